From an optimization exercise on the open Yosys and OpenROAD flow, aimed at small area; shortcuts taken in it are not production practice.
Only simulation tests tie the RTL to the original design; equivalence was not proved.
Order is by start time. A run may have started before the one above it ended, and the first run may already hold edits.
Not every run is shown, and edits may drop behaviour that the tests do not exercise.
No activity file was given, so power comes from the tool's default toggle rates.

==> design/flow/design.v <==
module pipeline #(
  parameter LENGTH = 1,
  parameter WIDTH = 1
)(
  input clk,
  input rst,
  input enable,
  input [WIDTH-1:0] in,
  output [WIDTH-1:0] out
);
reg [WIDTH-1:0] pipe_d [LENGTH-1:0];
reg [WIDTH-1:0] pipe_q [LENGTH-1:0];
integer i;
assign out = pipe_q[LENGTH-1];
always @(*) begin
  if (enable)
    pipe_d[0] = in;
  else 
    pipe_d[0] = pipe_q[0];
  for (i = 1; i < LENGTH; i = i + 1) begin
    if (enable)
      pipe_d[i] = pipe_q[i-1];
    else
      pipe_d[i] = pipe_q[i];
  end
end
always @(posedge clk) begin
  for (i = 0; i < LENGTH; i = i + 1) begin
    if (rst) 
      pipe_q[i] <= 1'd0;
    else
      pipe_q[i] <= pipe_d[i];
  end
end
endmodule
module hsv_div (
  output rfd,
  input clk,
  input [13:0] dividend,
  input [8:0] divisor,
  output [13:0] quotient,
  output [1:0] fractional
);
  localparam STEPS = 16;
  assign rfd = 1'b1;
  reg [15:0] num_q [0:STEPS];   
  reg [8:0]  rem_q [0:STEPS];
  reg [8:0]  den_q [0:STEPS];
  reg [15:0] out_q;
  reg [9:0] trial;
  reg [9:0] diff;
  integer i;
  always @(posedge clk) begin
    num_q[0] <= {dividend, 2'b00};
    rem_q[0] <= 9'd0;
    den_q[0] <= divisor;
    for (i = 0; i < STEPS; i = i + 1) begin
      trial = {rem_q[i], num_q[i][15]};
      diff = trial - {1'b0, den_q[i]};
      if (trial >= {1'b0, den_q[i]}) begin
        rem_q[i+1] <= diff[8:0];
        num_q[i+1] <= {num_q[i][14:0], 1'b1};
      end else begin
        rem_q[i+1] <= trial[8:0];
        num_q[i+1] <= {num_q[i][14:0], 1'b0};
      end
      den_q[i+1] <= den_q[i];
    end
    out_q <= num_q[STEPS];
  end
  assign quotient = out_q[15:2];
  assign fractional = out_q[1:0];
endmodule
module rgb_to_hsv(
    input clk,
    input rst,
    input [4:0] r,
    input [5:0] g,
    input [4:0] b,
    output reg [7:0] h,
    output reg [7:0] s,
    output [5:0] v,
    input in_valid,
    output out_valid
  );
  reg [5:0] r1,g1,b1;
  reg [5:0] max, min;
  reg [5:0] delta;
  reg [13:0] h_tmp;
  reg [13:0] h_top_d, h_top_q, s_top_d, s_top_q;
  reg [8:0] s_bottom_d, s_bottom_q, h_bottom_d, h_bottom_q;
  wire [15:0] h_div, s_div;
  reg [1:0] h_add;
  wire [1:0] h_add_delay;
  reg [7:0] h_add_tmp;
  reg h_neg;
  wire h_neg_delay;
  hsv_div h_divider (
      .clk(clk),  
      .rfd(),  
      .dividend(h_top_q),  
      .divisor(h_bottom_q),  
      .quotient(h_div),  
      .fractional()  
    );
  hsv_div s_divider (
      .clk(clk),  
      .rfd(),  
      .dividend(s_top_q),  
      .divisor(s_bottom_q),  
      .quotient(s_div),  
      .fractional()  
    );
  pipeline #(.LENGTH(19), .WIDTH(6+2+1+1)) v_pipe (
    .clk(clk),
    .rst(rst),
    .enable(1'b1),
    .in({max,h_add,h_neg,in_valid}),
    .out({v,h_add_delay,h_neg_delay,out_valid})
  );
  always @* begin
    max = 6'd0;
    h_add = 2'd0;
    h_top_d = h_top_q;
    h_bottom_d = h_bottom_q;
    s_top_d = s_top_q;
    s_bottom_d = s_bottom_q;
    h = 8'bx;
    s = 6'bx;
    h_neg = 1'bx;
    r1 = 6'd0;
    g1 = 6'd0;
    b1 = 6'd0;
    min = 6'd0;
    delta = 6'd0;
    h_tmp = 14'd0;
    h_add_tmp = 8'd0;
    if (in_valid) begin
      r1 = {r,r[4]};
      g1 = g;
      b1 = {b,b[4]};
      max = r1 > g1 ? (b1 > r1 ? b1 : r1) : (b1 > g1 ? b1 : g1);
      min = r1 < g1 ? (b1 < r1 ? b1 : r1) : (b1 < g1 ? b1 : g1);
      delta = max - min;
      s_top_d = {delta, 8'b0} - delta;  
      s_bottom_d = max > 0 ? max : 9'd1; 
      h_bottom_d = delta > 6'd0 ? delta * 6'd6 : 9'd6;
      if (r1 == max) begin
        h_tmp = (g1 >= b1 ? (g1 - b1) : (b1 - g1));
        h_neg = g1 >= b1 ? 1'b0 : 1'b1;
        h_add = 2'd0;
      end else if (g1 == max) begin
        h_tmp = (b1 >= r1 ? (b1 - r1) : (r1 - b1));
        h_neg = b1 >= r1 ? 1'b0 : 1'b1;
        h_add = 2'd1;
      end else begin
        h_tmp = (r1 >= g1 ? (r1 - g1) : (g1 - r1));
        h_neg = r1 >= g1 ? 1'b0 : 1'b1;
        h_add = 2'd2;
      end
      h_top_d = {h_tmp, 8'b0} - h_tmp;  
    end
    if (out_valid) begin
      h_add_tmp = {h_add_delay, 6'b0} + h_add_delay;  
      if (h_neg_delay && h_div > h_add_tmp) begin
        h = 8'd255 - h_div + h_add_tmp;
      end else if (h_neg_delay) begin
        h = h_add_tmp - h_div;
      end else begin
        h = h_div + h_add_tmp;
      end
      s = s_div[7:0];
    end
  end
  always @(posedge clk) begin
    h_top_q <= h_top_d;
    h_bottom_q <= h_bottom_d;
    s_top_q <= s_top_d;
    s_bottom_q <= s_bottom_d;
  end
endmodule
module color_threshold (
    input clk,
    input rst,
    input end_frame_in,
    input end_line_in,
    input new_pixel_in,
    input [15:0] pixel_in,
    output end_frame_out,
    output end_line_out,
    output new_pixel_out,
    output pixel_out
  );
  wire end_frame, end_line, new_pixel, pixel;
  pipeline #(.LENGTH(19), .WIDTH(2)) pixel_pipe (
    .clk(clk),
    .rst(rst),
    .enable(1'b1),
    .in({end_frame_in, end_line_in}),
    .out({end_frame, end_line})
  );
  pipeline #(.LENGTH(1), .WIDTH(4)) out_pipe (
    .clk(clk),
    .rst(rst),
    .enable(1'b1),
    .in({end_frame, end_line, new_pixel, pixel}),
    .out({end_frame_out, end_line_out, new_pixel_out, pixel_out})
  );
  wire [7:0] h,s;
  wire [5:0] v;
  rgb_to_hsv color_converter (
      .clk(clk),
      .rst(rst),
      .r(pixel_in[15:11]),
      .g(pixel_in[10:5]),
      .b(pixel_in[4:0]),
      .h(h),
      .s(s),
      .v(v),
      .in_valid(new_pixel_in),
      .out_valid(new_pixel)
    );
  assign pixel = (h < 5 || h > 245) && s > 115 && s < 210 && v > 30;
endmodule
module run_finder (
    input clk,
    input rst,
    input end_frame_in,
    input end_line_in,
    input new_pixel,
    input pixel,
    output reg [10:0] run_start,
    output reg [10:0] run_end,
    output reg new_run,
    output reg end_line_out,
    output reg end_frame_out
  );
  reg [10:0] row_d, row_q, col_d, col_q;
  reg [10:0] start_d, start_q;
  reg found_start_d, found_start_q;
  always @* begin
    row_d = row_q;
    col_d = col_q;
    found_start_d = found_start_q;
    start_d = start_q;
    run_start = 10'bx;
    run_end = 10'bx;
    new_run = 1'b0;
    end_line_out = 1'b0;
    end_frame_out = 1'b0;
    if (new_pixel) begin
      col_d = col_q + 1'b1;
      if (found_start_q) begin
        if (!pixel) begin
          run_start = start_q;
          run_end = col_q;
          new_run = 1'b1;
          found_start_d = 1'b0;
        end
      end else begin
        if (pixel) begin
          found_start_d = 1'b1;
          start_d = col_q;
        end
      end
    end
    if (end_line_in) begin
      col_d = 10'd0;
      row_d = row_q + 1'b1;
      found_start_d = 1'b0;
      if (found_start_q) begin
        run_start = start_q;
        run_end = col_q;
        new_run = 1'b1;
      end
      end_line_out = 1'b1;
    end
    if (end_frame_in) begin
      col_d = 10'd0;
      row_d = 10'd0;
      end_frame_out = 1'b1;
      found_start_d = 1'b0;
    end
  end
  always @(posedge clk) begin
    if (rst) begin
      row_q <= 10'd0;
      col_q <= 10'd0;
      found_start_q <= 1'b0;
    end else begin
      row_q <= row_d;
      col_q <= col_d;
      found_start_q <= found_start_d;
    end
    start_q <= start_d;
  end
endmodule
module color_run_finder (
    input clk,
    input rst,
    input end_frame_in,
    input end_line_in,
    input new_pixel_in,
    input [15:0] pixel_in,
    output [10:0] run_start,
    output [10:0] run_end,
    output new_run,
    output end_line_out,
    output end_frame_out
  );
  wire color_end_frame, color_end_line, color_new_pixel, color_pixel;
  color_threshold color_threshold (
      .clk(clk),
      .rst(rst),
      .end_frame_in(end_frame_in),
      .end_line_in(end_line_in),
      .new_pixel_in(new_pixel_in),
      .pixel_in(pixel_in),
      .end_frame_out(color_end_frame),
      .end_line_out(color_end_line),
      .new_pixel_out(color_new_pixel),
      .pixel_out(color_pixel)
    );
  run_finder run_finder (
      .clk(clk),
      .rst(rst),
      .end_frame_in(color_end_frame),
      .end_line_in(color_end_line),
      .new_pixel(color_new_pixel),
      .pixel(color_pixel),
      .run_start(run_start),
      .run_end(run_end),
      .new_run(new_run),
      .end_line_out(end_line_out),
      .end_frame_out(end_frame_out)
    );
endmodule
==> design/flow/run.sh <==
#!/bin/bash
# synth_recipe.tcl (not shown) runs the flow's synth.tcl, then flattens the netlist and writes it again
# the make line also repeats each setting of config.mk as NAME=value (left out here)
make -C /OpenROAD-flow-scripts/flow DESIGN_CONFIG=/design/flow/config.mk WORK_HOME=/design/flow/orfs CLKGATE_MAP_FILE= SYNTH_SCRIPT=/design/flow/synth_recipe.tcl finish
==> design/flow/config.mk <==
export PLATFORM = sky130hd
export DESIGN_NAME = color_run_finder
export DESIGN_NICKNAME = color_run_finder
export VERILOG_FILES = /design/flow/design.v
export SDC_FILE = /design/flow/constraint.sdc
export NUM_CORES = 4
export LEC_CHECK = 0
export CAP_MARGIN = 20
export CORE_MARGIN = 2
export CORE_UTILIZATION = 45
export PLACE_DENSITY = 0.6
export SLEW_MARGIN = 20
==> design/flow/constraint.sdc <==
create_clock -name core_clock -period 6.0 [get_ports {clk}]
set_input_delay 1.2000 -clock core_clock [delete_from_list [all_inputs] [get_ports {clk}]]
set_output_delay 1.2000 -clock core_clock [all_outputs]
set_load 0.01 [all_outputs]
==> results.sh, run 1 <==
export IMPL_outcome="timing/DRC/antenna clean"
export IMPL_cts_made_buffers=107
export IMPL_timing_final_setup_violations=0
export IMPL_reg2reg_setup_slack_ns=2.53
export IMPL_vias_per_cell=4.58
export IMPL_route_detailed_drc=0
export IMPL_synth_edf_count=52
export IMPL_hold_violations=0
export IMPL_power_ir_vdd_worst_mv=0.284
export IMPL_synth_async_reset_ratio=0
export IMPL_post_synth_top_area_cell="sky130_fd_sc_hd__dfxtp_1"
export IMPL_initial_utilization=0.454
export IMPL_fin_crit_ns=5.33
export IMPL_powerDensity_nw_per_um2=584
export IMPL_syn2layout_area_growth_pct=15.2
export IMPL_syn_area_um2=38600
export IMPL_grt_overflow=0
export IMPL_min_delay_path_depth=0
export IMPL_hold_bufs_at_cts=0
export IMPL_routed_length_on_met3_mm=1.99
export IMPL_timing_final_max_slew_violations=0
export IMPL_clk_pin_slew_worst_paths_ns=0.06
export IMPL_finalCritPeriodShare=0.888
export IMPL_global_route_wire_length_before_repair_mm=106
export IMPL_wl_per_cell_um=12.9
export IMPL_post_cts_repair_setup_buffers=0
export IMPL_worst_r2r_startpoint="color_threshold.color_converter.h_divider.out_q[2]"
export IMPL_drc_marker_count_from_the_first_detailed_route_iteration=923
export IMPL_fin_worst_skew_ns=0.0311
export IMPL_htree_levels=3
export IMPL_grt_max_degree=92
export IMPL_synth_sequential_area_ratio=0.589
export IMPL_ff_to_ff_end="color_threshold.out_pipe.pipe_q[0][0]"
export IMPL_die_width_um=297
export IMPL_worst_endpoint_arrival_ns=5.78
export IMPL_ctsRootBufferMaster="sky130_fd_sc_hd__clkbuf_16"
export IMPL_final_area_um2=44500
export IMPL_drtAntennaViolNets=0
export IMPL_yosysUniqueCellTypes=86
export IMPL_synthCells=3428
export IMPL_tritoncts_num_sinks=1110
export IMPL_min_delay_path_class="reg2reg"
export IMPL_pin_count=46
export IMPL_layout_nets=3887
export IMPL_critPathCaptureType="flop"
export IMPL_antenna_cell_count=0
export IMPL_slew_headroom=0.286
export IMPL_gp_congestion=0.889
export IMPL_max_clock_path_buffers=3
export IMPL_syn_mean_instance_area_um2=11.3
export IMPL_yosys_top_cells_area="sky130_fd_sc_hd__dfxtp_1 55%, sky130_fd_sc_hd__ha_1 8.2%, sky130_fd_sc_hd__nor2b_1 4.7%, sky130_fd_sc_hd__edfxtp_1 4.0%, sky130_fd_sc_hd__xnor2_1 3.0%"
export IMPL_dp_hpwl_mm=45.1
export IMPL_synth_seq_cells=1110
export IMPL_fp_row_count=107
export IMPL_grt_use_total=0.143
export IMPL_startpoint_to_endpoint_class_of_the_critical_path="in2reg"
export IMPL_transition_time_at_the_pin_with_the_least_slew_margin_ns=1.07
export IMPL_regArea_um2=22700
export IMPL_routed_top_layer="met4"
export IMPL_ys_warnings_count=17
export IMPL_routed_wl_mm=62.1
export IMPL_post_cts_resized_instances=0
export IMPL_finalPower_mw=26.0
export IMPL_multi_input_comb_area_um2=14500
export IMPL_filler_cell_count=7609
export IMPL_firstDrtPassIters=4
export IMPL_dr_total_vias=22078
export IMPL_chipHeight_um=297
export IMPL_met1_length_mm=28.0
export IMPL_unrepaired_setup_endpoints_after_global_routing="false"
export IMPL_core_area_um2=85100
export IMPL_fp_dieArea_um2=88200
export IMPL_p_leak_nw=19.7
export IMPL_number_of_antenna_violations_at_the_first_check_in_global_routing=0
export IMPL_cts_tree="built"
export IMPL_postSynthNetCount=3735
export IMPL_final_hold_worst_slack_ns=0.310
export IMPL_worstRegToRegCells=14
export IMPL_met2_length_mm=30.3
export IMPL_synth_top_area_share=0.549
export IMPL_drv_max_cap_violation_count=0
export IMPL_port_buffers=45
export IMPL_tns_ns=0
export IMPL_cp_max_fo=18
export IMPL_place_area_um2=40700
export IMPL_core_util_final=0.523
export IMPL_first_global_vias=22312
export IMPL_postSynth_topFlopCell="sky130_fd_sc_hd__dfxtp_1"
export IMPL_setup_worst_path_start_class="primary input"
export IMPL_insertion_delay_ns=0.66
export IMPL_crit_required_ns=6.45
export IMPL_achievable_freq_ghz=0.188
export IMPL_layout_cells_sized_above_1=0.0877
## where the power goes
part / total, mW / switching (mW) / internal (mW)
Clock: 6.86 / 2.75 / 4.11
Sequential: 10.8 / 0.953 / 9.87
Combinational: 8.32 / 4.32 / 4.00
Total: 26.0 / 8.02 / 18.0
## flip-flops by register name (all words and copies together) (netlist names), 8 cells and up
register and flops:
color_threshold.color_converter.h_bottom_q 8, color_threshold.color_converter.s_divider.den_q 78, run_finder.col_q 11, color_threshold.color_converter.h_divider.den_q 112, color_threshold.color_converter.s_divider.num_q 140, color_threshold.pixel_pipe.pipe_q 38, color_threshold.color_converter.h_divider.out_q 14, color_threshold.color_converter.h_divider.num_q 238
run_finder.start_q 11, color_threshold.color_converter.s_divider.rem_q 108, color_threshold.color_converter.s_top_q 13, color_threshold.color_converter.v_pipe.pipe_q 190, color_threshold.color_converter.h_divider.rem_q 117, color_threshold.color_converter.h_top_q 14
## cells in the final DEF (no fill, tap or decap), types with 68 or more instances in the layout
master                      instances
sky130_fd_sc_hd__dfxtp_1         1058
sky130_fd_sc_hd__inv_1            291
sky130_fd_sc_hd__nor2b_1          289
sky130_fd_sc_hd__ha_1             252
sky130_fd_sc_hd__a21oi_1          209
sky130_fd_sc_hd__nor2_1           199
sky130_fd_sc_hd__xnor2_1          132
sky130_fd_sc_hd__clkbuf_16        110
sky130_fd_sc_hd__a21o_1            94
sky130_fd_sc_hd__o21ai_0           91
sky130_fd_sc_hd__nand2b_1          84
sky130_fd_sc_hd__xor2_1            74
sky130_fd_sc_hd__buf_4             69
sky130_fd_sc_hd__nand2_1           68
## kinds of logic (layout without fill, tap and decap cells)
family                   Yosys count  count (layout)  synth area share
XOR/XNOR                         206             206            0.0467
AO/OA/AOI/OAI                    553             553            0.0929
adder cells (fa/ha/maj)          286             286            0.0993
buffers and inverters            363             608            0.0359
AND/OR/NAND/NOR                  861             861             0.122
flip-flops                      1110            1110             0.589
multiplexers                      49              49            0.0138
## how the worst max path moves through the flow
stage / start / end / slack (ns)
finish: pixel_in[2] / color_threshold.color_converter.h_top_q[13] / 0.67
detailed placement: pixel_in[2] / color_threshold.color_converter.s_top_q[10] / 0.04
global route: pixel_in[2] / color_threshold.color_converter.s_top_q[10] / 0.32
CTS: pixel_in[2] / color_threshold.color_converter.h_top_q[13] / 0.71
floorplan: pixel_in[10] / color_threshold.color_converter.s_top_q[10] / 0.44
global placement: pixel_in[3] / color_threshold.color_converter.s_top_q[10] / 0.10
## critical path, cell delays in order
cell	delay, ns
sky130_fd_sc_hd__clkdlybuf4s50_1	0.55
sky130_fd_sc_hd__inv_1	0.09
sky130_fd_sc_hd__ha_1	0.36
sky130_fd_sc_hd__and3_4	0.19
sky130_fd_sc_hd__a21boi_4	0.15
sky130_fd_sc_hd__o21ai_2	0.35
sky130_fd_sc_hd__mux2i_1	0.25
sky130_fd_sc_hd__o31a_1	0.39
sky130_fd_sc_hd__buf_4	0.32
sky130_fd_sc_hd__o31ai_1	0.11
sky130_fd_sc_hd__o22ai_1	0.42
sky130_fd_sc_hd__ha_1	0.34
sky130_fd_sc_hd__nand2_1	0.09
sky130_fd_sc_hd__nand2_1	0.05
sky130_fd_sc_hd__a21oi_1	0.17
sky130_fd_sc_hd__nor2b_1	0.06
sky130_fd_sc_hd__nor2_1	0.20
sky130_fd_sc_hd__o311ai_0	0.15
sky130_fd_sc_hd__a311oi_1	0.31
## per-stage QoR
step                      worst slack (ns)  std cells
after floorplan                      0.441       3428
after global placement               0.100       4615
after detailed placement            0.0399       4615
after CTS                            0.707       4817
after global routing                 0.323       4817
final                                0.674       4817
## synth_stat cells (all sizes together) (15+ instances only)
cell type  instances
nor2             200
nor2b            289
nor3              24
xnor2            132
nand3             27
mux2              29
fa                34
xor2              74
dfxtp           1058
edfxtp            52
a21o              94
o21bai            15
a21oi            212
nand4             42
inv              292
o21ai             97
ha               252
mux2i             20
and2              52
o31ai             21
clkbuf            62
nand2b            84
nand2             69
a211oi            17
## layer usage
metal  track usage  vias up
met5             0        -
li1              -    11689
met2         0.255      226
met4        0.0570        0
met1         0.172    10040
met3        0.0232      123
## cell type report
class | count | share of cell area
clock buffer | 153 | 0.0707
sequential | 1110 | 0.511
timing repair buffer | 114 | 0.0217
clock inverter | 49 | 0.0139
tap | 1144 | 0.0322
multi-input combinational | 1955 | 0.326
inverter | 292 | 0.0246
==> inputs of run 2 (changes only) <==
==> design/flow/design.v (replaced) <==
module color_match(input [15:0] p, output m);
  wire [4:0] r5 = p[15:11]; wire [5:0] G = p[10:5]; wire [5:0] R = {r5, r5[4]}; wire [5:0] B = {p[4:0], p[4]};
  wire [6:0] D = {1'b0,G} - {1'b0,B}; wire gb = ~D[6];
  wire [5:0] t = gb ? D[5:0] : (~D[5:0] + 6'd1);
  wire [5:0] mn = gb ? B : G;
  wire [6:0] d7 = {1'b0,R} - {1'b0,mn}; wire [5:0] d = d7[5:0];
  reg [5:0] LO, HI; reg [3:0] TG, TB;
  always @* begin case (r5[3:0])
    4'd0: begin LO = 6'd16; HI = 6'd27; end
    4'd1: begin LO = 6'd16; HI = 6'd28; end
    4'd2: begin LO = 6'd17; HI = 6'd30; end
    4'd3: begin LO = 6'd18; HI = 6'd32; end
    4'd4: begin LO = 6'd19; HI = 6'd33; end
    4'd5: begin LO = 6'd20; HI = 6'd35; end
    4'd6: begin LO = 6'd21; HI = 6'd37; end
    4'd7: begin LO = 6'd22; HI = 6'd38; end
    4'd8: begin LO = 6'd23; HI = 6'd40; end
    4'd9: begin LO = 6'd24; HI = 6'd41; end
    4'd10: begin LO = 6'd25; HI = 6'd43; end
    4'd11: begin LO = 6'd26; HI = 6'd45; end
    4'd12: begin LO = 6'd26; HI = 6'd46; end
    4'd13: begin LO = 6'd27; HI = 6'd48; end
    4'd14: begin LO = 6'd28; HI = 6'd50; end
    4'd15: begin LO = 6'd29; HI = 6'd51; end
  endcase end
  always @* begin case (d)
    6'd1: begin TG = 4'd0; TB = 4'd0; end
    6'd2: begin TG = 4'd0; TB = 4'd0; end
    6'd3: begin TG = 4'd0; TB = 4'd0; end
    6'd4: begin TG = 4'd0; TB = 4'd0; end
    6'd5: begin TG = 4'd0; TB = 4'd1; end
    6'd6: begin TG = 4'd0; TB = 4'd1; end
    6'd7: begin TG = 4'd0; TB = 4'd1; end
    6'd8: begin TG = 4'd0; TB = 4'd1; end
    6'd9: begin TG = 4'd1; TB = 4'd2; end
    6'd10: begin TG = 4'd1; TB = 4'd2; end
    6'd11: begin TG = 4'd1; TB = 4'd2; end
    6'd12: begin TG = 4'd1; TB = 4'd2; end
    6'd13: begin TG = 4'd1; TB = 4'd3; end
    6'd14: begin TG = 4'd1; TB = 4'd3; end
    6'd15: begin TG = 4'd1; TB = 4'd3; end
    6'd16: begin TG = 4'd1; TB = 4'd3; end
    6'd17: begin TG = 4'd1; TB = 4'd3; end
    6'd18: begin TG = 4'd2; TB = 4'd4; end
    6'd19: begin TG = 4'd2; TB = 4'd4; end
    6'd20: begin TG = 4'd2; TB = 4'd4; end
    6'd21: begin TG = 4'd2; TB = 4'd4; end
    6'd22: begin TG = 4'd2; TB = 4'd5; end
    6'd23: begin TG = 4'd2; TB = 4'd5; end
    6'd24: begin TG = 4'd2; TB = 4'd5; end
    6'd25: begin TG = 4'd2; TB = 4'd5; end
    6'd26: begin TG = 4'd3; TB = 4'd6; end
    6'd27: begin TG = 4'd3; TB = 4'd6; end
    6'd28: begin TG = 4'd3; TB = 4'd6; end
    6'd29: begin TG = 4'd3; TB = 4'd6; end
    6'd30: begin TG = 4'd3; TB = 4'd7; end
    6'd31: begin TG = 4'd3; TB = 4'd7; end
    6'd32: begin TG = 4'd3; TB = 4'd7; end
    6'd33: begin TG = 4'd3; TB = 4'd7; end
    6'd34: begin TG = 4'd3; TB = 4'd7; end
    6'd35: begin TG = 4'd4; TB = 4'd8; end
    6'd36: begin TG = 4'd4; TB = 4'd8; end
    6'd37: begin TG = 4'd4; TB = 4'd8; end
    6'd38: begin TG = 4'd4; TB = 4'd8; end
    6'd39: begin TG = 4'd4; TB = 4'd9; end
    6'd40: begin TG = 4'd4; TB = 4'd9; end
    6'd41: begin TG = 4'd4; TB = 4'd9; end
    6'd42: begin TG = 4'd4; TB = 4'd9; end
    6'd43: begin TG = 4'd5; TB = 4'd10; end
    6'd44: begin TG = 4'd5; TB = 4'd10; end
    6'd45: begin TG = 4'd5; TB = 4'd10; end
    6'd46: begin TG = 4'd5; TB = 4'd10; end
    6'd47: begin TG = 4'd5; TB = 4'd11; end
    6'd48: begin TG = 4'd5; TB = 4'd11; end
    6'd49: begin TG = 4'd5; TB = 4'd11; end
    6'd50: begin TG = 4'd5; TB = 4'd11; end
    6'd51: begin TG = 4'd5; TB = 4'd11; end
    6'd52: begin TG = 4'd6; TB = 4'd12; end
    6'd53: begin TG = 4'd6; TB = 4'd12; end
    6'd54: begin TG = 4'd6; TB = 4'd12; end
    6'd55: begin TG = 4'd6; TB = 4'd12; end
    6'd56: begin TG = 4'd6; TB = 4'd13; end
    6'd57: begin TG = 4'd6; TB = 4'd13; end
    6'd58: begin TG = 4'd6; TB = 4'd13; end
    6'd59: begin TG = 4'd6; TB = 4'd13; end
    6'd60: begin TG = 4'd7; TB = 4'd14; end
    6'd61: begin TG = 4'd7; TB = 4'd14; end
    6'd62: begin TG = 4'd7; TB = 4'd14; end
    6'd63: begin TG = 4'd7; TB = 4'd14; end
    default: begin TG = 4'd0; TB = 4'd0; end
  endcase end
  wire s_ok = ~d7[6] && d >= LO && d <= HI;
  wire h_ok = t[5:4]==2'b00 && (gb ? t[3:0] <= TG : t[3:0] <= TB);
  assign m = r5[4] && (R >= G) && (R >= B) && s_ok && h_ok;
endmodule
module run_finder (
    input clk,
    input rst,
    input end_frame_in,
    input end_line_in,
    input new_pixel,
    input pixel,
    output [10:0] run_start,
    output [10:0] run_end,
    output new_run,
    output end_line_out,
    output end_frame_out
  );
  reg [10:0] col_q, start_q;
  reg found_q;
  assign run_start = start_q;
  assign run_end = col_q;
  assign new_run = found_q & (end_line_in | (new_pixel & ~pixel));
  assign end_line_out = end_line_in;
  assign end_frame_out = end_frame_in;
  always @(posedge clk) begin
    if (rst || end_line_in || end_frame_in) begin
      col_q <= 11'd0;
      found_q <= 1'b0;
    end else if (new_pixel) begin
      col_q <= col_q + 1'b1;
      found_q <= pixel;
    end
    if (new_pixel && pixel && !found_q)
      start_q <= col_q;
  end
endmodule
module color_run_finder (
    input clk,
    input rst,
    input end_frame_in,
    input end_line_in,
    input new_pixel_in,
    input [15:0] pixel_in,
    output [10:0] run_start,
    output [10:0] run_end,
    output new_run,
    output end_line_out,
    output end_frame_out
  );
  wire match;
  color_match color_match (
      .p(pixel_in),
      .m(match)
    );
  run_finder run_finder (
      .clk(clk),
      .rst(rst),
      .end_frame_in(end_frame_in),
      .end_line_in(end_line_in),
      .new_pixel(new_pixel_in),
      .pixel(match),
      .run_start(run_start),
      .run_end(run_end),
      .new_run(new_run),
      .end_line_out(end_line_out),
      .end_frame_out(end_frame_out)
    );
endmodule
==> results.sh, run 2 <==
export IMPL_outcome="failed layout checks"
export IMPL_check_failures="negative setup slack"
export IMPL_crit_required_ns=4.80
export IMPL_port_buffers=45
export IMPL_drc_marker_count_from_the_first_detailed_route_iteration=88
export IMPL_insertion_delay_ns=0.26
export IMPL_postSynthNetCount=372
export IMPL_tritoncts_num_sinks=23
export IMPL_dr_total_vias=2566
export IMPL_dp_hpwl_mm=5.32
export IMPL_achievable_freq_ghz=0.138
export IMPL_route_detailed_drc=0
export IMPL_synth_edf_count=11
export IMPL_startpoint_to_endpoint_class_of_the_critical_path="in2out"
export IMPL_core_util_final=0.716
export IMPL_crit_buf_inv=3
export IMPL_synth_adder_area_share=0.253
export IMPL_complex_gate_fraction_of_the_synthesized_area=0.193
export IMPL_cell_at_the_slowest_stage_of_the_critical_path="sky130_fd_sc_hd__clkdlybuf4s50_1"
export IMPL_cts_made_buffers=3
export IMPL_worstRegToRegCells=5
export IMPL_transition_time_at_the_pin_with_the_least_slew_margin_ns=0.479
export IMPL_powerDensity_nw_per_um2=203
export IMPL_wl_per_cell_um=12.9
export IMPL_power_ir_vdd_worst_mv=0.108
export IMPL_mux_contribution_to_synthesized_area=0.0287
export IMPL_synthCells=301
export IMPL_chipHeight_um=79.6
export IMPL_vias_per_cell=5.17
export IMPL_ctsRootBufferMaster="sky130_fd_sc_hd__clkbuf_8"
export IMPL_drv_max_cap_violation_count=0
export IMPL_clk_pin_slew_worst_paths_ns=0.07
export IMPL_yosys_area_share_xor_xnor=0.0749
export IMPL_worst_endpoint_arrival_ns=6.05
export IMPL_number_of_antenna_violations_at_the_first_check_in_global_routing=0
export IMPL_worstPathCellList="clkdlybuf4s50_1 -> ha_4 -> a21oi_2 -> o21a_4 -> buf_6 -> nor2_4 -> a21o_1 -> ha_2 -> fa_2 -> nand2b_4 -> a21oi_4 -> xnor2_4 -> or4_4 -> nand2_2 -> a22oi_2 -> ha_1 -> nor2b_1 -> o21ai_1 -> a32oi_1 -> nor4_1 -> a31oi_1 -> or4_4 -> a22o_1 -> buf_2"
export IMPL_drtAntennaViolNets=0
export IMPL_global_route_wire_length_before_repair_mm=11.0
export IMPL_layout_cells_sized_above_1=0.297
export IMPL_first_global_vias=2489
export IMPL_firstDrtPassIters=4
export IMPL_synth_sequential_area_ratio=0.222
export IMPL_critPathCaptureType="primary output"
export IMPL_pre_cts_slack_ns=-2.33
export IMPL_antenna_cell_count=0
export IMPL_layout_nets=496
export IMPL_highest_count_cells_in_the_layout_ignoring_fill_and_taps="76 x sky130_fd_sc_hd__buf_4, 42 x sky130_fd_sc_hd__ha_1, 38 x sky130_fd_sc_hd__clkdlybuf4s50_1, 25 x sky130_fd_sc_hd__nor2_1, 25 x sky130_fd_sc_hd__a21oi_1"
export IMPL_fp_dieArea_um2=6340
export IMPL_timing_final_setup_violations=12
export IMPL_pin_count=46
export IMPL_grt_use_total=0.214
export IMPL_fin_crit_ns=7.25
export IMPL_fin_worst_skew_ns=0.00303
export IMPL_post_synth_top_area_cell="sky130_fd_sc_hd__ha_1"
export IMPL_synth_cells_most_frequent="48 x sky130_fd_sc_hd__ha_1, 27 x sky130_fd_sc_hd__nor2_1, 26 x sky130_fd_sc_hd__a21oi_1, 25 x sky130_fd_sc_hd__inv_1, 22 x sky130_fd_sc_hd__nand2_1"
export IMPL_yosysMostFrequentCell="sky130_fd_sc_hd__ha_1"
export IMPL_slew_headroom=0.678
export IMPL_unrepaired_setup_endpoints_after_global_routing="true"
export IMPL_critPathMaxStageDelay_ns=0.54
export IMPL_timing_final_max_slew_violations=0
export IMPL_htree_levels=1
export IMPL_setup_worst_path_start_class="primary input"
export IMPL_initial_utilization=0.467
export IMPL_gp_congestion=0.877
export IMPL_synth_top_area_share=0.233
export IMPL_cts_tree="built"
export IMPL_cp_max_fo=4
export IMPL_synth_async_reset_ratio=0
export IMPL_p_leak_nw=1.76
export IMPL_postSynth_topFlopCell="sky130_fd_sc_hd__dfxtp_1"
export IMPL_grt_max_degree=17
export IMPL_layout_commonest_cell="sky130_fd_sc_hd__buf_4"
export IMPL_hold_violations=0
export IMPL_ys_warnings_count=2
export IMPL_syn_mean_instance_area_um2=8.55
export IMPL_grt_overflow=0
export IMPL_critPathTopFamily="simple AND/OR/NAND/NOR gates"
export IMPL_synth_top_family_by_area="adder cells"
export IMPL_fp_row_count=27
export IMPL_hold_bufs_at_cts=0
export IMPL_yosys_top_cells_area="sky130_fd_sc_hd__ha_1 23%, sky130_fd_sc_hd__edfxtp_1 13%, sky130_fd_sc_hd__dfxtp_1 9.3%, sky130_fd_sc_hd__a21oi_1 5.1%, sky130_fd_sc_hd__xnor2_1 4.1%"
export IMPL_regArea_um2=571
export IMPL_multi_input_comb_area_um2=2030
export IMPL_min_delay_path_class="reg2reg"
export IMPL_largest_registers="run_finder.col_q: 11 flops, run_finder.start_q: 11 flops, run_finder.found_q: 1 flops"
export IMPL_yosysUniqueCellTypes=56
export IMPL_max_clock_path_buffers=2
export IMPL_finalCritPeriodShare=1.21
export IMPL_syn2layout_area_growth_pct=53.4
export IMPL_syn_area_um2=2570
export IMPL_core_area_um2=5510
export IMPL_synth_simple_gate_area_frac=0.175
export IMPL_filler_cell_count=449
export IMPL_number_of_logic_stages_on_the_critical_path_including_buffering=24
export IMPL_timing_critical_path_mode_cell="sky130_fd_sc_hd__or4_4"
export IMPL_synth_seq_cells=23
export IMPL_die_width_um=79.6
export IMPL_routed_wl_mm=6.42
export IMPL_min_delay_path_depth=0
export IMPL_layout_setup_ws_ns=-1.25
[run 2: cell count changes after synthesis, moves of 172 or more]
cell,change
sky130_fd_sc_hd__inv_1,-266
sky130_fd_sc_hd__ha_1,-204
sky130_fd_sc_hd__nor2b_1,-284
sky130_fd_sc_hd__dfxtp_1,-1046
sky130_fd_sc_hd__a21oi_1,-183
sky130_fd_sc_hd__nor2_1,-172
[run 2: worst register-to-register path, cell delays in order (launching register included)]
cell	delay [ns]
sky130_fd_sc_hd__dfxtp_1	0.41
sky130_fd_sc_hd__ha_1	0.20
sky130_fd_sc_hd__and3_1	0.28
sky130_fd_sc_hd__nand4_1	0.14
sky130_fd_sc_hd__xor2_1	0.15
sky130_fd_sc_hd__nor2_1	0.06
[run 2: cell families after synthesis]
kind of cell | after synthesis
mux | 6
xor+xnor | 22
flops | 23
buf+inv | 35
simple gates | 90
compound gates | 74
fa+ha+maj | 51
[run 2: per-layer routing]
metal | global-route usage | part of all wire | routed length, um
met5 | 0 | 0 | 0
met4 | 0.0638 | 0.016 | 102
met3 | 0.0124 | 0.028 | 177
met2 | 0.395 | 0.51 | 3310
met1 | 0.265 | 0.44 | 2830
[run 2: what timing repair did]
item                       in CTS  in global routing
setup buffers                   6                  5
resized for setup              32                 11
gates cloned                    2                  0
pin swaps                      18                 19
setup endpoints to repair      13                 13
[run 2: worst paths after layout]
kind                              from                     end  slack (ns)
hold reg to reg   run_finder.col_q[10]  run_finder.start_q[10]        0.49
setup / recovery          pixel_in[10]                 new_run       -1.25
setup reg to reg   run_finder.col_q[0]    run_finder.col_q[10]        4.64
hold / removal    run_finder.col_q[10]  run_finder.start_q[10]        0.49
[run 2: final cells by class]
cell class                      count  area share
Multi-Input combinational cell    244       0.513
Timing Repair Buffer              126       0.279
Sequential cell                    23       0.145
Inverter                           27      0.0289
Tap cell                           72      0.0228
Clock buffer                        4      0.0114
[run 2: stage by stage]
step	hold slack (ns)	TNS, ns	cell area [um2]	cells	total power [mW]
after floorplan	0.519	-4.98	2680	301	0.492
after global placement	0.458	-14.22	3700	479	0.664
after detailed placement	0.477	-15.74	3700	479	0.676
after CTS	0.496	-7.17	3860	491	0.790
after global routing	0.516	-7.16	3950	496	0.874
final	0.494	-4.88	3950	496	0.800
[run 2: power by group]
| group | switching (mW) | internal, mW |
|---|---|---|
| registers | 0.000359 | 0.163 |
| logic | 0.259 | 0.286 |
| clock network | 0.0440 | 0.0473 |
==> inputs of run 3 (changes only) <==
==> design/flow/design.v (replaced) <==
module color_match(p, m);
  input [15:0] p;
  wire [15:0] p;
  output m;
  wire m;
  wire [5:0] B;
  wire [5:0] DM;
  wire [5:0] G;
  wire [5:0] MLO;
  wire [5:0] R;
  wire _0_;
  wire _100_;
  wire _101_;
  wire _102_;
  wire _103_;
  wire _104_;
  wire _105_;
  wire _106_;
  wire _107_;
  wire _108_;
  wire _109_;
  wire _10_;
  wire _110_;
  wire _111_;
  wire _112_;
  wire _113_;
  wire _114_;
  wire _115_;
  wire _116_;
  wire _117_;
  wire _118_;
  wire _119_;
  wire _11_;
  wire _120_;
  wire _121_;
  wire _122_;
  wire _123_;
  wire _124_;
  wire _125_;
  wire _126_;
  wire _127_;
  wire _128_;
  wire _129_;
  wire _12_;
  wire _130_;
  wire _131_;
  wire _132_;
  wire _133_;
  wire _134_;
  wire _135_;
  wire _136_;
  wire _137_;
  wire _138_;
  wire _139_;
  wire _13_;
  wire _140_;
  wire _141_;
  wire _142_;
  wire _143_;
  wire _144_;
  wire _145_;
  wire _146_;
  wire _147_;
  wire _148_;
  wire _149_;
  wire _14_;
  wire _150_;
  wire _151_;
  wire _152_;
  wire _153_;
  wire _154_;
  wire _155_;
  wire _156_;
  wire _157_;
  wire _158_;
  wire _159_;
  wire _15_;
  wire _160_;
  wire _161_;
  wire _162_;
  wire _163_;
  wire _164_;
  wire _165_;
  wire _166_;
  wire _167_;
  wire _168_;
  wire _169_;
  wire _16_;
  wire _170_;
  wire _171_;
  wire _172_;
  wire _173_;
  wire _174_;
  wire _175_;
  wire _176_;
  wire _177_;
  wire _178_;
  wire _179_;
  wire _17_;
  wire _180_;
  wire _181_;
  wire _182_;
  wire _183_;
  wire _184_;
  wire _185_;
  wire _186_;
  wire _187_;
  wire _188_;
  wire _189_;
  wire _18_;
  wire _190_;
  wire _191_;
  wire _192_;
  wire _193_;
  wire _194_;
  wire _195_;
  wire _196_;
  wire _197_;
  wire _198_;
  wire _199_;
  wire _19_;
  wire _1_;
  wire _200_;
  wire _201_;
  wire _202_;
  wire _203_;
  wire _204_;
  wire _205_;
  wire _206_;
  wire _207_;
  wire _208_;
  wire _209_;
  wire _20_;
  wire _210_;
  wire _211_;
  wire _212_;
  wire _213_;
  wire _214_;
  wire _215_;
  wire _216_;
  wire _217_;
  wire _218_;
  wire _219_;
  wire _21_;
  wire _220_;
  wire _221_;
  wire _222_;
  wire _223_;
  wire _224_;
  wire _225_;
  wire _226_;
  wire _227_;
  wire _228_;
  wire _229_;
  wire _22_;
  wire _230_;
  wire _231_;
  wire _232_;
  wire _233_;
  wire _234_;
  wire _235_;
  wire _236_;
  wire _237_;
  wire _238_;
  wire _239_;
  wire _23_;
  wire _240_;
  wire _241_;
  wire _242_;
  wire _243_;
  wire _244_;
  wire _245_;
  wire _246_;
  wire _247_;
  wire _248_;
  wire _249_;
  wire _24_;
  wire _250_;
  wire _251_;
  wire _252_;
  wire _253_;
  wire _254_;
  wire _255_;
  wire _256_;
  wire _257_;
  wire _258_;
  wire _259_;
  wire _25_;
  wire _260_;
  wire _261_;
  wire _262_;
  wire _263_;
  wire _264_;
  wire _265_;
  wire _266_;
  wire _267_;
  wire _268_;
  wire _269_;
  wire _26_;
  wire _270_;
  wire _271_;
  wire _272_;
  wire _273_;
  wire _274_;
  wire _275_;
  wire _276_;
  wire _277_;
  wire _278_;
  wire _279_;
  wire _27_;
  wire _280_;
  wire _281_;
  wire _282_;
  wire _283_;
  wire _284_;
  wire _285_;
  wire _286_;
  wire _287_;
  wire _288_;
  wire _289_;
  wire _28_;
  wire _290_;
  wire _291_;
  wire _292_;
  wire _293_;
  wire _294_;
  wire _295_;
  wire _296_;
  wire _297_;
  wire _298_;
  wire _299_;
  wire _29_;
  wire _2_;
  wire _300_;
  wire _301_;
  wire _302_;
  wire _303_;
  wire _304_;
  wire _305_;
  wire _306_;
  wire _307_;
  wire _308_;
  wire _309_;
  wire _30_;
  wire _310_;
  wire _311_;
  wire _312_;
  wire _313_;
  wire _314_;
  wire _315_;
  wire _316_;
  wire _317_;
  wire _318_;
  wire _319_;
  wire _31_;
  wire _320_;
  wire _321_;
  wire _322_;
  wire _323_;
  wire _324_;
  wire _325_;
  wire _326_;
  wire _327_;
  wire _328_;
  wire _329_;
  wire _32_;
  wire _330_;
  wire _331_;
  wire _332_;
  wire _333_;
  wire _334_;
  wire _335_;
  wire _336_;
  wire _337_;
  wire _338_;
  wire _339_;
  wire _33_;
  wire _340_;
  wire _341_;
  wire _342_;
  wire _343_;
  wire _344_;
  wire _345_;
  wire _346_;
  wire _347_;
  wire _348_;
  wire _349_;
  wire _34_;
  wire _350_;
  wire _351_;
  wire _352_;
  wire _353_;
  wire _354_;
  wire _355_;
  wire _356_;
  wire _357_;
  wire _358_;
  wire _359_;
  wire _35_;
  wire _360_;
  wire _361_;
  wire _362_;
  wire _363_;
  wire _364_;
  wire _365_;
  wire _366_;
  wire _367_;
  wire _368_;
  wire _369_;
  wire _36_;
  wire _370_;
  wire _371_;
  wire _372_;
  wire _373_;
  wire _374_;
  wire _375_;
  wire _376_;
  wire _377_;
  wire _378_;
  wire _379_;
  wire _37_;
  wire _380_;
  wire _381_;
  wire _382_;
  wire _383_;
  wire _384_;
  wire _385_;
  wire _386_;
  wire _387_;
  wire _388_;
  wire _389_;
  wire _38_;
  wire _390_;
  wire _391_;
  wire _392_;
  wire _393_;
  wire _394_;
  wire _395_;
  wire _396_;
  wire _397_;
  wire _398_;
  wire _399_;
  wire _39_;
  wire _3_;
  wire _400_;
  wire _401_;
  wire _402_;
  wire _403_;
  wire _404_;
  wire _405_;
  wire _406_;
  wire _407_;
  wire _408_;
  wire _409_;
  wire _40_;
  wire _410_;
  wire _411_;
  wire _412_;
  wire _413_;
  wire _41_;
  wire _42_;
  wire _43_;
  wire _44_;
  wire _45_;
  wire _46_;
  wire _47_;
  wire _48_;
  wire _49_;
  wire _4_;
  wire _50_;
  wire _51_;
  wire _52_;
  wire _53_;
  wire _54_;
  wire _55_;
  wire _56_;
  wire _57_;
  wire _58_;
  wire _59_;
  wire _5_;
  wire _60_;
  wire _61_;
  wire _62_;
  wire _63_;
  wire _64_;
  wire _65_;
  wire _66_;
  wire _67_;
  wire _68_;
  wire _69_;
  wire _6_;
  wire _70_;
  wire _71_;
  wire _72_;
  wire _73_;
  wire _74_;
  wire _75_;
  wire _76_;
  wire _77_;
  wire _78_;
  wire _79_;
  wire _7_;
  wire _80_;
  wire _81_;
  wire _82_;
  wire _83_;
  wire _84_;
  wire _85_;
  wire _86_;
  wire _87_;
  wire _88_;
  wire _89_;
  wire _8_;
  wire _90_;
  wire _91_;
  wire _92_;
  wire _93_;
  wire _94_;
  wire _95_;
  wire _96_;
  wire _97_;
  wire _98_;
  wire _99_;
  wire _9_;
  wire [4:0] r5;
  assign _406_ = _410_ & p[13];
  assign _394_ = _413_ | _406_;
  assign _387_ = ~_394_;
  assign _386_ = _388_ & _387_;
  assign _142_ = ~p[14];
  assign _383_ = ~_401_;
  assign _381_ = _142_ & _383_;
  assign _230_ = _386_ | _381_;
  assign _340_ = _343_ & _342_;
  assign _231_ = _383_ | _142_;
  assign _2_ = _160_ | _157_;
  assign _314_ = _36_ & _2_;
  assign _309_ = ~_314_;
  assign _308_ = _407_ & _309_;
  assign _158_ = p[6] & _215_;
  assign _168_ = ~_158_;
  assign _303_ = _35_ & _309_;
  assign _300_ = _308_ | _303_;
  assign _172_ = _351_ & _168_;
  assign _330_ = _334_ & _340_;
  assign _295_ = _7_ & _309_;
  assign _204_ = _300_ | _295_;
  assign _409_ = ~p[10];
  assign _272_ = _360_ | _409_;
  assign _157_ = ~_163_;
  assign _245_ = _352_ & _272_;
  assign _348_ = _44_ & _70_;
  assign _163_ = _202_ | _275_;
  assign _229_ = _344_ & _272_;
  assign _199_ = _245_ | _229_;
  assign _179_ = _215_ & _168_;
  assign _198_ = _263_ & _320_;
  assign _191_ = ~_198_;
  assign _189_ = _192_ & _191_;
  assign _184_ = ~_199_;
  assign _212_ = _172_ | _179_;
  assign _180_ = _184_ & _191_;
  assign _232_ = _189_ | _180_;
  assign _149_ = ~p[13];
  assign _96_ = _142_ & _149_;
  assign _261_ = _360_ & p[10];
  assign _121_ = p[14] & p[13];
  assign _202_ = ~_215_;
  assign _108_ = _114_ | _323_;
  assign _53_ = ~_108_;
  assign _95_ = p[12] & _53_;
  assign _89_ = ~_95_;
  assign _297_ = _91_ & _89_;
  assign _290_ = p[4] & _202_;
  assign _73_ = _323_ & _110_;
  assign _390_ = _393_ | _392_;
  assign _41_ = _67_ | p[13];
  assign _312_ = ~_290_;
  assign _48_ = _149_ | _323_;
  assign _315_ = _111_ & _312_;
  assign _37_ = _48_ | _110_;
  assign _91_ = ~_96_;
  assign _19_ = _25_ & _91_;
  assign _265_ = ~_348_;
  assign _183_ = _202_ | _265_;
  assign _11_ = _142_ & _91_;
  assign _10_ = _19_ | _11_;
  assign _9_ = ~_37_;
  assign _328_ = _202_ & _312_;
  assign _5_ = _9_ & _91_;
  assign _0_ = _10_ | _5_;
  assign _403_ = _337_ & _336_;
  assign _23_ = _355_ & _212_;
  assign _67_ = ~_73_;
  assign _221_ = _149_ & _67_;
  assign _335_ = _315_ | _328_;
  assign _171_ = _221_ | _9_;
  assign _127_ = _142_ & _133_;
  assign _311_ = _302_ | _24_;
  assign _104_ = p[14] & _171_;
  assign _6_ = _127_ | _104_;
  assign _337_ = p[4] & _111_;
  assign _112_ = _212_ & _335_;
  assign _169_ = ~_6_;
  assign _222_ = _112_ & _169_;
  assign _355_ = ~_0_;
  assign _111_ = ~p[5];
  assign _209_ = _355_ & _335_;
  assign _215_ = _258_ & _249_;
  assign _247_ = _209_ & _169_;
  assign _29_ = _222_ | _247_;
  assign _12_ = ~_297_;
  assign _47_ = _167_ | _12_;
  assign _56_ = ~_29_;
  assign _63_ = _55_ & _56_;
  assign _66_ = ~_47_;
  assign _99_ = _63_ | _66_;
  assign _367_ = _54_ & _311_;
  assign _113_ = _167_ & _12_;
  assign _156_ = ~_367_;
  assign _370_ = _215_ | _156_;
  assign _137_ = _148_ & _91_;
  assign _141_ = _113_ | _137_;
  assign _151_ = ~_99_;
  assign _210_ = _141_ | _151_;
  assign _277_ = ~_79_;
  assign _239_ = _148_ | _91_;
  assign _24_ = ~_33_;
  assign _264_ = _246_ | _2_;
  assign _263_ = ~_272_;
  assign _267_ = _264_ | _263_;
  assign _271_ = ~_239_;
  assign _217_ = _267_ | _271_;
  assign _307_ = _313_ | _310_;
  assign _305_ = p[13] & p[12];
  assign _384_ = _202_ | _277_;
  assign _329_ = _305_ | _53_;
  assign _349_ = ~_329_;
  assign _354_ = p[13] & _349_;
  assign _302_ = _390_ & _304_;
  assign _260_ = _409_ & p[4];
  assign _358_ = p[12] & _349_;
  assign _26_ = _354_ | _358_;
  assign _281_ = _285_ | _284_;
  assign _368_ = _384_ | _311_;
  assign _344_ = ~_368_;
  assign _16_ = _121_ & _67_;
  assign _332_ = _352_ | _344_;
  assign _249_ = _252_ | _251_;
  assign _320_ = ~_332_;
  assign _273_ = _51_ & _320_;
  assign _14_ = _110_ & _142_;
  assign _17_ = _96_ | _14_;
  assign _21_ = ~_17_;
  assign _22_ = _20_ & _21_;
  assign _274_ = _279_ | _278_;
  assign _27_ = _22_ | _148_;
  assign _30_ = ~_26_;
  assign _31_ = _374_ & _30_;
  assign _32_ = ~_27_;
  assign _134_ = _31_ | _32_;
  assign _25_ = ~_41_;
  assign _45_ = _142_ & _25_;
  assign _114_ = ~_121_;
  assign _49_ = _323_ & _114_;
  assign _50_ = ~_45_;
  assign _71_ = _49_ & _50_;
  assign _324_ = _343_ & _327_;
  assign _61_ = _110_ & _108_;
  assign _64_ = ~_61_;
  assign _65_ = _89_ & _64_;
  assign _296_ = ~_207_;
  assign _268_ = _411_ | _296_;
  assign _405_ = _400_ & p[13];
  assign _72_ = _65_ | _45_;
  assign _256_ = ~_273_;
  assign _78_ = _76_ & _212_;
  assign _393_ = _395_ & _298_;
  assign _80_ = ~_71_;
  assign _81_ = _108_ & _80_;
  assign _82_ = _78_ | _81_;
  assign _131_ = ~_317_;
  assign _93_ = _82_ | _335_;
  assign _76_ = ~_72_;
  assign _94_ = _212_ | _76_;
  assign _97_ = ~_93_;
  assign _98_ = _374_ & _97_;
  assign _310_ = _380_ & _131_;
  assign _100_ = ~_94_;
  assign _101_ = _374_ & _100_;
  assign _102_ = _98_ | _101_;
  assign _253_ = _262_ | _256_;
  assign _234_ = ~_268_;
  assign _105_ = _30_ & _97_;
  assign _106_ = _102_ | _105_;
  assign _203_ = _253_ | _234_;
  assign _262_ = ~_276_;
  assign _109_ = _30_ & _100_;
  assign _135_ = _106_ | _109_;
  assign _275_ = ~p[9];
  assign _124_ = _21_ & _148_;
  assign _20_ = ~_16_;
  assign _125_ = _2_ | _20_;
  assign _128_ = ~_124_;
  assign _129_ = _20_ & _128_;
  assign _130_ = ~_125_;
  assign _136_ = _129_ | _130_;
  assign _139_ = ~_135_;
  assign _140_ = _138_ & _139_;
  assign _338_ = ~_2_;
  assign _270_ = _287_ & p[9];
  assign _143_ = _338_ & _272_;
  assign _144_ = _140_ | _143_;
  assign _145_ = ~_136_;
  assign _218_ = _144_ | _145_;
  assign _279_ = ~_282_;
  assign _152_ = _278_ & _279_;
  assign _153_ = _281_ & _282_;
  assign _170_ = _152_ | _153_;
  assign _252_ = ~_255_;
  assign _161_ = _251_ & _252_;
  assign _269_ = ~_274_;
  assign _188_ = _164_ & _249_;
  assign _8_ = _186_ | _262_;
  assign _174_ = _258_ & _202_;
  assign _258_ = ~_261_;
  assign _176_ = ~_170_;
  assign _177_ = _258_ & _176_;
  assign _178_ = _174_ | _177_;
  assign _380_ = ~p[7];
  assign _69_ = _202_ | _380_;
  assign _181_ = _252_ & _202_;
  assign _182_ = _178_ | _181_;
  assign _280_ = ~_311_;
  assign _43_ = p[1] & _202_;
  assign _185_ = _252_ & _176_;
  assign _190_ = _182_ | _185_;
  assign _193_ = ~_188_;
  assign _194_ = _176_ & _193_;
  assign _42_ = ~_69_;
  assign _196_ = _194_ | _283_;
  assign _197_ = ~_190_;
  assign _201_ = _196_ | _197_;
  assign _205_ = ~_201_;
  assign _206_ = _130_ & _205_;
  assign _374_ = _43_ | _42_;
  assign _208_ = _206_ & _191_;
  assign _294_ = _277_ & _280_;
  assign _77_ = _74_ & _165_;
  assign _211_ = _272_ & _205_;
  assign _54_ = _317_ | _119_;
  assign _213_ = _211_ & _191_;
  assign _219_ = _208_ | _213_;
  assign _192_ = ~_204_;
  assign _223_ = _184_ & _192_;
  assign _224_ = ~_217_;
  assign _225_ = _223_ | _224_;
  assign _226_ = ~_218_;
  assign _227_ = _225_ | _226_;
  assign _228_ = ~_219_;
  assign _233_ = _227_ | _228_;
  assign _236_ = ~_233_;
  assign _237_ = _235_ & _236_;
  assign _238_ = ~_231_;
  assign _299_ = _294_ & _215_;
  assign _240_ = _238_ & _236_;
  assign _241_ = _237_ | _240_;
  assign _242_ = ~_232_;
  assign _68_ = _70_ & _280_;
  assign _244_ = _242_ & _236_;
  assign m = _241_ | _244_;
  assign _220_ = _77_ | _68_;
  assign _360_ = ~p[4];
  assign _52_ = _340_ & _74_;
  assign _298_ = ~p[8];
  assign _395_ = ~p[2];
  assign _286_ = _331_ & _327_;
  assign _319_ = ~p[1];
  assign _292_ = _202_ | _367_;
  assign _207_ = _88_ | _107_;
  assign _369_ = ~p[6];
  assign _351_ = ~p[0];
  assign _333_ = ~_220_;
  assign _404_ = _292_ | _333_;
  assign _352_ = ~_370_;
  assign _316_ = _306_ | _352_;
  assign _343_ = ~_346_;
  assign _336_ = ~_340_;
  assign _334_ = ~_337_;
  assign _167_ = ~_374_;
  assign _379_ = _319_ & _380_;
  assign _346_ = _351_ & p[6];
  assign _376_ = _379_ | _378_;
  assign _413_ = _408_ | _412_;
  assign _214_ = _316_ | _167_;
  assign _287_ = ~p[3];
  assign _200_ = ~_404_;
  assign _118_ = _214_ | _200_;
  assign _306_ = ~_175_;
  assign _408_ = _402_ | _405_;
  assign _325_ = _299_ | _306_;
  assign _412_ = _410_ & _162_;
  assign _115_ = _316_ | _200_;
  assign _79_ = _70_ | _44_;
  assign _285_ = _287_ & _275_;
  assign _155_ = _339_ | _374_;
  assign _160_ = ~_166_;
  assign _373_ = ~_118_;
  assign _321_ = ~_324_;
  assign _342_ = ~_345_;
  assign _366_ = _187_ | _373_;
  assign _363_ = ~_155_;
  assign _289_ = _366_ | _363_;
  assign _62_ = ~_74_;
  assign _251_ = ~_254_;
  assign _293_ = _395_ & p[8];
  assign _304_ = ~_307_;
  assign _392_ = p[2] & p[8];
  assign _126_ = _321_ | _376_;
  assign _389_ = p[8] & _215_;
  assign _39_ = ~_389_;
  assign _243_ = ~_286_;
  assign _119_ = ~_126_;
  assign _60_ = _395_ & _39_;
  assign _282_ = _293_ | _302_;
  assign _357_ = ~_183_;
  assign _90_ = _215_ & _39_;
  assign _148_ = _60_ | _90_;
  assign _255_ = _270_ | _269_;
  assign _378_ = p[1] & p[7];
  assign _331_ = ~_403_;
  assign _276_ = _207_ | _212_;
  assign _317_ = _376_ & _321_;
  assign _301_ = _62_ & _331_;
  assign _327_ = ~_330_;
  assign _166_ = _215_ | _287_;
  assign _341_ = _301_ & _327_;
  assign _397_ = ~_341_;
  assign _398_ = _265_ & _397_;
  assign _411_ = ~_212_;
  assign _74_ = _334_ & _84_;
  assign _83_ = _398_ & _311_;
  assign _3_ = _325_ | _357_;
  assign _195_ = _367_ | _397_;
  assign _44_ = ~_52_;
  assign _254_ = _258_ & _257_;
  assign _248_ = _54_ & _44_;
  assign _257_ = ~_260_;
  assign _159_ = _248_ | _311_;
  assign _150_ = ~_195_;
  assign _339_ = ~_115_;
  assign _187_ = ~_8_;
  assign _410_ = ~_396_;
  assign _122_ = _202_ | _150_;
  assign _4_ = ~_148_;
  assign _120_ = ~_159_;
  assign _75_ = _122_ | _120_;
  assign _84_ = ~_87_;
  assign _87_ = _360_ & p[5];
  assign _59_ = ~_83_;
  assign _58_ = _202_ & _59_;
  assign _57_ = ~_75_;
  assign _86_ = ~_289_;
  assign _385_ = _1_ | _4_;
  assign _407_ = ~_322_;
  assign _28_ = ~_18_;
  assign _1_ = _58_ | _57_;
  assign _85_ = ~_1_;
  assign _13_ = _148_ | _85_;
  assign _123_ = ~_116_;
  assign _173_ = _243_ & _311_;
  assign _92_ = ~_13_;
  assign _103_ = _86_ | _92_;
  assign _36_ = ~_3_;
  assign _322_ = _103_ | _373_;
  assign _7_ = ~_385_;
  assign _18_ = _407_ | _7_;
  assign _34_ = _15_ & _28_;
  assign _35_ = ~_15_;
  assign _38_ = _35_ & _18_;
  assign _401_ = _34_ | _38_;
  assign _40_ = _338_ & _36_;
  assign _388_ = ~_399_;
  assign _116_ = _7_ | _92_;
  assign _46_ = _2_ & _3_;
  assign _117_ = _86_ | _373_;
  assign _132_ = ~_117_;
  assign _146_ = _123_ & _132_;
  assign _147_ = _116_ & _117_;
  assign _154_ = _146_ | _147_;
  assign _162_ = ~_154_;
  assign _399_ = p[13] & _162_;
  assign _15_ = _40_ | _46_;
  assign _216_ = _363_ | _373_;
  assign _165_ = ~_173_;
  assign _107_ = _280_ & _357_;
  assign _250_ = ~_216_;
  assign _259_ = _8_ | _250_;
  assign _266_ = ~_259_;
  assign _371_ = _86_ | _266_;
  assign _283_ = ~p[15];
  assign _288_ = _320_ & _283_;
  assign _51_ = ~_335_;
  assign _88_ = _54_ & _306_;
  assign _291_ = _51_ & _283_;
  assign _347_ = _288_ | _291_;
  assign _175_ = _215_ | _165_;
  assign _133_ = ~_171_;
  assign _318_ = _262_ | _234_;
  assign _326_ = ~_318_;
  assign _55_ = ~_23_;
  assign _350_ = _323_ & _326_;
  assign _33_ = _304_ | _390_;
  assign _246_ = ~_210_;
  assign _323_ = ~p[11];
  assign _353_ = _326_ | _323_;
  assign _278_ = ~_281_;
  assign _356_ = ~_347_;
  assign _359_ = _256_ & _356_;
  assign _345_ = _369_ & p[0];
  assign _361_ = ~_350_;
  assign _362_ = _359_ & _361_;
  assign _186_ = ~_203_;
  assign _364_ = _362_ | _186_;
  assign _365_ = ~_353_;
  assign _372_ = _364_ | _365_;
  assign _313_ = p[1] & _131_;
  assign _375_ = ~_371_;
  assign _377_ = _110_ & _375_;
  assign _284_ = p[3] & p[9];
  assign _382_ = ~_372_;
  assign _138_ = ~_134_;
  assign _391_ = _377_ | _382_;
  assign _110_ = ~p[12];
  assign _164_ = ~_161_;
  assign _396_ = _375_ | _110_;
  assign _70_ = ~_54_;
  assign _402_ = _400_ & _162_;
  assign _400_ = ~_391_;
  assign _235_ = ~_230_;
  assign DM = 6'hxx;
  assign MLO = 6'h0x;
  assign B = { p[4:0], p[4] };
  assign R = { p[15:11], p[15] };
  assign G = p[10:5];
  assign r5 = p[15:11];
endmodule
module run_finder (
    input clk,
    input rst,
    input end_frame_in,
    input end_line_in,
    input new_pixel,
    input pixel,
    output [10:0] run_start,
    output [10:0] run_end,
    output new_run,
    output end_line_out,
    output end_frame_out
  );
  reg np_q, x_q, ef_q;
  reg [10:0] col_q, start_q;
  reg found_q;
  always @(posedge clk) begin
    np_q <= ~rst & new_pixel;
    x_q <= ~rst & ((new_pixel & pixel) | end_line_in);
    ef_q <= ~rst & end_frame_in;
  end
  wire pm = np_q & x_q;
  wire pn = np_q & ~x_q;
  wire el = ~np_q & x_q;
  assign run_start = start_q;
  assign run_end = col_q;
  assign new_run = found_q & (pn | el);
  assign end_line_out = el;
  assign end_frame_out = ef_q;
  always @(posedge clk) begin
    if (rst || el || ef_q) begin
      col_q <= 11'd0;
      found_q <= 1'b0;
    end else if (np_q) begin
      col_q <= col_q + 1'b1;
      found_q <= x_q;
    end
    if (pm && !found_q)
      start_q <= col_q;
  end
endmodule
module color_run_finder (
    input clk,
    input rst,
    input end_frame_in,
    input end_line_in,
    input new_pixel_in,
    input [15:0] pixel_in,
    output [10:0] run_start,
    output [10:0] run_end,
    output new_run,
    output end_line_out,
    output end_frame_out
  );
  wire match;
  color_match color_match (
      .p(pixel_in),
      .m(match)
    );
  run_finder run_finder (
      .clk(clk),
      .rst(rst),
      .end_frame_in(end_frame_in),
      .end_line_in(end_line_in),
      .new_pixel(new_pixel_in),
      .pixel(match),
      .run_start(run_start),
      .run_end(run_end),
      .new_run(new_run),
      .end_line_out(end_line_out),
      .end_frame_out(end_frame_out)
    );
endmodule
==> results.sh, run 3 <==
export IMPL_chipHeight_um=72.8
export IMPL_p_leak_nw=1.10
export IMPL_crit_buf_inv=5
export IMPL_filler_cell_count=431
export IMPL_htree_levels=1
export IMPL_insertion_delay_ns=0.27
export IMPL_post_synth_top_area_cell="sky130_fd_sc_hd__edfxtp_1"
export IMPL_worstPathCellList="clkdlybuf4s50_1 -> inv_1 -> ha_1 -> inv_1 -> fa_1 -> fa_1 -> inv_1 -> fa_1 -> fa_1 -> fa_1 -> or3b_4 -> nor2_1 -> a21oi_1 -> ha_1 -> inv_1 -> a21oi_1 -> a2bb2oi_1 -> a2bb2oi_1 -> a21o_1 -> maj3_2 -> a211oi_2"
export IMPL_outcome="timing/DRC/antenna clean"
export IMPL_fp_row_count=25
export IMPL_synth_sequential_area_ratio=0.296
export IMPL_die_width_um=72.8
export IMPL_hold_bufs_at_cts=0
export IMPL_min_delay_path_class="reg2reg"
export IMPL_synth_async_reset_ratio=0
export IMPL_timing_critical_path_mode_cell="sky130_fd_sc_hd__fa_1"
export IMPL_number_of_antenna_violations_at_the_first_check_in_global_routing=0
export IMPL_cts_made_buffers=3
export IMPL_syn_area_um2=2130
export IMPL_port_buffers=45
export IMPL_grt_busiest_layer="met2"
export IMPL_largest_registers="run_finder.col_q: 11 flops, run_finder.start_q: 11 flops"
export IMPL_setup_worst_path_start_class="primary input"
export IMPL_synth_top_area_share=0.155
export IMPL_grt_use_total=0.176
export IMPL_vias_per_cell=5.36
export IMPL_syn_mean_instance_area_um2=9.14
export IMPL_post_cts_repair_setup_buffers=0
export IMPL_drc_marker_count_from_the_first_detailed_route_iteration=53
export IMPL_hold_violations=0
export IMPL_firstDrtPassIters=4
export IMPL_tns_ns=0
export IMPL_yosys_top_cells_area="sky130_fd_sc_hd__edfxtp_1 16%, sky130_fd_sc_hd__dfxtp_1 14%, sky130_fd_sc_hd__ha_1 10%, sky130_fd_sc_hd__fa_1 4.7%, sky130_fd_sc_hd__a21oi_1 4.0%"
export IMPL_multi_input_comb_area_um2=1350
export IMPL_cp_max_fo=7
export IMPL_use_met1=0.211
export IMPL_synth_edf_count=11
export IMPL_slew_headroom=0.370
export IMPL_tritoncts_num_sinks=26
export IMPL_layout_cells_non_filler=333
export IMPL_finalCritPeriodShare=0.925
export IMPL_wl_per_cell_um=13.2
export IMPL_core_area_um2=4630
export IMPL_routed_wl_mm=4.40
export IMPL_first_global_vias=1615
export IMPL_regArea_um2=631
export IMPL_dp_cells=329
export IMPL_syn2layout_area_growth_pct=26.6
export IMPL_pin_count=46
export IMPL_power_ir_vdd_worst_mv=0.109
export IMPL_min_delay_path_depth=0
export IMPL_critPathTopFamily="adder cells"
export IMPL_max_clock_path_buffers=2
export IMPL_ys_warnings_count=1
export IMPL_globalRouteMet3Util=0.0180
export IMPL_yosysUniqueCellTypes=60
export IMPL_highest_count_cells_in_the_layout_ignoring_fill_and_taps="45 x sky130_fd_sc_hd__clkdlybuf4s50_1, 21 x sky130_fd_sc_hd__inv_1, 21 x sky130_fd_sc_hd__nor2_1"
export IMPL_startpoint_to_endpoint_class_of_the_critical_path="in2reg"
export IMPL_global_route_wire_length_before_repair_mm=7.29
export IMPL_grt_overflow=0
export IMPL_timing_final_max_slew_violations=0
export IMPL_grt_max_degree=19
export IMPL_critPathMaxStageDelay_ns=0.51
export IMPL_layout_nets=323
export IMPL_fin_crit_ns=5.55
export IMPL_fp_dieArea_um2=5300
export IMPL_gp_congestion=0.780
export IMPL_cts_tree="built"
export IMPL_globalRouteMet2Util=0.319
export IMPL_ctsRootBufferMaster="sky130_fd_sc_hd__clkbuf_8"
export IMPL_drv_max_cap_violation_count=0
export IMPL_number_of_logic_stages_on_the_critical_path_including_buffering=21
export IMPL_postSynthNetCount=276
export IMPL_synthCells=233
export IMPL_drtAntennaViolNets=0
export IMPL_postSynth_topFlopCell="sky130_fd_sc_hd__dfxtp_1"
export IMPL_crit_required_ns=6.20
export IMPL_worstRegToRegCells=2
export IMPL_initial_utilization=0.460
export IMPL_transition_time_at_the_pin_with_the_least_slew_margin_ns=0.942
export IMPL_synth_seq_cells=26
export IMPL_post_cts_resized_instances=0
export IMPL_clk_pin_slew_worst_paths_ns=0.09
export IMPL_dr_total_vias=1785
export IMPL_layout_cells_sized_above_1=0.100
export IMPL_worst_endpoint_arrival_ns=5.75
export IMPL_unrepaired_setup_endpoints_after_global_routing="false"
export IMPL_achievable_freq_ghz=0.180
export IMPL_powerDensity_nw_per_um2=204
export IMPL_synth_cells_most_frequent="21 x sky130_fd_sc_hd__inv_1, 21 x sky130_fd_sc_hd__nor2_1, 17 x sky130_fd_sc_hd__a21oi_1, 17 x sky130_fd_sc_hd__ha_1, 17 x sky130_fd_sc_hd__nand2_1"
export IMPL_dp_hpwl_mm=3.61
export IMPL_route_detailed_drc=0
export IMPL_layout_commonest_cell="sky130_fd_sc_hd__clkdlybuf4s50_1"
export IMPL_fin_worst_skew_ns=0.00798
export IMPL_antenna_cell_count=0
export IMPL_timing_final_setup_violations=0
export IMPL_critPathCaptureType="flop"
export IMPL_cell_at_the_slowest_stage_of_the_critical_path="sky130_fd_sc_hd__fa_1"
run 3: changes by cell type after synthesis, moves of 5 or more:
cell / delta
sky130_fd_sc_hd__ha_1: -31
sky130_fd_sc_hd__a21oi_1: -9
sky130_fd_sc_hd__xnor2_1: -9
sky130_fd_sc_hd__nor2_1: -6
sky130_fd_sc_hd__o21ai_0: -6
sky130_fd_sc_hd__nand2_1: -5
run 3: logic make-up (layout without fill, tap and decap cells):
kind of cell	Yosys count	in the layout	share of synthesized area
AND/OR/NAND/NOR	77	77	0.189
AO/OA/AOI/OAI	53	53	0.174
buffers and inverters	30	76	0.0687
flip-flops	26	26	0.296
adder cells (fa/ha/maj)	24	24	0.157
XOR/XNOR	13	13	0.0605
multiplexers	10	10	0.0546
run 3: routing by layer:
layer	up-vias	routed length [um]	share of wire
li1	911	-	-
met1	811	1910	0.43
met2	54	2190	0.50
met3	9	200	0.045
met4	0	101	0.023
met5	-	0	0
run 3: cell type report:
cell class,count,share of cell area
multi-input combinational,177,0.502
sequential,26,0.234
timing repair buffer,51,0.184
inverter,21,0.0292
tap,54,0.0251
clock buffer,3,0.0153
clock inverter,1,0.0111
run 3: worst paths after layout:
kind / end / startpoint / slack (ns)
hold reg to reg: run_finder.start_q[10] / run_finder.col_q[10] / 0.50
hold / removal: run_finder.start_q[10] / run_finder.col_q[10] / 0.50
setup reg to reg: run_finder.start_q[2] / run_finder.np_q / 4.18
setup / recovery: run_finder.x_q / pixel_in[5] / 0.45
run 3: power by group:
part / switching (mW) / total, mW / leakage, nW / internal, mW
registers: 0.00356 / 0.192 / 0.224 / 0.188
logic: 0.111 / 0.216 / 0.837 / 0.105
clock network: 0.0523 / 0.142 / 0.0357 / 0.0892
run 3: per-stage QoR:
step | util | cell area, um2 | hold WS [ns] | worst slack, ns | power, mW
after floorplan | - | 2130 | 0.476 | 0.964 | 0.358
after global placement | 0.567 | 2630 | 0.479 | 0.245 | 0.412
after detailed placement | 0.567 | 2630 | 0.477 | 0.172 | 0.413
after CTS | 0.582 | 2700 | 0.498 | 0.450 | 0.554
after global routing | 0.582 | 2700 | 0.519 | 0.183 | 0.583
final | 0.582 | 2700 | 0.502 | 0.450 | 0.549
==> inputs of run 4 (changes only) <==
==> design/flow/flow/run.sh (new file) <==
#!/bin/bash
# Own layout flow: the standard synthesis, then the combinational cells of its netlist
# are re-synthesised for area with ABC (the flip-flop instances are kept as they are, with
# their names and cell types), then the standard layout from floorplan to finish, with
# the smallest buffer on the ports. Each tool's output goes to a log file in this folder.
set -euo pipefail
W=$(pwd)
R=$W/orfs/results/${FLOW_PLATFORM:-sky130hd}/color_run_finder/base
YOSYS=yosys
if [[ -x ${FLOW_HOME:-/OpenROAD-flow-scripts/flow}/../tools/install/yosys/bin/yosys ]]; then
  YOSYS=${FLOW_HOME:-/OpenROAD-flow-scripts/flow}/../tools/install/yosys/bin/yosys
fi
LIB=${FLOW_HOME:-/OpenROAD-flow-scripts/flow}/platforms/sky130hd/lib/sky130_fd_sc_hd__tt_025C_1v80.lib

bash standard.sh synth > $W/synth.log 2>&1
cp $R/1_2_yosys.v $W/synth_standard.v

DEEP_T=${DEEP_T:-60}
printf 'strash\ndc2\ndch\ndc2\n&get -n\n&deepsyn -T %s\n&put\nmap -a\ntopo\n' "$DEEP_T" > $W/reopt.abc
DU=$(grep -o 'sky130_fd_sc_hd__\(lpflow\|probe\)[a-z0-9_]*' $LIB | sort -u | sed 's/^/-dont_use /' | tr '\n' ' ')
$YOSYS -p "read_liberty -ignore_miss_func $LIB; read_verilog $W/synth_standard.v; hierarchy -top $FLOW_TOP; \
  blackbox sky130_fd_sc_hd__*df*; flatten; opt_clean; tee -o $W/reopt_before.txt stat -liberty $LIB; \
  opt -full; abc -liberty $LIB $DU -script $W/reopt.abc; opt_clean -purge; \
  hilomap -singleton -hicell sky130_fd_sc_hd__conb_1 HI -locell sky130_fd_sc_hd__conb_1 LO; \
  splitnets; opt_clean -purge; tee -o $W/reopt_after.txt stat -liberty $LIB; \
  write_verilog -noattr -nohex -nodec $W/synth_reopt.v" > $W/reopt.log 2>&1

cp $W/synth_reopt.v $R/1_2_yosys.v
rm -f $R/1_synth.odb $R/1_synth.sdc
bash standard.sh BUFFER_PORTS_ARGS="-buffer_cell sky130_fd_sc_hd__buf_1" finish > $W/finish.log 2>&1
==> design/flow/standard.sh (new file) <==
#!/bin/bash
# synth_recipe.tcl (not shown) runs the flow's synth.tcl, then flattens the netlist and writes it again
# the make line also repeats each setting of config.mk as NAME=value (left out here)
make -C /OpenROAD-flow-scripts/flow DESIGN_CONFIG=/design/flow/config.mk WORK_HOME=/design/flow/orfs CLKGATE_MAP_FILE= SYNTH_SCRIPT=/design/flow/synth_recipe.tcl "${@:-finish}"
removed: design/flow/run.sh
==> results.sh, run 4 <==
export IMPL_timing_final_setup_violations=0
export IMPL_grt_max_degree=15
export IMPL_crit_required_ns=6.24
export IMPL_chipHeight_um=62.6
export IMPL_transition_time_at_the_pin_with_the_least_slew_margin_ns=0.530
export IMPL_p_leak_nw=0.637
export IMPL_setup_worst_path_start_class="primary input"
export IMPL_cts_tree="built"
export IMPL_port_buffers=45
export IMPL_max_clock_path_buffers=2
export IMPL_fp_dieArea_um2=3920
export IMPL_power_ir_vdd_worst_mv=0.0729
export IMPL_htree_levels=1
export IMPL_power_sequential_fraction=0.518
export IMPL_critPathMaxStageDelay_ns=0.43
export IMPL_worstPathCellList="buf_1 -> clkinv_1 -> o22ai_1 -> and3_2 -> nor2_1 -> nor2_1 -> a21oi_1 -> or2_2 -> nand2_1 -> clkinv_1 -> nor2_1 -> nand2_1 -> a21boi_0 -> nand2_1 -> o311ai_0 -> o211ai_1 -> a21oi_1 -> nand2_1 -> o21ai_0"
export IMPL_post_cts_resized_instances=0
export IMPL_drc_marker_count_from_the_first_detailed_route_iteration=39
export IMPL_dp_cells=319
export IMPL_core_area_um2=3310
export IMPL_ff_to_ff_end="run_finder.col_q[10]"
export IMPL_reg2reg_setup_slack_ns=3.72
export IMPL_achievable_freq_ghz=0.244
export IMPL_unrepaired_setup_endpoints_after_global_routing="false"
export IMPL_drtAntennaViolNets=0
export IMPL_grt_use_total=0.183
export IMPL_final_hold_worst_slack_ns=0.475
export IMPL_timing_final_max_slew_violations=0
export IMPL_tritoncts_num_sinks=26
export IMPL_slew_headroom=0.644
export IMPL_ys_warnings_count=1
export IMPL_die_width_um=62.6
export IMPL_postSynthNetCount=248
export IMPL_dr_total_vias=1568
export IMPL_gp_congestion=0.778
export IMPL_drv_max_cap_violation_count=0
export IMPL_initial_utilization=0.467
export IMPL_synthCells=227
export IMPL_fin_worst_skew_ns=0.00230
export IMPL_fin_crit_ns=4.09
export IMPL_netSwitchingPower_mw=0.114
export IMPL_power_share_switching=0.315
export IMPL_filler_cell_count=350
export IMPL_critPathCaptureType="flop"
export IMPL_cell_at_the_slowest_stage_of_the_critical_path="sky130_fd_sc_hd__a21boi_0"
export IMPL_cp_max_fo=7
export IMPL_internal_power_mw=0.248
export IMPL_first_global_vias=1448
export IMPL_number_of_antenna_violations_at_the_first_check_in_global_routing=0
export IMPL_antenna_cell_count=0
export IMPL_firstDrtPassIters=4
export IMPL_critPathTopFamily="compound AO/OA/AOI/OAI gates"
export IMPL_largest_registers="run_finder.col_q: 11 flops, run_finder.start_q: 11 flops"
export IMPL_dp_hpwl_mm=2.81
export IMPL_grt_overflow=0
export IMPL_routed_wl_mm=3.35
export IMPL_power_clock_fraction=0.200
export IMPL_highest_count_cells_in_the_layout_ignoring_fill_and_taps="54 x sky130_fd_sc_hd__nor2_1, 45 x sky130_fd_sc_hd__buf_1, 38 x sky130_fd_sc_hd__clkinv_1, 32 x sky130_fd_sc_hd__nand2_1, 22 x sky130_fd_sc_hd__a21oi_1"
export IMPL_timing_critical_path_mode_cell="sky130_fd_sc_hd__nand2_1"
export IMPL_layout_cells_non_filler=323
export IMPL_hold_bufs_at_cts=0
export IMPL_min_from="run_finder.col_q[6]"
export IMPL_min_delay_path_class="reg2reg"
export IMPL_worst_r2r_startpoint="run_finder.np_q"
export IMPL_layout_cells_sized_above_1=0.0289
export IMPL_insertion_delay_ns=0.31
export IMPL_place_area_um2=1780
export IMPL_hold_violations=0
export IMPL_clk_pin_slew_worst_paths_ns=0.12
export IMPL_layout_commonest_cell="sky130_fd_sc_hd__nor2_1"
export IMPL_cts_made_buffers=3
export IMPL_p_comb_frac=0.281
export IMPL_timing_hold_worst_endpoint="run_finder.col_q[6]"
export IMPL_finalPower_mw=0.362
export IMPL_tns_ns=0
export IMPL_finalCritPeriodShare=0.682
export IMPL_route_detailed_drc=0
export IMPL_crit_buf_inv=3
export IMPL_outcome="timing/DRC/antenna clean"
export IMPL_syn2layout_area_growth_pct=16.8
export IMPL_min_delay_path_depth=2
export IMPL_wl_per_cell_um=10.4
export IMPL_worst_endpoint_arrival_ns=4.34
export IMPL_powerDensity_nw_per_um2=201
export IMPL_startpoint_to_endpoint_class_of_the_critical_path="in2reg"
export IMPL_global_route_wire_length_before_repair_mm=5.83
export IMPL_syn_mean_instance_area_um2=6.81
export IMPL_syn_area_um2=1550
export IMPL_vias_per_cell=4.85
export IMPL_worstRegToRegCells=17
export IMPL_layout_nets=299
export IMPL_pin_count=46
export IMPL_ctsRootBufferMaster="sky130_fd_sc_hd__clkbuf_4"
export IMPL_fp_row_count=21
export IMPL_post_cts_repair_setup_buffers=0
export IMPL_final_area_um2=1810
[run 4: changes by cell type in the layout (fill, tap and decap cells not counted), sizes merged, moves of 14 or more]
cell / delta
clkinv: +38
nor2: +33
inv: -21
ha: -17
clkdlybuf4s50: -45
nand2: +14
buf: +40
[run 4: metal layers]
| layer | vias up | global-route usage | share of wire |
|---|---|---|---|
| met1 | 669 | 0.198 | 0.42 |
| met4 | 0 | 0.0667 | 0.016 |
| met3 | 5 | 0.0162 | 0.034 |
| met2 | 40 | 0.362 | 0.53 |
| met5 | - | 0 | 0 |
| li1 | 854 | - | - |
[run 4: layout make-up]
type / count / area (um2) / area share
Sequential cell: 26 / 631 / 0.349
Tap cell: 46 / 57.6 / 0.0319
Timing Repair Buffer: 46 / 176 / 0.0977
Inverter: 38 / 143 / 0.0790
Multi-Input combinational cell: 163 / 772 / 0.428
Clock buffer: 4 / 26.3 / 0.0146
[run 4: worst register-to-register path, delay by kind of cell, from the launching register on]
kind                   cells  cell delay, ns
flip-flops                 1            0.41
AND/OR/NAND/NOR           10            1.21
AO/OA/AOI/OAI              2            0.21
buffers and inverters      5            0.39
[run 4: power by group through the flow]
stage                     Sequential (mW)  Clock [mW]  Combinational (mW)
after global placement              0.192           0               0.102
after CTS                           0.188      0.0751               0.102
after detailed placement            0.192           0               0.102
after global routing                0.188      0.0824               0.119
after floorplan                     0.193           0              0.0743
final                               0.188      0.0726               0.102
[run 4: worst max-delay path by stage]
stage	from	endpoint	cells after the start
finish	pixel_in[4]	run_finder.x_q	19
CTS	pixel_in[4]	run_finder.x_q	19
global placement	pixel_in[4]	run_finder.x_q	19
detailed placement	pixel_in[4]	run_finder.x_q	19
floorplan	pixel_in[4]	run_finder.x_q	18
global route	pixel_in[4]	run_finder.x_q	19
[run 4: stage by stage]
| step | setup slack (ns) | utilization |
|---|---|---|
| 4_1_cts | 1.90 | 0.545 |
| 2_1_floorplan | 2.30 | - |
| 3_3_place_gp | 1.75 | 0.537 |
| 3_5_place_dp | 1.58 | 0.537 |
| 5_1_grt | 1.48 | 0.545 |
| 6_report | 1.91 | 0.545 |
==> inputs of run 5 (changes only) <==
==> design/flow/flow/run.sh (replaced) <==
#!/bin/bash
# Own layout flow: the standard synthesis, then the combinational cells of its netlist
# are re-synthesised for area with ABC (the flip-flop instances are kept as they are, with
# their names and cell types; several ABC seeds run in parallel and the smallest result is
# kept), then the standard layout from floorplan to finish, with the smallest buffer on
# the ports. Each tool's output goes to a log file in this folder.
set -euo pipefail
W=$(pwd)
FH=${FLOW_HOME:-/OpenROAD-flow-scripts/flow}
R=$W/orfs/results/${FLOW_PLATFORM:-sky130hd}/color_run_finder/base
YOSYS=yosys
if [[ -x $FH/../tools/install/yosys/bin/yosys ]]; then YOSYS=$FH/../tools/install/yosys/bin/yosys; fi
LIB=$FH/platforms/sky130hd/lib/sky130_fd_sc_hd__tt_025C_1v80.lib

bash standard.sh synth > $W/synth.log 2>&1
cp $R/1_2_yosys.v $W/synth_standard.v

DEEP_T=${DEEP_T:-180}
DU=$(grep -o 'sky130_fd_sc_hd__\(lpflow\|probe\)[a-z0-9_]*' $LIB | sort -u | sed 's/^/-dont_use /' | tr '\n' ' ')
for s in 1 2 3 4; do
  printf 'strash\ndc2\ndch\ndc2\n&get -n\n&deepsyn -T %s -S %s\n&put\namap\ntopo\n' "$DEEP_T" "$s" > $W/reopt_$s.abc
  $YOSYS -p "read_liberty -ignore_miss_func $LIB; read_verilog $W/synth_standard.v; hierarchy -top $FLOW_TOP; \
    blackbox sky130_fd_sc_hd__*df*; flatten; opt_clean; \
    opt -full; abc -liberty $LIB $DU -script $W/reopt_$s.abc; opt_clean -purge; \
    hilomap -singleton -hicell sky130_fd_sc_hd__conb_1 HI -locell sky130_fd_sc_hd__conb_1 LO; \
    splitnets; opt_clean -purge; tee -o $W/reopt_$s.txt stat -liberty $LIB; \
    write_verilog -noattr -nohex -nodec $W/synth_reopt_$s.v" > $W/reopt_$s.log 2>&1 &
done
wait
best=""; besta=""
for s in 1 2 3 4; do
  a=$(grep -o "Chip area for module .*: [0-9.]*" $W/reopt_$s.txt | awk '{print $NF}') || continue
  [[ -n "$a" ]] || continue
  if [[ -z "$best" ]] || awk "BEGIN{exit !($a < $besta)}"; then best=$s; besta=$a; fi
done
echo "best seed $best area $besta" > $W/reopt_choice.txt
cp $W/synth_reopt_$best.v $R/1_2_yosys.v
rm -f $R/1_synth.odb $R/1_synth.sdc
bash standard.sh BUFFER_PORTS_ARGS="-buffer_cell sky130_fd_sc_hd__buf_1" finish > $W/finish.log 2>&1
--- a/design/flow/config.mk
+++ b/design/flow/config.mk
@@ -9,4 +9,5 @@
 export CORE_MARGIN = 2
 export CORE_UTILIZATION = 45
+export CTS_BUF_LIST = sky130_fd_sc_hd__clkbuf_8
 export PLACE_DENSITY = 0.6
 export SLEW_MARGIN = 20
==> results.sh, run 5 <==
export IMPL_hold_violations=0
export IMPL_clk_pin_slew_worst_paths_ns=0.08
export IMPL_vias_per_cell=5.26
export IMPL_global_route_wire_length_before_repair_mm=5.55
export IMPL_post_cts_repair_setup_buffers=0
export IMPL_layout_setup_ws_ns=0.988
export IMPL_finalPower_mw=0.365
export IMPL_cell_at_the_slowest_stage_of_the_critical_path="sky130_fd_sc_hd__a21oi_1"
export IMPL_hold_bufs_at_cts=0
export IMPL_layout_cells_sized_above_1=0.0207
export IMPL_syn2layout_area_growth_pct=19.2
export IMPL_drtAntennaViolNets=0
export IMPL_power_clock_fraction=0.256
export IMPL_timing_critical_path_mode_cell="sky130_fd_sc_hd__nor2_1"
export IMPL_max_clock_path_buffers=2
export IMPL_drc_marker_count_from_the_first_detailed_route_iteration=49
export IMPL_transition_time_at_the_pin_with_the_least_slew_margin_ns=0.450
export IMPL_ctsRootBufferMaster="sky130_fd_sc_hd__clkbuf_8"
export IMPL_power_ir_vdd_worst_mv=0.0899
export IMPL_layout_nets=264
export IMPL_die_width_um=61.4
export IMPL_core_area_um2=3100
export IMPL_gp_congestion=0.895
export IMPL_fin_crit_ns=5.01
export IMPL_critPathCaptureType="flop"
export IMPL_min_delay_path_class="reg2reg"
export IMPL_grt_overflow=0
export IMPL_routed_top_layer="met3"
export IMPL_fin_worst_skew_ns=0.00379
export IMPL_place_area_um2=1720
export IMPL_syn_area_um2=1480
export IMPL_timing_final_setup_violations=0
export IMPL_final_area_um2=1760
export IMPL_drv_max_cap_violation_count=0
export IMPL_crit_buf_inv=5
export IMPL_startpoint_to_endpoint_class_of_the_critical_path="in2reg"
export IMPL_power_sequential_fraction=0.512
export IMPL_dp_hpwl_mm=2.91
export IMPL_port_buffers=45
export IMPL_fp_row_count=20
export IMPL_tns_ns=0
export IMPL_p_leak_nw=0.741
export IMPL_met2_length_mm=1.86
export IMPL_routed_length_on_met3_um=162
export IMPL_powerDensity_nw_per_um2=207
export IMPL_post_cts_resized_instances=0
export IMPL_p_comb_frac=0.232
export IMPL_pre_cts_slack_ns=0.753
export IMPL_antenna_cell_count=0
export IMPL_chipHeight_um=61.4
export IMPL_worst_endpoint_arrival_ns=5.16
export IMPL_cts_tree="built"
export IMPL_firstDrtPassIters=4
export IMPL_achievable_freq_ghz=0.200
export IMPL_highest_count_cells_in_the_layout_ignoring_fill_and_taps="45 x sky130_fd_sc_hd__buf_1, 41 x sky130_fd_sc_hd__clkinv_1, 29 x sky130_fd_sc_hd__nor2_1, 19 x sky130_fd_sc_hd__o21ai_0, 18 x sky130_fd_sc_hd__nand2_1"
export IMPL_cts_made_buffers=3
export IMPL_insertion_delay_ns=0.26
export IMPL_internal_power_mw=0.260
export IMPL_initial_utilization=0.477
export IMPL_met1_length_mm=1.46
export IMPL_critPathTopFamily="compound AO/OA/AOI/OAI gates"
export IMPL_fp_dieArea_um2=3760
export IMPL_largest_registers="run_finder.col_q: 11 flops, run_finder.start_q: 11 flops"
export IMPL_routed_wl_mm=3.48
export IMPL_grt_use_total=0.195
export IMPL_crit_required_ns=6.15
export IMPL_dr_total_vias=1503
export IMPL_power_share_switching=0.287
export IMPL_pin_count=46
export IMPL_critPathMaxStageDelay_ns=0.31
export IMPL_outcome="timing/DRC/antenna clean"
export IMPL_cp_max_fo=7
export IMPL_setup_worst_path_start_class="primary input"
export IMPL_unrepaired_setup_endpoints_after_global_routing="false"
export IMPL_ys_warnings_count=1
export IMPL_layout_commonest_cell="sky130_fd_sc_hd__buf_1"
export IMPL_htree_levels=1
export IMPL_grt_max_degree=15
export IMPL_route_detailed_drc=0
export IMPL_timing_final_max_slew_violations=0
export IMPL_wl_per_cell_um=12.2
export IMPL_syn_mean_instance_area_um2=7.75
export IMPL_finalCritPeriodShare=0.835
export IMPL_postSynthNetCount=212
export IMPL_synthCells=191
export IMPL_tritoncts_num_sinks=26
export IMPL_netSwitchingPower_mw=0.105
export IMPL_slew_headroom=0.699
export IMPL_first_global_vias=1339
export IMPL_number_of_antenna_violations_at_the_first_check_in_global_routing=0
[run 5: metal layers]
metal | vias to the layer above | global-route usage
met5 | - | 0
met4 | 0 | 0.0729
met3 | 0 | 0.0252
met2 | 48 | 0.378
met1 | 669 | 0.212
li1 | 786 | -
[run 5: layout make-up]
type,count,area (um2)
fillers,318,1340
multi-input cells,125,699
flip-flops and latches,26,631
repair buffers,47,184
inverters,40,150
well taps,44,55.1
clock buffers,3,41.3
clock inverters,1,3.75
[run 5: worst register-to-register path, cell delays in order (launching register included)]
cell and delay, ns:
sky130_fd_sc_hd__dfxtp_1 0.35, sky130_fd_sc_hd__nand2_1 0.09, sky130_fd_sc_hd__clkinv_1 0.07, sky130_fd_sc_hd__nand2_1 0.10
sky130_fd_sc_hd__clkinv_1 0.09, sky130_fd_sc_hd__nand2_1 0.10, sky130_fd_sc_hd__clkinv_1 0.08, sky130_fd_sc_hd__nand2_1 0.09
sky130_fd_sc_hd__clkinv_1 0.08, sky130_fd_sc_hd__nand2_1 0.09, sky130_fd_sc_hd__clkinv_1 0.09, sky130_fd_sc_hd__nand2_1 0.10
sky130_fd_sc_hd__clkinv_1 0.08, sky130_fd_sc_hd__nand2_1 0.09, sky130_fd_sc_hd__clkinv_1 0.08, sky130_fd_sc_hd__nand2_1 0.09
sky130_fd_sc_hd__clkinv_1 0.08, sky130_fd_sc_hd__nand2_1 0.09, sky130_fd_sc_hd__clkinv_1 0.08, sky130_fd_sc_hd__nand2_1 0.09
sky130_fd_sc_hd__clkinv_1 0.07, sky130_fd_sc_hd__o21ai_0 0.16, sky130_fd_sc_hd__a21oi_1 0.06
[run 5: power by group through the flow]
stage | Combinational (mW) | Clock, mW | Sequential, mW
global route | 0.0957 | 0.104 | 0.187
CTS | 0.0842 | 0.0949 | 0.187
finish | 0.0848 | 0.0932 | 0.187
detailed placement | 0.0838 | 0 | 0.191
floorplan | 0.0574 | 0 | 0.192
global placement | 0.0823 | 0 | 0.191
[run 5: metrics by stage]
step                hold WS, ns   util  instances
global placement          0.430  0.554        282
finish                    0.446  0.569        286
CTS                       0.449  0.569        286
global route              0.472  0.569        286
floorplan                 0.481      -        191
detailed placement        0.436  0.554        282
[run 5: path summary, 6_finish.rpt]
check,from,end,slack (ns),cells after the start
worst max-delay path,pixel_in[8],run_finder.x_q,0.99,26
worst min-delay path,run_finder.ef_q,run_finder.found_q,0.45,1
worst max register to register,run_finder.np_q,run_finder.col_q[10],3.59,22
worst min register to register,run_finder.ef_q,run_finder.found_q,0.45,1
==> inputs of run 6 (changes only) <==
==> design/flow/design.v (replaced) <==
module color_match(input [15:0] p, output m);
  wire [4:0] r5 = p[15:11]; wire [5:0] G = p[10:5]; wire [5:0] R = {r5, r5[4]}; wire [5:0] B = {p[4:0], p[4]};
  reg [5:0] MLO, MHI; reg [5:0] DM;
  always @* begin case (r5[3:0])
    4'd0: begin MLO = 6'd16; MHI = 6'd27; end
    4'd1: begin MLO = 6'd16; MHI = 6'd28; end
    4'd2: begin MLO = 6'd17; MHI = 6'd30; end
    4'd3: begin MLO = 6'd18; MHI = 6'd32; end
    4'd4: begin MLO = 6'd19; MHI = 6'd33; end
    4'd5: begin MLO = 6'd20; MHI = 6'd35; end
    4'd6: begin MLO = 6'd21; MHI = 6'd37; end
    4'd7: begin MLO = 6'd22; MHI = 6'd38; end
    4'd8: begin MLO = 6'd23; MHI = 6'd40; end
    4'd9: begin MLO = 6'd24; MHI = 6'd41; end
    4'd10: begin MLO = 6'd25; MHI = 6'd43; end
    4'd11: begin MLO = 6'd26; MHI = 6'd45; end
    4'd12: begin MLO = 6'd26; MHI = 6'd46; end
    4'd13: begin MLO = 6'd27; MHI = 6'd48; end
    4'd14: begin MLO = 6'd28; MHI = 6'd50; end
    4'd15: begin MLO = 6'd29; MHI = 6'd51; end
  endcase end
  wire [6:0] D = {1'b0,G} - {1'b0,B}; wire gb = ~D[6];
  wire tsmall = gb ? (D[5:4] == 2'b00) : (D[5:4] == 2'b11);
  wire [5:0] mn = gb ? B : G;
  always @* begin case ({gb, D[3:0]})
    5'd0: DM = 6'd63;
    5'd1: DM = 6'd63;
    5'd2: DM = 6'd63;
    5'd3: DM = 6'd63;
    5'd4: DM = 6'd63;
    5'd5: DM = 6'd47;
    5'd6: DM = 6'd43;
    5'd7: DM = 6'd39;
    5'd8: DM = 6'd35;
    5'd9: DM = 6'd30;
    5'd10: DM = 6'd26;
    5'd11: DM = 6'd22;
    5'd12: DM = 6'd18;
    5'd13: DM = 6'd0;
    5'd14: DM = 6'd0;
    5'd15: DM = 6'd0;
    5'd16: DM = 6'd0;
    5'd17: DM = 6'd0;
    5'd18: DM = 6'd18;
    5'd19: DM = 6'd26;
    5'd20: DM = 6'd35;
    5'd21: DM = 6'd43;
    5'd22: DM = 6'd63;
    5'd23: DM = 6'd63;
    5'd24: DM = 6'd63;
    5'd25: DM = 6'd63;
    5'd26: DM = 6'd63;
    5'd27: DM = 6'd63;
    5'd28: DM = 6'd63;
    5'd29: DM = 6'd63;
    5'd30: DM = 6'd63;
    5'd31: DM = 6'd63;
  endcase end
  wire [6:0] d7 = {1'b0,R} - {1'b0,mn}; wire [5:0] d = d7[5:0];
  assign m = r5[4] && tsmall && !d7[6] && d >= MLO && d <= MHI && d >= DM;
endmodule
module run_finder (
    input clk,
    input rst,
    input end_frame_in,
    input end_line_in,
    input new_pixel,
    input pixel,
    output [10:0] run_start,
    output [10:0] run_end,
    output new_run,
    output end_line_out,
    output end_frame_out
  );
  reg np_q, x_q, ef_q;
  reg [10:0] col_q, start_q;
  reg found_q;
  always @(posedge clk) begin
    np_q <= ~rst & new_pixel;
    x_q <= ~rst & ((new_pixel & pixel) | end_line_in);
    ef_q <= ~rst & end_frame_in;
  end
  wire pm = np_q & x_q;
  wire pn = np_q & ~x_q;
  wire el = ~np_q & x_q;
  assign run_start = start_q;
  assign run_end = col_q;
  assign new_run = found_q & (pn | el);
  assign end_line_out = el;
  assign end_frame_out = ef_q;
  always @(posedge clk) begin
    if (rst || el || ef_q) begin
      col_q <= 11'd0;
      found_q <= 1'b0;
    end else if (np_q) begin
      col_q <= col_q + 1'b1;
      found_q <= x_q;
    end
    if (!found_q)
      start_q <= col_q;
  end
endmodule
module color_run_finder (
    input clk,
    input rst,
    input end_frame_in,
    input end_line_in,
    input new_pixel_in,
    input [15:0] pixel_in,
    output [10:0] run_start,
    output [10:0] run_end,
    output new_run,
    output end_line_out,
    output end_frame_out
  );
  wire match;
  color_match color_match (
      .p(pixel_in),
      .m(match)
    );
  run_finder run_finder (
      .clk(clk),
      .rst(rst),
      .end_frame_in(end_frame_in),
      .end_line_in(end_line_in),
      .new_pixel(new_pixel_in),
      .pixel(match),
      .run_start(run_start),
      .run_end(run_end),
      .new_run(new_run),
      .end_line_out(end_line_out),
      .end_frame_out(end_frame_out)
    );
endmodule
==> design/flow/flow/run.sh (replaced) <==
#!/bin/bash
# Own layout flow: the standard synthesis, then the combinational cells of its netlist
# are re-synthesised for area with ABC (the flip-flop instances are kept as they are, with
# their names and cell types): deepsyn from several random seeds, each mapped with &nf, and
# the smallest result is kept. Then the standard layout from floorplan to finish, with
# the smallest buffer on the ports. Each tool's output goes to a log file in this folder.
set -euo pipefail
W=$(pwd)
FH=${FLOW_HOME:-/OpenROAD-flow-scripts/flow}
R=$W/orfs/results/${FLOW_PLATFORM:-sky130hd}/color_run_finder/base
YOSYS=yosys
if [[ -x $FH/../tools/install/yosys/bin/yosys ]]; then YOSYS=$FH/../tools/install/yosys/bin/yosys; fi
LIB=$FH/platforms/sky130hd/lib/sky130_fd_sc_hd__tt_025C_1v80.lib

bash standard.sh synth > $W/synth.log 2>&1
cp $R/1_2_yosys.v $W/synth_standard.v

DEEP_T=${DEEP_T:-30}
SEEDS=${SEEDS:-16}
PAR=${PAR:-4}
DU=$(grep -o 'sky130_fd_sc_hd__\(lpflow\|probe\)[a-z0-9_]*' $LIB | sort -u | sed 's/^/-dont_use /' | tr '\n' ' ')
mkdir -p $W/reopt
reopt() {
  local s=$1
  printf 'strash\ndc2\ndch\ndc2\n&get -n\n&deepsyn -T %s -S %s\n&put\n&get -n\n&nf -R 1000 -F 10 -A 10\n&put\ntopo\n' "$DEEP_T" "$s" > $W/reopt/r$s.abc
  $YOSYS -p "read_liberty -ignore_miss_func $LIB; read_verilog $W/synth_standard.v; hierarchy -top $FLOW_TOP; \
    blackbox sky130_fd_sc_hd__*df*; flatten; opt_clean; \
    opt -full; abc -liberty $LIB $DU -script $W/reopt/r$s.abc; opt_clean -purge; \
    hilomap -singleton -hicell sky130_fd_sc_hd__conb_1 HI -locell sky130_fd_sc_hd__conb_1 LO; \
    splitnets; opt_clean -purge; tee -o $W/reopt/r$s.txt stat -liberty $LIB; \
    write_verilog -noattr -nohex -nodec $W/reopt/r$s.v" > $W/reopt/r$s.log 2>&1 || true
}
s=1
while (( s <= SEEDS )); do
  for ((k = 0; k < PAR && s <= SEEDS; k++, s++)); do reopt $s & done
  wait
done
best=""; besta=""
for ((s = 1; s <= SEEDS; s++)); do
  [[ -f $W/reopt/r$s.v && -f $W/reopt/r$s.txt ]] || continue
  a=$(grep -o "Chip area for module .*: [0-9.]*" $W/reopt/r$s.txt | awk '{print $NF}' || true)
  [[ -n "$a" ]] || continue
  if [[ -z "$best" ]] || awk "BEGIN{exit !($a < $besta)}"; then best=$s; besta=$a; fi
done
echo "best seed $best area $besta" > $W/reopt_choice.txt
if [[ -n "$best" ]]; then cp $W/reopt/r$best.v $R/1_2_yosys.v; fi
rm -f $R/1_synth.odb $R/1_synth.sdc
bash standard.sh BUFFER_PORTS_ARGS="-buffer_cell sky130_fd_sc_hd__buf_1" finish > $W/finish.log 2>&1
==> results.sh, run 6 <==
export IMPL_chipHeight_um=60.2
export IMPL_ff_to_ff_end="run_finder.col_q[10]"
export IMPL_synthCells=161
export IMPL_die_width_um=60.2
export IMPL_wl_per_cell_um=11.8
export IMPL_p_leak_nw=0.596
export IMPL_transition_time_at_the_pin_with_the_least_slew_margin_ns=0.713
export IMPL_p_comb_frac=0.272
export IMPL_drc_marker_count_from_the_first_detailed_route_iteration=61
export IMPL_outcome="timing/DRC/antenna clean"
export IMPL_postSynthNetCount=182
export IMPL_powerDensity_nw_per_um2=232
export IMPL_drtAntennaViolNets=0
export IMPL_post_cts_repair_setup_buffers=0
export IMPL_achievable_freq_ghz=0.207
export IMPL_layout_nets=232
export IMPL_grt_use_total=0.168
export IMPL_critical_path_startpoint="pixel_in[4]"
export IMPL_dr_total_vias=1339
export IMPL_startpoint_to_endpoint_class_of_the_critical_path="in2reg"
export IMPL_dp_hpwl_mm=2.36
export IMPL_critPathMaxStageDelay_ns=0.52
export IMPL_internal_power_mw=0.276
export IMPL_power_clock_fraction=0.238
export IMPL_fin_crit_ns=4.82
export IMPL_cts_tree="built"
export IMPL_routed_wl_mm=2.99
export IMPL_global_route_wire_length_before_repair_mm=4.76
export IMPL_timing_final_max_slew_violations=0
export IMPL_critPathTopFamily="adder cells"
export IMPL_number_of_logic_stages_on_the_critical_path_including_buffering=19
export IMPL_filler_cell_count=288
export IMPL_fp_dieArea_um2=3620
export IMPL_finalCritPeriodShare=0.804
export IMPL_grt_max_degree=15
export IMPL_vias_per_cell=5.27
export IMPL_number_of_antenna_violations_at_the_first_check_in_global_routing=0
export IMPL_final_hold_worst_slack_ns=0.483
export IMPL_route_detailed_drc=0
export IMPL_syn_mean_instance_area_um2=8.82
export IMPL_tns_ns=0
export IMPL_cts_made_buffers=3
export IMPL_antenna_cell_count=0
export IMPL_power_sequential_fraction=0.491
export IMPL_setup_worst_path_end="run_finder.x_q"
export IMPL_core_area_um2=3030
export IMPL_cell_at_the_slowest_stage_of_the_critical_path="sky130_fd_sc_hd__xor2_1"
export IMPL_first_global_vias=1121
export IMPL_layout_cells_sized_above_1=0.0143
export IMPL_worstRegToRegCells=7
export IMPL_post_cts_resized_instances=0
export IMPL_fp_row_count=20
export IMPL_ys_warnings_count=2
export IMPL_port_buffers=45
export IMPL_layout_commonest_cell="sky130_fd_sc_hd__buf_1"
export IMPL_worst_endpoint_arrival_ns=4.97
export IMPL_min_delay_path_class="reg2reg"
export IMPL_power_ir_vdd_worst_mv=0.115
export IMPL_clk_pin_slew_worst_paths_ns=0.08
export IMPL_setup_worst_path_start_class="primary input"
export IMPL_initial_utilization=0.469
export IMPL_fin_worst_skew_ns=0.00432
export IMPL_syn2layout_area_growth_pct=18.9
export IMPL_highest_count_cells_in_the_layout_ignoring_fill_and_taps="45 x sky130_fd_sc_hd__buf_1, 24 x sky130_fd_sc_hd__a21oi_1, 15 x sky130_fd_sc_hd__clkinv_1, 15 x sky130_fd_sc_hd__dfxtp_1"
export IMPL_unrepaired_setup_endpoints_after_global_routing="false"
export IMPL_drv_max_cap_violation_count=0
export IMPL_worst_r2r_startpoint="run_finder.np_q"
export IMPL_grt_overflow=0
export IMPL_crit_required_ns=6.14
export IMPL_hold_bufs_at_cts=0
export IMPL_max_clock_path_buffers=2
export IMPL_worstPathCellList="buf_1 -> nand2b_1 -> maj3_1 -> clkinv_1 -> maj3_1 -> nand2_1 -> o21ai_0 -> xor2_1 -> mux2i_1 -> nor2_1 -> clkinv_1 -> maj3_1 -> nor2_1 -> a21o_1 -> o22ai_1 -> a311oi_1 -> nor2_1 -> nor3_1 -> o32ai_1"
export IMPL_place_area_um2=1640
export IMPL_crit_buf_inv=3
export IMPL_critPathCaptureType="flop"
export IMPL_reg2reg_setup_slack_ns=4.01
export IMPL_slew_headroom=0.524
export IMPL_netSwitchingPower_mw=0.116
export IMPL_pin_count=46
export IMPL_ctsRootBufferMaster="sky130_fd_sc_hd__clkbuf_8"
export IMPL_firstDrtPassIters=4
export IMPL_gp_congestion=0.847
export IMPL_htree_levels=1
export IMPL_largest_registers="run_finder.col_q: 11 flops, run_finder.start_q: 11 flops"
export IMPL_cp_max_fo=9
export IMPL_hold_violations=0
export IMPL_tritoncts_num_sinks=26
export IMPL_power_share_switching=0.297
export IMPL_insertion_delay_ns=0.26
export IMPL_timing_final_setup_violations=0
export IMPL_syn_area_um2=1420
export IMPL_final_area_um2=1690
## run 6: worst reg2reg max path: stages, from the launching register on
cell and delay [ns]:
sky130_fd_sc_hd__dfxtp_1 0.44, sky130_fd_sc_hd__and3_1 0.28, sky130_fd_sc_hd__and3_1 0.27, sky130_fd_sc_hd__and3_1 0.27, sky130_fd_sc_hd__and3_1 0.27, sky130_fd_sc_hd__and3_1 0.23, sky130_fd_sc_hd__o21bai_1 0.07, sky130_fd_sc_hd__a21oi_1 0.11
## run 6: through the flow
step	power (mW)	cells	util	setup WS, ns
after detailed placement	0.302	250	0.543	0.919
after floorplan	0.273	161	-	1.54
after global placement	0.301	250	0.543	1.08
after global routing	0.414	254	0.558	0.753
final	0.392	254	0.558	1.18
after CTS	0.393	254	0.558	1.19
## run 6: how the worst min path moves through the flow
stage	to	slack, ns	cells after the start	startpoint
after floorplan	run_finder.found_q	0.47	2	run_finder.found_q
after global placement	run_finder.start_q[9]	0.46	0	run_finder.col_q[9]
after detailed placement	run_finder.start_q[9]	0.46	0	run_finder.col_q[9]
after CTS	run_finder.col_q[10]	0.48	1	run_finder.col_q[10]
after global routing	run_finder.start_q[3]	0.50	0	run_finder.col_q[3]
final	run_finder.start_q[3]	0.48	0	run_finder.col_q[3]
## run 6: power groups by stage
stage          Clock (mW)  Combinational, mW  Sequential (mW)
2_1_floorplan           0             0.0738            0.199
3_3_place_gp            0              0.104            0.197
3_5_place_dp            0              0.105            0.197
4_1_cts            0.0946              0.106            0.193
5_1_grt             0.101              0.119            0.193
6_report           0.0932              0.106            0.192
## run 6: metal layers
| layer | GRT usage | vias to the layer above | share of wire |
|---|---|---|---|
| met5 | 0 | - | 0 |
| met2 | 0.311 | 39 | 0.51 |
| met1 | 0.206 | 604 | 0.44 |
| li1 | - | 694 | - |
| met3 | 0.00649 | 2 | 0.038 |
| met4 | 0.0540 | 0 | 0.0090 |
## run 6: final cells by class
class | instances | area (um2) | area share
multi-input combinational | 121 | 737 | 0.436
sequential | 26 | 631 | 0.373
timing repair buffer | 45 | 169 | 0.100
tap | 44 | 55.1 | 0.0326
inverter | 14 | 52.6 | 0.0311
clock buffer | 3 | 41.3 | 0.0244
clock inverter | 1 | 3.75 | 0.00222
==> inputs of run 7 (changes only) <==
==> design/flow/design.v (replaced) <==
module color_match(p, m);
  input [15:0] p;
  wire [15:0] p;
  output m;
  wire m;
  wire _0_;
  wire _100_;
  wire _101_;
  wire _102_;
  wire _103_;
  wire _104_;
  wire _105_;
  wire _106_;
  wire _107_;
  wire _108_;
  wire _109_;
  wire _10_;
  wire _110_;
  wire _111_;
  wire _112_;
  wire _113_;
  wire _114_;
  wire _115_;
  wire _116_;
  wire _117_;
  wire _118_;
  wire _119_;
  wire _11_;
  wire _120_;
  wire _121_;
  wire _122_;
  wire _123_;
  wire _124_;
  wire _125_;
  wire _126_;
  wire _127_;
  wire _128_;
  wire _129_;
  wire _12_;
  wire _130_;
  wire _131_;
  wire _132_;
  wire _133_;
  wire _134_;
  wire _135_;
  wire _136_;
  wire _137_;
  wire _138_;
  wire _139_;
  wire _13_;
  wire _140_;
  wire _141_;
  wire _142_;
  wire _143_;
  wire _144_;
  wire _145_;
  wire _146_;
  wire _147_;
  wire _148_;
  wire _149_;
  wire _14_;
  wire _150_;
  wire _151_;
  wire _152_;
  wire _153_;
  wire _154_;
  wire _155_;
  wire _156_;
  wire _157_;
  wire _158_;
  wire _159_;
  wire _15_;
  wire _160_;
  wire _161_;
  wire _162_;
  wire _163_;
  wire _164_;
  wire _165_;
  wire _166_;
  wire _167_;
  wire _168_;
  wire _169_;
  wire _16_;
  wire _170_;
  wire _171_;
  wire _172_;
  wire _173_;
  wire _174_;
  wire _175_;
  wire _176_;
  wire _177_;
  wire _178_;
  wire _179_;
  wire _17_;
  wire _180_;
  wire _181_;
  wire _182_;
  wire _183_;
  wire _184_;
  wire _185_;
  wire _186_;
  wire _187_;
  wire _188_;
  wire _189_;
  wire _18_;
  wire _190_;
  wire _191_;
  wire _192_;
  wire _193_;
  wire _194_;
  wire _195_;
  wire _196_;
  wire _197_;
  wire _198_;
  wire _199_;
  wire _19_;
  wire _1_;
  wire _200_;
  wire _201_;
  wire _202_;
  wire _203_;
  wire _204_;
  wire _205_;
  wire _206_;
  wire _207_;
  wire _208_;
  wire _209_;
  wire _20_;
  wire _210_;
  wire _211_;
  wire _212_;
  wire _213_;
  wire _214_;
  wire _215_;
  wire _216_;
  wire _21_;
  wire _22_;
  wire _23_;
  wire _24_;
  wire _25_;
  wire _26_;
  wire _27_;
  wire _28_;
  wire _29_;
  wire _2_;
  wire _30_;
  wire _31_;
  wire _32_;
  wire _33_;
  wire _34_;
  wire _35_;
  wire _36_;
  wire _37_;
  wire _38_;
  wire _39_;
  wire _3_;
  wire _40_;
  wire _41_;
  wire _42_;
  wire _43_;
  wire _44_;
  wire _45_;
  wire _46_;
  wire _47_;
  wire _48_;
  wire _49_;
  wire _4_;
  wire _50_;
  wire _51_;
  wire _52_;
  wire _53_;
  wire _54_;
  wire _55_;
  wire _56_;
  wire _57_;
  wire _58_;
  wire _59_;
  wire _5_;
  wire _60_;
  wire _61_;
  wire _62_;
  wire _63_;
  wire _64_;
  wire _65_;
  wire _66_;
  wire _67_;
  wire _68_;
  wire _69_;
  wire _6_;
  wire _70_;
  wire _71_;
  wire _72_;
  wire _73_;
  wire _74_;
  wire _75_;
  wire _76_;
  wire _77_;
  wire _78_;
  wire _79_;
  wire _7_;
  wire _80_;
  wire _81_;
  wire _82_;
  wire _83_;
  wire _84_;
  wire _85_;
  wire _86_;
  wire _87_;
  wire _88_;
  wire _89_;
  wire _8_;
  wire _90_;
  wire _91_;
  wire _92_;
  wire _93_;
  wire _94_;
  wire _95_;
  wire _96_;
  wire _97_;
  wire _98_;
  wire _99_;
  wire _9_;
  wire \u.g08.A ;
  wire \u.g11.B1 ;
  wire \u.g11.C1 ;
  wire \u.g12.A1 ;
  wire \u.g12.A2 ;
  wire \u.g12.B1 ;
  wire \u.g13.A1 ;
  wire \u.g13.B1 ;
  wire \u.g14.A ;
  wire \u.g14.B ;
  wire \u.g15.A2 ;
  wire \u.g16.A ;
  wire \u.g16.B ;
  wire \u.g18.B ;
  wire \u.g19.A2 ;
  wire \u.g21.B ;
  wire \u.g22.A1 ;
  wire \u.g22.S ;
  wire \u.g23.B ;
  wire \u.g24.A ;
  wire \u.g25.A3 ;
  wire \u.g27.B ;
  wire \u.g29.C ;
  wire \u.g31.A ;
  wire \u.g31.B ;
  wire \u.g33.B1 ;
  wire \u.g36.B ;
  wire \u.g37.B ;
  wire \u.g37.C ;
  wire \u.g38.B1 ;
  wire \u.g39.A_N ;
  wire \u.g39.B ;
  wire \u.g42.B ;
  wire \u.g43.A2 ;
  wire \u.g44.B ;
  wire \u.g45.C ;
  wire \u.g47.A1 ;
  wire \u.g47.A2 ;
  wire \u.g47.B1 ;
  wire \u.g48.A1 ;
  wire \u.g48.A2 ;
  wire \u.g48.B1 ;
  wire \u.g50.A2 ;
  wire \u.g51.B ;
  wire \u.g53.A2 ;
  wire \u.g53.B1 ;
  wire \u.g54.A1 ;
  wire \u.g54.A2 ;
  wire \u.g55.B1 ;
  wire \u.g56.A2 ;
  wire \u.g56.A3 ;
  wire \u.g57.A ;
  wire \u.g57.B ;
  wire \u.g58.A ;
  wire \u.g58.B ;
  wire \u.g61.A2 ;
  wire \u.g62.A ;
  wire \u.g62.B ;
  wire \u.g63.B1 ;
  wire \u.g63.B2 ;
  wire \u.g66.A1 ;
  wire \u.g66.A2 ;
  wire \u.g66.B1 ;
  wire \u.g66.C1 ;
  wire \u.g68.B ;
  wire \u.g69.A3 ;
  wire \u.g69.B1 ;
  wire \u.g72.A4 ;
  wire \u.g73.B1 ;
  wire \u.g73.B2 ;
  wire \u.g74.A1 ;
  wire \u.g74.A2 ;
  wire \u.g74.A3 ;
  wire \u.g75.B1 ;
  wire \u.g77.D ;
  wire \u.g79.A2 ;
  wire \u.g82.A1 ;
  wire \u.g82.A2 ;
  wire \u.g82.B1 ;
  wire \u.g83.C1 ;
  wire \u.g86.B ;
  wire \u.g87.B1 ;
  wire \u.g87.B2 ;
  wire \u.g91.B ;
  wire \u.g92.B ;
  wire \u.g92.C ;
  wire \u.g92.D ;
  wire \u.g93.A1 ;
  wire \u.g93.A2 ;
  wire \u.g93.B1 ;
  wire \u.g94.B1 ;
  wire \u.g94.C1 ;
  wire \u.g95.A1 ;
  wire \u.g95.A2 ;
  wire \u.g95.B1 ;
  assign _21_ = ~\u.g45.C ;
  assign _20_ = _18_ & _19_;
  assign _19_ = ~\u.g37.B ;
  assign _98_ = ~p[12];
  assign \u.g47.B1  = _5_ | _18_;
  assign _99_ = ~\u.g36.B ;
  assign _5_ = _4_ | _19_;
  assign _16_ = ~\u.g11.C1 ;
  assign _4_ = _2_ | _21_;
  assign _18_ = ~p[11];
  assign _2_ = _31_ & _33_;
  assign _166_ = ~p[10];
  assign _131_ = \u.g15.A2  & _130_;
  assign \u.g48.B1  = _179_ | _183_;
  assign _183_ = ~\u.g47.B1 ;
  assign _179_ = _175_ & _176_;
  assign _176_ = ~\u.g47.A2 ;
  assign _71_ = ~\u.g74.A1 ;
  assign \u.g57.A  = _145_ | _151_;
  assign _151_ = ~\u.g48.B1 ;
  assign _145_ = _142_ & _143_;
  assign _143_ = ~\u.g48.A2 ;
  assign _130_ = ~\u.g33.B1 ;
  assign \u.g56.A2  = _74_ & _80_;
  assign \u.g44.B  = ~\u.g24.A ;
  assign _133_ = _112_ & _130_;
  assign \u.g54.A1  = _107_ | _119_;
  assign _119_ = p[8] & p[2];
  assign _173_ = p[3] | p[4];
  assign _175_ = ~\u.g47.A1 ;
  assign _107_ = _90_ | _106_;
  assign _106_ = p[8] & \u.g51.B ;
  assign _142_ = ~\u.g48.A1 ;
  assign _190_ = ~p[15];
  assign _90_ = _104_ | _83_;
  assign _83_ = _101_ & p[2];
  assign _198_ = ~\u.g93.A1 ;
  assign _74_ = ~\u.g39.A_N ;
  assign _104_ = _101_ & \u.g51.B ;
  assign _216_ = ~\u.g95.A1 ;
  assign \u.g36.B  = _131_ | _133_;
  assign \u.g53.B1  = p[8] & p[9];
  assign _28_ = \u.g08.A  & \u.g15.A2 ;
  assign _80_ = ~\u.g39.B ;
  assign \u.g53.A2  = \u.g50.A2  & \u.g51.B ;
  assign \u.g47.A2  = _20_ & _21_;
  assign _57_ = \u.g73.B1  & \u.g73.B2 ;
  assign \u.g54.A2  = _184_ | _9_;
  assign _9_ = _141_ & _199_;
  assign _199_ = ~\u.g53.B1 ;
  assign _141_ = ~\u.g53.A2 ;
  assign _184_ = _146_ & _199_;
  assign _100_ = _98_ & _99_;
  assign \u.g33.B1  = p[1] & _112_;
  assign \u.g55.B1  = _128_ | _120_;
  assign _120_ = _127_ & _135_;
  assign _31_ = ~\u.g37.C ;
  assign _127_ = ~\u.g54.A2 ;
  assign _128_ = _136_ & _135_;
  assign \u.g45.C  = \u.g18.B  | \u.g24.A ;
  assign \u.g37.C  = _100_ | _103_;
  assign \u.g56.A3  = _206_ | _191_;
  assign _191_ = _136_ & _207_;
  assign _207_ = ~\u.g55.B1 ;
  assign \u.g68.B  = _121_ | \u.g33.B1 ;
  assign _206_ = _135_ & _207_;
  assign _32_ = _31_ & \u.g38.B1 ;
  assign \u.g38.B1  = _94_ | \u.g37.C ;
  assign \u.g57.B  = _24_ | _17_;
  assign _17_ = _38_ & _143_;
  assign \u.g14.A  = _104_ | _109_;
  assign _38_ = ~\u.g56.A3 ;
  assign _24_ = _30_ | _29_;
  assign _29_ = _54_ & _143_;
  assign _109_ = p[3] & p[9];
  assign _54_ = ~\u.g56.A2 ;
  assign _30_ = _51_ | _35_;
  assign _35_ = _38_ & _142_;
  assign \u.g18.B  = ~p[5];
  assign \u.g51.B  = ~p[9];
  assign _51_ = _55_ | _52_;
  assign _52_ = _54_ & _142_;
  assign _33_ = ~\u.g43.A2 ;
  assign \u.g12.B1  = _86_ | _89_;
  assign _55_ = _61_ | _58_;
  assign _58_ = _72_ & _143_;
  assign _89_ = \u.g13.A1  & p[8];
  assign _101_ = ~p[3];
  assign _61_ = _72_ & _142_;
  assign _86_ = p[2] & \u.g50.A2 ;
  assign _42_ = ~p[0];
  assign \u.g58.B  = _93_ | _91_;
  assign _91_ = ~\u.g57.B ;
  assign _147_ = _81_ & _146_;
  assign \u.g66.A1  = _105_ | _97_;
  assign _97_ = ~\u.g58.B ;
  assign _149_ = ~\u.g29.C ;
  assign \u.g63.B2  = _112_ | _110_;
  assign _34_ = _33_ & \u.g38.B1 ;
  assign _121_ = p[7] & \u.g16.A ;
  assign \u.g61.A2  = _129_ | _126_;
  assign _126_ = p[5] & _42_;
  assign \u.g12.A1  = p[1] | \u.g15.A2 ;
  assign _178_ = ~p[4];
  assign _129_ = _178_ & _42_;
  assign \u.g47.A1  = _32_ | _34_;
  assign _152_ = _149_ & _146_;
  assign \u.g62.B  = _139_ | \u.g21.B ;
  assign _139_ = _114_ & _140_;
  assign _140_ = ~\u.g61.A2 ;
  assign \u.g31.B  = _147_ | _152_;
  assign \u.g63.B1  = _157_ | _155_;
  assign _155_ = ~\u.g62.B ;
  assign _205_ = ~\u.g21.B ;
  assign \u.g66.A2  = _168_ | _167_;
  assign _167_ = \u.g63.B1  & \u.g63.B2 ;
  assign _168_ = _169_ & \u.g62.B ;
  assign \u.g31.A  = _163_ & \u.g29.C ;
  assign \u.g66.B1  = _180_ | _177_;
  assign _177_ = _38_ & _54_;
  assign \u.g11.B1  = _42_ & p[6];
  assign _103_ = p[12] & \u.g36.B ;
  assign _180_ = _72_ & _54_;
  assign \u.g11.C1  = p[6] | _42_;
  assign \u.g39.B  = _100_ | _92_;
  assign \u.g66.C1  = _72_ & _38_;
  assign _46_ = p[4] & _43_;
  assign \u.g08.A  = ~p[1];
  assign \u.g95.A1  = _0_ | \u.g66.C1 ;
  assign _0_ = _1_ | \u.g66.B1 ;
  assign \u.g29.C  = \u.g13.A1  | \u.g50.A2 ;
  assign \u.g69.A3  = p[12] | _114_;
  assign _92_ = ~\u.g38.B1 ;
  assign \u.g69.B1  = _146_ & _7_;
  assign _7_ = ~\u.g68.B ;
  assign _172_ = \u.g19.A2  & _171_;
  assign \u.g74.A2  = _13_ | _10_;
  assign _10_ = _12_ & _38_;
  assign \u.g12.A2  = _11_ | _16_;
  assign _12_ = ~\u.g69.B1 ;
  assign _13_ = _15_ & _14_;
  assign _14_ = ~\u.g69.A3 ;
  assign _15_ = _18_ & _43_;
  assign \u.g50.A2  = ~p[8];
  assign \u.g15.A2  = ~p[7];
  assign \u.g73.B1  = _22_ | _98_;
  assign _11_ = _204_ | _8_;
  assign _22_ = _23_ | _19_;
  assign _8_ = p[1] & \u.g15.A2 ;
  assign _23_ = _25_ & _43_;
  assign _146_ = ~p[13];
  assign _25_ = p[9] & _18_;
  assign _136_ = ~\u.g54.A1 ;
  assign _174_ = _88_ & \u.g27.B ;
  assign \u.g72.A4  = \u.g18.B  & \u.g51.B ;
  assign _204_ = _181_ & \u.g18.B ;
  assign \u.g48.A1  = _172_ | _174_;
  assign \u.g73.B2  = _40_ | _37_;
  assign _37_ = _39_ & _38_;
  assign _135_ = ~\u.g31.A ;
  assign _39_ = ~\u.g72.A4 ;
  assign _40_ = _44_ | _41_;
  assign _41_ = _14_ & _38_;
  assign _118_ = \u.g82.A1  & \u.g82.A2 ;
  assign \u.g13.B1  = _60_ | _116_;
  assign _44_ = _47_ | _45_;
  assign _45_ = _112_ & _38_;
  assign _116_ = _67_ & _59_;
  assign _59_ = ~\u.g12.B1 ;
  assign _47_ = _18_ & _38_;
  assign _67_ = ~\u.g12.A2 ;
  assign _88_ = ~\u.g19.A2 ;
  assign \u.g74.A3  = _57_ | _56_;
  assign _56_ = p[13] & \u.g68.B ;
  assign \u.g39.A_N  = \u.g31.A  | \u.g31.B ;
  assign \u.g75.B1  = _65_ | _62_;
  assign _62_ = _64_ & _70_;
  assign _70_ = ~\u.g66.A2 ;
  assign _64_ = ~\u.g74.A3 ;
  assign _65_ = _69_ | _66_;
  assign _66_ = _68_ & _70_;
  assign _60_ = _53_ & _59_;
  assign _68_ = ~\u.g74.A2 ;
  assign _69_ = _71_ & _70_;
  assign _72_ = ~p[14];
  assign \u.g27.B  = _112_ | _192_;
  assign \u.g95.A2  = _76_ | _75_;
  assign _75_ = ~\u.g75.B1 ;
  assign _76_ = _105_ & _97_;
  assign _50_ = _178_ & \u.g42.B ;
  assign _112_ = ~\u.g16.A ;
  assign \u.g77.D  = _18_ & _98_;
  assign \u.g14.B  = _124_ | _210_;
  assign _81_ = ~\u.g14.A ;
  assign \u.g94.B1  = _85_ | _84_;
  assign _84_ = ~\u.g77.D ;
  assign _85_ = _87_ | _38_;
  assign _210_ = \u.g50.A2  & _6_;
  assign _87_ = _72_ | _54_;
  assign _6_ = ~\u.g13.B1 ;
  assign \u.g62.A  = _112_ & _110_;
  assign \u.g79.A2  = _114_ & _84_;
  assign _93_ = ~\u.g57.A ;
  assign _192_ = ~\u.g25.A3 ;
  assign \u.g82.A1  = _95_ | _72_;
  assign _124_ = p[2] & _6_;
  assign _95_ = _43_ & _96_;
  assign _96_ = ~\u.g79.A2 ;
  assign _193_ = \u.g62.A  & _192_;
  assign \u.g82.A2  = _102_ | _146_;
  assign _105_ = ~\u.g58.A ;
  assign _102_ = _18_ | _98_;
  assign \u.g43.A2  = _46_ | _50_;
  assign _1_ = \u.g66.A1  & \u.g66.A2 ;
  assign \u.g82.B1  = _111_ | _108_;
  assign _108_ = _72_ & _19_;
  assign \u.g16.A  = _78_ | _36_;
  assign _36_ = \u.g14.A  & \u.g14.B ;
  assign _111_ = _146_ & _19_;
  assign _78_ = _81_ & _79_;
  assign \u.g58.A  = _193_ | \u.g44.B ;
  assign \u.g83.C1  = _117_ | \u.g68.B ;
  assign _117_ = _118_ | \u.g82.B1 ;
  assign _113_ = _42_ & _112_;
  assign \u.g93.A1  = _123_ | _122_;
  assign _122_ = ~\u.g83.C1 ;
  assign _123_ = _125_ | \u.g50.A2 ;
  assign _79_ = ~\u.g14.B ;
  assign _125_ = \u.g13.A1  & _101_;
  assign \u.g37.B  = _113_ | _115_;
  assign \u.g74.A1  = \u.g39.A_N  | _80_;
  assign \u.g87.B1  = _132_ | p[8];
  assign \u.g16.B  = _211_ | _134_;
  assign _132_ = _99_ & _19_;
  assign _134_ = _59_ & _6_;
  assign _209_ = ~\u.g23.B ;
  assign \u.g86.B  = _138_ | _137_;
  assign _137_ = _112_ & _84_;
  assign _181_ = ~\u.g11.B1 ;
  assign _171_ = ~\u.g27.B ;
  assign _138_ = \u.g18.B  & _84_;
  assign _211_ = _27_ | _3_;
  assign \u.g24.A  = _112_ | _209_;
  assign \u.g87.B2  = _72_ & _144_;
  assign _144_ = ~\u.g86.B ;
  assign _94_ = p[11] | \u.g37.B ;
  assign \u.g93.A2  = _153_ | _148_;
  assign _148_ = _150_ & \u.g51.B ;
  assign _3_ = p[7] & _6_;
  assign _150_ = _146_ & _161_;
  assign _161_ = ~\u.g87.B2 ;
  assign _114_ = ~p[6];
  assign _153_ = _158_ | _154_;
  assign _154_ = _156_ & \u.g51.B ;
  assign _157_ = ~\u.g62.A ;
  assign _156_ = _146_ & _165_;
  assign _165_ = ~\u.g87.B1 ;
  assign _27_ = \u.g08.A  & _6_;
  assign _158_ = _162_ | _159_;
  assign _159_ = _160_ & \u.g51.B ;
  assign _169_ = \u.g12.B1  & \u.g44.B ;
  assign _160_ = _166_ & _161_;
  assign _43_ = ~\u.g42.B ;
  assign \u.g21.B  = _28_ | _48_;
  assign _162_ = _164_ & \u.g51.B ;
  assign _110_ = ~\u.g16.B ;
  assign _164_ = _166_ & _165_;
  assign \u.g42.B  = \u.g18.B  | _112_;
  assign _82_ = ~\u.g22.S ;
  assign \u.g92.B  = _170_ | _178_;
  assign \u.g25.A3  = \u.g11.B1  | _16_;
  assign _170_ = _101_ & _127_;
  assign _115_ = _114_ & \u.g16.A ;
  assign _63_ = _205_ & _82_;
  assign \u.g92.C  = _173_ | \u.g54.A2 ;
  assign _49_ = ~\u.g22.A1 ;
  assign \u.g91.B  = _72_ | _141_;
  assign \u.g19.A2  = _178_ & p[5];
  assign _26_ = _49_ & \u.g22.S ;
  assign \u.g92.D  = _166_ | _182_;
  assign _182_ = ~\u.g91.B ;
  assign \u.g23.B  = _63_ | _26_;
  assign \u.g93.B1  = _186_ | _185_;
  assign _185_ = ~\u.g92.D ;
  assign _186_ = _188_ | _187_;
  assign _187_ = ~\u.g92.C ;
  assign _188_ = _190_ | _189_;
  assign _189_ = ~\u.g92.B ;
  assign \u.g48.A2  = _73_ | _77_;
  assign \u.g94.C1  = _196_ | _194_;
  assign _194_ = _195_ & _197_;
  assign _197_ = ~\u.g93.B1 ;
  assign _195_ = ~\u.g93.A2 ;
  assign _196_ = _198_ & _197_;
  assign _53_ = ~\u.g12.A1 ;
  assign \u.g22.A1  = \u.g13.B1  | _205_;
  assign \u.g95.B1  = _201_ | _200_;
  assign _200_ = ~\u.g94.C1 ;
  assign _201_ = _203_ | _202_;
  assign _202_ = ~\u.g94.B1 ;
  assign _203_ = _180_ & _38_;
  assign _73_ = \u.g39.A_N  & _80_;
  assign _48_ = p[1] & p[7];
  assign \u.g22.S  = _208_ | _16_;
  assign _77_ = _74_ & \u.g39.B ;
  assign m = _214_ | _212_;
  assign _212_ = _213_ & _215_;
  assign _215_ = ~\u.g95.B1 ;
  assign _213_ = ~\u.g95.A2 ;
  assign _214_ = _216_ & _215_;
  assign \u.g13.A1  = ~p[2];
  assign _163_ = p[13] & \u.g14.A ;
  assign _208_ = _181_ & _88_;
endmodule
module run_finder (
    input clk,
    input rst,
    input end_frame_in,
    input end_line_in,
    input new_pixel,
    input pixel,
    output [10:0] run_start,
    output [10:0] run_end,
    output new_run,
    output end_line_out,
    output end_frame_out
  );
  reg np_q, x_q, ef_q;
  reg [10:0] col_q, start_q;
  reg found_q;
  always @(posedge clk) begin
    np_q <= ~rst & new_pixel;
    x_q <= ~rst & ((new_pixel & pixel) | end_line_in);
    ef_q <= ~rst & end_frame_in;
  end
  wire pm = np_q & x_q;
  wire pn = np_q & ~x_q;
  wire el = ~np_q & x_q;
  assign run_start = start_q;
  assign run_end = col_q;
  assign new_run = found_q & (pn | el);
  assign end_line_out = el;
  assign end_frame_out = ef_q;
  always @(posedge clk) begin
    if (rst || el || ef_q) begin
      col_q <= 11'd0;
      found_q <= 1'b0;
    end else if (np_q) begin
      col_q <= col_q + 1'b1;
      found_q <= x_q;
    end
    if (!found_q)
      start_q <= col_q;
  end
endmodule
module color_run_finder (
    input clk,
    input rst,
    input end_frame_in,
    input end_line_in,
    input new_pixel_in,
    input [15:0] pixel_in,
    output [10:0] run_start,
    output [10:0] run_end,
    output new_run,
    output end_line_out,
    output end_frame_out
  );
  wire match;
  color_match color_match (
      .p(pixel_in),
      .m(match)
    );
  run_finder run_finder (
      .clk(clk),
      .rst(rst),
      .end_frame_in(end_frame_in),
      .end_line_in(end_line_in),
      .new_pixel(new_pixel_in),
      .pixel(match),
      .run_start(run_start),
      .run_end(run_end),
      .new_run(new_run),
      .end_line_out(end_line_out),
      .end_frame_out(end_frame_out)
    );
endmodule
==> results.sh, run 7 <==
export IMPL_outcome="timing/DRC/antenna clean"
export IMPL_firstDrtPassIters=4
export IMPL_worst_endpoint_arrival_ns=4.57
export IMPL_timing_final_max_slew_violations=0
export IMPL_cts_made_buffers=3
export IMPL_post_cts_repair_setup_buffers=0
export IMPL_grt_busiest_layer="met2"
export IMPL_crit_buf_inv=1
export IMPL_powerDensity_nw_per_um2=229
export IMPL_critPathMaxStageDelay_ns=0.59
export IMPL_use_met1=0.215
export IMPL_die_width_um=59.5
export IMPL_core_area_um2=3000
export IMPL_global_route_wire_length_before_repair_mm=4.86
export IMPL_pin_count=46
export IMPL_dp_hpwl_mm=2.37
export IMPL_layout_setup_ws_ns=1.64
export IMPL_syn2layout_area_growth_pct=18.4
export IMPL_layout_nets=228
export IMPL_fin_crit_ns=4.36
export IMPL_fin_worst_skew_ns=0.00119
export IMPL_setup_worst_path_start_class="primary input"
export IMPL_route_detailed_drc=0
export IMPL_globalRouteMet3Util=0.0109
export IMPL_pre_cts_slack_ns=1.39
export IMPL_layout_cells_non_filler=239
export IMPL_chipHeight_um=59.5
export IMPL_drtAntennaViolNets=0
export IMPL_largest_registers="run_finder.col_q: 11 flops, run_finder.start_q: 11 flops"
export IMPL_synthCells=157
export IMPL_layout_commonest_cell="sky130_fd_sc_hd__buf_1"
export IMPL_grt_overflow=0
export IMPL_highest_count_cells_in_the_layout_ignoring_fill_and_taps="45 x sky130_fd_sc_hd__buf_1, 17 x sky130_fd_sc_hd__a21oi_1, 15 x sky130_fd_sc_hd__nor2_1, 15 x sky130_fd_sc_hd__dfxtp_1"
export IMPL_critical_path_startpoint="pixel_in[6]"
export IMPL_insertion_delay_ns=0.26
export IMPL_p_leak_nw=0.592
export IMPL_postSynthNetCount=178
export IMPL_cts_tree="built"
export IMPL_worstPathCellList="buf_1 -> nor2_1 -> o211ai_1 -> o21ai_0 -> xor2_1 -> mux2i_1 -> xnor2_1 -> nor3_1 -> nor3_1 -> maj3_1 -> a21oi_1 -> a2111oi_0 -> a21oi_1 -> nor2_1"
export IMPL_port_buffers=45
export IMPL_fp_row_count=20
export IMPL_finalCritPeriodShare=0.727
export IMPL_timing_final_setup_violations=0
export IMPL_max_clock_path_buffers=2
export IMPL_dr_total_vias=1299
export IMPL_syn_area_um2=1390
export IMPL_globalRouteMet2Util=0.314
export IMPL_transition_time_at_the_pin_with_the_least_slew_margin_ns=0.688
export IMPL_cp_max_fo=11
export IMPL_grt_max_degree=15
export IMPL_grt_use_total=0.177
export IMPL_routed_wl_mm=2.97
export IMPL_syn_mean_instance_area_um2=8.83
export IMPL_dp_cells=235
export IMPL_ys_warnings_count=1
export IMPL_min_from="run_finder.col_q[9]"
export IMPL_place_area_um2=1600
export IMPL_startpoint_to_endpoint_class_of_the_critical_path="in2reg"
export IMPL_final_hold_worst_slack_ns=0.483
export IMPL_vias_per_cell=5.44
export IMPL_wl_per_cell_um=12.4
export IMPL_fp_dieArea_um2=3540
export IMPL_hold_violations=0
export IMPL_worst_r2r_startpoint="run_finder.np_q"
export IMPL_number_of_antenna_violations_at_the_first_check_in_global_routing=0
export IMPL_unrepaired_setup_endpoints_after_global_routing="false"
export IMPL_min_delay_path_class="reg2reg"
export IMPL_cell_at_the_slowest_stage_of_the_critical_path="sky130_fd_sc_hd__xor2_1"
export IMPL_drv_max_cap_violation_count=0
export IMPL_first_global_vias=1104
export IMPL_ctsRootBufferMaster="sky130_fd_sc_hd__clkbuf_8"
export IMPL_tns_ns=0
export IMPL_gp_congestion=0.846
export IMPL_initial_utilization=0.462
export IMPL_filler_cell_count=294
export IMPL_drc_marker_count_from_the_first_detailed_route_iteration=22
export IMPL_layout_cells_sized_above_1=0.0146
export IMPL_antenna_cell_count=0
export IMPL_hold_bufs_at_cts=0
export IMPL_achievable_freq_ghz=0.229
export IMPL_slew_headroom=0.540
export IMPL_clk_pin_slew_worst_paths_ns=0.08
export IMPL_critPathCaptureType="flop"
export IMPL_critPathTopFamily="compound AO/OA/AOI/OAI gates"
export IMPL_tritoncts_num_sinks=26
export IMPL_htree_levels=1
export IMPL_post_cts_resized_instances=0
export IMPL_power_ir_vdd_worst_mv=0.0970
export IMPL_crit_required_ns=6.21
export IMPL_final_area_um2=1640
[run 7: path summary, 6_finish.rpt]
kind,endpoint,slack (ns),cells past startpoint
worst min-delay path,run_finder.start_q[9],0.48,0
worst max register to register,run_finder.col_q[10],3.99,7
worst min register to register,run_finder.start_q[9],0.48,0
worst max-delay path,run_finder.x_q,1.64,14
[run 7: area by class of cell]
| type | count | area [um2] | share of cell area |
|---|---|---|---|
| clock inverters | 1 | 3.75 | 0.00229 |
| repair buffers | 45 | 169 | 0.103 |
| multi-input cells | 121 | 718 | 0.438 |
| flip-flops and latches | 26 | 631 | 0.384 |
| inverters | 10 | 37.5 | 0.0229 |
| well taps | 33 | 41.3 | 0.0252 |
| clock buffers | 3 | 41.3 | 0.0252 |
[run 7: power breakdown]
| part | leakage, nW | internal, mW | switching (mW) |
|---|---|---|---|
| Clock | 0.0231 | 0.0457 | 0.0486 |
| Sequential | 0.252 | 0.189 | 0.00269 |
| Combinational | 0.317 | 0.0330 | 0.0572 |
[run 7: per-stage QoR]
stage                     utilization  power, mW
after floorplan                     -      0.258
after global routing            0.547      0.397
after CTS                       0.547      0.380
after global placement          0.532      0.284
final                           0.547      0.376
after detailed placement        0.532      0.286
[run 7: metal layers]
metal  up-vias  part of all wire
met2        38              0.51
met1       572              0.43
met3         4             0.041
li1        685                 -
met5         -                 0
met4         0             0.014
==> inputs of run 8 (changes only) <==
==> design/flow/design.v (replaced) <==
module color_match(p, m);
  input [15:0] p;
  wire [15:0] p;
  output m;
  wire m;
  wire _0_;
  wire _100_;
  wire _101_;
  wire _102_;
  wire _103_;
  wire _104_;
  wire _105_;
  wire _106_;
  wire _107_;
  wire _108_;
  wire _109_;
  wire _10_;
  wire _110_;
  wire _111_;
  wire _112_;
  wire _113_;
  wire _114_;
  wire _115_;
  wire _116_;
  wire _117_;
  wire _118_;
  wire _119_;
  wire _11_;
  wire _120_;
  wire _121_;
  wire _122_;
  wire _123_;
  wire _124_;
  wire _125_;
  wire _126_;
  wire _127_;
  wire _128_;
  wire _129_;
  wire _12_;
  wire _130_;
  wire _131_;
  wire _132_;
  wire _133_;
  wire _134_;
  wire _135_;
  wire _136_;
  wire _137_;
  wire _138_;
  wire _139_;
  wire _13_;
  wire _140_;
  wire _141_;
  wire _142_;
  wire _143_;
  wire _144_;
  wire _145_;
  wire _146_;
  wire _147_;
  wire _148_;
  wire _149_;
  wire _14_;
  wire _150_;
  wire _151_;
  wire _152_;
  wire _153_;
  wire _154_;
  wire _155_;
  wire _156_;
  wire _157_;
  wire _158_;
  wire _159_;
  wire _15_;
  wire _160_;
  wire _161_;
  wire _162_;
  wire _163_;
  wire _164_;
  wire _165_;
  wire _166_;
  wire _167_;
  wire _168_;
  wire _169_;
  wire _16_;
  wire _170_;
  wire _171_;
  wire _172_;
  wire _173_;
  wire _174_;
  wire _175_;
  wire _176_;
  wire _177_;
  wire _178_;
  wire _179_;
  wire _17_;
  wire _180_;
  wire _181_;
  wire _182_;
  wire _183_;
  wire _184_;
  wire _185_;
  wire _186_;
  wire _187_;
  wire _188_;
  wire _189_;
  wire _18_;
  wire _190_;
  wire _191_;
  wire _192_;
  wire _193_;
  wire _194_;
  wire _195_;
  wire _196_;
  wire _197_;
  wire _198_;
  wire _199_;
  wire _19_;
  wire _1_;
  wire _200_;
  wire _201_;
  wire _202_;
  wire _203_;
  wire _204_;
  wire _205_;
  wire _206_;
  wire _207_;
  wire _208_;
  wire _209_;
  wire _20_;
  wire _210_;
  wire _211_;
  wire _212_;
  wire _213_;
  wire _214_;
  wire _215_;
  wire _216_;
  wire _217_;
  wire _21_;
  wire _22_;
  wire _23_;
  wire _24_;
  wire _25_;
  wire _26_;
  wire _27_;
  wire _28_;
  wire _29_;
  wire _2_;
  wire _30_;
  wire _31_;
  wire _32_;
  wire _33_;
  wire _34_;
  wire _35_;
  wire _36_;
  wire _37_;
  wire _38_;
  wire _39_;
  wire _3_;
  wire _40_;
  wire _41_;
  wire _42_;
  wire _43_;
  wire _44_;
  wire _45_;
  wire _46_;
  wire _47_;
  wire _48_;
  wire _49_;
  wire _4_;
  wire _50_;
  wire _51_;
  wire _52_;
  wire _53_;
  wire _54_;
  wire _55_;
  wire _56_;
  wire _57_;
  wire _58_;
  wire _59_;
  wire _5_;
  wire _60_;
  wire _61_;
  wire _62_;
  wire _63_;
  wire _64_;
  wire _65_;
  wire _66_;
  wire _67_;
  wire _68_;
  wire _69_;
  wire _6_;
  wire _70_;
  wire _71_;
  wire _72_;
  wire _73_;
  wire _74_;
  wire _75_;
  wire _76_;
  wire _77_;
  wire _78_;
  wire _79_;
  wire _7_;
  wire _80_;
  wire _81_;
  wire _82_;
  wire _83_;
  wire _84_;
  wire _85_;
  wire _86_;
  wire _87_;
  wire _88_;
  wire _89_;
  wire _8_;
  wire _90_;
  wire _91_;
  wire _92_;
  wire _93_;
  wire _94_;
  wire _95_;
  wire _96_;
  wire _97_;
  wire _98_;
  wire _99_;
  wire _9_;
  wire \u.g05.B ;
  wire \u.g10.A1 ;
  wire \u.g10.A2 ;
  wire \u.g10.A3 ;
  wire \u.g10.B1 ;
  wire \u.g10.C1 ;
  wire \u.g11.A1 ;
  wire \u.g11.B1 ;
  wire \u.g13.A ;
  wire \u.g13.B ;
  wire \u.g15.B ;
  wire \u.g16.B ;
  wire \u.g17.B ;
  wire \u.g18.A ;
  wire \u.g18.B ;
  wire \u.g20.A ;
  wire \u.g20.B ;
  wire \u.g22.A1 ;
  wire \u.g22.A2 ;
  wire \u.g22.B1_N ;
  wire \u.g25.A1 ;
  wire \u.g25.A2 ;
  wire \u.g25.B1 ;
  wire \u.g27.B ;
  wire \u.g29.B ;
  wire \u.g32.B ;
  wire \u.g32.C ;
  wire \u.g33.A ;
  wire \u.g33.B ;
  wire \u.g35.B ;
  wire \u.g36.A ;
  wire \u.g36.B ;
  wire \u.g38.A ;
  wire \u.g38.B ;
  wire \u.g40.B ;
  wire \u.g41.A2 ;
  wire \u.g43.A2 ;
  wire \u.g43.B1 ;
  wire \u.g45.A1 ;
  wire \u.g45.A2 ;
  wire \u.g45.B1 ;
  wire \u.g45.B2 ;
  wire \u.g50.A ;
  wire \u.g50.B ;
  wire \u.g52.B1 ;
  wire \u.g53.A1 ;
  wire \u.g53.A2 ;
  wire \u.g53.B1 ;
  wire \u.g53.B2 ;
  wire \u.g54.B1 ;
  wire \u.g55.B ;
  wire \u.g55.C ;
  wire \u.g57.A ;
  wire \u.g57.B ;
  wire \u.g57.C ;
  wire \u.g59.A2 ;
  wire \u.g61.C ;
  wire \u.g62.A2 ;
  wire \u.g62.B1 ;
  wire \u.g63.A1 ;
  wire \u.g63.A2 ;
  wire \u.g63.B1 ;
  wire \u.g66.A ;
  wire \u.g68.A1 ;
  wire \u.g68.A2 ;
  wire \u.g68.B1 ;
  wire \u.g69.B2 ;
  wire \u.g72.A ;
  wire \u.g73.C ;
  wire \u.g74.B1 ;
  wire \u.g74.B2 ;
  wire \u.g75.B1 ;
  wire \u.g75.B2 ;
  wire \u.g76.A1 ;
  wire \u.g76.A2 ;
  wire \u.g76.B1 ;
  wire \u.g79.B2 ;
  wire \u.g81.A2 ;
  wire \u.g82.A1 ;
  wire \u.g82.A2 ;
  wire \u.g85.A2 ;
  wire \u.g85.B1 ;
  wire \u.g87.A ;
  wire \u.g87.B ;
  wire \u.g87.C ;
  wire \u.g90.B ;
  wire \u.g91.B1 ;
  wire \u.g92.A ;
  wire \u.g92.B ;
  wire \u.g92.C ;
  wire \u.g93.B1 ;
  wire \u.g93.C1 ;
  wire \u.g93.D1 ;
  assign \u.g35.B  = \u.g11.A1  | _37_;
  assign \u.g45.B1  = _17_ | _18_;
  assign _18_ = ~\u.g43.B1 ;
  assign _17_ = _117_ & _16_;
  assign _16_ = ~\u.g43.A2 ;
  assign _6_ = ~p[3];
  assign \u.g45.B2  = _4_ | _128_;
  assign _27_ = ~\u.g16.B ;
  assign _4_ = _205_ | _207_;
  assign _207_ = ~\u.g41.A2 ;
  assign _205_ = _127_ & _18_;
  assign _153_ = ~p[1];
  assign _32_ = ~\u.g50.A ;
  assign \u.g73.C  = ~\u.g72.A ;
  assign _210_ = ~\u.g20.A ;
  assign \u.g57.A  = _137_ | _151_;
  assign _151_ = _129_ & _118_;
  assign _118_ = ~\u.g45.B2 ;
  assign _129_ = ~\u.g45.A2 ;
  assign _137_ = _124_ | _135_;
  assign _135_ = _129_ & _103_;
  assign _103_ = ~\u.g45.B1 ;
  assign _126_ = ~\u.g32.B ;
  assign _124_ = _104_ | _122_;
  assign _122_ = _102_ & _118_;
  assign _59_ = \u.g38.A  & \u.g74.B1 ;
  assign _148_ = ~p[12];
  assign _104_ = _102_ & _103_;
  assign _89_ = ~\u.g76.A1 ;
  assign _136_ = p[12] & \u.g29.B ;
  assign \u.g22.A1  = _210_ | _198_;
  assign _92_ = ~p[14];
  assign \u.g45.A2  = \u.g55.B  | _68_;
  assign _114_ = ~p[0];
  assign \u.g32.C  = \u.g33.A  | _136_;
  assign \u.g53.A1  = \u.g36.A  & _93_;
  assign _11_ = ~\u.g10.B1 ;
  assign \u.g36.B  = _24_ | _99_;
  assign \u.g50.A  = _37_ & \u.g66.A ;
  assign \u.g81.A2  = p[13] & p[14];
  assign _130_ = \u.g22.B1_N  & \u.g20.B ;
  assign \u.g50.B  = \u.g11.A1  & _6_;
  assign _125_ = ~p[11];
  assign _143_ = _114_ & _209_;
  assign \u.g53.A2  = _32_ & _110_;
  assign _110_ = ~\u.g50.B ;
  assign _105_ = ~\u.g11.B1 ;
  assign _145_ = _85_ & \u.g22.B1_N ;
  assign \u.g53.B1  = _166_ | _31_;
  assign _31_ = _32_ & _5_;
  assign _5_ = ~\u.g52.B1 ;
  assign _141_ = ~\u.g82.A1 ;
  assign _166_ = \u.g36.A  & _5_;
  assign _150_ = ~\u.g29.B ;
  assign \u.g32.B  = _143_ | _145_;
  assign \u.g54.B1  = _76_ | _34_;
  assign _34_ = _53_ & _43_;
  assign _43_ = ~\u.g53.A2 ;
  assign _113_ = ~\u.g33.A ;
  assign _76_ = _101_ & _81_;
  assign _81_ = ~\u.g53.B2 ;
  assign _99_ = ~\u.g35.B ;
  assign \u.g55.C  = _186_ | _175_;
  assign _175_ = _43_ & _195_;
  assign _195_ = ~\u.g54.B1 ;
  assign \u.g11.A1  = ~p[2];
  assign _186_ = _53_ & _195_;
  assign _164_ = ~p[10];
  assign _85_ = ~p[6];
  assign \u.g57.B  = _15_ & \u.g55.C ;
  assign \u.g33.A  = _148_ & _150_;
  assign \u.g57.C  = _102_ & _129_;
  assign _173_ = ~\u.g87.A ;
  assign _181_ = ~\u.g25.A1 ;
  assign \u.g63.A2  = _46_ & _45_;
  assign _45_ = ~\u.g57.C ;
  assign _46_ = _51_ & _49_;
  assign _24_ = ~\u.g13.B ;
  assign _209_ = ~\u.g22.B1_N ;
  assign \u.g59.A2  = _73_ | _60_;
  assign _60_ = p[5] & _114_;
  assign \u.g36.A  = ~p[13];
  assign _70_ = ~p[7];
  assign _73_ = _203_ & _114_;
  assign _194_ = p[3] & \u.g91.B1 ;
  assign _157_ = _153_ & _209_;
  assign \u.g62.A2  = _95_ | _132_;
  assign _202_ = ~\u.g92.A ;
  assign _95_ = _85_ & _96_;
  assign _96_ = ~\u.g59.A2 ;
  assign _51_ = ~\u.g57.A ;
  assign \u.g61.C  = _105_ | _210_;
  assign _49_ = ~\u.g57.B ;
  assign _159_ = _70_ & \u.g22.B1_N ;
  assign \u.g62.B1  = _130_ & \u.g61.C ;
  assign \u.g29.B  = _157_ | _159_;
  assign \u.g63.B1  = _144_ | _138_;
  assign _138_ = _142_ & _146_;
  assign _146_ = ~\u.g62.B1 ;
  assign _142_ = ~\u.g62.A2 ;
  assign _144_ = _181_ & _146_;
  assign _30_ = ~\u.g55.C ;
  assign \u.g53.B2  = p[13] & _93_;
  assign \u.g76.A1  = _161_ | _152_;
  assign _152_ = ~\u.g63.B1 ;
  assign _161_ = _165_ & _162_;
  assign _162_ = ~\u.g63.A2 ;
  assign _167_ = ~\u.g27.B ;
  assign \u.g76.A2  = _177_ | _176_;
  assign _176_ = \u.g55.B  & \u.g55.C ;
  assign _177_ = _15_ | _178_;
  assign _178_ = p[14] & \u.g55.C ;
  assign _168_ = _27_ & _167_;
  assign \u.g68.A1  = _148_ | _126_;
  assign \u.g43.B1  = \u.g15.B  | _182_;
  assign _169_ = \u.g16.B  & \u.g27.B ;
  assign \u.g68.A2  = _217_ | _47_;
  assign \u.g33.B  = _127_ & _128_;
  assign _217_ = _1_ | _198_;
  assign _40_ = _39_ & \u.g32.B ;
  assign _1_ = p[9] | _125_;
  assign \u.g05.B  = _114_ & p[6];
  assign \u.g45.A1  = _168_ | _169_;
  assign \u.g68.B1  = _10_ | _7_;
  assign _7_ = _126_ & _148_;
  assign _41_ = \u.g41.A2  & p[11];
  assign \u.g10.A1  = \u.g15.B  & _107_;
  assign _10_ = _12_ & _47_;
  assign _61_ = ~\u.g38.B ;
  assign _12_ = p[9] & _125_;
  assign _42_ = _41_ & \u.g32.B ;
  assign _93_ = ~\u.g36.B ;
  assign \u.g69.B2  = _21_ | _19_;
  assign _19_ = _20_ & _22_;
  assign _22_ = ~\u.g68.B1 ;
  assign _20_ = ~\u.g68.A2 ;
  assign _21_ = _23_ & _22_;
  assign \u.g10.A2  = _85_ & p[0];
  assign _63_ = ~\u.g22.A1 ;
  assign \u.g75.B1  = _28_ | _25_;
  assign _25_ = p[13] & _150_;
  assign \u.g43.A2  = _40_ | _42_;
  assign \u.g10.A3  = _70_ & p[1];
  assign _28_ = _30_ & _29_;
  assign _29_ = ~\u.g69.B2 ;
  assign \u.g20.B  = _158_ | _105_;
  assign \u.g74.B1  = _36_ | _33_;
  assign _33_ = _150_ & _30_;
  assign _128_ = ~\u.g32.C ;
  assign \u.g10.B1  = p[1] | _70_;
  assign _36_ = p[13] & _30_;
  assign _48_ = p[4] & _47_;
  assign _15_ = p[14] & \u.g55.B ;
  assign \u.g72.A  = _125_ & _148_;
  assign \u.g10.C1  = _38_ | _44_;
  assign \u.g27.B  = \u.g25.A2  | _209_;
  assign \u.g38.A  = _113_ & _117_;
  assign \u.g74.B2  = _52_ & \u.g72.A ;
  assign _44_ = p[2] & p[8];
  assign _52_ = _126_ & _47_;
  assign _38_ = \u.g11.A1  & _37_;
  assign _53_ = ~\u.g53.A1 ;
  assign \u.g75.B2  = _55_ | _54_;
  assign _54_ = \u.g38.B  & \u.g74.B2 ;
  assign _55_ = _57_ | _56_;
  assign _56_ = \u.g38.A  & \u.g74.B2 ;
  assign _57_ = _59_ | _58_;
  assign _58_ = \u.g38.B  & \u.g74.B1 ;
  assign _184_ = _181_ & _182_;
  assign \u.g76.B1  = _66_ | _62_;
  assign _62_ = _64_ & _152_;
  assign _203_ = ~p[4];
  assign _64_ = _162_ & _75_;
  assign _75_ = ~\u.g75.B2 ;
  assign _23_ = ~\u.g68.A1 ;
  assign _66_ = _71_ | _67_;
  assign _67_ = _69_ & _152_;
  assign \u.g11.B1  = _13_ | _14_;
  assign _69_ = _162_ & _80_;
  assign _80_ = ~\u.g75.B1 ;
  assign _14_ = ~\u.g10.C1 ;
  assign _71_ = _77_ | _72_;
  assign _72_ = _74_ & _152_;
  assign _13_ = _9_ | _11_;
  assign _74_ = _165_ & _75_;
  assign _47_ = ~\u.g40.B ;
  assign _9_ = _3_ & _8_;
  assign _77_ = _79_ & _152_;
  assign _39_ = \u.g32.C  & p[11];
  assign _79_ = _165_ & _80_;
  assign _3_ = _0_ & _2_;
  assign _185_ = ~\u.g25.A2 ;
  assign \u.g93.B1  = _87_ | _84_;
  assign _84_ = _86_ & _88_;
  assign _88_ = ~\u.g76.B1 ;
  assign _86_ = ~\u.g76.A2 ;
  assign _87_ = _89_ & _88_;
  assign _107_ = ~\u.g05.B ;
  assign _182_ = ~\u.g25.B1 ;
  assign \u.g93.C1  = _90_ & _30_;
  assign _50_ = _203_ & \u.g40.B ;
  assign _90_ = _92_ & _91_;
  assign _91_ = ~\u.g55.B ;
  assign _187_ = _185_ & _182_;
  assign \u.g79.B2  = _97_ | \u.g15.B ;
  assign \u.g13.A  = _100_ | _105_;
  assign _97_ = _98_ | _209_;
  assign _117_ = ~\u.g33.B ;
  assign _98_ = _85_ & \u.g73.C ;
  assign _100_ = p[2] & _37_;
  assign \u.g63.A1  = _184_ | _187_;
  assign \u.g82.A1  = _108_ | _106_;
  assign _106_ = \u.g36.A  & _121_;
  assign _121_ = ~\u.g79.B2 ;
  assign _2_ = ~\u.g10.A2 ;
  assign _108_ = _111_ | _109_;
  assign _109_ = _148_ & _121_;
  assign \u.g41.A2  = _48_ | _50_;
  assign \u.g13.B  = _180_ | _196_;
  assign _111_ = _115_ | _112_;
  assign _112_ = \u.g36.A  & _92_;
  assign _196_ = p[3] & p[9];
  assign _180_ = _6_ & \u.g66.A ;
  assign _115_ = _119_ | _116_;
  assign _116_ = _148_ & _92_;
  assign _102_ = ~\u.g45.A1 ;
  assign _127_ = _125_ & _126_;
  assign _119_ = _123_ | _120_;
  assign _120_ = _125_ & _121_;
  assign \u.g22.B1_N  = _197_ | _179_;
  assign _179_ = \u.g13.A  & \u.g13.B ;
  assign _123_ = _125_ & _92_;
  assign _197_ = _26_ & _24_;
  assign \u.g38.B  = \u.g53.B2  | _83_;
  assign _101_ = ~\u.g53.B1 ;
  assign \u.g82.A2  = _133_ | _150_;
  assign _132_ = ~\u.g18.A ;
  assign _133_ = _126_ & _134_;
  assign _134_ = ~\u.g81.A2 ;
  assign \u.g25.A2  = _107_ & _2_;
  assign \u.g87.A  = _139_ | _43_;
  assign _198_ = ~\u.g20.B ;
  assign _139_ = _141_ & _140_;
  assign _140_ = ~\u.g82.A2 ;
  assign _83_ = \u.g36.A  & \u.g36.B ;
  assign \u.g85.A2  = _150_ & _126_;
  assign \u.g18.A  = \u.g10.A3  | _11_;
  assign \u.g15.B  = ~p[5];
  assign \u.g85.B1  = _149_ | _147_;
  assign _147_ = \u.g72.A  & _92_;
  assign \u.g40.B  = \u.g15.B  | _209_;
  assign _0_ = ~\u.g10.A1 ;
  assign _149_ = _47_ & _92_;
  assign \u.g16.B  = _203_ & p[5];
  assign \u.g25.A1  = _209_ & _198_;
  assign \u.g87.B  = _155_ | _154_;
  assign _154_ = ~\u.g85.B1 ;
  assign _155_ = _37_ & _156_;
  assign _156_ = ~\u.g85.A2 ;
  assign _158_ = _8_ & _14_;
  assign \u.g87.C  = _163_ | _160_;
  assign _160_ = \u.g36.A  & \u.g66.A ;
  assign _8_ = ~\u.g10.A3 ;
  assign _165_ = ~\u.g63.A1 ;
  assign _163_ = _164_ & \u.g66.A ;
  assign \u.g17.B  = _107_ & _27_;
  assign _35_ = _63_ & \u.g22.B1_N ;
  assign \u.g92.A  = _171_ | _170_;
  assign _170_ = ~\u.g87.C ;
  assign _171_ = _173_ | _172_;
  assign _172_ = ~\u.g87.B ;
  assign _94_ = ~\u.g22.A2 ;
  assign \u.g92.B  = _174_ | _203_;
  assign _37_ = ~p[8];
  assign _174_ = _6_ & _101_;
  assign \u.g55.B  = \u.g38.A  & _61_;
  assign _78_ = _94_ & \u.g22.B1_N ;
  assign \u.g90.B  = _92_ | _32_;
  assign \u.g18.B  = _2_ & _82_;
  assign \u.g25.B1  = _35_ | _78_;
  assign \u.g91.B1  = _164_ | _183_;
  assign _183_ = ~\u.g90.B ;
  assign \u.g66.A  = ~p[9];
  assign \u.g92.C  = _190_ | _188_;
  assign _188_ = _189_ & p[15];
  assign _189_ = \u.g53.B1  & \u.g91.B1 ;
  assign _190_ = _193_ | _191_;
  assign _191_ = _192_ & p[15];
  assign _192_ = p[4] & \u.g91.B1 ;
  assign _193_ = _194_ & p[15];
  assign \u.g52.B1  = p[8] & p[9];
  assign \u.g93.D1  = _200_ | _199_;
  assign _199_ = ~\u.g92.C ;
  assign _200_ = _202_ | _201_;
  assign _201_ = ~\u.g92.B ;
  assign \u.g22.A2  = _132_ | _131_;
  assign m = _211_ | _204_;
  assign _204_ = _206_ & _212_;
  assign _212_ = ~\u.g93.D1 ;
  assign _206_ = _208_ & _214_;
  assign _214_ = ~\u.g93.C1 ;
  assign _208_ = \u.g73.C  & _216_;
  assign _216_ = ~\u.g93.B1 ;
  assign _82_ = ~\u.g17.B ;
  assign _211_ = _213_ & _212_;
  assign _65_ = ~\u.g38.A ;
  assign _213_ = _215_ & _214_;
  assign \u.g20.A  = _132_ & _131_;
  assign _215_ = _49_ & _216_;
  assign _131_ = ~\u.g18.B ;
  assign _26_ = ~\u.g13.A ;
  assign _68_ = _65_ & \u.g38.B ;
endmodule
module run_finder (
    input clk,
    input rst,
    input end_frame_in,
    input end_line_in,
    input new_pixel,
    input pixel,
    output [10:0] run_start,
    output [10:0] run_end,
    output new_run,
    output end_line_out,
    output end_frame_out
  );
  reg np_q, x_q, ef_q;
  reg [10:0] col_q, start_q;
  reg found_q;
  always @(posedge clk) begin
    np_q <= ~rst & new_pixel;
    x_q <= ~rst & ((new_pixel & pixel) | end_line_in);
    ef_q <= ~rst & end_frame_in;
  end
  wire pm = np_q & x_q;
  wire pn = np_q & ~x_q;
  wire el = ~np_q & x_q;
  assign run_start = start_q;
  assign run_end = col_q;
  assign new_run = found_q & (pn | el);
  assign end_line_out = el;
  assign end_frame_out = ef_q;
  always @(posedge clk) begin
    if (rst || el || ef_q) begin
      col_q <= 11'd0;
      found_q <= 1'b0;
    end else if (np_q) begin
      col_q <= col_q + 1'b1;
      found_q <= x_q;
    end
    if (!found_q)
      start_q <= col_q;
  end
endmodule
module color_run_finder (
    input clk,
    input rst,
    input end_frame_in,
    input end_line_in,
    input new_pixel_in,
    input [15:0] pixel_in,
    output [10:0] run_start,
    output [10:0] run_end,
    output new_run,
    output end_line_out,
    output end_frame_out
  );
  wire match;
  color_match color_match (
      .p(pixel_in),
      .m(match)
    );
  run_finder run_finder (
      .clk(clk),
      .rst(rst),
      .end_frame_in(end_frame_in),
      .end_line_in(end_line_in),
      .new_pixel(new_pixel_in),
      .pixel(match),
      .run_start(run_start),
      .run_end(run_end),
      .new_run(new_run),
      .end_line_out(end_line_out),
      .end_frame_out(end_frame_out)
    );
endmodule
--- a/design/flow/flow/run.sh
+++ b/design/flow/flow/run.sh
@@ -2,6 +2,7 @@
 # Own layout flow: the standard synthesis, then the combinational cells of its netlist
 # are re-synthesised for area with ABC (the flip-flop instances are kept as they are, with
-# their names and cell types): deepsyn from several random seeds, each mapped with &nf, and
-# the smallest result is kept. Then the standard layout from floorplan to finish, with
+# their names and cell types): plain &nf mapping, and deepsyn from several random seeds
+# (from the netlist as it is, or after dc2/dch), each mapped with &nf; the smallest result is
+# kept. Then the standard layout from floorplan to finish, with
 # the smallest buffer on the ports. Each tool's output goes to a log file in this folder.
 set -euo pipefail
@@ -17,5 +18,5 @@
 
 DEEP_T=${DEEP_T:-30}
-SEEDS=${SEEDS:-16}
+SEEDS=${SEEDS:-24}
 PAR=${PAR:-4}
 DU=$(grep -o 'sky130_fd_sc_hd__\(lpflow\|probe\)[a-z0-9_]*' $LIB | sort -u | sed 's/^/-dont_use /' | tr '\n' ' ')
@@ -23,5 +24,11 @@
 reopt() {
   local s=$1
-  printf 'strash\ndc2\ndch\ndc2\n&get -n\n&deepsyn -T %s -S %s\n&put\n&get -n\n&nf -R 1000 -F 10 -A 10\n&put\ntopo\n' "$DEEP_T" "$s" > $W/reopt/r$s.abc
+  if (( s == 1 )); then
+    printf 'strash\n&get -n\n&nf -R 1000 -F 10 -A 10\n&put\ntopo\n' > $W/reopt/r$s.abc
+  elif (( s % 2 == 0 )); then
+    printf 'strash\ndc2\ndch\ndc2\n&get -n\n&deepsyn -T %s -S %s\n&put\n&get -n\n&nf -R 1000 -F 10 -A 10\n&put\ntopo\n' "$DEEP_T" "$s" > $W/reopt/r$s.abc
+  else
+    printf 'strash\n&get -n\n&deepsyn -T %s -S %s\n&put\n&get -n\n&nf -R 1000 -F 10 -A 10\n&put\ntopo\n' "$DEEP_T" "$s" > $W/reopt/r$s.abc
+  fi
   $YOSYS -p "read_liberty -ignore_miss_func $LIB; read_verilog $W/synth_standard.v; hierarchy -top $FLOW_TOP; \
     blackbox sky130_fd_sc_hd__*df*; flatten; opt_clean; \
==> results.sh, run 8 <==
export IMPL_outcome="timing/DRC/antenna clean"
export IMPL_insertion_delay_ns=0.26
export IMPL_firstDrtPassIters=4
export IMPL_worstRegToRegCells=7
export IMPL_cts_tree="built"
export IMPL_finalCritPeriodShare=0.718
export IMPL_post_cts_repair_setup_buffers=0
export IMPL_fp_row_count=20
export IMPL_grt_overflow=0
export IMPL_syn_area_um2=1390
export IMPL_drc_marker_count_from_the_first_detailed_route_iteration=71
export IMPL_cts_made_buffers=3
export IMPL_gp_congestion=0.837
export IMPL_power_ir_vdd_worst_mv=0.250
export IMPL_antenna_cell_count=0
export IMPL_global_route_wire_length_before_repair_mm=4.86
export IMPL_reg2reg_setup_slack_ns=4.00
export IMPL_syn_mean_instance_area_um2=8.48
export IMPL_max_clock_path_buffers=2
export IMPL_startpoint_to_endpoint_class_of_the_critical_path="in2reg"
export IMPL_port_buffers=45
export IMPL_layout_commonest_cell="sky130_fd_sc_hd__buf_1"
export IMPL_critical_path_startpoint="pixel_in[6]"
export IMPL_fin_worst_skew_ns=0.000450
export IMPL_worst_endpoint_arrival_ns=4.46
export IMPL_crit_required_ns=6.15
export IMPL_layout_cells_sized_above_1=0.0141
export IMPL_synthCells=164
export IMPL_wl_per_cell_um=12.3
export IMPL_fin_crit_ns=4.31
export IMPL_die_width_um=59.6
export IMPL_first_global_vias=1101
export IMPL_finalPower_mw=0.386
export IMPL_tns_ns=0
export IMPL_min_delay_path_class="reg2reg"
export IMPL_routed_wl_mm=3.02
export IMPL_worst_r2r_startpoint="run_finder.np_q"
export IMPL_hold_bufs_at_cts=0
export IMPL_final_hold_worst_slack_ns=0.479
export IMPL_drv_max_cap_violation_count=0
export IMPL_pin_count=46
export IMPL_critPathCaptureType="flop"
export IMPL_filler_cell_count=298
export IMPL_highest_count_cells_in_the_layout_ignoring_fill_and_taps="45 x sky130_fd_sc_hd__buf_1, 24 x sky130_fd_sc_hd__a21oi_1, 20 x sky130_fd_sc_hd__nor2_1, 17 x sky130_fd_sc_hd__nand2_1, 15 x sky130_fd_sc_hd__dfxtp_1"
export IMPL_grt_max_degree=15
export IMPL_route_detailed_drc=0
export IMPL_timing_final_max_slew_violations=0
export IMPL_powerDensity_nw_per_um2=235
export IMPL_vias_per_cell=5.31
export IMPL_timing_final_setup_violations=0
export IMPL_fp_dieArea_um2=3550
export IMPL_ff_to_ff_end="run_finder.col_q[10]"
export IMPL_largest_registers="run_finder.col_q: 11 flops, run_finder.start_q: 11 flops"
export IMPL_dp_hpwl_mm=2.32
export IMPL_tritoncts_num_sinks=26
export IMPL_chipHeight_um=59.6
export IMPL_syn2layout_area_growth_pct=18.4
export IMPL_number_of_antenna_violations_at_the_first_check_in_global_routing=0
export IMPL_layout_nets=235
export IMPL_drtAntennaViolNets=0
export IMPL_setup_worst_path_end="run_finder.x_q"
export IMPL_layout_setup_ws_ns=1.69
export IMPL_setup_worst_path_start_class="primary input"
export IMPL_cp_max_fo=7
export IMPL_htree_levels=1
export IMPL_ys_warnings_count=1
export IMPL_initial_utilization=0.463
export IMPL_clk_pin_slew_worst_paths_ns=0.08
export IMPL_dr_total_vias=1307
export IMPL_core_area_um2=3000
export IMPL_transition_time_at_the_pin_with_the_least_slew_margin_ns=0.559
export IMPL_slew_headroom=0.625
export IMPL_pre_cts_slack_ns=1.44
export IMPL_post_cts_resized_instances=0
export IMPL_unrepaired_setup_endpoints_after_global_routing="false"
export IMPL_core_util_final=0.548
export IMPL_achievable_freq_ghz=0.232
export IMPL_ctsRootBufferMaster="sky130_fd_sc_hd__clkbuf_8"
export IMPL_p_leak_nw=0.597
export IMPL_hold_violations=0
export IMPL_grt_use_total=0.178
export IMPL_postSynthNetCount=185
==> run 8: changes by cell type in the layout (fill, tap and decap cells not counted), moves of 2 or more <==
cell	previous run	this run
sky130_fd_sc_hd__a211oi_1	0	2
sky130_fd_sc_hd__a21oi_1	17	24
sky130_fd_sc_hd__clkinv_1	11	8
sky130_fd_sc_hd__nand2_1	11	17
sky130_fd_sc_hd__nand2b_1	3	1
sky130_fd_sc_hd__nor2_1	15	20
sky130_fd_sc_hd__o211ai_1	3	0
sky130_fd_sc_hd__xnor2_1	6	8
sky130_fd_sc_hd__xor2_1	5	3
==> run 8: metrics by stage <==
step	std cells	instance area [um2]
2_1_floorplan	164	1390
3_3_place_gp	242	1600
3_5_place_dp	242	1600
4_1_cts	246	1650
5_1_grt	246	1650
6_report	246	1650
==> run 8: how the worst min path moves through the flow <==
stage	from	to	depth (start not counted)
final	run_finder.col_q[10]	run_finder.col_q[10]	1
after floorplan	run_finder.found_q	run_finder.found_q	2
after detailed placement	run_finder.col_q[3]	run_finder.start_q[3]	0
after global placement	run_finder.col_q[10]	run_finder.col_q[10]	1
after global routing	run_finder.col_q[10]	run_finder.col_q[10]	1
after CTS	run_finder.col_q[10]	run_finder.col_q[10]	1
==> run 8: where the power goes <==
group | switching (mW) | internal, mW
logic | 0.0618 | 0.0362
registers | 0.00296 | 0.190
clock network | 0.0500 | 0.0457
total | 0.115 | 0.272
==> run 8: worst max-delay path, cell delays in order <==
cell	delay (ns)
sky130_fd_sc_hd__buf_1	0.17
sky130_fd_sc_hd__nor2b_1	0.26
sky130_fd_sc_hd__o21ai_0	0.10
sky130_fd_sc_hd__o21ai_0	0.10
sky130_fd_sc_hd__and2_0	0.18
sky130_fd_sc_hd__a21oi_1	0.06
sky130_fd_sc_hd__xnor2_1	0.48
sky130_fd_sc_hd__mux2_1	0.48
sky130_fd_sc_hd__xnor2_1	0.34
sky130_fd_sc_hd__a21oi_1	0.20
sky130_fd_sc_hd__xnor2_1	0.20
sky130_fd_sc_hd__a21oi_1	0.09
sky130_fd_sc_hd__nor3_1	0.23
sky130_fd_sc_hd__o21ai_0	0.11
sky130_fd_sc_hd__a21oi_1	0.15
sky130_fd_sc_hd__o22ai_1	0.09
==> run 8: final cells by class <==
cell class              instances  area, um2  share of cell area
well taps                      33       41.3              0.0251
clock buffers                   3       41.3              0.0251
inverters                       7       26.3              0.0160
multi-input cells             131        733               0.446
clock inverters                 1       3.75             0.00228
flip-flops and latches         26        631               0.383
repair buffers                 45        169               0.103
==> run 8: per-layer routing <==
metal	GRT usage	wire [um]
met2	0.268	1290
met4	0.00952	0
met3	0.0480	118
met5	0	0
met1	0.269	1610
==> inputs of run 9 (changes only) <==
--- a/design/flow/flow/run.sh
+++ b/design/flow/flow/run.sh
@@ -5,5 +5,5 @@
 # (from the netlist as it is, or after dc2/dch), each mapped with &nf; the smallest result is
 # kept. Then the standard layout from floorplan to finish, with
-# the smallest buffer on the ports. Each tool's output goes to a log file in this folder.
+# the smallest buffer on the ports and CTS without a dummy load on the clock tree. Each tool's output goes to a log file in this folder.
 set -euo pipefail
 W=$(pwd)
@@ -18,5 +18,5 @@
 
 DEEP_T=${DEEP_T:-30}
-SEEDS=${SEEDS:-24}
+SEEDS=${SEEDS:-32}
 PAR=${PAR:-4}
 DU=$(grep -o 'sky130_fd_sc_hd__\(lpflow\|probe\)[a-z0-9_]*' $LIB | sort -u | sed 's/^/-dont_use /' | tr '\n' ' ')
@@ -53,3 +53,3 @@
 if [[ -n "$best" ]]; then cp $W/reopt/r$best.v $R/1_2_yosys.v; fi
 rm -f $R/1_synth.odb $R/1_synth.sdc
-bash standard.sh BUFFER_PORTS_ARGS="-buffer_cell sky130_fd_sc_hd__buf_1" finish > $W/finish.log 2>&1
+bash standard.sh BUFFER_PORTS_ARGS="-buffer_cell sky130_fd_sc_hd__buf_1" CTS_ARGS="-buf_list sky130_fd_sc_hd__clkbuf_8 -sink_clustering_enable -repair_clock_nets -dont_use_dummy_load" finish > $W/finish.log 2>&1
==> results.sh, run 9 <==
export IMPL_max_clock_path_buffers=2
export IMPL_drtAntennaViolNets=0
export IMPL_core_area_um2=3000
export IMPL_first_global_vias=1101
export IMPL_insertion_delay_ns=0.26
export IMPL_synthCells=164
export IMPL_gp_congestion=0.837
export IMPL_fp_row_count=20
export IMPL_core_util_final=0.547
export IMPL_filler_cell_count=297
export IMPL_port_buffers=45
export IMPL_power_ir_vdd_worst_mv=0.241
export IMPL_outcome="timing/DRC/antenna clean"
export IMPL_die_width_um=59.6
export IMPL_p_leak_nw=0.595
export IMPL_slew_headroom=0.624
export IMPL_number_of_antenna_violations_at_the_first_check_in_global_routing=0
export IMPL_highest_count_cells_in_the_layout_ignoring_fill_and_taps="45 x sky130_fd_sc_hd__buf_1, 24 x sky130_fd_sc_hd__a21oi_1, 20 x sky130_fd_sc_hd__nor2_1, 17 x sky130_fd_sc_hd__nand2_1, 15 x sky130_fd_sc_hd__dfxtp_1"
export IMPL_timing_final_max_slew_violations=0
export IMPL_post_cts_repair_setup_buffers=0
export IMPL_cts_tree="built"
export IMPL_syn2layout_area_growth_pct=18.1
export IMPL_vias_per_cell=5.33
export IMPL_fp_dieArea_um2=3550
export IMPL_firstDrtPassIters=4
export IMPL_min_delay_path_class="reg2reg"
export IMPL_grt_max_degree=15
export IMPL_tns_ns=0
export IMPL_dp_hpwl_mm=2.32
export IMPL_hold_bufs_at_cts=0
export IMPL_ys_warnings_count=1
export IMPL_unrepaired_setup_endpoints_after_global_routing="false"
export IMPL_critPathCaptureType="flop"
export IMPL_pin_count=46
export IMPL_worst_endpoint_arrival_ns=4.46
export IMPL_layout_cells_sized_above_1=0.0142
export IMPL_clk_pin_slew_worst_paths_ns=0.07
export IMPL_cp_max_fo=7
export IMPL_fin_worst_skew_ns=0.00537
export IMPL_fin_crit_ns=4.31
export IMPL_startpoint_to_endpoint_class_of_the_critical_path="in2reg"
export IMPL_grt_overflow=0
export IMPL_ctsRootBufferMaster="sky130_fd_sc_hd__clkbuf_8"
export IMPL_setup_worst_path_start_class="primary input"
export IMPL_postSynthNetCount=185
export IMPL_layout_nets=235
export IMPL_finalCritPeriodShare=0.719
export IMPL_htree_levels=1
export IMPL_initial_utilization=0.463
export IMPL_hold_violations=0
export IMPL_crit_required_ns=6.14
export IMPL_route_detailed_drc=0
export IMPL_syn_mean_instance_area_um2=8.48
export IMPL_powerDensity_nw_per_um2=233
export IMPL_largest_registers="run_finder.col_q: 11 flops, run_finder.start_q: 11 flops"
export IMPL_syn_area_um2=1390
export IMPL_global_route_wire_length_before_repair_mm=4.86
export IMPL_drv_max_cap_violation_count=0
export IMPL_wl_per_cell_um=12.2
export IMPL_dr_total_vias=1306
export IMPL_routed_wl_mm=2.99
export IMPL_drc_marker_count_from_the_first_detailed_route_iteration=55
export IMPL_grt_use_total=0.178
export IMPL_transition_time_at_the_pin_with_the_least_slew_margin_ns=0.559
export IMPL_tritoncts_num_sinks=26
export IMPL_achievable_freq_ghz=0.232
export IMPL_timing_final_setup_violations=0
export IMPL_cts_made_buffers=3
export IMPL_chipHeight_um=59.6
export IMPL_layout_commonest_cell="sky130_fd_sc_hd__buf_1"
export IMPL_antenna_cell_count=0
export IMPL_post_cts_resized_instances=0
[run 9: report_power, final]
group / switching [mW] / total (mW) / internal, mW
sequential: 0.00297 / 0.193 / 0.190
clock: 0.0471 / 0.0919 / 0.0448
combinational: 0.0616 / 0.0978 / 0.0362
total: 0.112 / 0.382 / 0.271
[run 9: final timing paths]
| kind | start | to | slack [ns] | cells after the start |
|---|---|---|---|---|
| min reg2reg | run_finder.col_q[10] | run_finder.col_q[10] | 0.48 | 1 |
| max | pixel_in[6] | run_finder.x_q | 1.69 | 16 |
| max reg2reg | run_finder.np_q | run_finder.col_q[10] | 4.00 | 7 |
| min | run_finder.col_q[10] | run_finder.col_q[10] | 0.48 | 1 |
[run 9: cell type report]
cell class | count | area, um2 | share of cell area
multi-input combinational | 131 | 733 | 0.447
sequential | 26 | 631 | 0.384
timing repair buffer | 45 | 169 | 0.103
clock buffer | 3 | 41.3 | 0.0252
tap | 33 | 41.3 | 0.0252
inverter | 7 | 26.3 | 0.0160
[run 9: metal layers]
| layer | track usage | routed length, um | vias to the layer above |
|---|---|---|---|
| met2 | 0.268 | 1320 | 35 |
| met5 | 0 | 0 | - |
| met3 | 0.0480 | 123 | 0 |
| li1 | - | - | 697 |
| met4 | 0.00952 | 0 | 0 |
| met1 | 0.269 | 1550 | 574 |
[run 9: per-stage QoR]
step	hold slack (ns)	power (mW)	setup WS [ns]	cells	cell area, um2
2_1_floorplan	0.468	0.266	2.06	164	1390
3_3_place_gp	0.457	0.292	1.67	242	1600
3_5_place_dp	0.470	0.293	1.44	242	1600
4_1_cts	0.482	0.384	1.71	245	1640
5_1_grt	0.495	0.405	1.36	245	1640
6_report	0.476	0.382	1.69	245	1640
[run 9: critical path, stage by stage]
cell,delay (ns)
sky130_fd_sc_hd__buf_1,0.17
sky130_fd_sc_hd__nor2b_1,0.26
sky130_fd_sc_hd__o21ai_0,0.10
sky130_fd_sc_hd__o21ai_0,0.10
sky130_fd_sc_hd__and2_0,0.18
sky130_fd_sc_hd__a21oi_1,0.06
sky130_fd_sc_hd__xnor2_1,0.48
sky130_fd_sc_hd__mux2_1,0.48
sky130_fd_sc_hd__xnor2_1,0.34
sky130_fd_sc_hd__a21oi_1,0.20
sky130_fd_sc_hd__xnor2_1,0.20
sky130_fd_sc_hd__a21oi_1,0.09
sky130_fd_sc_hd__nor3_1,0.23
sky130_fd_sc_hd__o21ai_0,0.11
sky130_fd_sc_hd__a21oi_1,0.15
sky130_fd_sc_hd__o22ai_1,0.10
==> inputs of run 10 (changes only) <==
==> design/flow/flow/run.sh (replaced) <==
#!/bin/bash
# Own layout flow: the standard synthesis, then the combinational cells of its netlist
# are re-synthesised for area with ABC (the flip-flop instances are kept as they are, with
# their names and cell types): plain &nf mapping, and deepsyn from several random seeds
# (from the netlist as it is, or after dc2/dch), each mapped with &nf; the smallest result is
# kept, and later rounds start deepsyn again from the best netlist so far. Then the standard flow's
# standard layout from floorplan to finish, with the smallest buffer on the ports and CTS
# without a dummy load on the clock tree. Each tool's output goes to a log file in this folder.
set -euo pipefail
W=$(pwd)
FH=${FLOW_HOME:-/OpenROAD-flow-scripts/flow}
R=$W/orfs/results/${FLOW_PLATFORM:-sky130hd}/color_run_finder/base
YOSYS=yosys
if [[ -x $FH/../tools/install/yosys/bin/yosys ]]; then YOSYS=$FH/../tools/install/yosys/bin/yosys; fi
LIB=$FH/platforms/sky130hd/lib/sky130_fd_sc_hd__tt_025C_1v80.lib

bash standard.sh synth > $W/synth.log 2>&1
cp $R/1_2_yosys.v $W/synth_standard.v

DEEP_T=${DEEP_T:-30}
SEEDS=${SEEDS:-16}
ROUNDS=${ROUNDS:-3}
PAR=${PAR:-4}
DU=$(grep -o 'sky130_fd_sc_hd__\(lpflow\|probe\)[a-z0-9_]*' $LIB | sort -u | sed 's/^/-dont_use /' | tr '\n' ' ')
mkdir -p $W/reopt
# reopt IN TAG SCRIPT: re-synthesise the combinational cells of netlist IN with the ABC script
reopt() {
  local in=$1 tag=$2
  printf "$3" > $W/reopt/$tag.abc
  $YOSYS -p "read_liberty -ignore_miss_func $LIB; read_verilog $in; hierarchy -top $FLOW_TOP; \
    blackbox sky130_fd_sc_hd__*df*; flatten; opt_clean; \
    opt -full; abc -liberty $LIB $DU -script $W/reopt/$tag.abc; opt_clean -purge; \
    hilomap -singleton -hicell sky130_fd_sc_hd__conb_1 HI -locell sky130_fd_sc_hd__conb_1 LO; \
    splitnets; opt_clean -purge; tee -o $W/reopt/$tag.txt stat -liberty $LIB; \
    write_verilog -noattr -nohex -nodec $W/reopt/$tag.v" > $W/reopt/$tag.log 2>&1 || true
}
area_of() {
  [[ -f $W/reopt/$1.v && -f $W/reopt/$1.txt ]] || return 0
  grep -o "Chip area for module .*: [0-9.]*" $W/reopt/$1.txt | awk '{print $NF}' || true
}
MAP='&get -n\n&nf -R 1000 -F 10 -A 10\n&put\ntopo\n'
# round 0 starts from the standard synthesis; each later round from the best netlist so far
best=""; besta=""; start=$W/synth_standard.v
for ((round = 0; round < ROUNDS; round++)); do
  s=1
  while (( s <= SEEDS )); do
    for ((k = 0; k < PAR && s <= SEEDS; k++, s++)); do
      seed=$(( (round * SEEDS + s) % 101 ))
      if (( round == 0 && s == 1 )); then
        reopt $start r${round}_$s "strash\n$MAP" &
      elif (( round == 0 && s % 2 == 0 )); then
        reopt $start r${round}_$s "strash\ndc2\ndch\ndc2\n&get -n\n&deepsyn -T $DEEP_T -S $seed\n&put\n$MAP" &
      else
        reopt $start r${round}_$s "strash\n&get -n\n&deepsyn -T $DEEP_T -S $seed\n&put\n$MAP" &
      fi
    done
    wait
  done
  for ((s = 1; s <= SEEDS; s++)); do
    a=$(area_of r${round}_$s)
    [[ -n "$a" ]] || continue
    if [[ -z "$best" ]] || awk "BEGIN{exit !($a < $besta)}"; then best=r${round}_$s; besta=$a; fi
  done
  echo "after round $round: best $best area $besta" >> $W/reopt_choice.txt
  [[ -n "$best" ]] && start=$W/reopt/$best.v
done
if [[ -n "$best" ]]; then cp $W/reopt/$best.v $R/1_2_yosys.v; fi
rm -f $R/1_synth.odb $R/1_synth.sdc
bash standard.sh BUFFER_PORTS_ARGS="-buffer_cell sky130_fd_sc_hd__buf_1" CTS_ARGS="-buf_list sky130_fd_sc_hd__clkbuf_8 -sink_clustering_enable -repair_clock_nets -dont_use_dummy_load" finish > $W/finish.log 2>&1
==> results.sh, run 10 <==
export IMPL_startpoint_to_endpoint_class_of_the_critical_path="in2reg"
export IMPL_firstDrtPassIters=4
export IMPL_antenna_cell_count=0
export IMPL_drv_max_cap_violation_count=0
export IMPL_layout_commonest_cell="sky130_fd_sc_hd__buf_1"
export IMPL_setup_worst_path_start_class="primary input"
export IMPL_max_clock_path_buffers=2
export IMPL_slew_headroom=0.540
export IMPL_ctsRootBufferMaster="sky130_fd_sc_hd__clkbuf_8"
export IMPL_min_delay_path_class="reg2reg"
export IMPL_fp_dieArea_um2=3540
export IMPL_finalCritPeriodShare=0.757
export IMPL_power_ir_vdd_worst_mv=0.229
export IMPL_dr_total_vias=1301
export IMPL_port_buffers=45
export IMPL_finalPower_mw=0.379
export IMPL_cp_max_fo=8
export IMPL_timing_final_max_slew_violations=0
export IMPL_core_area_um2=3000
export IMPL_die_width_um=59.5
export IMPL_filler_cell_count=304
export IMPL_worst_endpoint_arrival_ns=4.68
export IMPL_outcome="timing/DRC/antenna clean"
export IMPL_vias_per_cell=5.44
export IMPL_insertion_delay_ns=0.26
export IMPL_fin_worst_skew_ns=0.00791
export IMPL_place_area_um2=1600
export IMPL_number_of_antenna_violations_at_the_first_check_in_global_routing=0
export IMPL_drc_marker_count_from_the_first_detailed_route_iteration=59
export IMPL_hold_violations=0
export IMPL_syn_mean_instance_area_um2=8.77
export IMPL_grt_use_total=0.176
export IMPL_htree_levels=1
export IMPL_transition_time_at_the_pin_with_the_least_slew_margin_ns=0.686
export IMPL_pre_cts_slack_ns=1.24
export IMPL_layout_nets=229
export IMPL_achievable_freq_ghz=0.220
export IMPL_postSynthNetCount=179
export IMPL_tritoncts_num_sinks=26
export IMPL_timing_final_setup_violations=0
export IMPL_hold_bufs_at_cts=0
export IMPL_wl_per_cell_um=13.0
export IMPL_initial_utilization=0.462
export IMPL_crit_required_ns=6.14
export IMPL_ys_warnings_count=1
export IMPL_routed_wl_mm=3.11
export IMPL_unrepaired_setup_endpoints_after_global_routing="false"
export IMPL_synthCells=158
export IMPL_cts_tree="built"
export IMPL_global_route_wire_length_before_repair_mm=4.74
export IMPL_fp_row_count=20
export IMPL_post_cts_repair_setup_buffers=0
export IMPL_syn2layout_area_growth_pct=18.1
export IMPL_first_global_vias=1068
export IMPL_pin_count=46
export IMPL_post_cts_resized_instances=0
export IMPL_p_leak_nw=0.601
export IMPL_powerDensity_nw_per_um2=231
export IMPL_drtAntennaViolNets=0
export IMPL_syn_area_um2=1390
export IMPL_layout_setup_ws_ns=1.46
export IMPL_route_detailed_drc=0
export IMPL_critPathCaptureType="flop"
export IMPL_dp_hpwl_mm=2.47
export IMPL_dp_cells=236
export IMPL_cts_made_buffers=3
export IMPL_largest_registers="run_finder.col_q: 11 flops, run_finder.start_q: 11 flops"
export IMPL_fin_crit_ns=4.54
export IMPL_layout_cells_sized_above_1=0.0146
export IMPL_grt_max_degree=15
export IMPL_final_area_um2=1640
export IMPL_layout_cells_non_filler=239
export IMPL_tns_ns=0
export IMPL_gp_congestion=0.873
export IMPL_clk_pin_slew_worst_paths_ns=0.08
export IMPL_highest_count_cells_in_the_layout_ignoring_fill_and_taps="45 x sky130_fd_sc_hd__buf_1, 20 x sky130_fd_sc_hd__a21oi_1, 18 x sky130_fd_sc_hd__nand2_1, 15 x sky130_fd_sc_hd__nor2_1, 15 x sky130_fd_sc_hd__dfxtp_1"
export IMPL_chipHeight_um=59.5
export IMPL_grt_overflow=0
## run 10: per-layer routing
layer | routed length (um) | track usage | up-vias
li1 | - | - | 678
met1 | 1560 | 0.275 | 578
met2 | 1350 | 0.248 | 45
met3 | 209 | 0.0546 | 0
met4 | 0 | 0.0127 | 0
met5 | 0 | 0 | -
## run 10: metrics by stage
step	utilization	hold slack, ns
2_1_floorplan	-	0.464
6_report	0.545	0.485
4_1_cts	0.545	0.484
3_3_place_gp	0.532	0.455
5_1_grt	0.545	0.501
3_5_place_dp	0.532	0.461
## run 10: power by group
group	leakage (nW)	switching [mW]	internal (mW)
registers	0.252	0.00285	0.190
clock network	0.0216	0.0470	0.0448
logic	0.328	0.0585	0.0361
## run 10: path summary, 6_finish.rpt
check | slack [ns] | depth (start not counted) | to | start
max | 1.46 | 14 | run_finder.x_q | pixel_in[7]
min reg2reg | 0.49 | 0 | run_finder.start_q[7] | run_finder.col_q[7]
min | 0.49 | 0 | run_finder.start_q[7] | run_finder.col_q[7]
max reg2reg | 4.00 | 7 | run_finder.col_q[10] | run_finder.np_q
## run 10: layout make-up
type	count	area, um2	area share
flip-flops and latches	26	631	0.385
well taps	33	41.3	0.0252
clock buffers	3	41.3	0.0252
multi-input cells	123	722	0.441
inverters	9	33.8	0.0206
repair buffers	45	169	0.103
## run 10: worst max-delay path, stage by stage
cell                       delay, ns
sky130_fd_sc_hd__buf_1          0.15
sky130_fd_sc_hd__clkinv_1       0.10
sky130_fd_sc_hd__o21ai_0        0.25
sky130_fd_sc_hd__a21o_1         0.16
sky130_fd_sc_hd__o21ai_0        0.11
sky130_fd_sc_hd__xnor2_1        0.57
sky130_fd_sc_hd__mux2i_1        0.55
sky130_fd_sc_hd__xnor2_1        0.18
sky130_fd_sc_hd__nor3_1         0.30
sky130_fd_sc_hd__nor3_1         0.13
sky130_fd_sc_hd__maj3_1         0.39
sky130_fd_sc_hd__o31a_1         0.31
sky130_fd_sc_hd__nor3_1         0.17
sky130_fd_sc_hd__o32ai_1        0.10

==> separate check: timing with driven ports <==
In the flow no input, the clock included, has a driving cell. The finished layouts below were timed again as built, in two steps. Step 1 (the two cells are an assumption about what drives the block):
set clk [get_ports {clk}]
set_driving_cell -lib_cell sky130_fd_sc_hd__clkbuf_16 $clk
set_driving_cell -lib_cell sky130_fd_sc_hd__buf_2 [delete_from_list [all_inputs] $clk]
Step 2 times the ports against the registers' clock, not the clock port: input delays grow and output delays shrink by t, the midpoint of the rising clock arrivals with the driver on. a / b / c = ideal / step 1 / step 2; a / b = the first two.
run	shift t [ns]	setup WS [ns]	hold WS [ns]	worst register clock-pin slew, ns
run 1	0.708	0.674 / 0.711 / 0.003	0.310 / 0.310 / 0.310	0.06 / 0.06
run 2	0.281	-1.249 / -1.276 / -1.276	0.494 / 0.494 / 0.494	0.07 / 0.07
run 3	0.291	0.450 / 0.451 / 0.160	0.502 / 0.502 / 0.502	0.09 / 0.09
run 4	0.332	1.905 / 1.902 / 1.570	0.475 / 0.475 / 0.475	0.12 / 0.12
run 5	0.277	0.988 / 0.989 / 0.712	0.446 / 0.446 / 0.446	0.08 / 0.08
run 6	0.278	1.177 / 1.181 / 0.903	0.483 / 0.483 / 0.483	0.08 / 0.08
run 7	0.282	1.635 / 1.636 / 1.354	0.483 / 0.483 / 0.483	0.08 / 0.08
run 8	0.281	1.692 / 1.691 / 1.410	0.479 / 0.479 / 0.479	0.08 / 0.08
run 9	0.279	1.686 / 1.685 / 1.407	0.476 / 0.476 / 0.476	0.08 / 0.08
run 10	0.279	1.456 / 1.451 / 1.172	0.485 / 0.485 / 0.485	0.08 / 0.08
For run 1, which loses most, drivers alone change the setup slack by +0.037 ns; drivers and shift together by -0.671 ns.
